Context: an optimization exercise on an open-source flow, tuned for small area. The choices shown serve that exercise and are no tape-out recipe.
Where RTL was checked, it was by simulation tests only, not by an equivalence proof against the original.
The runs stand in the order in which they began. Some may have run side by side, so a run need not build on the results above it, and the first need not be the original design.
Not every run is shown, and edits may drop behaviour that the tests do not exercise.
No functional check of the RTL was part of runs 19, 21 and 23.
The clock port is modelled as an ideal driver; clocking choices that lean on that would not hold on a real chip.
Power and IR drop assume default switching activity.

`flow/design.v`:
```
module Clock_Divider (
        input clk, reset,
        output clk_1ms
        );
        reg [7:0] count;
        always @(posedge clk)
        begin
                if (!reset)
                        count <= 0;
                else
                        count <= count + 1;
        end
        assign clk_1ms = (count == 8'd255);
endmodule
module VGASigGen(
        input clk,reset,
        output hsync,vsync, video,
        output [9:0] pxl_x,pxl_y 
        );
        reg pxl_temp;
        wire pxl_nxt;
        wire pxl_counter;
        reg [9:0] h_c_temp, h_c_nxt, v_c_temp, v_c_nxt;
        reg vsync_temp, hsync_temp;
        wire vsync_nxt, hsync_nxt;
        always @(posedge clk)
                if(!reset)
                begin
                  pxl_temp <= 0;
                  v_c_temp <= 0;
                  h_c_temp <= 0;
                  vsync_temp   <= 0;
                  hsync_temp   <= 0;
                end
                else
                begin
                  pxl_temp <= pxl_nxt;
                  v_c_temp <= v_c_nxt;
                  h_c_temp <= h_c_nxt;
                  vsync_temp   <= vsync_nxt;
                  hsync_temp   <= hsync_nxt;
                end
        assign pxl_nxt = pxl_temp + 1;
        assign pxl_counter = (pxl_temp == 0);
        always @*
                begin
if (pxl_counter) begin
        if (h_c_temp == (640 + 60 + 56 + 40 - 1)) begin
        h_c_nxt = 0;
        end else begin
        h_c_nxt = h_c_temp + 1;
        end
end else begin
        h_c_nxt = h_c_temp;
end
if (pxl_counter && h_c_temp == (640 + 60 + 56 + 40 - 1)) begin
        if (v_c_temp == (480 + 33 + 0 + 2 - 1)) begin
        v_c_nxt = 0;
        end else begin
        v_c_nxt = v_c_temp + 1;
        end
end else begin
        v_c_nxt = v_c_temp;
end
                end
   assign hsync_nxt = h_c_temp >= (640 + 56) && h_c_temp <= (640 + 56 + 40 - 1);
   assign vsync_nxt = v_c_temp >= (480 + 0) && v_c_temp <= (480 + 0 + 2 - 1);
   assign video = (h_c_temp < 640) && (v_c_temp < 480);
   assign hsync  = hsync_temp;
   assign vsync  = vsync_temp;
   assign pxl_x        = h_c_temp;
   assign pxl_y        = v_c_temp;
endmodule
module StateGm(
        	input clk, clk_1ms, reset,
        	input [3:0] p1_scr, p2_scr,
        	output reg [1:0] stateGm
        	);
        	always @ (posedge clk)
        	begin
                    	if (!reset)
                                	stateGm <= 0;  
                    	else
                    	begin
                                	if ( p1_scr == 4'b0101)
                                            	stateGm <= 2'b10; 
                                	else if ( p2_scr == 4'b0101)
                                            	stateGm <= 2'b11; 
                                	else
                                            	stateGm <= 2'b01; 
                    	end
        	end
endmodule
module Ball(
        	input clk,clk_1ms,reset,
        	input [9:0] x, y,
        	output ball_on,
        	output [11:0] rgb_ball,
        	input [9:0] x_pdl1, x_pdl2, y_pdl1, y_pdl2,
        	output reg [3:0]  p1_scr, p2_scr,
        	input [1:0] stateGm
        	);
        	integer dx, dy;
        	reg [9:0] x_ball, y_ball;
        	always @ (posedge clk)
        	begin
                    	if(!reset)
                    	begin
                                	x_ball <= 640/2;
                                	y_ball <= 480/2;
                                	p1_scr <= 0;
                                	p2_scr <= 0;
                                dx = 1;
                                dy = 1;
                    	end
                    	else if (clk_1ms && stateGm == 2'b01)
                    	begin
                                	if ((y_ball == (16/2)+1) || (y_ball == (480-(16/2)-1)))
                                            	dy = dy*-1;
                                	if ((x_ball > (x_pdl2-16/2) && y_ball > (y_pdl2 - 80/2) && y_ball < (y_pdl2 + 80/2))
                                	|| (x_ball < (x_pdl1+16/2) && y_ball > (y_pdl1 - 80/2) && y_ball < (y_pdl1 + 80/2)))
                                            	dx = dx*-1;
                                	if (x_ball == (640 -16/2))
                                	begin
                                            	x_ball <= 640/2;
                                            	y_ball <= 480/2;
                                            	dy = dy*-1;
                                            	dx = dx*-1;
                                            	p1_scr <= p1_scr+1;
                                	end
                                	else if (x_ball == 0)
                                	begin
                                            	x_ball <= 640/2;
                                            	y_ball <= 480/2;
                                            	dy = dy*-1;
                                            	dx = dx*-1;
                                            	p2_scr <= p2_scr+1;
                                	end
                                	else
                                	begin
                                            	x_ball <= x_ball + dx;
                                            	y_ball <= y_ball + dy; 
                                	end
                    	end
                    	else
                    	begin
                                	x_ball <= x_ball;
                                	y_ball <= y_ball;
                    	end     
        	end
        	assign ball_on = (x >= x_ball-(16/2) && x <= x_ball+(16/2) && y >= y_ball-(16/2) && y <= y_ball+(16/2))?1:0;
        	assign rgb_ball = 12'b000011111111;
endmodule
module Pdl_Object(
        	input clk,clk_1ms,reset,
        	input btn, btn1, btn2, btn3,
        	input [9:0] x, y,
        	output pdl1_on,pdl2_on,
        	output [11:0] rgb_pdl1, rgb_pdl2,
        	output reg [9:0] x_pdl1,
        	output reg [9:0] y_pdl1,
        	output reg [9:0] x_pdl2,
        	output reg [9:0] y_pdl2
        	);
        	always @ (posedge clk)
        	begin
                    	if(!reset)  
                    	begin  
                                	x_pdl1 <= 20 + (16/2);
                                	y_pdl1 <= 480/2;
                                	x_pdl2 <= 640-(20 + (16/2));
                                	y_pdl2 <= 480/2;
                    	end
                    	else if (!clk_1ms)
                                y_pdl1 <= y_pdl1;
                        else if (!btn && y_pdl1-(80/2) > 0)
                                	y_pdl1 <= y_pdl1-1;
                    	else if (!btn1 && y_pdl1+(80/2) < 480)
                                	y_pdl1 <= y_pdl1+1;
                    	else if (!btn2 && y_pdl2-(80/2) > 0)
                                	y_pdl2 <= y_pdl2-1;
                    	else if (!btn3 && y_pdl2+(80/2) < 480 )
                                	y_pdl2 <= y_pdl2+1;
                    	else
                    	begin
        		    	y_pdl1 <= y_pdl1;
        		    	y_pdl2 <= y_pdl2;
                    	end
        	end
        	assign pdl1_on = (x >= x_pdl1-(16/2) && x <= x_pdl1+(16/2) && y >= y_pdl1-(80/2) && y < y_pdl1+(80/2))?1:0;
        	assign pdl2_on = (x >= x_pdl2-(16/2) && x <= x_pdl2+(16/2) && y >= y_pdl2-(80/2) && y < y_pdl2+(80/2))?1:0;
        	assign rgb_pdl1 = 12'b111100000000;
        	assign rgb_pdl2 = 12'b000000001111;
endmodule
module DispVGA(
        	input clk, reset,
        	input [9:0] x, y, 
        	input video,
        	output [11:0]redgrnblu,
        	input clk_1ms,
        	input pdl1_on, pdl2_on, ball_on,
        	input [11:0]redgrnblu_pdl1, redgrnblu_pdl2, redgrnblu_ball,
        	input [1:0] stateGm
        	);
        	reg [11:0] redgrnblu_reg;
        	always @(posedge clk)
        	begin
        	if (!reset)
                    	redgrnblu_reg <= 0;
        	else
                    	begin
                    		if (stateGm == 2'b10)
                    		begin
                                            	redgrnblu_reg <= redgrnblu_pdl1;
                                	end
                                	else if (stateGm == 2'b01)
                                	begin
                                            	if (pdl2_on)
                                                        	redgrnblu_reg <= redgrnblu_pdl2;
                                            	else if (pdl1_on)
                                                        	redgrnblu_reg <= redgrnblu_pdl1;
                                            	else if (ball_on)
                                                        	redgrnblu_reg <= redgrnblu_ball;
                                            	else
                                                        	redgrnblu_reg <= 12'b111111111111;
                                	end
                                	else if (stateGm == 2'b11)
                                            	redgrnblu_reg <= redgrnblu_pdl2;
                                	else redgrnblu_reg <= 0;
                    	end
        	end
        	assign redgrnblu = (video) ? redgrnblu_reg : 8'b0;
endmodule
module Seven_Segment_Display (
        input clk, clk_1ms, reset,
        input [3:0] p1_score, p2_score,
        output reg [6:0] seg1, seg2
        );
        reg [6:0] digit1, digit2;
        always @*
        begin
                case (p1_score)
                        4'd0: digit1 = 7'b1000000;
                        4'd1: digit1 = 7'b1111001;
                        4'd2: digit1 = 7'b0100100;
                        4'd3: digit1 = 7'b0110000;
                        4'd4: digit1 = 7'b0011001;
                        4'd5: digit1 = 7'b0010010;
                        4'd6: digit1 = 7'b0000010;
                        4'd7: digit1 = 7'b1111000;
                        4'd8: digit1 = 7'b0000000;
                        4'd9: digit1 = 7'b0010000;
                        default: digit1 = 7'b1111111;
                endcase
                case (p2_score)
                        4'd0: digit2 = 7'b1000000;
                        4'd1: digit2 = 7'b1111001;
                        4'd2: digit2 = 7'b0100100;
                        4'd3: digit2 = 7'b0110000;
                        4'd4: digit2 = 7'b0011001;
                        4'd5: digit2 = 7'b0010010;
                        4'd6: digit2 = 7'b0000010;
                        4'd7: digit2 = 7'b1111000;
                        4'd8: digit2 = 7'b0000000;
                        4'd9: digit2 = 7'b0010000;
                        default: digit2 = 7'b1111111;
                endcase
        end
        always @(posedge clk)
        begin
                if (!reset)
                begin
                        seg1 <= 7'b1111111;
                        seg2 <= 7'b1111111;
                end
                else
                begin
                        seg1 <= digit1;
                        seg2 <= digit2;
                end
        end
endmodule
module Top_Module (
        input clk, reset, btn, btn1, btn2, btn3,
        output [11:0] redgrnblu,
        output hsync, vsync,
        output [6:0] seg1, seg2
        );
        wire [9:0] tempx,tempy;
        wire video;
        wire clk_1ms;
        wire [11:0] redgrnblu_pdl1, redgrnblu_pdl2, redgrnblu_ball;
        wire ball_on, pdl1_on, pdl2_on;
        wire [9:0] tempx_pdl1, tempx_pdl2, tempy_pdl1, tempy_pdl2;
        wire [3:0] p1_score, p2_score;
        wire [1:0] stateGm;
        VGASigGen v1 (.clk(clk), .reset(reset), .hsync(hsync), .vsync(vsync), .pxl_x(tempx), .pxl_y(tempy), .video(video));
        DispVGA r1 (.clk(clk), .reset(reset), .x(tempx), .y(tempy), .video(video), .redgrnblu(redgrnblu), .clk_1ms(clk_1ms),
                    .pdl1_on(pdl1_on), .pdl2_on(pdl2_on), .ball_on(ball_on),
                    .redgrnblu_pdl1(redgrnblu_pdl1), .redgrnblu_pdl2(redgrnblu_pdl2), .redgrnblu_ball(redgrnblu_ball),
                    .stateGm(stateGm));
        Clock_Divider c1 (.clk(clk), .reset(reset), .clk_1ms(clk_1ms));
        Ball b1 (.clk(clk), .clk_1ms(clk_1ms), .reset(reset), .x(tempx), .y(tempy), .ball_on(ball_on), .rgb_ball(redgrnblu_ball),
                 .x_pdl1(tempx_pdl1), .x_pdl2(tempx_pdl2), .y_pdl1(tempy_pdl1), .y_pdl2(tempy_pdl2),
                 .p1_scr(p1_score), .p2_scr(p2_score), .stateGm(stateGm));
        Pdl_Object p1 (.clk(clk), .clk_1ms(clk_1ms), .reset(reset), .x(tempx), .y(tempy),
                       .btn(btn), .btn1(btn1), .btn2(btn2), .btn3(btn3),
                       .pdl1_on(pdl1_on), .rgb_pdl1(redgrnblu_pdl1), .pdl2_on(pdl2_on), .rgb_pdl2(redgrnblu_pdl2),
                       .x_pdl1(tempx_pdl1), .x_pdl2(tempx_pdl2), .y_pdl1(tempy_pdl1), .y_pdl2(tempy_pdl2));
        StateGm s1 (.clk(clk), .clk_1ms(clk_1ms), .reset(reset), .p1_scr(p1_score), .p2_scr(p2_score), .stateGm(stateGm));
        Seven_Segment_Display d1 (.clk(clk), .clk_1ms(clk_1ms), .reset(reset), .p1_score(p1_score), .p2_score(p2_score), .seg1(seg1), .seg2(seg2));
endmodule
```
`flow/run.sh`:
```
#!/bin/bash
# synth_recipe.tcl (not shown) runs the flow's synth.tcl, then flattens the netlist and writes it again
# the make line also repeats each setting of config.mk as NAME=value (left out here)
make -C /OpenROAD-flow-scripts/flow DESIGN_CONFIG=/design/flow/config.mk WORK_HOME=/design/flow/orfs CLKGATE_MAP_FILE= SYNTH_SCRIPT=/design/flow/synth_recipe.tcl finish
```
`flow/config.mk`:
```
export PLATFORM = sky130hd
export DESIGN_NAME = Top_Module
export DESIGN_NICKNAME = Top_Module
export VERILOG_FILES = /design/flow/design.v
export SDC_FILE = /design/flow/constraint.sdc
export NUM_CORES = 4
export LEC_CHECK = 0
export CAP_MARGIN = 20
export CORE_MARGIN = 2
export CORE_UTILIZATION = 40
export SLEW_MARGIN = 20
```
`flow/constraint.sdc`:
```
create_clock -name core_clock -period 8.0 [get_ports {clk}]
set_input_delay 1.6000 -clock core_clock [delete_from_list [all_inputs] [get_ports {clk}]]
set_output_delay 1.6000 -clock core_clock [all_outputs]
set_load 0.01 [all_outputs]
```
==> Flow_metrics.wiki, run 1 <==
{| class="wikitable"
! Metric !! Value
|-
| Yosys Warn Count || 7
|-
| Fraction of post-synthesis cell area in the top cell type by area || 23.7%
|-
| Final Skew || approximately 0.0092 ns
|-
| Synthesized-area fraction occupied by ao, oa, aoi and oai cells || 18.9%
|-
| Part of the Yosys area used for sequential elements || roughly a quarter
|-
| Wire length of the first global-routing pass || roughly 40000 um
|-
| Async S/R FF share, synth || 0%
|-
| Slew Limit Fails || 0
|-
| Mapped Area || 0.00979 mm2
|-
| Adder-cell area share of the yosys netlist || around a fifth
|-
| Final worst-path cycle share || between 60% and 70%
|-
| RSZ-0062 raised after global routing || no
|-
| Total of cells resized after clock tree synthesis || 0
|-
| Initial core utilization || between 40% and 50%
|-
| DRT antenna net count || 0
|-
| Insertion delay of the later-clocked pin in the worst-skew pair || 0.42 ns
|-
| Sw Pwr || between 300 and 400 uW
|-
| FILL cells || 2366
|-
| Clock tree root buffer cell || clkbuf_16
|-
| Top flip-flop cell by instance count after synthesis || dfxtp_1
|-
| DRC || 0
|-
| Number of flops mapped to enable cells by yosys || 0
|-
| Standby leakage power || between 4 and 5 nW
|-
| Final standard cell utilization of the core || between 40% and 50%
|-
| Worst Hold Class || reg -> reg
|-
| Yosys cell types || 75
|-
| Family with the most delay on the worst path || compound AO/OA/AOI/OAI gates
|-
| Overall routing resource usage || a little under a fifth
|-
| Post-synthesis mux area share || 1.69%
|-
| Standard cell area after detailed placement || between 0.01 and 0.015 mm2
|-
| Wirelength per Cell || approximately 16 um
|-
| Die X || 160 um
|-
| TritonCTS clock tree || built
|-
| Sum of negative setup slack || 0 ns
|-
| Port bufs || 33
|-
| Max clock buf depth || 2
|-
| Setup slack of the critical path after layout || between 2 and 3 ns
|-
| Seq cells post-synth || 116
|-
| Net count of the mapped netlist || 1346
|-
| Crit path capture type || register
|-
| Final worst path period need || between 5 and 6 ns
|-
| Worst-path maximum fanout || 14
|-
| Kind of start point of the critical path || register
|-
| Number of sinks handled by clock tree synthesis || 116
|-
| Number of buffers inserted during clock tree synthesis || 17
|-
| Standard cell core area || roughly 0.024 mm2
|-
| Placed wire-length estimate || ~18000 um
|-
| Peak ir drop on the vdd network || approximately 0.11 mV
|-
| Finished layout cell area || 0.0108 mm2
|-
| Post-Synth Simple-Gate Area || between 20% and 30%
|-
| Initial antenna violation count || 0
|-
| Dominant combinational cell family by area after synthesis || simple AND/OR/NAND/NOR gates
|-
| Power Dens Cells || between 100 and 150 mW/mm2
|-
| Cell Chain, Critical Path || inv_1, ha_1, nand2b_1, nand2_1, xor2_1, ha_1, o21ai_0, a221oi_1, nand4_1, a221oi_2, a22oi_1, buf_4, xnor2_1, ha_1, a21o_1, a21oi_1, o21ai_0, o41a_1, and4_1, nor3_1, xnor2_1, a31o_2
|-
| Layout net count || between 1000 and 1500
|-
| Max-cap viol count || 0
|-
| Number of inserted diodes || 0
|-
| Most frequent cell on the critical path || ha_1
|-
| Cell count after synthesis || roughly 1200
|-
| Site Rows || 57
|-
| Number of global-route vias before repair || just under 8000
|-
| Iteration count of the initial detailed-routing pass || 5
|-
| Relative slew slack || between 40% and 50%
|-
| Top area cells in the synthesized netlist || dfxtp_1 24%, ha_1 18%, xnor2_1 5.4%
|-
| Post-synthesis cell type with the largest combined area || dfxtp_1
|-
| DRT Wirelength || approximately 24000 um
|-
| Worst path required time || 8.31 ns
|-
| Post-CTS Repair Setup Buffers || 0
|-
| Category of the most critical setup path || reg -> reg
|-
| Post-Place Worst Slack || roughly 2.7 ns
|-
| Clk slew on worst S/H paths || around 0.060 ns
|-
| Die Area || around 0.026 mm2
|-
| Final Hold Vio Count || 0
|-
| Routability congestion estimate || about 0.87
|-
| Pin slew with the least headroom to its limit || roughly 0.85 ns
|-
| Cell-internal power || ~1.1 mW
|-
| # H-tree levels || 4
|-
| Top-Level Pins || 34
|-
| Minimum hold slack || around 0.46 ns
|-
| Maximum number of pins on one net before global-route repair || 62
|-
| Crit path DAT || ~5.7 ns
|-
| Cell with the biggest individual delay on the critical path || dfxtp_1
|-
| Fraction of synthesized cell area in xor and xnor cells || 10.9%
|-
| Violation count after the first detailed-route iteration || about 530
|-
| Highest clock rate || ~190 MHz
|-
| Setup violators final || 0
|-
| Fraction of power consumed by combinational cells || 6.1%
|-
| CTS hold repair buffers || 0
|-
| Die Height || roughly 160 um
|-
| Residual overflow from global routing || 0
|-
| Critical path's largest stage delay || about 0.65 ns
|-
| Switching part of the total power || 25.6%
|-
| Combined buffer and inverter count along the critical path || 2
|-
| Area Growth Syn to Fin || 10.2%
|-
| Clock network fraction of design power || around half
|-
| Share of power burned in registers || a little over two fifths
|-
| Outcome || timing/DRC/antenna clean
|-
| Per-cell via count in the routed design || 5.44
|-
| Average size of a mapped cell || 8.21 um2
|-
| Routed vias || a little over 8000
|-
| Share of cells above drive strength 1 || 4.67%
|}
[cell usage after synthesis, types with 12 or more instances]
cell	number
o211ai_1	12
nor4_1	14
nor2_1	112
nand2b_1	23
nand3_1	40
clkbuf_1	36
nor2b_1	18
xor2_1	57
mux2i_1	15
o21a_1	14
nand2_1	81
a21o_1	13
inv_1	56
nand4_1	12
dfxtp_1	116
xnor2_1	60
o21ai_0	66
and3_1	16
ha_1	143
nor3_1	27
a21oi_1	68
[per-layer routing]
| metal | up-vias | GRT usage, % | share of wire, % |
|---|---|---|---|
| met5 | - | 0 | 0 |
| met1 | 3847 | 26.6 | 50 |
| li1 | 4256 | - | - |
| met2 | 166 | 30.0 | 44 |
| met3 | 26 | 3.13 | 4.2 |
| met4 | 0 | 5.98 | 2.0 |
[final timing paths]
kind | from | end | slack (ns) | cells after the start
hold reg to reg | c1.count[0] | c1.count[0] | 0.46 | 1
setup / recovery | p1.y_pdl2[3] | b1.x_ball[9] | 2.63 | 22
setup reg to reg | p1.y_pdl2[3] | b1.x_ball[9] | 2.63 | 22
hold / removal | c1.count[0] | c1.count[0] | 0.46 | 1
[cells in the final DEF (no fill, tap or decap), types with 5 or more instances in the layout]
master,synthesis,layout
clkbuf_16,0,17
a31oi_1,6,6
o21a_1,14,14
nor2_1,112,112
a2111oi_0,5,5
o22ai_1,10,10
a22oi_1,11,11
nor3_1,27,27
nor2b_1,18,18
o21bai_1,6,6
and4_1,7,7
nand2b_1,23,23
nor4_1,14,14
a21oi_1,68,68
or3_1,11,11
nand2_1,81,81
nand3_1,40,40
o21ai_0,66,66
a211oi_1,10,10
xor2_1,57,57
nand3b_1,6,6
xnor2_1,60,60
o211ai_1,12,12
ha_1,143,143
inv_1,56,55
and3_1,16,16
mux2i_1,15,15
clkdlybuf4s50_1,0,32
dfxtp_1,116,116
nand4_1,12,12
and2_1,11,11
a21o_1,13,13
clkinvlp_4,0,5
buf_4,11,5
o31ai_1,6,6
[power by group through the flow]
stage	Combinational (mW)	Sequential, mW	Clock, mW
3_5_place_dp	0.0862	0.609	0
6_report	0.0861	0.596	0.734
2_1_floorplan	0.0615	0.605	0
3_3_place_gp	0.0849	0.609	0
4_1_cts	0.0865	0.596	0.750
5_1_grt	0.0960	0.598	0.781
[stage by stage]
| stage | power [mW] | instances |
|---|---|---|
| after floorplan | 0.667 | 1193 |
| after global placement | 0.694 | 1492 |
| after detailed placement | 0.695 | 1492 |
| after CTS | 1.43 | 1524 |
| after global routing | 1.47 | 1524 |
| final | 1.42 | 1524 |
[cell type report]
type                            instances  area, um2  share of cell area (%)
Multi-Input combinational cell        958       6930                    64.2
Clock buffer                           17        425                    3.94
Clock inverter                         15        135                    1.25
Sequential cell                       116       2320                    21.5
Tap cell                              324        405                    3.76
Inverter                               56        210                    1.95
Timing Repair Buffer                   38        363                    3.36
[cells by family (layout without fill, tap and decap cells)]
family | count (synthesis) | count (layout)
buf+inv | 119 | 126
compound gates | 279 | 279
mux | 16 | 16
fa+ha+maj | 148 | 148
simple gates | 396 | 396
xor+xnor | 119 | 119
flops | 116 | 116
==> inputs of run 2 (changes only) <==
==> flow/design.v (replaced) <==
module Top_Module (
        input clk, reset, btn, btn1, btn2, btn3,
        output [11:0] redgrnblu,
        output hsync, vsync,
        output [6:0] seg1, seg2
        );
        function [9:0] updn10(input [9:0] x, input up, input dn);
                integer i;
                reg c;
                begin
                        c = up | dn;
                        for (i = 0; i < 10; i = i + 1) begin
                                updn10[i] = x[i] ^ c;
                                c = c & (x[i] ^ dn);
                        end
                end
        endfunction
        function [9:0] subn10(input [9:0] x, input [9:0] yn);
                integer i;
                reg c;
                begin
                        c = 1'b1;
                        for (i = 0; i < 10; i = i + 1) begin
                                subn10[i] = x[i] ^ yn[i] ^ c;
                                c = (x[i] & yn[i]) | ((x[i] ^ yn[i]) & c);
                        end
                end
        endfunction
        function gt10(input [9:0] x, input [9:0] y);
                integer i;
                reg g;
                begin
                        g = 1'b0;
                        for (i = 0; i < 10; i = i + 1)
                                g = (x[i] & ~y[i]) | (~(x[i] ^ y[i]) & g);
                        gt10 = g;
                end
        endfunction
        reg  [9:0] a, v;
        reg        b;
        reg  [4:0] c5;
        reg  [9:0] xbn;            
        reg  [8:0] yb;             
        reg        dx, dy;         
        reg  [8:0] t1n, t2n;       
        reg  [2:0] s1, s2;
        reg        pend1, pend2;
        reg        hit;
        reg  [2:0] col;            
        wire [9:0] xb = ~xbn;
        wire [8:0] t1 = ~t1n, t2 = ~t2n;
        wire       a_end    = (a == 10'd795);
        wire       line_end = b & a_end;
        wire [9:0] a_nx     = line_end ? 10'd0 : updn10(a, b, 1'b0);
        wire       v_end    = (v == 10'd514);
        wire [9:0] v_nx     = (line_end & v_end) ? 10'd0 : updn10(v, line_end, 1'b0);
        wire       c5_inc   = b & a[1] & a[0];
        wire       tick     = c5_inc & (&c5);
        wire [9:0] c5_nx    = updn10({5'd0, c5}, c5_inc, 1'b0);
        assign hsync = (a[9:3] == 7'b1010111) | (a[9:5] == 5'b10110);
        assign vsync = (v[9:1] == 9'b011110000);
        wire video = ~(a_nx[9] & (a_nx[8] | a_nx[7])) & ~v_nx[9] & ~(&v_nx[8:5]);
        wire blank   = (s1 == 3'd7);
        wire win1    = (s1 == 3'd5);
        wire win2    = (s2 == 3'd5);
        wire playing = ~blank & ~win1 & ~win2;
        wire px1 = (a_nx[9:5] == 5'd0) & a_nx[4] & (a_nx[3] | a_nx[2])
                 | (a_nx[9:2] == 8'd8) | (a_nx == 10'd36);
        wire px2 = (a_nx[9:2] == 8'd151) | (a_nx[9:3] == 7'd76) | (a_nx[9:2] == 8'd154) | (a_nx == 10'd620);
        wire pxa = px1 | px2;
        wire xr = gt10(xb, 10'd604);
        wire xl = gt10(10'd36, xb);
        wire [8:0] pa  = pxa ? v_nx[8:0] : yb;
        wire       sl1 = pxa ? px1 : xl;
        wire [8:0] pbn = sl1 ? t1n : t2n;
        wire [9:0] p   = subn10({1'b0, pa}, {1'b1, pbn});
        wire pin = ~p[8] & ~p[7] & ~(p[6] & (p[5] | p[4]));
        wire hit_nx = pxa ? hit : ((xl | xr) & pin & (p[8:0] != 9'd0));
        wire edge_y = (yb == 9'd9) || (yb == 9'd471);
        wire dy1 = dy ^ edge_y;
        wire dx1 = dx ^ hit;
        wire sc1 = (xb == 10'd632);
        wire sc2 = (xb == 10'd0);
        wire step = tick & playing;
        wire mv   = step & ~sc1 & ~sc2;
        wire srv  = step & (sc1 | sc2);
        wire [9:0] xbn_mv = updn10(xbn, mv & ~dx1, mv & dx1);
        wire [9:0] yb_mv  = updn10({1'b0, yb}, mv & dy1, mv & ~dy1);
        wire t1_up = ~btn  & (t1 != 9'd0);
        wire t1_dn = ~btn1 & (t1 != 9'd400);
        wire t2_up = ~btn2 & (t2 != 9'd0);
        wire t2_dn = ~btn3 & (t2 != 9'd400);
        wire m1u = tick & t1_up;
        wire m1d = tick & ~t1_up & t1_dn;
        wire m2u = tick & ~t1_up & ~t1_dn & t2_up;
        wire m2d = tick & ~t1_up & ~t1_dn & ~t2_up & t2_dn;
        wire [9:0] t1n_nx = updn10({1'b0, t1n}, m1u, m1d);
        wire [9:0] t2n_nx = updn10({1'b0, t2n}, m2u, m2d);
        wire [9:0] zx = subn10(a_nx, xbn);
        wire [9:0] zy = subn10({1'b0, v_nx[8:0]}, {1'b1, ~yb});
        wire ball_x = ((&zx[9:3]) | (zx[9:3] == 7'd0) | (zx == 10'd8)) & (xb[9:3] != 7'd0);
        wire ball_y = (&zy[8:3]) | (zy[8:3] == 6'd0) | (zy[8:0] == 9'd8);
        wire ball_on = ball_x & ball_y;
        wire pdl1_on = px1 & pin;
        wire pdl2_on = px2 & pin;
        reg [2:0] col_nx;
        always @* begin
                if (blank) col_nx = 3'b000;
                else if (win1) col_nx = 3'b100;
                else if (win2) col_nx = 3'b001;
                else if (pdl2_on) col_nx = 3'b001;
                else if (pdl1_on) col_nx = 3'b100;
                else if (ball_on) col_nx = 3'b011;
                else col_nx = 3'b111;
        end
        always @(posedge clk) begin
                hit <= hit_nx;
                if (!reset) begin
                        a <= 0; b <= 0; v <= 0; c5 <= 0;
                        xbn <= ~10'd320; yb <= 9'd240; dx <= 1'b1; dy <= 1'b1;
                        t1n <= ~9'd200; t2n <= ~9'd200;
                        s1 <= 3'd7; s2 <= 3'd7; pend1 <= 1'b0; pend2 <= 1'b0;
                        col <= 3'b000;
                end else begin
                        b <= ~b;
                        a <= a_nx;
                        v <= v_nx;
                        c5 <= c5_nx[4:0];
                        s1 <= blank ? 3'd0 : (pend1 ? (s1 == 3'd0 ? 3'd1 : s1 == 3'd1 ? 3'd2 : s1 == 3'd2 ? 3'd3 : s1 == 3'd3 ? 3'd4 : 3'd5) : s1);
                        s2 <= blank ? 3'd0 : (pend2 ? (s2 == 3'd0 ? 3'd1 : s2 == 3'd1 ? 3'd2 : s2 == 3'd2 ? 3'd3 : s2 == 3'd3 ? 3'd4 : 3'd5) : s2);
                        pend1 <= step & sc1;
                        pend2 <= step & sc2;
                        xbn <= srv ? ~10'd320 : xbn_mv;
                        yb  <= srv ? 9'd240 : yb_mv[8:0];
                        if (step) begin
                                dx <= dx1 ^ srv;
                                dy <= dy1 ^ srv;
                        end
                        t1n <= t1n_nx[8:0];
                        t2n <= t2n_nx[8:0];
                        col <= col_nx;
                end
        end
        wire r  = video & col[2];
        wire g  = video & col[1];
        wire bl = video & col[0];
        assign redgrnblu = {r, r, r, r, g, g, g, g, bl, bl, bl, bl};
        function [6:0] seg7(input [2:0] s);
                case (s)
                        3'd0: seg7 = 7'b1000000;
                        3'd1: seg7 = 7'b1111001;
                        3'd2: seg7 = 7'b0100100;
                        3'd3: seg7 = 7'b0110000;
                        3'd4: seg7 = 7'b0011001;
                        3'd5: seg7 = 7'b0010010;
                        default: seg7 = 7'b1111111;
                endcase
        endfunction
        assign seg1 = seg7(s1);
        assign seg2 = seg7(s2);
endmodule
==> Flow_metrics.wiki, run 2 <==
{| class="wikitable"
! Metric !! Value
|-
| Outcome || timing/DRC/antenna clean
|-
| Iteration count of the initial detailed-routing pass || 5 (unchanged)
|-
| Wire length of the first global-routing pass || 21200 um (-47%)
|-
| Seq cells post-synth || 77 (-34%)
|-
| Most common cell after layout, fill and taps aside || dfxtp_1
|-
| Share of cells above drive strength 1 || 6.99% (+2.3 points)
|-
| Post-CTS Repair Setup Buffers || 0 (unchanged)
|-
| Final worst-path cycle share || 90.0% (+23 points)
|-
| Critical path's largest stage delay || 0.54 ns (-0.11 ns)
|-
| Final worst path period need || 7.20 ns (+1.83 ns)
|-
| Cell-internal power || 750 uW (-29%)
|-
| Yosys cell types || 79 (+5.3%)
|-
| Cell count after synthesis || 646 (-46%)
|-
| Worst r2r dst || col[2]
|-
| Kind of start point of the critical path || register
|-
| Fraction of post-synthesis cell area in the top cell type by area || 27.7% (+4.0 points)
|-
| Placed wire-length estimate || 9530 um (-46%)
|-
| Clock network fraction of design power || 46.1% (-5.7 points)
|-
| DRC || 0 (unchanged)
|-
| Highest-count cells in the layout ignoring fill and taps || 76 x dfxtp_1, 67 x nand2_1, 38 x nor2_1
|-
| Die X || 121 um (-24%)
|-
| Clk slew on worst S/H paths || 0.06 ns (about the same)
|-
| Peak ir drop on the vdd network || 0.107 mV (-2.7%)
|-
| Violation count after the first detailed-route iteration || 318 (-40%)
|-
| Slack of the worst reg-to-reg path || 0.80 ns (-1.83 ns)
|-
| Wirelength per Cell || 15.0 um (-5.1%)
|-
| Yosys Warn Count || 1 (-6)
|-
| Standby leakage power || 2.55 nW (-43%)
|-
| Relative slew slack || 51.0% (+8.3 points)
|-
| Met2 WL post-DR || 5650 um (-47%)
|-
| Residual overflow from global routing || 0 (unchanged)
|-
| Crit path DAT || 7.47 ns (+1.79 ns)
|-
| Origin of the critical flop-to-flop path || a[0]
|-
| Cell with the biggest individual delay on the critical path || or4b_1
|-
| Max-cap viol count || 0 (unchanged)
|-
| Clock tree root buffer cell || clkbuf_16
|-
| Worst Reg-to-Reg Cells || 32 (+45%)
|-
| Wl on met1 || 6080 um (-49%)
|-
| Worst path required time || 8.27 ns (-0.04 ns)
|-
| Routability congestion estimate || 0.895 (+2.6%)
|-
| Total length of routed met3 wires || 560 um (-45%)
|-
| Sw Pwr || 232 uW (-36%)
|-
| Total of cells resized after clock tree synthesis || 0 (unchanged)
|-
| Part of the Yosys area used for sequential elements || 28.3% (+4.5 points)
|-
| Area Growth Syn to Fin || 12.2%
|-
| Category of the most critical setup path || reg -> reg
|-
| Setup slack of the critical path after layout || 0.802 ns (-1.83 ns)
|-
| Standard cell core area || 0.0133 mm2 (-45%)
|-
| Share of power burned in registers || 41.3% (-0.8 points)
|-
| Family with the most delay on the worst path || adder cells
|-
| Regs by FF count || a: 10 flops, v: 10 flops, xbn: 10 flops
|-
| Post-Place Worst Slack || 0.886 ns (-1.81 ns)
|-
| Worst-path maximum fanout || 13 (-1)
|-
| Switching part of the total power || 23.6% (-2.0 points)
|-
| Port bufs || 33 (unchanged)
|-
| Routed vias || 4563 (-45%)
|-
| Average size of a mapped cell || 8.50 um2 (+3.5%)
|-
| Slew Limit Fails || 0 (unchanged)
|-
| Setup violators final || 0 (unchanged)
|-
| TritonCTS clock tree || built
|-
| Overall routing resource usage || 18.1% (-0.93 points)
|-
| Die Area || 0.0147 mm2 (-43%)
|-
| RSZ-0062 raised after global routing || no
|-
| Top-Level Pins || 34 (unchanged)
|-
| Die Height || 121 um (-24%)
|-
| Most instantiated library cell after synthesis || dfxtp_1
|-
| Number of inserted diodes || 0 (unchanged)
|-
| Most common library cells after synthesis || 76 x dfxtp_1, 67 x nand2_1, 38 x nor2_1
|-
| Fraction of power consumed by combinational cells || 12.6% (+6.5 points)
|-
| Highest clock rate || 139 MHz (-25%)
|-
| Crit path capture type || register
|-
| Maximum number of pins on one net before global-route repair || 58 (-6.5%)
|-
| Final Hold Vio Count || 0 (unchanged)
|-
| Post-synthesis cell type with the largest combined area || dfxtp_1
|-
| Instance count along the most critical hold path || 1 (unchanged)
|-
| Top area cells in the synthesized netlist || dfxtp_1 28%, fa_1 8.0%, ha_1 6.2%
|-
| Per-cell via count in the routed design || 5.47 (+0.52%)
|-
| Top flip-flop cell by instance count after synthesis || dfxtp_1
|-
| Site Rows || 42 (-26%)
|-
| Worst hold start || b
|-
| Final Skew || 0.00661 ns (-0.00257 ns)
|-
| DRT antenna net count || 0 (unchanged)
|-
| Number of sinks handled by clock tree synthesis || 77 (-34%)
|-
| Pin slew with the least headroom to its limit || 0.734 ns (-0.113 ns)
|-
| Sum of negative setup slack || 0 ns (unchanged)
|-
| Net count of the mapped netlist || 701 (-48%)
|-
| Most frequent cell on the critical path || ha_1
|-
| Number of flops mapped to enable cells by yosys || 1 (+1)
|-
| CTS hold repair buffers || 0 (unchanged)
|-
| Number of buffers inserted during clock tree synthesis || 9 (-8)
|-
| Power Dens Cells || 159 mW/mm2 (+21%)
|-
| FILL cells || 1312 (-45%)
|-
| Insertion delay of the later-clocked pin in the worst-skew pair || 0.35 ns (-0.07 ns)
|-
| Number of global-route vias before repair || 4479 (-42%)
|-
| Combined buffer and inverter count along the critical path || 5 (+3)
|-
| Mapped Area || 0.00549 mm2 (-44%)
|-
| Max clock buf depth || 2 (unchanged)
|-
| # H-tree levels || 3 (-1)
|-
| Async S/R FF share, synth || 0% (unchanged)
|-
| Initial core utilization || 41.1% (+0.63 points)
|-
| Layout net count || 709 (-47%)
|-
| Hold Path End || b
|-
| DRT Wirelength || 12500 um (-48%)
|-
| Initial antenna violation count || 0 (unchanged)
|-
| Worst Hold Class || reg -> reg
|-
| Top routing layer in use || met4
|}
[run 2: cell type report]
class | count | area (um2) | area share [%]
well taps | 176 | 220 | 3.57
repair buffers | 35 | 345 | 5.61
multi-input cells | 501 | 3610 | 58.5
clock buffers | 12 | 256 | 4.16
inverters | 30 | 113 | 1.83
clock inverters | 3 | 68.8 | 1.12
flip-flops and latches | 77 | 1550 | 25.2
[run 2: per-layer routing]
layer | up-vias | track usage [%]
li1 | 2265 | -
met1 | 2171 | 24.2
met2 | 114 | 28.7
met3 | 13 | 4.23
met4 | 0 | 6.32
met5 | - | 0
[run 2: worst register-to-register path, delay by kind of cell, from the launching register on]
family / cells / cell delay, ns
adder cells (fa/ha/maj): 17 / 3.82
AND/OR/NAND/NOR: 4 / 1.17
buffers and inverters: 5 / 0.30
flip-flops: 1 / 0.32
AO/OA/AOI/OAI: 4 / 1.13
XOR/XNOR: 2 / 0.41
[run 2: worst max-delay path by stage]
| stage | from | endpoint | slack [ns] | depth (start not counted) |
|---|---|---|---|---|
| floorplan | a[0] | col[2] | 1.41 | 30 |
| global placement | a[0] | col[2] | 1.13 | 32 |
| detailed placement | b | col[2] | 0.89 | 32 |
| CTS | b | col[2] | 0.89 | 32 |
| global route | a[0] | col[2] | 0.38 | 32 |
| finish | a[0] | col[2] | 0.80 | 32 |
[run 2: stage by stage]
stage	hold WS, ns	instance area [um2]	cells	power [mW]	utilization [%]
2_1_floorplan	0.418	5490	646	0.490	-
3_3_place_gp	0.430	5840	819	0.536	43.7
3_5_place_dp	0.465	5840	819	0.538	43.7
4_1_cts	0.474	6160	834	0.992	46.2
5_1_grt	0.495	6160	834	1.02	46.2
6_report	0.460	6160	834	0.982	46.2
[run 2: cells by family after synthesis]
| family | Yosys count | synth area share [%] |
|---|---|---|
| adder cells (fa/ha/maj) | 49 | 14.2 |
| XOR/XNOR | 52 | 8.43 |
| flip-flops | 77 | 28.3 |
| buffers and inverters | 68 | 6.06 |
| multiplexers | 19 | 3.65 |
| AND/OR/NAND/NOR | 278 | 27.0 |
| AO/OA/AOI/OAI | 103 | 12.4 |
[run 2: power by group through the flow]
stage | Combinational (mW) | Sequential (mW) | Clock [mW]
floorplan | 0.0847 | 0.405 | 0
global placement | 0.123 | 0.413 | 0
CTS | 0.125 | 0.405 | 0.461
finish | 0.124 | 0.405 | 0.453
detailed placement | 0.125 | 0.414 | 0
global route | 0.136 | 0.407 | 0.481
==> inputs of run 3 (changes only) <==
==> flow/flow/run.sh (new file) <==
#!/bin/bash
# Own layout flow: the standard synthesis, then the combinational logic of
# its netlist is re-mapped for area by Yosys/ABC (flip-flops kept as they are,
# same names and cells), checked equivalent to the standard netlist, and laid
# out with the standard ORFS steps using small port buffers and a clock tree
# without dummy loads.
set -uo pipefail
HERE=$PWD
R=$HERE/orfs/results/sky130hd/Top_Module/base
LIB=$FLOW_HOME/platforms/sky130hd/lib/sky130_fd_sc_hd__tt_025C_1v80.lib
FLOWDIR=$HERE/flow
CTS_BUF=${CTS_BUF:-sky130_fd_sc_hd__clkbuf_8}
if [[ -f $FLOWDIR/params.sh ]]; then source $FLOWDIR/params.sh; fi

bash standard.sh $R/1_2_yosys.v > $HERE/synth_standard.log 2>&1 || exit 1
cp $R/1_2_yosys.v $HERE/netlist_standard.v

LIB=$LIB ABCSCR="${ABCSCR:-+strash;&get,-n;&deepsyn,-T,30;&put;dch,-f;amap;}" IN_V=$HERE/netlist_standard.v OUT_V=$HERE/netlist_reopt.v \
  yosys -c $FLOWDIR/reopt.tcl > $HERE/reopt.log 2>&1
if LIB=$LIB A_V=$HERE/netlist_standard.v B_V=$HERE/netlist_reopt.v yosys -c $FLOWDIR/eqv.tcl > $HERE/equiv.log 2>&1; then
  cp $HERE/netlist_reopt.v $R/1_2_yosys.v
  echo "using re-mapped netlist" > $HERE/netlist_choice.log
else
  echo "re-mapped netlist not proven equivalent; using the standard netlist" > $HERE/netlist_choice.log
fi

bash standard.sh finish \
  BUFFER_PORTS_ARGS="-buffer_cell sky130_fd_sc_hd__buf_1" \
  CTS_ARGS="-sink_clustering_enable -repair_clock_nets -dont_use_dummy_load -buf_list $CTS_BUF" \
  > $HERE/layout_standard.log 2>&1
==> flow/flow/eqv.tcl (new file) <==
set lib $::env(LIB)
yosys read_liberty -ignore_miss_func $lib
yosys read_verilog $::env(A_V)
yosys rename Top_Module gold
yosys read_verilog $::env(B_V)
yosys rename Top_Module gate
yosys hierarchy -check
yosys proc
yosys flatten
yosys memory
yosys opt_clean
yosys equiv_make gold gate eq
yosys hierarchy -top eq
yosys equiv_simple -seq 2
yosys equiv_induct
yosys equiv_status -assert
==> flow/flow/reopt.tcl (new file) <==
# Re-map the combinational logic of the standard synthesis netlist for area.
# Flip-flop instances are kept as they are (same names, cells and nets).
set lib $::env(LIB)
set scr $::env(ABCSCR)
yosys read_liberty -ignore_miss_func $lib
yosys read_verilog $::env(IN_V)
yosys hierarchy -top Top_Module
# keep sequential cells as black boxes
foreach c {dfxtp_1 dfxtp_2 dfxtp_4 dfrtp_1 dfrtp_2 dfrtp_4 dfstp_1 dfstp_2 dfstp_4 conb_1} {
  yosys blackbox sky130_fd_sc_hd__$c
}
yosys flatten
yosys rename -hide w:*.*
yosys opt_clean -purge
yosys opt -full
yosys abc -liberty $lib -dont_use sky130_fd_sc_hd__lpflow_* -dont_use sky130_fd_sc_hd__probe* -dont_use *_16 -dont_use *_12 -script $scr
yosys opt_clean -purge
yosys hilomap -singleton -hicell sky130_fd_sc_hd__conb_1 HI -locell sky130_fd_sc_hd__conb_1 LO
yosys insbuf -buf sky130_fd_sc_hd__buf_1 A X
yosys rename -enumerate -pattern {_r%_} w:\$*
yosys rename -enumerate -pattern {_c%_} c:\$*
yosys stat -liberty $lib
yosys write_verilog -noattr -nohex -nodec $::env(OUT_V)
==> flow/standard.sh (new file) <==
#!/bin/bash
# synth_recipe.tcl (not shown) runs the flow's synth.tcl, then flattens the netlist and writes it again
# the make line also repeats each setting of config.mk as NAME=value (left out here)
make -C /OpenROAD-flow-scripts/flow DESIGN_CONFIG=/design/flow/config.mk WORK_HOME=/design/flow/orfs CLKGATE_MAP_FILE= SYNTH_SCRIPT=/design/flow/synth_recipe.tcl "${@:-finish}"
removed: flow/run.sh
==> Flow_metrics.wiki, run 3 <==
{| class="wikitable"
! Metric !! Value
|-
| Stopping stage || netlist read-in after synthesis
|-
| First logged error message || [ERROR STA-0171] /design/flow/orfs/results/sky130hd/Top_Module/base/1_2_yosys.v line 623, syntax error
|-
| Yosys Warn Count || 1 (unchanged)
|-
| Outcome || aborted with a tool error
|}
==> inputs of run 4 (changes only) <==
--- a/flow/flow/reopt.tcl
+++ b/flow/flow/reopt.tcl
@@ -8,4 +8,4 @@
 # keep sequential cells as black boxes
-foreach c {dfxtp_1 dfxtp_2 dfxtp_4 dfrtp_1 dfrtp_2 dfrtp_4 dfstp_1 dfstp_2 dfstp_4 conb_1} {
-  yosys blackbox sky130_fd_sc_hd__$c
+foreach pat {*df* *dl* *conb* *sdf*} {
+  yosys blackbox sky130_fd_sc_hd__$pat
 }
==> Flow_metrics.wiki, run 4 <==
{| class="wikitable"
! Metric !! Value
|-
| Max-cap viol count || 0
|-
| Clock tree root buffer cell || clkbuf_8
|-
| Cell count along the critical path || 28
|-
| DRC || 0
|-
| Initial core utilization || slightly above 40%
|-
| Die Area || between 0.01 and 0.015 mm2
|-
| Net count of the mapped netlist || roughly 670
|-
| Post-CTS Repair Setup Buffers || 0
|-
| Mapped Area || 0.00448 mm2
|-
| Number of buffers inserted during clock tree synthesis || 9
|-
| Setup slack of the critical path after layout || about 2.2 ns
|-
| Overall routing resource usage || about a fifth
|-
| Average size of a mapped cell || 6.78 um2
|-
| Outcome || timing/DRC/antenna clean
|-
| Pin slew with the least headroom to its limit || roughly 0.91 ns
|-
| Worst Reg-to-Reg Cells || 28
|-
| Critical path's largest stage delay || about 0.63 ns
|-
| CTS hold repair buffers || 0
|-
| Final worst-path cycle share || about 73%
|-
| CP Capture Point || col[2]
|-
| Setup violators final || 0
|-
| Peak ir drop on the vdd network || approximately 0.096 mV
|-
| Category of the most critical setup path || reg -> reg
|-
| Standby leakage power || ~1.6 nW
|-
| Cell count after synthesis || around 660
|-
| Number of global-route vias before repair || roughly 4200
|-
| Worst r2r dst || col[2]
|-
| Cell with the biggest individual delay on the critical path || a21oi_1
|-
| Port bufs || 33
|-
| Final worst path period need || around 5.8 ns
|-
| Share of cells above drive strength 1 || about 1.6%
|-
| Residual overflow from global routing || 0
|-
| Kind of start point of the critical path || register
|-
| Regs by FF count || a: 10 flops, v: 10 flops, xbn: 10 flops
|-
| Family with the most delay on the worst path || compound AO/OA/AOI/OAI gates
|-
| Die X || between 100 and 150 um
|-
| Number of sinks handled by clock tree synthesis || 77
|-
| Post-Place Worst Slack || 2.29 ns
|-
| Sum of negative setup slack || 0 ns
|-
| Clk slew on worst S/H paths || approximately 0.070 ns
|-
| Crit path launch || b
|-
| Final Hold Vio Count || 0
|-
| Highest clock rate || approximately 170 MHz
|-
| Slew Limit Fails || 0
|-
| Violation count after the first detailed-route iteration || roughly 250
|-
| Worst path required time || about 8.3 ns
|-
| Die Height || approximately 110 um
|-
| Number of inserted diodes || 0
|-
| Final Skew || about 0.017 ns
|-
| Yosys Warn Count || 1 (unchanged)
|-
| # H-tree levels || 3
|-
| Crit path capture type || register
|-
| Worst-path maximum fanout || 10
|-
| Top-Level Pins || 34
|-
| Area Growth Syn to Fin || 8.82%
|-
| Wire length of the first global-routing pass || ~19000 um
|-
| Origin of the critical flop-to-flop path || b
|-
| RSZ-0062 raised after global routing || no
|-
| Worst Hold Class || reg -> reg
|-
| Crit path DAT || between 6 and 7 ns
|-
| DRT Wirelength || 11600 um
|-
| DRT antenna net count || 0
|-
| Standard cell core area || 0.0109 mm2
|-
| Combined buffer and inverter count along the critical path || 4
|-
| Routability congestion estimate || 0.894
|-
| Placed wire-length estimate || 9020 um
|-
| Worst hold start || b
|-
| Wirelength per Cell || between 10 and 15 um
|-
| Total of cells resized after clock tree synthesis || 0
|-
| Maximum number of pins on one net before global-route repair || between 40 and 50
|-
| Iteration count of the initial detailed-routing pass || 5
|-
| Insertion delay of the later-clocked pin in the worst-skew pair || roughly 0.36 ns
|-
| Per-cell via count in the routed design || about 5.7
|-
| Site Rows || 38
|-
| TritonCTS clock tree || built
|-
| Most common cell after layout, fill and taps aside || clkinv_1
|-
| Highest-count cells in the layout ignoring fill and taps || 107 x clkinv_1, 106 x nor2_1, 76 x dfxtp_1
|-
| Max clock buf depth || 2
|-
| Routed vias || about 4700
|-
| Relative slew slack || between 30% and 40%
|-
| Layout net count || between 700 and 800
|-
| Initial antenna violation count || 0
|-
| Total power draw || 696 uW
|-
| Slack of the worst reg-to-reg path || ~2.2 ns
|-
| Power Dens Cells || ~140 mW/mm2
|}
-- run 4: metrics by stage --
stage	hold slack, ns	instance area, um2	utilization [%]	cells
after detailed placement	0.419	4750	43.6	824
final	0.437	4880	44.8	833
after global routing	0.455	4880	44.8	833
after floorplan	0.395	4480	-	661
after CTS	0.435	4870	44.8	833
after global placement	0.411	4750	43.6	824
-- run 4: where the power goes --
| part | internal, mW | switching [mW] | total, mW |
|---|---|---|---|
| clock | 0.101 | 0.130 | 0.230 |
| sequential | 0.391 | 0.00637 | 0.397 |
| combinational | 0.0213 | 0.0475 | 0.0688 |
| total | 0.513 | 0.183 | 0.696 |
-- run 4: layout make-up --
class                           count  area, um2
Tap cell                          140        175
Fill cell                        1126       6010
Clock buffer                        9        124
Inverter                          107        402
Timing Repair Buffer               34        131
Multi-Input combinational cell    466       2500
Sequential cell                    77       1550
-- run 4: worst min path at each step --
stage	to	slack, ns	cells past startpoint
after floorplan	b	0.40	1
after global placement	b	0.41	1
after detailed placement	b	0.42	1
after CTS	b	0.44	1
after global routing	b	0.45	1
final	b	0.44	1
-- run 4: metal layers --
metal	wire length (um)	global-route usage [%]	vias up
li1	-	-	2446
met1	5470	26.7	2122
met2	5280	32.9	145
met3	559	2.73	23
met4	314	10.7	0
met5	0	0	-
==> inputs of run 5 (changes only) <==
--- a/flow/flow/run.sh
+++ b/flow/flow/run.sh
@@ -11,4 +11,6 @@
 FLOWDIR=$HERE/flow
-CTS_BUF=${CTS_BUF:-sky130_fd_sc_hd__clkbuf_8}
+CTS_BUF=sky130_fd_sc_hd__clkbuf_8
+MY_CTS_ARGS=""
 if [[ -f $FLOWDIR/params.sh ]]; then source $FLOWDIR/params.sh; fi
+MY_CTS_ARGS=${MY_CTS_ARGS:-"-sink_clustering_enable -repair_clock_nets -dont_use_dummy_load -buf_list $CTS_BUF"}
 
@@ -28,3 +30,3 @@
   BUFFER_PORTS_ARGS="-buffer_cell sky130_fd_sc_hd__buf_1" \
-  CTS_ARGS="-sink_clustering_enable -repair_clock_nets -dont_use_dummy_load -buf_list $CTS_BUF" \
+  CTS_ARGS="$MY_CTS_ARGS" \
   > $HERE/layout_standard.log 2>&1
==> flow/flow/params.sh (new file) <==
MY_CTS_ARGS="-sink_clustering_enable -sink_clustering_size 40 -sink_clustering_max_diameter 300 -repair_clock_nets -dont_use_dummy_load -buf_list sky130_fd_sc_hd__clkbuf_8"
==> Flow_metrics.wiki, run 5 <==
{| class="wikitable"
! Metric !! Value
|-
| Insertion delay of the later-clocked pin in the worst-skew pair || 0.36 ns (about the same)
|-
| Overall routing resource usage || 20.5% (unchanged)
|-
| Worst path required time || 8.29 ns (about the same)
|-
| Critical path's largest stage delay || 0.63 ns (about the same)
|-
| Slew Limit Fails || 0 (unchanged)
|-
| Setup slack of the critical path after layout || 2.18 ns (unchanged)
|-
| Cell with the biggest individual delay on the critical path || a21oi_1
|-
| Minimum hold slack || 0.437 ns (unchanged)
|-
| Combined buffer and inverter count along the critical path || 4 (unchanged)
|-
| Category of the most critical setup path || reg -> reg
|-
| Maximum number of pins on one net before global-route repair || 44 (unchanged)
|-
| Clk slew on worst S/H paths || 0.07 ns (about the same)
|-
| Clock tree root buffer cell || clkbuf_8
|-
| Cell-internal power || 513 uW (unchanged)
|-
| Mapped Area || 0.00448 mm2 (unchanged)
|-
| Initial antenna violation count || 0 (unchanged)
|-
| Highest-count cells in the layout ignoring fill and taps || 107 x clkinv_1, 106 x nor2_1, 76 x dfxtp_1
|-
| Pin slew with the least headroom to its limit || 0.906 ns (unchanged)
|-
| Number of sinks handled by clock tree synthesis || 77 (unchanged)
|-
| Number of global-route vias before repair || 4171 (unchanged)
|-
| Top-Level Pins || 34 (unchanged)
|-
| DRC || 0 (unchanged)
|-
| Initial core utilization || 41.2% (unchanged)
|-
| Final Hold Vio Count || 0 (unchanged)
|-
| Fraction of power consumed by combinational cells || 9.9% (about the same)
|-
| Cell count after synthesis || 661 (unchanged)
|-
| Wire length of the first global-routing pass || 19400 um (unchanged)
|-
| Total of cells resized after clock tree synthesis || 0 (unchanged)
|-
| Peak ir drop on the vdd network || 0.0960 mV (unchanged)
|-
| RSZ-0062 raised after global routing || no
|-
| Routability congestion estimate || 0.894 (unchanged)
|-
| Placed wire-length estimate || 9020 um (unchanged)
|-
| Number of inserted diodes || 0 (unchanged)
|-
| Switching part of the total power || 26.3% (unchanged)
|-
| Post-Place Worst Slack || 2.29 ns (unchanged)
|-
| Share of cells above drive strength 1 || 1.59% (unchanged)
|-
| Kind of start point of the critical path || register
|-
| DRT antenna net count || 0 (unchanged)
|-
| # H-tree levels || 3 (unchanged)
|-
| Relative slew slack || 39.4% (unchanged)
|-
| Worst-path maximum fanout || 10 (unchanged)
|-
| Number of buffers inserted during clock tree synthesis || 9 (unchanged)
|-
| Highest clock rate || 172 MHz (unchanged)
|-
| TritonCTS clock tree || built
|-
| Regs by FF count || a: 10 flops, v: 10 flops, xbn: 10 flops
|-
| Layout net count || 701 (unchanged)
|-
| Routed vias || 4736 (unchanged)
|-
| Family with the most delay on the worst path || compound AO/OA/AOI/OAI gates
|-
| Setup violators final || 0 (unchanged)
|-
| Final Skew || 0.0167 ns (unchanged)
|-
| Violation count after the first detailed-route iteration || 248 (unchanged)
|-
| Most common cell after layout, fill and taps aside || clkinv_1
|-
| Net count of the mapped netlist || 667 (unchanged)
|-
| Iteration count of the initial detailed-routing pass || 5 (unchanged)
|-
| Share of power burned in registers || 57.1% (about the same)
|-
| Worst Hold Class || reg -> reg
|-
| Residual overflow from global routing || 0 (unchanged)
|-
| Wirelength per Cell || 14.0 um (unchanged)
|-
| Max-cap viol count || 0 (unchanged)
|-
| CTS hold repair buffers || 0 (unchanged)
|-
| Post-CTS Repair Setup Buffers || 0 (unchanged)
|-
| Standby leakage power || 1.62 nW (unchanged)
|-
| Sw Pwr || 183 uW (unchanged)
|-
| Final worst path period need || 5.82 ns (unchanged)
|-
| Crit path DAT || 6.11 ns (about the same)
|-
| Die Area || 0.0121 mm2 (unchanged)
|-
| Average size of a mapped cell || 6.78 um2 (unchanged)
|-
| Final worst-path cycle share || 72.7% (unchanged)
|-
| Max clock buf depth || 2 (unchanged)
|-
| DRT Wirelength || 11600 um (unchanged)
|-
| Die X || 110 um (unchanged)
|-
| Area Growth Syn to Fin || 8.82% (unchanged)
|-
| Yosys Warn Count || 1 (unchanged)
|-
| Port bufs || 33 (unchanged)
|-
| Sum of negative setup slack || 0 ns (unchanged)
|-
| Site Rows || 38 (unchanged)
|-
| Crit path capture type || register
|-
| Clock network fraction of design power || 33.1% (about the same)
|-
| Die Height || 110 um (unchanged)
|-
| Power Dens Cells || 143 mW/mm2 (unchanged)
|-
| Outcome || timing/DRC/antenna clean
|-
| Per-cell via count in the routed design || 5.69 (unchanged)
|-
| Standard cell core area || 0.0109 mm2 (unchanged)
|}
==> run 5: path summary, 6_finish.rpt <==
check	from	to	slack, ns	depth (start not counted)
setup / recovery	b	col[2]	2.18	28
hold / removal	b	b	0.44	1
setup reg to reg	b	col[2]	2.18	28
hold reg to reg	b	b	0.44	1
==> run 5: layout make-up <==
| type | instances | area (um2) |
|---|---|---|
| clock buffer | 9 | 124 |
| timing repair buffer | 34 | 131 |
| sequential | 77 | 1550 |
| tap | 140 | 175 |
| fill | 1126 | 6010 |
| inverter | 107 | 402 |
| multi-input combinational | 466 | 2500 |
==> run 5: power by group through the flow <==
stage          combinational, mW  clock [mW]  sequential [mW]
2_1_floorplan             0.0486           0            0.404
3_3_place_gp              0.0689           0            0.406
3_5_place_dp              0.0686           0            0.406
4_1_cts                   0.0689       0.236            0.397
5_1_grt                   0.0763       0.252            0.399
6_report                  0.0688       0.230            0.397
==> run 5: metrics by stage <==
stage	total power, mW	std cells	utilization, %	instance area (um2)
floorplan	0.453	661	-	4480
finish	0.696	833	44.8	4880
detailed placement	0.474	824	43.6	4750
global route	0.726	833	44.8	4880
CTS	0.702	833	44.8	4870
global placement	0.475	824	43.6	4750
==> run 5: layer usage <==
| metal | part of all wire (%) | GRT usage, % | routed length (um) |
|---|---|---|---|
| met1 | 47 | 26.7 | 5470 |
| met2 | 45 | 32.9 | 5280 |
| met3 | 4.8 | 2.73 | 559 |
| met4 | 2.7 | 10.7 | 314 |
| met5 | 0 | 0 | 0 |
==> run 5: worst reg2reg max path, delay by kind of cell, from the launching register on <==
family,cells,cell delay [ns]
compound gates,14,3.40
buf+inv,4,0.70
flops,1,0.36
simple gates,10,1.28
==> inputs of run 6 (changes only) <==
==> flow/flow/params.sh (replaced) <==
MY_CTS_ARGS="-sink_clustering_enable -sink_clustering_size 100 -sink_clustering_max_diameter 500 -sink_clustering_levels 1 -dont_use_dummy_load -buf_list sky130_fd_sc_hd__clkbuf_16"
==> Flow_metrics.wiki, run 6 <==
{| class="wikitable"
! Metric !! Value
|-
| Maximum number of pins on one net before global-route repair || 44 (unchanged)
|-
| Post-CTS Repair Setup Buffers || 0 (unchanged)
|-
| Finished layout cell area || 0.00498 mm2 (+2.1%)
|-
| DRT antenna net count || 0 (unchanged)
|-
| Register area || 0.00155 mm2 (unchanged)
|-
| Violation count after the first detailed-route iteration || 254 (+2.4%)
|-
| Worst-path maximum fanout || 10 (unchanged)
|-
| Share of cells above drive strength 1 || 1.59% (unchanged)
|-
| Standby leakage power || 1.67 nW (+2.8%)
|-
| Site Rows || 38 (unchanged)
|-
| Per-cell via count in the routed design || 5.65 (-0.68%)
|-
| Routability congestion estimate || 0.894 (unchanged)
|-
| Setup slack of the critical path after layout || 2.21 ns (+0.0311 ns)
|-
| CTS hold repair buffers || 0 (unchanged)
|-
| Number of global-route vias before repair || 4168 (-0.072%)
|-
| TritonCTS clock tree || built
|-
| Number of buffers inserted during clock tree synthesis || 9 (unchanged)
|-
| Power Dens Cells || 161 mW/mm2 (+13%)
|-
| Crit path DAT || 6.06 ns (-0.05 ns)
|-
| Instance count along the most critical hold path || 1 (unchanged)
|-
| Total power draw || 804 uW (+15%)
|-
| Final worst path period need || 5.79 ns (-0.0311 ns)
|-
| Highest clock rate || 173 MHz (+0.54%)
|-
| Standard cell area after detailed placement || 0.00475 mm2 (unchanged)
|-
| Layout net count || 701 (unchanged)
|-
| Setup violators final || 0 (unchanged)
|-
| DRT Wirelength || 11600 um (-0.39%)
|-
| Slew Limit Fails || 0 (unchanged)
|-
| Clock tree root buffer cell || clkbuf_16
|-
| Port bufs || 33 (unchanged)
|-
| Wirelength per Cell || 13.9 um (-0.39%)
|-
| Mapped Area || 0.00448 mm2 (unchanged)
|-
| Clk slew on worst S/H paths || 0.06 ns (about the same)
|-
| Die Area || 0.0121 mm2 (unchanged)
|-
| Pin slew with the least headroom to its limit || 0.868 ns (-0.0384 ns)
|-
| Critical path's largest stage delay || 0.63 ns (about the same)
|-
| Yosys Warn Count || 1 (unchanged)
|-
| Number of inserted diodes || 0 (unchanged)
|-
| Average size of a mapped cell || 6.78 um2 (unchanged)
|-
| Initial core utilization || 41.2% (unchanged)
|-
| Final worst-path cycle share || 72.3% (-0.39 points)
|-
| Cell with the biggest individual delay on the critical path || a21oi_1
|-
| RSZ-0062 raised after global routing || no
|-
| Area Growth Syn to Fin || 11.1%
|-
| Die X || 110 um (unchanged)
|-
| Max clock buf depth || 2 (unchanged)
|-
| Wire length of the first global-routing pass || 19400 um (-0.18%)
|-
| Number of sinks handled by clock tree synthesis || 77 (unchanged)
|-
| Iteration count of the initial detailed-routing pass || 5 (unchanged)
|-
| Final Hold Vio Count || 0 (unchanged)
|-
| Kind of start point of the critical path || register
|-
| Top-Level Pins || 34 (unchanged)
|-
| Post-Place Worst Slack || 2.29 ns (unchanged)
|-
| Standard cell core area || 0.0109 mm2 (unchanged)
|-
| Die Height || 110 um (unchanged)
|-
| # H-tree levels || 3 (unchanged)
|-
| DRC || 0 (unchanged)
|-
| Crit path capture type || register
|-
| Final standard cell utilization of the core || 45.7% (+0.93 points)
|-
| Cell count after synthesis || 661 (unchanged)
|-
| Overall routing resource usage || 20.5% (about the same)
|-
| Max-cap viol count || 0 (unchanged)
|-
| Net count of the mapped netlist || 667 (unchanged)
|-
| Category of the most critical setup path || reg -> reg
|-
| Outcome || timing/DRC/antenna clean
|-
| Initial antenna violation count || 0 (unchanged)
|-
| Worst Hold Class || reg -> reg
|-
| Placed wire-length estimate || 9020 um (unchanged)
|-
| Total of cells resized after clock tree synthesis || 0 (unchanged)
|-
| Worst path required time || 8.27 ns (-0.02 ns)
|-
| Most common cell after layout, fill and taps aside || clkinv_1
|-
| Insertion delay of the later-clocked pin in the worst-skew pair || 0.33 ns (-0.03 ns)
|-
| Highest-count cells in the layout ignoring fill and taps || 107 x clkinv_1, 106 x nor2_1, 76 x dfxtp_1
|-
| Routed vias || 4704 (-0.68%)
|-
| Multi-input combinational cell area || 0.00250 mm2 (unchanged)
|-
| FILL cells || 1115 (-0.98%)
|-
| Peak ir drop on the vdd network || 0.106 mV (+11%)
|-
| Final Skew || 0.0107 ns (-0.00594 ns)
|-
| Residual overflow from global routing || 0 (unchanged)
|-
| Relative slew slack || 41.9% (+2.6 points)
|-
| Worst Reg-to-Reg Cells || 28 (unchanged)
|-
| Regs by FF count || a: 10 flops, v: 10 flops, xbn: 10 flops
|-
| Sum of negative setup slack || 0 ns (unchanged)
|}
## run 6: stage by stage
stage          hold WS (ns)  std cells
2_1_floorplan         0.395        661
6_report              0.433        833
5_1_grt               0.449        833
3_3_place_gp          0.411        824
4_1_cts               0.430        833
3_5_place_dp          0.419        824
## run 6: layout make-up
| cell class | instances | area share [%] |
|---|---|---|
| multi-input combinational | 466 | 50.1 |
| sequential | 77 | 31.1 |
| inverter | 107 | 8.06 |
| clock buffer | 9 | 4.52 |
| tap | 140 | 3.52 |
| timing repair buffer | 34 | 2.64 |
## run 6: power by group
| group | total [mW] | internal [mW] | switching (mW) |
|---|---|---|---|
| clock network | 0.337 | 0.197 | 0.140 |
| logic | 0.0687 | 0.0213 | 0.0474 |
| registers | 0.398 | 0.392 | 0.00637 |
| total | 0.804 | 0.610 | 0.194 |
## run 6: metal layers
layer / global-route usage [%] / vias to the layer above / share of wire, %
li1: - / 2447 / -
met1: 26.7 / 2095 / 47
met2: 32.9 / 139 / 46
met3: 2.73 / 23 / 4.6
met4: 10.7 / 0 / 2.5
met5: 0 / - / 0
## run 6: path summary, 6_finish.rpt
path	to	slack, ns	from
max	col[2]	2.21	b
max reg2reg	col[2]	2.21	b
min	b	0.43	b
min reg2reg	b	0.43	b
## run 6: critical path: cells and delay by family, from the launching register on
| family | cells | cell delay [ns] |
|---|---|---|
| AOI/OAI and AO/OA | 14 | 3.37 |
| buffers and inverters | 4 | 0.69 |
| DFF | 1 | 0.35 |
| and+or+nand+nor | 10 | 1.28 |
==> inputs of run 7 (changes only) <==
==> flow/flow/params.sh (replaced) <==
MY_CTS_ARGS="-repair_clock_nets -dont_use_dummy_load -buf_list sky130_fd_sc_hd__clkbuf_16 -root_buf sky130_fd_sc_hd__clkbuf_16"
==> Flow_metrics.wiki, run 7 <==
{| class="wikitable"
! Metric !! Value
|-
| Worst-path maximum fanout || 10 (unchanged)
|-
| Cell with the biggest individual delay on the critical path || a21oi_1
|-
| Final worst path period need || 5.79 ns (unchanged)
|-
| DRT antenna net count || 0 (unchanged)
|-
| Slack of the worst reg-to-reg path || 2.21 ns (about the same)
|-
| Max clock buf depth || 2 (unchanged)
|-
| Kind of start point of the critical path || register
|-
| Placed wire-length estimate || 9020 um (unchanged)
|-
| Category of the most critical setup path || reg -> reg
|-
| Max-cap viol count || 0 (unchanged)
|-
| DRT Wirelength || 11600 um (unchanged)
|-
| Register area || 0.00155 mm2 (unchanged)
|-
| Overall routing resource usage || 20.5% (unchanged)
|-
| Setup violators final || 0 (unchanged)
|-
| Cell count after synthesis || 661 (unchanged)
|-
| Mapped Area || 0.00448 mm2 (unchanged)
|-
| Number of sinks handled by clock tree synthesis || 77 (unchanged)
|-
| Die Area || 0.0121 mm2 (unchanged)
|-
| Port bufs || 33 (unchanged)
|-
| Most common cell after layout, fill and taps aside || clkinv_1
|-
| Layout net count || 701 (unchanged)
|-
| Final standard cell utilization of the core || 45.7% (unchanged)
|-
| Wirelength per Cell || 13.9 um (unchanged)
|-
| DRC || 0 (unchanged)
|-
| Power Dens Cells || 161 mW/mm2 (unchanged)
|-
| Fraction of power consumed by combinational cells || 8.5% (about the same)
|-
| Clock tree root buffer cell || clkbuf_16
|-
| Top-Level Pins || 34 (unchanged)
|-
| Area Growth Syn to Fin || 11.1% (unchanged)
|-
| Regs by FF count || a: 10 flops, v: 10 flops, xbn: 10 flops
|-
| Clock network fraction of design power || 41.9% (about the same)
|-
| Die X || 110 um (unchanged)
|-
| Pin slew with the least headroom to its limit || 0.868 ns (unchanged)
|-
| Total power draw || 804 uW (unchanged)
|-
| TritonCTS clock tree || built
|-
| Yosys Warn Count || 1 (unchanged)
|-
| FILL cells || 1115 (unchanged)
|-
| Worst Reg-to-Reg Cells || 28 (unchanged)
|-
| Total of cells resized after clock tree synthesis || 0 (unchanged)
|-
| Highest-count cells in the layout ignoring fill and taps || 107 x clkinv_1, 106 x nor2_1, 76 x dfxtp_1
|-
| Worst Hold Class || reg -> reg
|-
| Critical path's largest stage delay || 0.63 ns (about the same)
|-
| Post-Place Worst Slack || 2.29 ns (unchanged)
|-
| Outcome || timing/DRC/antenna clean
|-
| Crit path capture type || register
|-
| Number of global-route vias before repair || 4168 (unchanged)
|-
| Share of power burned in registers || 49.5% (about the same)
|-
| Final Skew || 0.0107 ns (unchanged)
|-
| Violation count after the first detailed-route iteration || 254 (unchanged)
|-
| Final worst-path cycle share || 72.3% (unchanged)
|-
| Clk slew on worst S/H paths || 0.06 ns (about the same)
|-
| Number of buffers inserted during clock tree synthesis || 9 (unchanged)
|-
| Number of inserted diodes || 0 (unchanged)
|-
| Routed vias || 4704 (unchanged)
|-
| Slew Limit Fails || 0 (unchanged)
|-
| Share of cells above drive strength 1 || 1.59% (unchanged)
|-
| Initial core utilization || 41.2% (unchanged)
|-
| Worst r2r dst || col[2]
|-
| Wire length of the first global-routing pass || 19400 um (unchanged)
|-
| Origin of the critical flop-to-flop path || b
|-
| Instance count along the most critical hold path || 1 (unchanged)
|-
| Iteration count of the initial detailed-routing pass || 5 (unchanged)
|-
| Relative slew slack || 41.9% (unchanged)
|-
| Post-CTS Repair Setup Buffers || 0 (unchanged)
|-
| Per-cell via count in the routed design || 5.65 (unchanged)
|-
| Insertion delay of the later-clocked pin in the worst-skew pair || 0.33 ns (about the same)
|-
| Maximum number of pins on one net before global-route repair || 44 (unchanged)
|-
| Worst hold start || b
|-
| Site Rows || 38 (unchanged)
|-
| Average size of a mapped cell || 6.78 um2 (unchanged)
|-
| Hold Path End || b
|-
| Setup slack of the critical path after layout || 2.21 ns (unchanged)
|-
| RSZ-0062 raised after global routing || no
|-
| Final Hold Vio Count || 0 (unchanged)
|-
| Net count of the mapped netlist || 667 (unchanged)
|-
| Worst path required time || 8.27 ns (about the same)
|-
| Standby leakage power || 1.67 nW (unchanged)
|-
| Sum of negative setup slack || 0 ns (unchanged)
|-
| Sw Pwr || 194 uW (unchanged)
|-
| Initial antenna violation count || 0 (unchanged)
|-
| Multi-input combinational cell area || 0.00250 mm2 (unchanged)
|-
| Standard cell core area || 0.0109 mm2 (unchanged)
|-
| Switching part of the total power || 24.1% (unchanged)
|-
| Routability congestion estimate || 0.894 (unchanged)
|-
| Peak ir drop on the vdd network || 0.106 mV (unchanged)
|-
| Highest clock rate || 173 MHz (unchanged)
|-
| Crit path DAT || 6.06 ns (about the same)
|-
| Cell-internal power || 610 uW (unchanged)
|-
| CTS hold repair buffers || 0 (unchanged)
|-
| Residual overflow from global routing || 0 (unchanged)
|-
| # H-tree levels || 3 (unchanged)
|-
| Die Height || 110 um (unchanged)
|}
-- run 7: through the flow --
| stage | cells | cell area [um2] | hold WS, ns |
|---|---|---|---|
| 5_1_grt | 833 | 4980 | 0.449 |
| 4_1_cts | 833 | 4970 | 0.430 |
| 6_report | 833 | 4980 | 0.433 |
| 3_5_place_dp | 824 | 4750 | 0.419 |
| 2_1_floorplan | 661 | 4480 | 0.395 |
| 3_3_place_gp | 824 | 4750 | 0.411 |
-- run 7: worst max-delay path by stage --
| stage | from | to | slack, ns | depth (start not counted) |
|---|---|---|---|---|
| after floorplan | b | col[2] | 3.35 | 28 |
| after global placement | b | col[2] | 2.75 | 28 |
| after detailed placement | b | col[2] | 2.29 | 28 |
| after CTS | b | col[2] | 2.27 | 28 |
| after global routing | b | col[2] | 1.37 | 28 |
| final | b | col[2] | 2.21 | 28 |
-- run 7: cell type report --
type | count | share of cell area, %
flip-flops and latches | 77 | 31.1
clock buffers | 9 | 4.52
inverters | 107 | 8.06
multi-input cells | 466 | 50.1
well taps | 140 | 3.52
repair buffers | 34 | 2.64
-- run 7: worst max-delay path, delay by kind of cell, from the launching register on --
kind / cells / cell delay [ns]
DFF: 1 / 0.35
buffers and inverters: 4 / 0.69
and+or+nand+nor: 10 / 1.28
AOI/OAI and AO/OA: 14 / 3.37
-- run 7: metal layers --
layer / share of wire, % / vias up / global-route usage (%)
li1: - / 2447 / -
met3: 4.6 / 23 / 2.73
met1: 47 / 2095 / 26.7
met2: 46 / 139 / 32.9
met4: 2.5 / 0 / 10.7
met5: 0 / - / 0
-- run 7: power groups by stage --
stage	combinational, mW	clock [mW]	sequential [mW]
6_report	0.0687	0.337	0.398
5_1_grt	0.0763	0.361	0.399
4_1_cts	0.0689	0.346	0.398
3_5_place_dp	0.0686	0	0.406
3_3_place_gp	0.0689	0	0.406
2_1_floorplan	0.0486	0	0.404
==> inputs of run 8 (changes only) <==
--- a/flow/design.v
+++ b/flow/design.v
@@ -51,6 +51,6 @@
         wire [8:0] t1 = ~t1n, t2 = ~t2n;
-        wire       a_end    = (a == 10'd795);
+        wire       a_end    = a[9] & a[8] & a[4] & a[3] & a[1] & a[0];    
         wire       line_end = b & a_end;
         wire [9:0] a_nx     = line_end ? 10'd0 : updn10(a, b, 1'b0);
-        wire       v_end    = (v == 10'd514);
+        wire       v_end    = v[9] & v[1];                                
         wire [9:0] v_nx     = (line_end & v_end) ? 10'd0 : updn10(v, line_end, 1'b0);
@@ -60,4 +60,4 @@
         assign hsync = (a[9:3] == 7'b1010111) | (a[9:5] == 5'b10110);
-        assign vsync = (v[9:1] == 9'b011110000);
-        wire video = ~(a_nx[9] & (a_nx[8] | a_nx[7])) & ~v_nx[9] & ~(&v_nx[8:5]);
+        assign vsync = (&v[8:5]) & ~(|v[4:1]);
+        wire video = ~(a_nx[9] & (a_nx[8] | a_nx[7])) & ~(v_nx[9] | (&v_nx[8:5]));
         wire blank   = (s1 == 3'd7);
@@ -78,6 +78,6 @@
         wire hit_nx = pxa ? hit : ((xl | xr) & pin & (p[8:0] != 9'd0));
-        wire edge_y = (yb == 9'd9) || (yb == 9'd471);
+        wire edge_y = (yb[8:4] == 5'd0) & yb[3] & ~yb[2] & ~yb[1] | (yb[8] & yb[7] & yb[6] & yb[4] & yb[2] & yb[1] & yb[0]);
         wire dy1 = dy ^ edge_y;
         wire dx1 = dx ^ hit;
-        wire sc1 = (xb == 10'd632);
+        wire sc1 = xb[9] & xb[6] & xb[5] & xb[4] & xb[3];    
         wire sc2 = (xb == 10'd0);
@@ -89,5 +89,5 @@
         wire t1_up = ~btn  & (t1 != 9'd0);
-        wire t1_dn = ~btn1 & (t1 != 9'd400);
+        wire t1_dn = ~btn1 & ~(t1[8] & t1[7] & t1[4]);      
         wire t2_up = ~btn2 & (t2 != 9'd0);
-        wire t2_dn = ~btn3 & (t2 != 9'd400);
+        wire t2_dn = ~btn3 & ~(t2[8] & t2[7] & t2[4]);
         wire m1u = tick & t1_up;
@@ -128,4 +128,4 @@
                         c5 <= c5_nx[4:0];
-                        s1 <= blank ? 3'd0 : (pend1 ? (s1 == 3'd0 ? 3'd1 : s1 == 3'd1 ? 3'd2 : s1 == 3'd2 ? 3'd3 : s1 == 3'd3 ? 3'd4 : 3'd5) : s1);
-                        s2 <= blank ? 3'd0 : (pend2 ? (s2 == 3'd0 ? 3'd1 : s2 == 3'd1 ? 3'd2 : s2 == 3'd2 ? 3'd3 : s2 == 3'd3 ? 3'd4 : 3'd5) : s2);
+                        s1 <= blank ? 3'd0 : s1 + {2'd0, pend1};
+                        s2 <= blank ? 3'd0 : s2 + {2'd0, pend2};
                         pend1 <= step & sc1;
--- a/flow/flow/run.sh
+++ b/flow/flow/run.sh
@@ -13,2 +13,5 @@
 MY_CTS_ARGS=""
+COLLAPSE_CLOCK_TREE=1
+export MY_CLK_PORT=clk
+export MY_CLK_ROOT=sky130_fd_sc_hd__clkbuf_16
 if [[ -f $FLOWDIR/params.sh ]]; then source $FLOWDIR/params.sh; fi
@@ -28,3 +31,5 @@
 
-bash standard.sh finish \
+POST_CTS=""
+if [[ $COLLAPSE_CLOCK_TREE == 1 ]]; then POST_CTS="POST_CTS_TCL=$FLOWDIR/post_cts.tcl"; fi
+bash standard.sh finish $POST_CTS \
   BUFFER_PORTS_ARGS="-buffer_cell sky130_fd_sc_hd__buf_1" \
==> flow/flow/post_cts.tcl (new file) <==
# Collapse the clock tree that CTS built into a single root buffer that drives
# every clock sink directly (the design has under a hundred flip-flops).
set blk [ord::get_db_block]
set clk_net [$blk findNet $::env(MY_CLK_PORT)]
set roots {}
foreach it [$clk_net getITerms] {
  if {[$it isInputSignal]} { lappend roots [$it getInst] }
}
if {[llength $roots] == 1} {
  set root [lindex $roots 0]
  set root_out ""
  foreach it [$root getITerms] { if {[$it isOutputSignal]} { set root_out [$it getNet] } }
  set leaves {}
  foreach it [$root_out getITerms] {
    if {[$it isInputSignal]} {
      set inst [$it getInst]
      set m [[$inst getMaster] getName]
      if {[string match "*clkbuf*" $m]} { lappend leaves $inst }
    }
  }
  foreach leaf $leaves {
    set lout ""
    foreach it [$leaf getITerms] { if {[$it isOutputSignal]} { set lout [$it getNet] } }
    set sinks {}
    foreach it [$lout getITerms] { if {[$it isInputSignal]} { lappend sinks $it } }
    foreach it [$leaf getITerms] { if {[$it getNet] ne "NULL"} { $it disconnect } }
    foreach it $sinks { $it disconnect; $it connect $root_out }
    odb::dbInst_destroy $leaf
    odb::dbNet_destroy $lout
  }
  replace_cell $root $::env(MY_CLK_ROOT)
  puts "post_cts: collapsed [llength $leaves] leaf buffers into [$root getName] ($::env(MY_CLK_ROOT))"
  detailed_placement
  estimate_parasitics -placement
  report_clock_skew
} else {
  puts "post_cts: clock port drives [llength $roots] cells; tree left as built"
}
removed: flow/flow/params.sh
==> Flow_metrics.wiki, run 8 <==
{| class="wikitable"
! Metric !! Value
|-
| Mapped Area || 0.00454 mm2 (+1.2%)
|-
| Outcome || aborted with a tool error
|-
| Standard cell area after detailed placement || 0.00481 mm2 (+1.3%)
|-
| Average size of a mapped cell || 6.63 um2 (-2.2%)
|-
| Net count of the mapped netlist || 690 (+3.4%)
|-
| First logged error message || [ERROR STA-0124] instance type 'odb__dbInst' is not an instance.
|-
| Site Rows || 38 (unchanged)
|-
| Routability congestion estimate || 0.912 (+1.9%)
|-
| Port bufs || 33 (unchanged)
|-
| Stopping stage || clock tree synthesis
|-
| Yosys Warn Count || 1 (unchanged)
|-
| Die Height || 111 um (+0.56%)
|-
| Top-Level Pins || 34 (unchanged)
|-
| Initial core utilization || 41.5% (+0.30 points)
|-
| Die X || 111 um (+0.56%)
|-
| Cell count after synthesis || 684 (+3.5%)
|-
| Placed wire-length estimate || 9360 um (+3.7%)
|}
run 8: worst max-delay path by stage:
stage               cells after the start       endpoint
floorplan                              14  redgrnblu[10]
global placement                       25         col[2]
detailed placement                     26         col[2]
run 8: metrics by stage:
| stage | total power [mW] | worst slack, ns | cells | util (%) |
|---|---|---|---|---|
| after global placement | 0.497 | 3.18 | 848 | 44.0 |
| after detailed placement | 0.498 | 2.98 | 848 | 44.0 |
| after floorplan | 0.472 | 3.25 | 684 | - |
run 8: power by group through the flow:
stage               Combinational (mW)  Sequential (mW)  Clock [mW]
floorplan                       0.0636            0.408           0
global placement                0.0877            0.410           0
detailed placement              0.0882            0.410           0
==> inputs of run 9 (changes only) <==
--- a/flow/flow/run.sh
+++ b/flow/flow/run.sh
@@ -5,3 +5,3 @@
 # out with the standard ORFS steps using small port buffers and a clock tree
-# without dummy loads.
+# without dummy loads whose buffers are then shrunk while the clock slew allows.
 set -uo pipefail
@@ -13,5 +13,4 @@
 MY_CTS_ARGS=""
-COLLAPSE_CLOCK_TREE=1
-export MY_CLK_PORT=clk
-export MY_CLK_ROOT=sky130_fd_sc_hd__clkbuf_16
+SHRINK_CLOCK_TREE=1
+export MY_CLK_SLEW=0.112
 if [[ -f $FLOWDIR/params.sh ]]; then source $FLOWDIR/params.sh; fi
@@ -32,3 +31,3 @@
 POST_CTS=""
-if [[ $COLLAPSE_CLOCK_TREE == 1 ]]; then POST_CTS="POST_CTS_TCL=$FLOWDIR/post_cts.tcl"; fi
+if [[ $SHRINK_CLOCK_TREE == 1 ]]; then POST_CTS="POST_CTS_TCL=$FLOWDIR/post_cts.tcl"; fi
 bash standard.sh finish $POST_CTS \
==> flow/flow/post_cts.tcl (replaced) <==
# Shrink the clock buffers that CTS placed: each buffer takes the smallest
# clkbuf size that keeps every flip-flop clock pin's estimated slew under
# MY_CLK_SLEW (ns), leaves first, then the root.
proc clk_max_slew {} {
  estimate_parasitics -placement
  set mx 0
  foreach p [get_pins -hierarchical */CLK] {
    set s [get_property $p slew_max]
    if {$s > $mx} { set mx $s }
  }
  return $mx
}
set limit $::env(MY_CLK_SLEW)
set sizes {sky130_fd_sc_hd__clkbuf_1 sky130_fd_sc_hd__clkbuf_2 sky130_fd_sc_hd__clkbuf_4 sky130_fd_sc_hd__clkbuf_8 sky130_fd_sc_hd__clkbuf_16}
set bufs {}
set root {}
foreach inst [[ord::get_db_block] getInsts] {
  set m [[$inst getMaster] getName]
  if {[string match "sky130_fd_sc_hd__clkbuf_*" $m]} {
    set n [$inst getName]
    if {[string match "clkbuf_0_*" $n]} { lappend root $n } else { lappend bufs $n }
  }
}
puts "post_cts: start max clock slew [clk_max_slew]"
foreach n [concat $bufs $root] {
  set orig [[[[ord::get_db_block] findInst $n] getMaster] getName]
  foreach sz $sizes {
    if {$sz eq $orig} { break }
    replace_cell $n $sz
    if {[clk_max_slew] <= $limit} { break }
    replace_cell $n $orig
  }
  puts "post_cts: $n $orig -> [[[[ord::get_db_block] findInst $n] getMaster] getName]"
}
puts "post_cts: final max clock slew [clk_max_slew]"
detailed_placement
estimate_parasitics -placement
==> Flow_metrics.wiki, run 9 <==
{| class="wikitable"
! Metric !! Value
|-
| Number of global-route vias before repair || approximately 4400
|-
| Worst r2r dst || col[2]
|-
| Final Hold Vio Count || 0
|-
| Number of inserted diodes || 0
|-
| Worst Reg-to-Reg Cells || 25
|-
| Total power draw || ~700 uW
|-
| Routability congestion estimate || 0.912 (unchanged)
|-
| CP Capture Point || redgrnblu[8]
|-
| Worst Hold Class || reg -> reg
|-
| Setup violators final || 0
|-
| Final worst-path cycle share || approximately two thirds
|-
| Net count of the mapped netlist || 690 (unchanged)
|-
| Slack of the worst reg-to-reg path || about 3 ns
|-
| RSZ-0062 raised after global routing || no
|-
| TritonCTS clock tree || built
|-
| Peak ir drop on the vdd network || roughly 0.084 mV
|-
| Crit path DAT || roughly 3.8 ns
|-
| Kind of start point of the critical path || register
|-
| Clk slew on worst S/H paths || approximately 0.080 ns
|-
| Combined buffer and inverter count along the critical path || 6
|-
| Maximum number of pins on one net before global-route repair || 43
|-
| FILL cells || roughly 1100
|-
| Crit path capture type || primary output
|-
| Family with the most delay on the worst path || simple AND/OR/NAND/NOR gates
|-
| Standby leakage power || around 1.6 nW
|-
| Cell count after synthesis || 684 (unchanged)
|-
| DRT antenna net count || 0
|-
| DRC || 0
|-
| Highest-count cells in the layout ignoring fill and taps || 146 x nor2_1, 114 x clkinv_1, 76 x dfxtp_1
|-
| Max-cap viol count || 0
|-
| Placed cell count || 848 (unchanged)
|-
| Finished Layout Cells || approximately 860
|-
| Site Rows || 38 (unchanged)
|-
| Category of the most critical setup path || reg -> out
|-
| Crit path launch || a[1]
|-
| Share of cells above drive strength 1 || between 1.5 and 2%
|-
| Standard cell core area || 0.0109 mm2
|-
| Routed vias || just under 5000
|-
| Sum of negative setup slack || 0 ns
|-
| Minimum hold slack || approximately 0.46 ns
|-
| Power Dens Cells || ~140 mW/mm2
|-
| Top-Level Pins || 34 (unchanged)
|-
| Standard cell area after detailed placement || 0.00481 mm2 (unchanged)
|-
| Area Growth Syn to Fin || 7.92%
|-
| Highest clock rate || ~190 MHz
|-
| Finished layout cell area || ~0.0049 mm2
|-
| Most common cell after layout, fill and taps aside || nor2_1
|-
| Origin of the critical flop-to-flop path || a[1]
|-
| Insertion delay of the later-clocked pin in the worst-skew pair || 0.46 ns
|-
| Per-cell via count in the routed design || roughly 5.6
|-
| Slew Limit Fails || 0
|-
| Cell count along the critical path || 15
|-
| Overall routing resource usage || between 20% and 30%
|-
| Violation count after the first detailed-route iteration || ~380
|-
| Yosys Warn Count || 1 (unchanged)
|-
| Placed wire-length estimate || 9360 um (unchanged)
|-
| Die Height || 111 um (unchanged)
|-
| Multi-input combinational cell area || about 0.0025 mm2
|-
| Final standard cell utilization of the core || ~45%
|-
| Number of sinks handled by clock tree synthesis || between 70 and 80
|-
| Residual overflow from global routing || 0
|-
| Die X || 111 um (unchanged)
|-
| Wirelength per Cell || about 14 um
|-
| DRT Wirelength || between 10000 and 15000 um
|-
| Critical path's largest stage delay || between 0.3 and 0.4 ns
|-
| Iteration count of the initial detailed-routing pass || 5
|-
| Wire length of the first global-routing pass || about 21000 um
|-
| Cell Chain, Critical Path || clkinv_1, nor2_1, clkinv_1, nor4_1, buf_4, clkinv_1, nor2_1, clkinv_1, nor3_1, nand2_1, nor2_1, o22ai_1, o221ai_1, nor2b_1, buf_1
|-
| Post-Place Worst Slack || 2.98 ns (unchanged)
|-
| Pin slew with the least headroom to its limit || 0.872 ns
|-
| Mapped Area || 0.00454 mm2 (unchanged)
|-
| Most frequent cell on the critical path || clkinv_1
|-
| Outcome || timing/DRC/antenna clean
|-
| Average size of a mapped cell || 6.63 um2 (unchanged)
|-
| Worst-path maximum fanout || 7
|-
| Cell with the biggest individual delay on the critical path || dfxtp_1
|-
| Worst path required time || between 6 and 7 ns
|-
| Layout net count || 725
|-
| Port bufs || 33 (unchanged)
|-
| Final Skew || 0.0376 ns
|-
| Initial antenna violation count || 0
|-
| Setup slack of the critical path after layout || between 2 and 3 ns
|-
| Register area || roughly 0.0016 mm2
|-
| Final worst path period need || approximately 5.4 ns
|-
| Regs by FF count || a: 10 flops, v: 10 flops, xbn: 10 flops
|-
| Die Area || between 0.01 and 0.015 mm2
|-
| Initial core utilization || 41.5% (unchanged)
|-
| Relative slew slack || between 40% and 50%
|}
==> run 9: final cells by class <==
class | instances | share of cell area [%]
Multi-Input combinational cell | 482 | 51.4
Timing Repair Buffer | 35 | 2.84
Tap cell | 140 | 3.58
Inverter | 114 | 8.74
Sequential cell | 77 | 31.7
Clock buffer | 9 | 1.76
==> run 9: how the worst min path moves through the flow <==
stage	from	to	slack, ns	cells past startpoint
floorplan	b	b	0.41	1
global placement	b	b	0.43	1
detailed placement	b	b	0.44	1
global route	b	b	0.50	1
finish	b	b	0.46	1
==> run 9: layer usage <==
| metal | up-vias | global-route usage, % | wire (um) | part of all wire [%] |
|---|---|---|---|---|
| met3 | 27 | 3.13 | 559 | 4.7 |
| li1 | 2494 | - | - | - |
| met5 | - | 0 | 0 | 0 |
| met2 | 123 | 32.1 | 5330 | 44 |
| met4 | 0 | 8.58 | 310 | 2.6 |
| met1 | 2170 | 27.5 | 5800 | 48 |
==> run 9: where the power goes <==
| group | internal [mW] | switching (mW) |
|---|---|---|
| logic | 0.0284 | 0.0594 |
| clock network | 0.0680 | 0.130 |
| registers | 0.393 | 0.00765 |
| total | 0.490 | 0.197 |
==> inputs of run 10 (changes only) <==
--- a/flow/flow/run.sh
+++ b/flow/flow/run.sh
@@ -21,9 +21,32 @@
 
-LIB=$LIB ABCSCR="${ABCSCR:-+strash;&get,-n;&deepsyn,-T,30;&put;dch,-f;amap;}" IN_V=$HERE/netlist_standard.v OUT_V=$HERE/netlist_reopt.v \
-  yosys -c $FLOWDIR/reopt.tcl > $HERE/reopt.log 2>&1
-if LIB=$LIB A_V=$HERE/netlist_standard.v B_V=$HERE/netlist_reopt.v yosys -c $FLOWDIR/eqv.tcl > $HERE/equiv.log 2>&1; then
-  cp $HERE/netlist_reopt.v $R/1_2_yosys.v
-  echo "using re-mapped netlist" > $HERE/netlist_choice.log
+# several ABC runs in parallel (deepsyn seeds, plus plain amap); keep the
+# smallest netlist that is proven equivalent to the standard one
+SCRIPTS=(
+  "+strash;&get,-n;&deepsyn,-T,40,-S,1;&put;dch,-f;amap;"
+  "+strash;&get,-n;&deepsyn,-T,40,-S,2;&put;dch,-f;amap;"
+  "+strash;&get,-n;&deepsyn,-T,40,-S,3;&put;dch,-f;amap;"
+  "+strash;&get,-n;&deepsyn,-T,40;&put;dch,-f;amap;"
+  "+strash;dch,-f;amap;"
+)
+for i in "${!SCRIPTS[@]}"; do
+  LIB=$LIB ABCSCR="${SCRIPTS[$i]}" IN_V=$HERE/netlist_standard.v OUT_V=$HERE/netlist_reopt_$i.v \
+    yosys -c $FLOWDIR/reopt.tcl > $HERE/reopt_$i.log 2>&1 &
+done
+wait
+best=""; best_area=""
+for i in "${!SCRIPTS[@]}"; do
+  area=$(grep "Chip area" $HERE/reopt_$i.log | tail -1 | awk '{print $NF}')
+  [[ -z "$area" ]] && continue
+  if LIB=$LIB A_V=$HERE/netlist_standard.v B_V=$HERE/netlist_reopt_$i.v yosys -c $FLOWDIR/eqv.tcl > $HERE/equiv_$i.log 2>&1; then
+    echo "script $i area $area equivalent" >> $HERE/netlist_choice.log
+    if [[ -z "$best" ]] || awk "BEGIN{exit !($area < $best_area)}"; then best=$i; best_area=$area; fi
+  else
+    echo "script $i area $area NOT proven equivalent" >> $HERE/netlist_choice.log
+  fi
+done
+if [[ -n "$best" ]]; then
+  cp $HERE/netlist_reopt_$best.v $R/1_2_yosys.v
+  echo "using re-mapped netlist $best (area $best_area)" >> $HERE/netlist_choice.log
 else
-  echo "re-mapped netlist not proven equivalent; using the standard netlist" > $HERE/netlist_choice.log
+  echo "no re-mapped netlist proven equivalent; using the standard netlist" >> $HERE/netlist_choice.log
 fi
==> Flow_metrics.wiki, run 10 <==
{| class="wikitable"
! Metric !! Value
|-
| Share of cells above drive strength 1 || 1.86% (+0.33 points)
|-
| Wire length of the first global-routing pass || 19600 um (-4.7%)
|-
| Highest-count cells in the layout ignoring fill and taps || 113 x nor2_1, 106 x clkinv_1, 80 x o21ai_0
|-
| Pin slew with the least headroom to its limit || 0.804 ns (-0.0674 ns)
|-
| Final worst-path cycle share || 66.6% (-0.42 points)
|-
| Category of the most critical setup path || reg -> reg
|-
| Final Skew || 0.0280 ns (-0.00957 ns)
|-
| DRC || 0 (unchanged)
|-
| Initial core utilization || 41.0% (-0.46 points)
|-
| Standard cell core area || 0.0109 mm2 (-0.44%)
|-
| Net count of the mapped netlist || 670 (-2.9%)
|-
| Number of sinks handled by clock tree synthesis || 77 (unchanged)
|-
| Number of inserted diodes || 0 (unchanged)
|-
| Yosys Warn Count || 1 (unchanged)
|-
| Area Growth Syn to Fin || 8.46%
|-
| Regs by FF count || a: 10 flops, v: 10 flops, xbn: 10 flops
|-
| Final standard cell utilization of the core || 44.5% (-0.28 points)
|-
| Residual overflow from global routing || 0 (unchanged)
|-
| Slew Limit Fails || 0 (unchanged)
|-
| Final worst path period need || 5.33 ns (-0.0340 ns)
|-
| Worst Hold Class || reg -> reg
|-
| Port bufs || 33 (unchanged)
|-
| TritonCTS clock tree || built
|-
| Routability congestion estimate || 0.895 (-1.9%)
|-
| RSZ-0062 raised after global routing || no
|-
| Overall routing resource usage || 21.0% (+0.72 points)
|-
| Top-Level Pins || 34 (unchanged)
|-
| Finished layout cell area || 0.00484 mm2 (-1.0%)
|-
| Site Rows || 38 (unchanged)
|-
| Cell with the biggest individual delay on the critical path || a21oi_1
|-
| Outcome || timing/DRC/antenna clean
|-
| Crit path capture type || register
|-
| Die Height || 110 um (-0.75%)
|-
| Final Hold Vio Count || 0 (unchanged)
|-
| Setup violators final || 0 (unchanged)
|-
| Insertion delay of the later-clocked pin in the worst-skew pair || 0.56 ns (+0.10 ns)
|-
| Maximum number of pins on one net before global-route repair || 47 (+9.3%)
|-
| Per-cell via count in the routed design || 5.59 (-0.49%)
|-
| Placed cell count || 830 (-2.1%)
|-
| Max-cap viol count || 0 (unchanged)
|-
| Critical path's largest stage delay || 0.63 ns (+0.26 ns)
|-
| Worst path required time || 8.39 ns (+1.99 ns)
|-
| Relative slew slack || 46.2% (+4.4 points)
|-
| Sum of negative setup slack || 0 ns (unchanged)
|-
| Number of global-route vias before repair || 4187 (-4.5%)
|-
| Highest clock rate || 188 MHz (+0.64%)
|-
| Cell count after synthesis || 664 (-2.9%)
|-
| Finished Layout Cells || 839 (-2.1%)
|-
| Crit path DAT || 5.71 ns (+1.95 ns)
|-
| Placed wire-length estimate || 9110 um (-2.6%)
|-
| Die X || 110 um (-0.75%)
|-
| FILL cells || 1151 (+1.9%)
|-
| Peak ir drop on the vdd network || 0.102 mV (+22%)
|-
| Violation count after the first detailed-route iteration || 257 (-32%)
|-
| Power Dens Cells || 142 mW/mm2 (+1.1%)
|-
| Standby leakage power || 1.58 nW (+0.17%)
|-
| Standard cell area after detailed placement || 0.00475 mm2 (-1.1%)
|-
| Iteration count of the initial detailed-routing pass || 5 (unchanged)
|-
| Worst-path maximum fanout || 10 (+3)
|-
| Layout net count || 707 (-2.5%)
|-
| Wirelength per Cell || 14.1 um (+0.66%)
|-
| DRT antenna net count || 0 (unchanged)
|-
| Routed vias || 4690 (-2.6%)
|-
| Initial antenna violation count || 0 (unchanged)
|-
| Kind of start point of the critical path || register
|-
| Most common cell after layout, fill and taps aside || nor2_1
|-
| Cell Chain, Critical Path || nand2_1, clkinv_1, nand2_1, clkinv_1, nand2_1, nor2_1, clkinv_1, o21ai_0, nand2b_1, o22a_1, nor3_1, nand2_1, a21oi_1, clkinv_1, o22ai_1, o21a_1, a222oi_1, o22ai_1, a22oi_1, o21ai_0, o21ai_0, a221oi_1, o221ai_1, nor3_1
|-
| Average size of a mapped cell || 6.73 um2 (+1.4%)
|-
| DRT Wirelength || 11800 um (-1.5%)
|-
| Mapped Area || 0.00447 mm2 (-1.5%)
|-
| Minimum hold slack || 0.426 ns (-0.0299 ns)
|-
| Clk slew on worst S/H paths || 0.08 ns (about the same)
|-
| Die Area || 0.0120 mm2 (-1.5%)
|}
==> run 10: path summary, 6_finish.rpt <==
kind,cells after the start,to,slack [ns],startpoint
setup / recovery,24,hit,2.67,b
hold / removal,1,b,0.43,b
setup reg to reg,24,hit,2.67,b
hold reg to reg,1,b,0.43,b
==> run 10: cell type report <==
cell class	instances	area, um2	share of cell area (%)
tap	140	175	3.62
inverter	106	398	8.21
clock buffer	9	90.1	1.86
sequential	77	1550	32.0
timing repair buffer	37	154	3.18
multi-input combinational	470	2480	51.1
==> run 10: power breakdown <==
| part | internal, mW | switching [mW] |
|---|---|---|
| sequential | 0.393 | 0.00742 |
| clock | 0.0698 | 0.128 |
| combinational | 0.0278 | 0.0606 |
==> run 10: worst max-delay path: cells and delay by family (launching register included) <==
kind	cells	cell delay, ns
and+or+nand+nor	8	1.08
buffers and inverters	4	0.72
DFF	1	0.34
AOI/OAI and AO/OA	12	3.02
==> run 10: stage by stage <==
step | power, mW | setup slack, ns
2_1_floorplan | 0.470 | 3.57
3_3_place_gp | 0.497 | 3.01
3_5_place_dp | 0.498 | 2.83
5_1_grt | 0.721 | 1.99
6_report | 0.687 | 2.67
==> run 10: metal layers <==
metal  global-route usage, %  up-vias  part of all wire, %
li1                        -     2453                    -
met1                    27.6     2130                   48
met2                    34.7       92                   46
met3                    3.44       15                  4.3
met4                    7.78        0                  1.8
met5                       0        -                    0
==> inputs of run 11 (changes only) <==
--- a/flow/config.mk
+++ b/flow/config.mk
@@ -9,3 +9,3 @@
 export CORE_MARGIN = 2
-export CORE_UTILIZATION = 40
+export CORE_UTILIZATION = 65
 export SLEW_MARGIN = 20
==> Flow_metrics.wiki, run 11 <==
{| class="wikitable"
! Metric !! Value
|-
| Outcome || timing/DRC/antenna clean
|-
| Cell with the biggest individual delay on the critical path || nor3_1
|-
| Worst path required time || 6.40 ns (-1.99 ns)
|-
| RSZ-0062 raised after global routing || no
|-
| Worst Reg-to-Reg Cells || 19 (-21%)
|-
| Iteration count of the initial detailed-routing pass || 5 (unchanged)
|-
| Category of the most critical setup path || reg -> out
|-
| Finished layout cell area || 0.00475 mm2 (-2.0%)
|-
| Most common cell after layout, fill and taps aside || nor2_1
|-
| Cell count after synthesis || 664 (unchanged)
|-
| Standard cell core area || 0.00672 mm2 (-38%)
|-
| Critical path's largest stage delay || 0.82 ns (+0.19 ns)
|-
| Routability congestion estimate || 0.966 (+8.0%)
|-
| Standby leakage power || 1.56 nW (-0.82%)
|-
| Placed wire-length estimate || 8710 um (-4.4%)
|-
| Mapped Area || 0.00447 mm2 (unchanged)
|-
| TritonCTS clock tree || built
|-
| Wire length of the first global-routing pass || 18700 um (-4.5%)
|-
| Maximum number of pins on one net before global-route repair || 47 (unchanged)
|-
| Setup violators final || 0 (unchanged)
|-
| Peak ir drop on the vdd network || 0.150 mV (+47%)
|-
| Final worst path period need || 5.60 ns (+0.273 ns)
|-
| Wirelength per Cell || 14.8 um (+4.8%)
|-
| Yosys Warn Count || 1 (unchanged)
|-
| Total power draw || 677 uW (-1.4%)
|-
| Power Dens Cells || 143 mW/mm2 (+0.60%)
|-
| Number of inserted diodes || 0 (unchanged)
|-
| Cell Chain, Critical Path || nand2_1, clkinv_1, nand2_1, nor3_1, nand2_1, nor4_1, nand2_1, nor2_1, clkinv_1, nand2_1, o221ai_1, nor2b_1, buf_1
|-
| Highest-count cells in the layout ignoring fill and taps || 113 x nor2_1, 106 x clkinv_1, 80 x o21ai_0
|-
| Relative slew slack || 28.7% (-17 points)
|-
| Residual overflow from global routing || 0 (unchanged)
|-
| Overall routing resource usage || 31.1% (+10 points)
|-
| DRC || 0 (unchanged)
|-
| Routed vias || 4871 (+3.9%)
|-
| Number of global-route vias before repair || 4306 (+2.8%)
|-
| Final Skew || 0.0324 ns (+0.00446 ns)
|-
| Worst hold start || b
|-
| Family with the most delay on the worst path || simple AND/OR/NAND/NOR gates
|-
| Slew Limit Fails || 0 (unchanged)
|-
| Per-cell via count in the routed design || 6.27 (+12%)
|-
| Worst Hold Class || reg -> reg
|-
| Regs by FF count || a: 10 flops, v: 10 flops, xbn: 10 flops
|-
| Kind of start point of the critical path || register
|-
| Net count of the mapped netlist || 670 (unchanged)
|-
| DRT antenna net count || 0 (unchanged)
|-
| Crit path capture type || primary output
|-
| Port bufs || 33 (unchanged)
|-
| Die Height || 86.9 um (-21%)
|-
| Clk slew on worst S/H paths || 0.09 ns (about the same)
|-
| Highest clock rate || 178 MHz (-4.9%)
|-
| Instance count along the most critical hold path || 1 (unchanged)
|-
| Worst-path maximum fanout || 10 (unchanged)
|-
| Max-cap viol count || 0 (unchanged)
|-
| Initial antenna violation count || 0 (unchanged)
|-
| Worst r2r dst || col[2]
|-
| Crit path DAT || 4.00 ns (-1.71 ns)
|-
| Hold Path End || b
|-
| Minimum hold slack || 0.433 ns (+0.00668 ns)
|-
| Area Growth Syn to Fin || 6.30%
|-
| Average size of a mapped cell || 6.73 um2 (unchanged)
|-
| Pin slew with the least headroom to its limit || 1.06 ns (+0.257 ns)
|-
| Placed cell count || 768 (-7.5%)
|-
| Sum of negative setup slack || 0 ns (unchanged)
|-
| Standard cell area after detailed placement || 0.00466 mm2 (-1.9%)
|-
| Initial core utilization || 66.5% (+25 points)
|-
| Combined buffer and inverter count along the critical path || 3 (-1)
|-
| Number of sinks handled by clock tree synthesis || 77 (unchanged)
|-
| Layout net count || 705 (-0.28%)
|-
| Insertion delay of the later-clocked pin in the worst-skew pair || 0.53 ns (-0.03 ns)
|-
| Share of cells above drive strength 1 || 1.58% (-0.28 points)
|-
| Most frequent cell on the critical path || nand2_1
|-
| Origin of the critical flop-to-flop path || b
|-
| Slack of the worst reg-to-reg path || 2.43 ns (-0.24 ns)
|-
| Top-Level Pins || 34 (unchanged)
|-
| Final worst-path cycle share || 70.0% (+3.4 points)
|-
| Die Area || 0.00755 mm2 (-37%)
|-
| Final Hold Vio Count || 0 (unchanged)
|-
| Site Rows || 30 (-21%)
|-
| Violation count after the first detailed-route iteration || 622 (+140%)
|-
| DRT Wirelength || 11500 um (-3.0%)
|-
| Finished Layout Cells || 777 (-7.4%)
|-
| Die X || 86.9 um (-21%)
|}
-- run 11: changes by cell type in the layout (fill, tap and decap cells not counted) --
| cell | change |
|---|---|
| buf_4 | -2 |
| clkbuf_4 | +1 |
| clkbuf_8 | -1 |
-- run 11: final cells by class --
cell class              count  area [um2]
clock buffers               9        83.8
fillers                   606        1970
inverters                 106         398
multi-input cells         470        2480
flip-flops and latches     77        1550
well taps                  80         100
repair buffers             35         139
-- run 11: metal layers --
layer	routed length, um	global-route usage [%]	share of wire (%)
met1	5050	39.0	44
met2	5360	52.3	47
met3	780	6.54	6.8
met4	288	12.2	2.5
met5	0	0	0
-- run 11: how the worst max path moves through the flow --
stage	endpoint	slack, ns	startpoint	cells past startpoint
6_report	redgrnblu[0]	2.40	b	13
5_1_grt	col[2]	1.99	b	19
3_5_place_dp	hit	2.64	b	19
3_3_place_gp	col[2]	3.05	b	19
2_1_floorplan	redgrnblu[10]	3.57	b	13
-- run 11: power by group --
group | switching [mW] | leakage (nW) | internal (mW)
Clock | 0.124 | 0.0487 | 0.0647
Sequential | 0.00760 | 0.629 | 0.393
Combinational | 0.0601 | 0.887 | 0.0274
Total | 0.192 | 1.56 | 0.485
-- run 11: through the flow --
stage / utilization [%] / worst slack [ns]
final: 70.7 / 2.40
after global routing: 70.7 / 1.99
after detailed placement: 69.4 / 2.64
after global placement: 69.4 / 3.05
after floorplan: - / 3.57
==> inputs of run 12 (changes only) <==
--- a/flow/design.v
+++ b/flow/design.v
@@ -8,8 +8,10 @@
                 integer i;
-                reg c;
+                reg o, z;
                 begin
-                        c = up | dn;
+                        o = 1'b1;
+                        z = 1'b1;
                         for (i = 0; i < 10; i = i + 1) begin
-                                updn10[i] = x[i] ^ c;
-                                c = c & (x[i] ^ dn);
+                                updn10[i] = x[i] ^ ((up & o) | (dn & z));
+                                o = o & x[i];
+                                z = z & ~x[i];
                         end
--- a/flow/config.mk
+++ b/flow/config.mk
@@ -9,3 +9,3 @@
 export CORE_MARGIN = 2
-export CORE_UTILIZATION = 65
+export CORE_UTILIZATION = 75
 export SLEW_MARGIN = 20
==> Flow_metrics.wiki, run 12 <==
{| class="wikitable"
! Metric !! Value
|-
| DRC || 0 (unchanged)
|-
| Standard cell area after detailed placement || 0.00462 mm2 (-0.91%)
|-
| Wire length of the first global-routing pass || 18900 um (+0.59%)
|-
| Final Skew || 0.0374 ns (+0.00493 ns)
|-
| Met3 track demand over resource || 6.44% (-0.096 points)
|-
| Kind of start point of the critical path || register
|-
| TritonCTS clock tree || built
|-
| Initial antenna violation count || 0 (unchanged)
|-
| Power Dens Cells || 150 mW/mm2 (+4.9%)
|-
| Area Growth Syn to Fin || 6.23% (about the same)
|-
| Final worst path period need || 5.65 ns (+0.0464 ns)
|-
| Port bufs || 33 (unchanged)
|-
| Worst Hold Class || reg -> reg
|-
| Cell Chain, Critical Path || clkinv_1, nor2_1, clkinv_1, nor2_1, nand3_1, nor2_1, a211oi_1, nor4_1, nor2_1, nor2_1, clkinv_1, o22ai_1, nand2_1, o21a_1, nand2_1, nor3_1, o21ai_0, clkinv_1, a221o_1, o32a_1, o21ai_0, o41ai_1, o211a_1
|-
| Met1 track utilization from global routing || 46.0% (+6.9 points)
|-
| DRT Wirelength || 12000 um (+4.5%)
|-
| Routed vias || 4966 (+2.0%)
|-
| Category of the most critical setup path || reg -> reg
|-
| Cell-internal power || 503 uW (+3.7%)
|-
| Sum of negative setup slack || 0 ns (unchanged)
|-
| Overall routing resource usage || 37.1% (+6.0 points)
|-
| Top-Level Pins || 34 (unchanged)
|-
| Peak ir drop on the vdd network || 0.136 mV (-9.5%)
|-
| Die X || 80.9 um (-6.9%)
|-
| Cell count after synthesis || 654 (-1.5%)
|-
| Max-cap viol count || 0 (unchanged)
|-
| Die Area || 0.00655 mm2 (-13%)
|-
| Standby leakage power || 1.57 nW (+0.55%)
|-
| Total power draw || 705 uW (+4.2%)
|-
| Finished Layout Cells || 761 (-2.1%)
|-
| Initial core utilization || 76.3% (+9.8 points)
|-
| Multi-input combinational cell area || 0.00249 mm2 (+0.51%)
|-
| FILL cells || 418 (-31%)
|-
| Cell with the biggest individual delay on the critical path || nor4_1
|-
| Number of sinks handled by clock tree synthesis || 77 (unchanged)
|-
| Crit path capture type || register
|-
| Layout net count || 694 (-1.6%)
|-
| Violation count after the first detailed-route iteration || 492 (-21%)
|-
| Site Rows || 28 (-6.7%)
|-
| Routability congestion estimate || 0.954 (-1.2%)
|-
| Net count of the mapped netlist || 660 (-1.5%)
|-
| Instance count along the most critical hold path || 1 (unchanged)
|-
| Number of inserted diodes || 0 (unchanged)
|-
| Maximum number of pins on one net before global-route repair || 45 (-4.3%)
|-
| Per-cell via count in the routed design || 6.53 (+4.1%)
|-
| Worst Reg-to-Reg Cells || 23 (+4)
|-
| RSZ-0062 raised after global routing || no
|-
| Register area || 0.00155 mm2 (unchanged)
|-
| Regs by FF count || a: 10 flops, v: 10 flops, xbn: 10 flops
|-
| Share of power burned in registers || 57.2% (-2.0 points)
|-
| Insertion delay of the later-clocked pin in the worst-skew pair || 0.37 ns (-0.16 ns)
|-
| Fraction of power consumed by combinational cells || 14.9% (+2.0 points)
|-
| Mapped Area || 0.00444 mm2 (-0.64%)
|-
| Final worst-path cycle share || 70.6% (+0.58 points)
|-
| Setup slack of the critical path after layout || 2.35 ns (-0.0464 ns)
|-
| Highest-count cells in the layout ignoring fill and taps || 121 x nor2_1, 95 x clkinv_1, 76 x dfxtp_1
|-
| Number of global-route vias before repair || 4276 (-0.70%)
|-
| Worst-path maximum fanout || 11 (+1)
|-
| Setup violators final || 0 (unchanged)
|-
| Sw Pwr || 202 uW (+5.2%)
|-
| Slew Limit Fails || 0 (unchanged)
|-
| GRT met2 Usage || 62.6% (+10 points)
|-
| Outcome || timing/DRC/antenna clean
|-
| Most common cell after layout, fill and taps aside || nor2_1
|-
| Crit path DAT || 5.89 ns (+1.89 ns)
|-
| Final Hold Vio Count || 0 (unchanged)
|-
| Yosys Warn Count || 1 (unchanged)
|-
| Finished layout cell area || 0.00471 mm2 (-0.71%)
|-
| Most frequent cell on the critical path || nor2_1
|-
| Residual overflow from global routing || 0 (unchanged)
|-
| Iteration count of the initial detailed-routing pass || 5 (unchanged)
|-
| Placed cell count || 752 (-2.1%)
|-
| Standard cell core area || 0.00582 mm2 (-13%)
|-
| Average size of a mapped cell || 6.79 um2 (+0.87%)
|-
| Relative slew slack || 40.2% (+12 points)
|-
| DRT antenna net count || 0 (unchanged)
|-
| Die Height || 80.9 um (-6.9%)
|-
| Highest clock rate || 177 MHz (-0.82%)
|-
| Post-Place Worst Slack || 2.63 ns (-0.0113 ns)
|-
| Clk slew on worst S/H paths || 0.11 ns (+0.02 ns)
|-
| GRT Max-Usage Layer || met2
|-
| Switching part of the total power || 28.7% (+0.30 points)
|-
| Placed wire-length estimate || 9060 um (+4.0%)
|-
| Share of cells above drive strength 1 || 1.46% (-0.12 points)
|-
| Clock network fraction of design power || 27.9% (about the same)
|-
| Wirelength per Cell || 15.8 um (+6.7%)
|-
| Pin slew with the least headroom to its limit || 0.890 ns (-0.172 ns)
|-
| Critical path's largest stage delay || 0.51 ns (-0.31 ns)
|-
| Worst path required time || 8.24 ns (+1.84 ns)
|}
run 12: power by group through the flow:
stage / clock network [mW] / logic [mW] / registers, mW
after global placement: 0 / 0.101 / 0.411
after global routing: 0.207 / 0.119 / 0.405
final: 0.197 / 0.105 / 0.403
after floorplan: 0 / 0.0763 / 0.410
after detailed placement: 0 / 0.105 / 0.412
run 12: worst max-delay path: cells and delay by family, from the launching register on:
family	cells	cell delay, ns
AOI/OAI and AO/OA	9	2.02
buffers and inverters	4	0.82
DFF	1	0.37
and+or+nand+nor	10	2.32
run 12: layer usage:
layer	vias to the layer above	wire length, um
li1	2419	-
met1	2206	4910
met2	296	5610
met3	45	1090
met4	0	390
met5	-	0
run 12: final timing paths:
kind / slack (ns) / endpoint / startpoint
max: 2.35 / col[2] / a[1]
min: 0.45 / b / b
max reg2reg: 2.35 / col[2] / a[1]
min reg2reg: 0.45 / b / b
run 12: cell type report:
type | count | area share [%]
multi-input cells | 471 | 52.8
flip-flops and latches | 77 | 32.9
inverters | 95 | 7.56
repair buffers | 34 | 2.79
well taps | 75 | 1.99
clock buffers | 9 | 1.96
run 12: per-stage QoR:
step / hold slack [ns] / utilization [%]
6_report: 0.447 / 81.1
5_1_grt: 0.456 / 81.1
3_5_place_dp: 0.414 / 79.5
3_3_place_gp: 0.413 / 79.5
2_1_floorplan: 0.398 / -
==> inputs of run 13 (changes only) <==
--- a/flow/flow/run.sh
+++ b/flow/flow/run.sh
@@ -15,2 +15,3 @@
 export MY_CLK_SLEW=0.112
+export MY_CLK_LEAVES=8
 if [[ -f $FLOWDIR/params.sh ]]; then source $FLOWDIR/params.sh; fi
==> flow/flow/post_cts.tcl (replaced) <==
# Trim the clock tree that CTS built. First the leaf buffers are merged
# pairwise (closest first) until at most MY_CLK_LEAVES remain, each merged leaf
# moved to the middle of its sinks; then each clock buffer takes the smallest
# clkbuf size that keeps every flip-flop clock pin's estimated slew under
# MY_CLK_SLEW (ns), leaves first, then the root.
proc clk_max_slew {} {
  estimate_parasitics -placement
  set mx 0
  foreach p [get_pins -hierarchical */CLK] {
    set s [get_property $p slew_max]
    if {$s > $mx} { set mx $s }
  }
  return $mx
}
proc out_net {inst} {
  foreach it [$inst getITerms] { if {[$it isOutputSignal]} { return [$it getNet] } }
  return "NULL"
}
proc sink_iterms {net} {
  set r {}
  foreach it [$net getITerms] { if {[$it isInputSignal]} { lappend r $it } }
  return $r
}
proc centroid {iterms} {
  set sx 0; set sy 0; set n 0
  foreach it $iterms {
    set b [[$it getInst] getBBox]
    set sx [expr {$sx + ([$b xMin] + [$b xMax]) / 2}]
    set sy [expr {$sy + ([$b yMin] + [$b yMax]) / 2}]
    incr n
  }
  if {$n == 0} { return {0 0} }
  return [list [expr {$sx / $n}] [expr {$sy / $n}]]
}
set blk [ord::get_db_block]
set limit $::env(MY_CLK_SLEW)
set max_leaves $::env(MY_CLK_LEAVES)
set sizes {sky130_fd_sc_hd__clkbuf_1 sky130_fd_sc_hd__clkbuf_2 sky130_fd_sc_hd__clkbuf_4 sky130_fd_sc_hd__clkbuf_8 sky130_fd_sc_hd__clkbuf_16}
set root {}
set leaves {}
foreach inst [$blk getInsts] {
  set m [[$inst getMaster] getName]
  if {[string match "sky130_fd_sc_hd__clkbuf_*" $m]} {
    if {[string match "clkbuf_0_*" [$inst getName]]} { lappend root $inst } else { lappend leaves $inst }
  }
}
puts "post_cts: start max clock slew [clk_max_slew], [llength $leaves] leaves"
# merge leaves whose input is the root's output
while {[llength $leaves] > $max_leaves} {
  set best {}
  set bd 1e18
  for {set i 0} {$i < [llength $leaves]} {incr i} {
    set ci [centroid [sink_iterms [out_net [lindex $leaves $i]]]]
    for {set j [expr {$i + 1}]} {$j < [llength $leaves]} {incr j} {
      set cj [centroid [sink_iterms [out_net [lindex $leaves $j]]]]
      set d [expr {abs([lindex $ci 0] - [lindex $cj 0]) + abs([lindex $ci 1] - [lindex $cj 1])}]
      if {$d < $bd} { set bd $d; set best [list $i $j] }
    }
  }
  set a [lindex $leaves [lindex $best 0]]
  set b [lindex $leaves [lindex $best 1]]
  set na [out_net $a]
  set nb [out_net $b]
  foreach it [sink_iterms $nb] { $it disconnect; $it connect $na }
  foreach it [$b getITerms] { if {[$it getNet] ne "NULL"} { $it disconnect } }
  odb::dbInst_destroy $b
  odb::dbNet_destroy $nb
  set c [centroid [sink_iterms $na]]
  $a setLocation [lindex $c 0] [lindex $c 1]
  replace_cell [$a getName] sky130_fd_sc_hd__clkbuf_8
  set leaves [lreplace $leaves [lindex $best 1] [lindex $best 1]]
}
if {[llength $leaves] > 0} { detailed_placement }
puts "post_cts: [llength $leaves] leaves, max clock slew [clk_max_slew]"
foreach inst [concat $leaves $root] {
  set n [$inst getName]
  set orig [[$inst getMaster] getName]
  foreach sz $sizes {
    if {$sz eq $orig} { break }
    replace_cell $n $sz
    if {[clk_max_slew] <= $limit} { break }
    replace_cell $n $orig
  }
  puts "post_cts: $n $orig -> [[[$blk findInst $n] getMaster] getName]"
}
puts "post_cts: final max clock slew [clk_max_slew]"
detailed_placement
estimate_parasitics -placement
--- a/flow/config.mk
+++ b/flow/config.mk
@@ -10,2 +10,3 @@
 export CORE_UTILIZATION = 75
+export GPL_TIMING_DRIVEN = 0
 export SLEW_MARGIN = 20
==> Flow_metrics.wiki, run 13 <==
{| class="wikitable"
! Metric !! Value
|-
| Mapped Area || 0.00444 mm2 (unchanged)
|-
| Final worst-path cycle share || 79.2% (+8.6 points)
|-
| Pin slew with the least headroom to its limit || 1.10 ns (+0.209 ns)
|-
| Setup slack of the critical path after layout || 1.66 ns (-0.687 ns)
|-
| Highest clock rate || 158 MHz (-11%)
|-
| Number of sinks handled by clock tree synthesis || 77 (unchanged)
|-
| Placed wire-length estimate || 8780 um (-3.1%)
|-
| Port bufs || 33 (unchanged)
|-
| Post-Place Worst Slack || 2.01 ns (-0.625 ns)
|-
| Per-cell via count in the routed design || 6.60 (+1.2%)
|-
| RSZ-0062 raised after global routing || no
|-
| Sum of negative setup slack || 0 ns (unchanged)
|-
| Relative slew slack || 26.1% (-14 points)
|-
| Net count of the mapped netlist || 660 (unchanged)
|-
| Final worst path period need || 6.34 ns (+0.687 ns)
|-
| Iteration count of the initial detailed-routing pass || 8 (+3)
|-
| Highest-count cells in the layout ignoring fill and taps || 121 x nor2_1, 94 x clkinv_1, 76 x dfxtp_1
|-
| DRC || 0 (unchanged)
|-
| Number of global-route vias before repair || 4455 (+4.2%)
|-
| Regs by FF count || a: 10 flops, v: 10 flops, xbn: 10 flops
|-
| Outcome || timing/DRC/antenna clean
|-
| Kind of start point of the critical path || register
|-
| Area Growth Syn to Fin || 6.68%
|-
| Crit path capture type || register
|-
| Setup violators final || 0 (unchanged)
|-
| Layout net count || 704 (+1.4%)
|-
| Cell with the biggest individual delay on the critical path || nor4_1
|-
| Yosys Warn Count || 1 (unchanged)
|-
| Number of inserted diodes || 0 (unchanged)
|-
| Most common cell after layout, fill and taps aside || nor2_1
|-
| Family with the most delay on the worst path || simple AND/OR/NAND/NOR gates
|-
| Overall routing resource usage || 37.3% (+0.18 points)
|-
| Die X || 80.9 um (unchanged)
|-
| Critical path's largest stage delay || 0.86 ns (+0.35 ns)
|-
| Cell Chain, Critical Path || clkinv_1, nor2_1, clkinv_1, nor2_1, nand3_1, nor2_1, a211oi_1, nor4_1, nor2_1, nor2_1, clkinv_1, o22ai_1, nand2_1, o21a_1, nand2_1, nor3_1, o21ai_0, clkinv_1, a221o_1, o32a_1, o21ai_0, o41ai_1, o211a_1
|-
| Initial core utilization || 76.3% (unchanged)
|-
| Standard cell core area || 0.00582 mm2 (unchanged)
|-
| Standby leakage power || 1.58 nW (+0.31%)
|-
| Combined buffer and inverter count along the critical path || 4 (unchanged)
|-
| Multi-input combinational cell area || 0.00249 mm2 (unchanged)
|-
| FILL cells || 418 (unchanged)
|-
| Category of the most critical setup path || reg -> reg
|-
| Die Area || 0.00655 mm2 (unchanged)
|-
| DRT antenna net count || 0 (unchanged)
|-
| Crit path DAT || 6.73 ns (+0.84 ns)
|-
| Most frequent cell on the critical path || nor2_1
|-
| Final Skew || 0.0334 ns (-0.00396 ns)
|-
| Max-cap viol count || 0 (unchanged)
|-
| Slew Limit Fails || 0 (unchanged)
|-
| Top-Level Pins || 34 (unchanged)
|-
| Violation count after the first detailed-route iteration || 556 (+13%)
|-
| Wire length of the first global-routing pass || 19200 um (+1.6%)
|-
| Routed vias || 5092 (+2.5%)
|-
| TritonCTS clock tree || built
|-
| Initial antenna violation count || 0 (unchanged)
|-
| Worst Hold Class || reg -> reg
|-
| Cell count after synthesis || 654 (unchanged)
|-
| Wirelength per Cell || 15.4 um (-2.2%)
|-
| Register area || 0.00155 mm2 (unchanged)
|-
| Residual overflow from global routing || 0 (unchanged)
|-
| Average size of a mapped cell || 6.79 um2 (unchanged)
|-
| Maximum number of pins on one net before global-route repair || 46 (+2.2%)
|-
| Site Rows || 28 (unchanged)
|-
| Die Height || 80.9 um (unchanged)
|-
| Clk slew on worst S/H paths || 0.11 ns (about the same)
|-
| Peak ir drop on the vdd network || 0.133 mV (-2.2%)
|-
| Routability congestion estimate || 0.970 (+1.7%)
|-
| Worst path required time || 8.39 ns (+0.15 ns)
|-
| Worst-path maximum fanout || 11 (unchanged)
|-
| Minimum hold slack || 0.443 ns (-0.00403 ns)
|-
| DRT Wirelength || 11900 um (-0.88%)
|-
| Share of cells above drive strength 1 || 1.44% (-0.021 points)
|-
| Power Dens Cells || 147 mW/mm2 (-1.8%)
|-
| Final Hold Vio Count || 0 (unchanged)
|-
| Insertion delay of the later-clocked pin in the worst-skew pair || 0.50 ns (+0.13 ns)
|}
-- run 13: stage by stage --
stage / cell area [um2] / total power, mW / util [%] / cells
floorplan: 4440 / 0.486 / - / 654
global placement: 4660 / 0.520 / 80.1 / 762
detailed placement: 4660 / 0.523 / 80.1 / 762
global route: 4730 / 0.727 / 81.4 / 771
finish: 4730 / 0.696 / 81.4 / 771
-- run 13: report_power, final --
group | switching [mW] | internal [mW] | leakage [nW]
combinational | 0.0734 | 0.0384 | 0.903
sequential | 0.00804 | 0.395 | 0.629
clock | 0.121 | 0.0596 | 0.0461
total | 0.203 | 0.493 | 1.58
-- run 13: cell type report --
class / count / share of cell area, %
plain buffers: 11 / 0.872
multi-input cells: 471 / 52.6
inverters: 95 / 7.56
flip-flops and latches: 77 / 32.8
well taps: 75 / 1.98
repair buffers: 33 / 2.62
clock buffers: 9 / 1.64
-- run 13: metal layers --
metal | track usage [%] | wire [um] | vias up
li1 | - | - | 2440
met1 | 43.4 | 4590 | 2245
met2 | 63.5 | 5510 | 326
met3 | 9.22 | 1260 | 81
met4 | 19.3 | 538 | 0
met5 | 0 | 0 | -
-- run 13: worst paths after layout --
kind	from	to	slack, ns	cells after the start
hold / removal	b	b	0.44	1
setup reg to reg	a[1]	col[2]	1.66	23
hold reg to reg	b	b	0.44	1
setup / recovery	a[1]	col[2]	1.66	23
==> inputs of run 14 (changes only) <==
--- a/flow/config.mk
+++ b/flow/config.mk
@@ -9,3 +9,3 @@
 export CORE_MARGIN = 2
-export CORE_UTILIZATION = 75
+export CORE_UTILIZATION = 85
 export GPL_TIMING_DRIVEN = 0
==> Flow_metrics.wiki, run 14 <==
{| class="wikitable"
! Metric !! Value
|-
| Outcome || aborted with a tool error
|-
| Stopping stage || global placement without I/O
|-
| First logged error message || [ERROR GPL-0301] Utilization 104.114 % exceeds 100%.
|-
| Die X || 76.3 um (-5.8%)
|-
| Mapped Area || 0.00444 mm2 (unchanged)
|-
| Yosys Warn Count || 1 (unchanged)
|-
| Average size of a mapped cell || 6.79 um2 (unchanged)
|-
| Initial core utilization || 87.5% (+11 points)
|-
| Net count of the mapped netlist || 660 (unchanged)
|-
| Die Height || 76.3 um (-5.8%)
|-
| Cell count after synthesis || 654 (unchanged)
|-
| Site Rows || 26 (-7.1%)
|}
==> inputs of run 15 (changes only) <==
--- a/flow/flow/run.sh
+++ b/flow/flow/run.sh
@@ -29,4 +29,8 @@
   "+strash;&get,-n;&deepsyn,-T,40;&put;dch,-f;amap;"
+  "+strash;&get,-n;&deepsyn,-T,40,-S,4;&put;dch,-f;amap;"
+  "+strash;&get,-n;&deepsyn,-T,40,-S,5;&put;dch,-f;amap;"
+  "+strash;&get,-n;&deepsyn,-T,40,-S,6;&put;dch,-f;amap;"
   "+strash;dch,-f;amap;"
 )
+JOBS=${NUM_CORES:-4}
 for i in "${!SCRIPTS[@]}"; do
@@ -34,2 +38,3 @@
     yosys -c $FLOWDIR/reopt.tcl > $HERE/reopt_$i.log 2>&1 &
+  if (( (i + 1) % JOBS == 0 )); then wait; fi
 done
--- a/flow/config.mk
+++ b/flow/config.mk
@@ -9,4 +9,3 @@
 export CORE_MARGIN = 2
-export CORE_UTILIZATION = 85
-export GPL_TIMING_DRIVEN = 0
+export CORE_UTILIZATION = 80
 export SLEW_MARGIN = 20
==> Flow_metrics.wiki, run 15 <==
{| class="wikitable"
! Metric !! Value
|-
| Outcome || timing/DRC/antenna clean
|-
| DRT Wirelength || between 10000 and 15000 um
|-
| Die Area || 0.00614 mm2
|-
| Maximum number of pins on one net before global-route repair || 45
|-
| Power Dens Cells || ~140 mW/mm2
|-
| Peak ir drop on the vdd network || 0.121 mV
|-
| Most common cell after layout, fill and taps aside || nor2_1
|-
| Routability congestion estimate || between 1 and 1.5
|-
| Top-Level Pins || 34
|-
| Standard cell core area || ~0.0054 mm2
|-
| DRC || 0
|-
| Initial core utilization || 81.8% (-5.7 points)
|-
| Net count of the mapped netlist || 651 (-1.4%)
|-
| Post-Place Worst Slack || just under 2 ns
|-
| Share of cells above drive strength 1 || under 10%
|-
| DRT antenna net count || 0
|-
| Overall routing resource usage || 39.5%
|-
| Pin slew with the least headroom to its limit || 0.961 ns
|-
| Worst-path maximum fanout || 10
|-
| Violation count after the first detailed-route iteration || around 690
|-
| Iteration count of the initial detailed-routing pass || 5
|-
| Final Skew || ~0.038 ns
|-
| Clk slew on worst S/H paths || ~0.11 ns
|-
| Worst path required time || ~8.3 ns
|-
| Setup violators final || 0
|-
| Number of sinks handled by clock tree synthesis || 77
|-
| Wirelength per Cell || 15.5 um
|-
| Crit path capture type || register
|-
| Slew Limit Fails || 0
|-
| Worst Reg-to-Reg Cells || 29
|-
| Placed cell count || around 740
|-
| Layout net count || slightly below 700
|-
| Regs by FF count || a: 10 flops, v: 10 flops, xbn: 10 flops
|-
| Sum of negative setup slack || 0 ns
|-
| Final worst path period need || roughly 6.3 ns
|-
| Crit path DAT || between 6 and 7 ns
|-
| Number of inserted diodes || 0
|-
| Routed vias || around 5000
|-
| Cell with the biggest individual delay on the critical path || o21ai_0
|-
| Residual overflow from global routing || 0
|-
| Average size of a mapped cell || 6.85 um2 (+1.0%)
|-
| Most frequent cell on the critical path || nor2_1
|-
| Category of the most critical setup path || reg -> reg
|-
| Initial antenna violation count || 0
|-
| Yosys Warn Count || 1 (unchanged)
|-
| Mapped Area || 0.00442 mm2 (-0.39%)
|-
| Port bufs || 33
|-
| Die Height || 78.3 um (+2.7%)
|-
| Minimum hold slack || 0.435 ns
|-
| Final Hold Vio Count || 0
|-
| Final worst-path cycle share || between 70% and 80%
|-
| Setup slack of the critical path after layout || approximately 1.7 ns
|-
| Critical path's largest stage delay || a little under 0.8 ns
|-
| RSZ-0062 raised after global routing || no
|-
| Relative slew slack || between 30% and 40%
|-
| Instance count along the most critical hold path || 1
|-
| TritonCTS clock tree || built
|-
| Insertion delay of the later-clocked pin in the worst-skew pair || around 0.43 ns
|-
| Area Growth Syn to Fin || 6.06%
|-
| Wire length of the first global-routing pass || roughly 19000 um
|-
| Placed wire-length estimate || about 8500 um
|-
| Kind of start point of the critical path || register
|-
| Worst Hold Class || reg -> reg
|-
| Per-cell via count in the routed design || approximately 6.7
|-
| Number of global-route vias before repair || about 4300
|-
| Max-cap viol count || 0
|-
| Standby leakage power || 1.59 nW
|-
| Highest clock rate || ~160 MHz
|-
| Cell count after synthesis || 645 (-1.4%)
|-
| Site Rows || 27 (+3.8%)
|-
| Highest-count cells in the layout ignoring fill and taps || 119 x nor2_1, 82 x clkinv_1, 76 x dfxtp_1
|-
| Finished Layout Cells || 750
|-
| Die X || 78.3 um (+2.7%)
|}
-- run 15: power by group --
part | internal (mW) | total, mW | switching [mW] | leakage (nW)
registers | 0.393 | 0.401 | 0.00780 | 0.629
clock network | 0.0629 | 0.183 | 0.120 | 0.0466
logic | 0.0262 | 0.0846 | 0.0584 | 0.910
total | 0.482 | 0.668 | 0.186 | 1.59
-- run 15: layout make-up --
cell class                      instances  area, um2
Multi-Input combinational cell        475       2520
Sequential cell                        77       1550
Timing Repair Buffer                   35        139
Clock buffer                            9       80.1
Fill cell                             318        717
Inverter                               82        308
Tap cell                               72       90.1
-- run 15: per-layer routing --
| layer | part of all wire, % | GRT usage [%] |
|---|---|---|
| met4 | 3.7 | 15.4 |
| met3 | 9.6 | 4.71 |
| met5 | 0 | 0 |
| met1 | 40 | 51.8 |
| met2 | 46 | 66.8 |
-- run 15: worst paths after layout --
| check | from | end | slack (ns) |
|---|---|---|---|
| max | b | col[2] | 1.66 |
| min | b | b | 0.43 |
| max reg2reg | b | col[2] | 1.66 |
| min reg2reg | b | b | 0.43 |
-- run 15: worst max-delay path, delay by kind of cell, from the launching register on --
kind,cells,cell delay [ns]
flops,1,0.36
compound gates,11,3.03
simple gates,12,1.54
buf+inv,6,1.32
-- run 15: through the flow --
step	power (mW)	area [um2]	utilization [%]
after global placement	0.489	4610	85.3
after floorplan	0.466	4420	-
after global routing	0.689	4690	86.7
after detailed placement	0.493	4610	85.3
final	0.668	4690	86.7
==> inputs of run 16 (changes only) <==
--- a/flow/config.mk
+++ b/flow/config.mk
@@ -9,3 +9,3 @@
 export CORE_MARGIN = 2
-export CORE_UTILIZATION = 80
+export CORE_UTILIZATION = 75
 export SLEW_MARGIN = 20
==> Flow_metrics.wiki, run 16 <==
{| class="wikitable"
! Metric !! Value
|-
| Most frequent cell on the critical path || nor2_1
|-
| Die X || 80.8 um (+3.1%)
|-
| Die Area || 0.00652 mm2 (+6.3%)
|-
| Top-Level Pins || 34 (unchanged)
|-
| Share of cells above drive strength 1 || 1.62% (unchanged)
|-
| Slew Limit Fails || 0 (unchanged)
|-
| Relative slew slack || 31.2% (-4.0 points)
|-
| Worst path required time || 8.41 ns (+0.10 ns)
|-
| DRC || 0 (unchanged)
|-
| GRT Max-Usage Layer || met2
|-
| Layout net count || 686 (unchanged)
|-
| Die Height || 80.8 um (+3.1%)
|-
| TritonCTS clock tree || built
|-
| Finished Layout Cells || 750 (unchanged)
|-
| Regs by FF count || a: 10 flops, v: 10 flops, xbn: 10 flops
|-
| Sum of negative setup slack || 0 ns (unchanged)
|-
| Yosys Warn Count || 1 (unchanged)
|-
| Mapped Area || 0.00442 mm2 (unchanged)
|-
| Pin slew with the least headroom to its limit || 1.03 ns (+0.0704 ns)
|-
| Final worst-path cycle share || 78.3% (-0.89 points)
|-
| Crit path DAT || 6.68 ns (+0.03 ns)
|-
| Worst Reg-to-Reg Cells || 28 (-3.4%)
|-
| Power Dens Cells || 142 mW/mm2 (-0.68%)
|-
| Crit path launch || a[0]
|-
| Wire length of the first global-routing pass || 19300 um (-0.36%)
|-
| GRT met2 Usage || 63.7% (-3.1 points)
|-
| Number of inserted diodes || 0 (unchanged)
|-
| Final Hold Vio Count || 0 (unchanged)
|-
| Final worst path period need || 6.26 ns (-0.0712 ns)
|-
| Initial antenna violation count || 0 (unchanged)
|-
| Origin of the critical flop-to-flop path || a[0]
|-
| Site Rows || 27 (unchanged)
|-
| Most common cell after layout, fill and taps aside || nor2_1
|-
| RSZ-0062 raised after global routing || no
|-
| Crit path capture type || register
|-
| Number of sinks handled by clock tree synthesis || 77 (unchanged)
|-
| Final standard cell utilization of the core || 83.6% (-3.2 points)
|-
| Number of global-route vias before repair || 4469 (+5.0%)
|-
| Insertion delay of the later-clocked pin in the worst-skew pair || 0.49 ns (+0.06 ns)
|-
| Multi-input combinational cell area || 0.00252 mm2 (unchanged)
|-
| Clk slew on worst S/H paths || 0.10 ns (about the same)
|-
| Max-cap viol count || 0 (unchanged)
|-
| Per-cell via count in the routed design || 6.65 (-0.16%)
|-
| Port bufs || 33 (unchanged)
|-
| Cell with the biggest individual delay on the critical path || o21ai_0
|-
| Worst-path maximum fanout || 10 (unchanged)
|-
| Net count of the mapped netlist || 651 (unchanged)
|-
| Overall routing resource usage || 37.5% (-2.0 points)
|-
| Setup violators final || 0 (unchanged)
|-
| Worst Hold Class || reg -> reg
|-
| Wirelength per Cell || 15.8 um (+1.5%)
|-
| Category of the most critical setup path || reg -> reg
|-
| Standby leakage power || 1.58 nW (about the same)
|-
| Routed vias || 4986 (-0.16%)
|-
| Critical path's largest stage delay || 0.83 ns (+0.04 ns)
|-
| Area Growth Syn to Fin || 6.00% (about the same)
|-
| Highest-count cells in the layout ignoring fill and taps || 119 x nor2_1, 82 x clkinv_1, 76 x dfxtp_1
|-
| Slack of the worst reg-to-reg path || 1.74 ns (+0.07 ns)
|-
| Standard cell core area || 0.00561 mm2 (+3.8%)
|-
| Register area || 0.00155 mm2 (unchanged)
|-
| Met3 track demand over resource || 6.89% (+2.2 points)
|-
| Violation count after the first detailed-route iteration || 649 (-6.1%)
|-
| Placed cell count || 741 (unchanged)
|-
| Placed wire-length estimate || 8870 um (+4.5%)
|-
| Highest clock rate || 160 MHz (+1.1%)
|-
| Initial core utilization || 78.8% (-3.0 points)
|-
| FILL cells || 360 (+13%)
|-
| Residual overflow from global routing || 0 (unchanged)
|-
| Routability congestion estimate || 0.920 (-15%)
|-
| Worst r2r dst || col[0]
|-
| Iteration count of the initial detailed-routing pass || 7 (+2)
|-
| Average size of a mapped cell || 6.85 um2 (unchanged)
|-
| DRT Wirelength || 11800 um (+1.5%)
|-
| Outcome || timing/DRC/antenna clean
|-
| Final Skew || 0.0397 ns (+0.00165 ns)
|-
| DRT antenna net count || 0 (unchanged)
|-
| Peak ir drop on the vdd network || 0.125 mV (+2.7%)
|-
| Met1 track utilization from global routing || 46.1% (-5.7 points)
|-
| Kind of start point of the critical path || register
|-
| Maximum number of pins on one net before global-route repair || 46 (+2.2%)
|-
| Cell count after synthesis || 645 (unchanged)
|-
| CP Capture Point || col[0]
|}
run 16: how the worst min path moves through the flow:
stage               endpoint  startpoint  cells past startpoint  slack, ns
floorplan                  b           b                      1       0.40
global placement           b           b                      1       0.42
detailed placement         b           b                      1       0.43
global route               b           b                      1       0.46
finish                     b           b                      1       0.44
run 16: where the power goes:
| group | internal, mW | leakage, nW | switching (mW) | total [mW] |
|---|---|---|---|---|
| Clock | 0.0595 | 0.0461 | 0.117 | 0.177 |
| Combinational | 0.0262 | 0.910 | 0.0598 | 0.0860 |
| Sequential | 0.393 | 0.629 | 0.00750 | 0.400 |
run 16: cell type report:
type,instances,area share [%]
multi-input combinational,475,53.8
timing repair buffer,35,2.96
inverter,82,6.57
sequential,77,33.1
clock buffer,9,1.66
tap,72,1.92
run 16: stage by stage:
stage / setup slack [ns] / hold slack [ns] / cell area (um2) / total power, mW
global placement: 2.43 / 0.416 / 4610 / 0.489
detailed placement: 1.98 / 0.431 / 4610 / 0.494
floorplan: 2.63 / 0.399 / 4420 / 0.466
finish: 1.74 / 0.444 / 4690 / 0.663
global route: 1.09 / 0.461 / 4690 / 0.687
run 16: critical path, delay by kind of cell (launching register included):
kind            cells  cell delay, ns
flops               1            0.36
simple gates       12            1.62
compound gates     10            2.87
buf+inv             6            1.33
run 16: per-layer routing:
metal | wire length [um] | part of all wire, % | vias up
met5 | 0 | 0 | -
li1 | - | - | 2390
met3 | 1150 | 9.7 | 58
met4 | 361 | 3.1 | 0
met2 | 5480 | 46 | 309
met1 | 4840 | 41 | 2229
==> inputs of run 17 (changes only) <==
--- a/flow/design.v
+++ b/flow/design.v
@@ -16,2 +16,15 @@
                                 z = z & ~x[i];
+                        end
+                end
+        endfunction
+        function [9:0] subn10p8(input [9:0] x, input [9:0] yn);
+                integer i;
+                reg c;
+                reg [9:0] k;
+                begin
+                        c = 1'b1;
+                        k = 10'd8;
+                        for (i = 0; i < 10; i = i + 1) begin
+                                subn10p8[i] = x[i] ^ yn[i] ^ k[i] ^ c;
+                                c = (x[i] & yn[i]) | ((x[i] ^ yn[i]) & c) | (k[i] & ((x[i] ^ yn[i]) ^ c));
                         end
@@ -72,3 +85,3 @@
         wire pxa = px1 | px2;
-        wire xr = gt10(xb, 10'd604);
+        wire xr = xb[9] & xb[6] & (xb[5] | (xb[4] & xb[3] & xb[2] & (xb[1] | xb[0])));    
         wire xl = gt10(10'd36, xb);
@@ -100,6 +113,6 @@
         wire [9:0] t2n_nx = updn10({1'b0, t2n}, m2u, m2d);
-        wire [9:0] zx = subn10(a_nx, xbn);
-        wire [9:0] zy = subn10({1'b0, v_nx[8:0]}, {1'b1, ~yb});
-        wire ball_x = ((&zx[9:3]) | (zx[9:3] == 7'd0) | (zx == 10'd8)) & (xb[9:3] != 7'd0);
-        wire ball_y = (&zy[8:3]) | (zy[8:3] == 6'd0) | (zy[8:0] == 9'd8);
+        wire [9:0] zx = a_nx + xbn + 10'd9;        
+        wire [9:0] zy = {1'b0, v_nx[8:0]} + {1'b1, ~yb} + 10'd9;    
+        wire ball_x = (zx[9:5] == 5'd0) & (~zx[4] | (zx[3:0] == 4'd0)) & (xb[9:3] != 7'd0);
+        wire ball_y = (zy[8:5] == 4'd0) & (~zy[4] | (zy[3:0] == 4'd0));
         wire ball_on = ball_x & ball_y;
--- a/flow/flow/run.sh
+++ b/flow/flow/run.sh
@@ -25,2 +25,3 @@
 SCRIPTS=(
+  "+strash;&get,-n;&deepsyn,-T,40;&put;dch,-f;amap;"
   "+strash;&get,-n;&deepsyn,-T,40,-S,1;&put;dch,-f;amap;"
@@ -28,3 +29,2 @@
   "+strash;&get,-n;&deepsyn,-T,40,-S,3;&put;dch,-f;amap;"
-  "+strash;&get,-n;&deepsyn,-T,40;&put;dch,-f;amap;"
   "+strash;&get,-n;&deepsyn,-T,40,-S,4;&put;dch,-f;amap;"
@@ -32,2 +32,7 @@
   "+strash;&get,-n;&deepsyn,-T,40,-S,6;&put;dch,-f;amap;"
+  "+strash;&get,-n;&deepsyn,-T,40,-S,7;&put;dch,-f;amap;"
+  "+strash;&get,-n;&deepsyn,-T,40,-S,8;&put;dch,-f;amap;"
+  "+strash;&get,-n;&deepsyn,-T,40,-S,9;&put;dch,-f;amap;"
+  "+strash;&get,-n;&deepsyn,-T,40,-S,10;&put;dch,-f;amap;"
+  "+strash;&get,-n;&deepsyn,-T,40,-S,11;&put;dch,-f;amap;"
   "+strash;dch,-f;amap;"
==> Flow_metrics.wiki, run 17 <==
{| class="wikitable"
! Metric !! Value
|-
| Outcome || timing/DRC/antenna clean
|-
| Number of global-route vias before repair || 4298 (-3.8%)
|-
| Standard cell core area || 0.00557 mm2 (-0.60%)
|-
| Sum of negative setup slack || 0 ns (unchanged)
|-
| Highest clock rate || 182 MHz (+14%)
|-
| Per-cell via count in the routed design || 6.48 (-2.5%)
|-
| DRC || 0 (unchanged)
|-
| Clk slew on worst S/H paths || 0.08 ns (-0.02 ns)
|-
| Wirelength per Cell || 15.4 um (-2.5%)
|-
| Critical path's largest stage delay || 0.43 ns (-0.40 ns)
|-
| Power Dens Cells || 144 mW/mm2 (+2.1%)
|-
| Site Rows || 27 (unchanged)
|-
| Crit path launch || a[1]
|-
| Layout net count || 693 (+1.0%)
|-
| Routed vias || 4908 (-1.6%)
|-
| RSZ-0062 raised after global routing || no
|-
| Share of cells above drive strength 1 || 1.61% (-0.017 points)
|-
| Worst hold start || b
|-
| Number of sinks handled by clock tree synthesis || 77 (unchanged)
|-
| Number of inserted diodes || 0 (unchanged)
|-
| Highest-count cells in the layout ignoring fill and taps || 132 x nor2_1, 96 x clkinv_1, 76 x dfxtp_1
|-
| Standby leakage power || 1.57 nW (-0.95%)
|-
| Port bufs || 33 (unchanged)
|-
| Final Skew || 0.0347 ns (-0.00492 ns)
|-
| TritonCTS clock tree || built
|-
| Die X || 80.5 um (-0.36%)
|-
| Placed cell count || 748 (+0.94%)
|-
| Most frequent cell on the critical path || clkinv_1
|-
| Net count of the mapped netlist || 658 (+1.1%)
|-
| Final Hold Vio Count || 0 (unchanged)
|-
| DRT antenna net count || 0 (unchanged)
|-
| Pin slew with the least headroom to its limit || 0.714 ns (-0.317 ns)
|-
| Die Height || 80.5 um (-0.36%)
|-
| GRT met2 Usage || 63.7% (unchanged)
|-
| Worst Reg-to-Reg Cells || 21 (-25%)
|-
| Category of the most critical setup path || reg -> out
|-
| Worst r2r dst || col[2]
|-
| Routability congestion estimate || 0.931 (+1.2%)
|-
| Setup violators final || 0 (unchanged)
|-
| Residual overflow from global routing || 0 (unchanged)
|-
| Maximum number of pins on one net before global-route repair || 47 (+2.2%)
|-
| Most common cell after layout, fill and taps aside || nor2_1
|-
| Final worst path period need || 5.50 ns (-0.760 ns)
|-
| Relative slew slack || 52.2% (+21 points)
|-
| Met3 track demand over resource || 8.65% (+1.8 points)
|-
| Overall routing resource usage || 37.2% (-0.31 points)
|-
| Average size of a mapped cell || 6.73 um2 (-1.8%)
|-
| Mapped Area || 0.00439 mm2 (-0.76%)
|-
| Cell with the biggest individual delay on the critical path || a211oi_1
|-
| Peak ir drop on the vdd network || 0.144 mV (+15%)
|-
| Crit path DAT || 3.90 ns (-2.78 ns)
|-
| Die Area || 0.00648 mm2 (-0.72%)
|-
| Slew Limit Fails || 0 (unchanged)
|-
| Max-cap viol count || 0 (unchanged)
|-
| Worst-path maximum fanout || 11 (+1)
|-
| Slack of the worst reg-to-reg path || 2.86 ns (+1.12 ns)
|-
| Cell count after synthesis || 652 (+1.1%)
|-
| DRT Wirelength || 11600 um (-1.6%)
|-
| Top-Level Pins || 34 (unchanged)
|-
| Worst path required time || 6.40 ns (-2.01 ns)
|-
| Initial core utilization || 78.7% (-0.13 points)
|-
| Regs by FF count || a: 10 flops, v: 10 flops, xbn: 10 flops
|-
| Cell Chain, Critical Path || clkinv_1, nor2_1, clkinv_1, nor4_1, buf_4, nand2_1, clkinv_1, nand2_1, clkinv_1, nand2_1, clkinv_1, nand2_1, clkinv_1, nand2_1, a211oi_1, clkinv_1, o221ai_1, nor2b_1, buf_1
|-
| Wire length of the first global-routing pass || 18900 um (-2.4%)
|-
| Finished layout cell area || 0.00465 mm2 (-0.80%)
|-
| Finished Layout Cells || 757 (+0.93%)
|-
| Insertion delay of the later-clocked pin in the worst-skew pair || 0.43 ns (-0.06 ns)
|-
| Met1 track utilization from global routing || 44.5% (-1.6 points)
|-
| Iteration count of the initial detailed-routing pass || 5 (-2)
|-
| Violation count after the first detailed-route iteration || 449 (-31%)
|-
| GRT Max-Usage Layer || met2
|-
| Origin of the critical flop-to-flop path || a[1]
|-
| Standard cell area after detailed placement || 0.00457 mm2 (-0.73%)
|-
| Placed wire-length estimate || 8730 um (-1.6%)
|-
| Final worst-path cycle share || 68.8% (-9.5 points)
|-
| CP Capture Point || redgrnblu[4]
|-
| Kind of start point of the critical path || register
|-
| Initial antenna violation count || 0 (unchanged)
|-
| Area Growth Syn to Fin || 5.96% (about the same)
|-
| Yosys Warn Count || 1 (unchanged)
|-
| Crit path capture type || primary output
|-
| Worst Hold Class || reg -> reg
|}
[run 17: worst min-delay path by stage]
stage / slack (ns) / end / cells past startpoint
finish: 0.45 / b / 1
floorplan: 0.41 / b / 1
global route: 0.48 / b / 1
global placement: 0.42 / b / 1
detailed placement: 0.43 / b / 1
[run 17: where the power goes]
part | internal, mW | total (mW) | leakage (nW) | switching (mW)
combinational | 0.0291 | 0.0942 | 0.897 | 0.0651
clock | 0.0576 | 0.176 | 0.0440 | 0.119
sequential | 0.393 | 0.401 | 0.629 | 0.00822
[run 17: worst max-delay path: cells and delay by family (launching register included)]
family | cells | cell delay, ns
buffers and inverters | 9 | 1.19
AO/OA/AOI/OAI | 2 | 0.83
AND/OR/NAND/NOR | 8 | 1.16
flip-flops | 1 | 0.32
[run 17: metal layers]
metal / wire [um] / share of wire, % / vias up
li1: - / - / 2398
met1: 4760 / 41 / 2204
met2: 5510 / 47 / 260
met3: 992 / 8.5 / 46
met4: 375 / 3.2 / 0
met5: 0 / 0 / -
[run 17: stage by stage]
| stage | power (mW) | setup slack (ns) | util, % | hold slack, ns |
|---|---|---|---|---|
| after detailed placement | 0.501 | 2.97 | 82.1 | 0.434 |
| after global placement | 0.496 | 3.32 | 82.1 | 0.424 |
| final | 0.671 | 2.50 | 83.4 | 0.453 |
| after global routing | 0.696 | 2.19 | 83.4 | 0.481 |
| after floorplan | 0.473 | 2.94 | - | 0.408 |
[run 17: cell type report]
| class | count | area [um2] |
|---|---|---|
| fill | 367 | 926 |
| sequential | 77 | 1550 |
| inverter | 96 | 360 |
| multi-input combinational | 468 | 2430 |
| timing repair buffer | 35 | 139 |
| clock buffer | 9 | 73.8 |
| tap | 72 | 90.1 |
==> inputs of run 18 (changes only) <==
--- a/flow/flow/run.sh
+++ b/flow/flow/run.sh
@@ -14,3 +14,3 @@
 SHRINK_CLOCK_TREE=1
-export MY_CLK_SLEW=0.112
+export MY_CLK_SLEW=0.105
 export MY_CLK_LEAVES=8
@@ -22,17 +22,14 @@
 
-# several ABC runs in parallel (deepsyn seeds, plus plain amap); keep the
-# smallest netlist that is proven equivalent to the standard one
+# several ABC runs in parallel (deepsyn seeds, each stopping after 500 steps
+# without improvement, plus plain amap); keep the smallest netlist that is
+# proven equivalent to the standard one
 SCRIPTS=(
-  "+strash;&get,-n;&deepsyn,-T,40;&put;dch,-f;amap;"
-  "+strash;&get,-n;&deepsyn,-T,40,-S,1;&put;dch,-f;amap;"
-  "+strash;&get,-n;&deepsyn,-T,40,-S,2;&put;dch,-f;amap;"
-  "+strash;&get,-n;&deepsyn,-T,40,-S,3;&put;dch,-f;amap;"
-  "+strash;&get,-n;&deepsyn,-T,40,-S,4;&put;dch,-f;amap;"
-  "+strash;&get,-n;&deepsyn,-T,40,-S,5;&put;dch,-f;amap;"
-  "+strash;&get,-n;&deepsyn,-T,40,-S,6;&put;dch,-f;amap;"
-  "+strash;&get,-n;&deepsyn,-T,40,-S,7;&put;dch,-f;amap;"
-  "+strash;&get,-n;&deepsyn,-T,40,-S,8;&put;dch,-f;amap;"
-  "+strash;&get,-n;&deepsyn,-T,40,-S,9;&put;dch,-f;amap;"
-  "+strash;&get,-n;&deepsyn,-T,40,-S,10;&put;dch,-f;amap;"
-  "+strash;&get,-n;&deepsyn,-T,40,-S,11;&put;dch,-f;amap;"
+  "+strash;&get,-n;&deepsyn,-J,500,-S,0;&put;dch,-f;amap;"
+  "+strash;&get,-n;&deepsyn,-J,500,-S,1;&put;dch,-f;amap;"
+  "+strash;&get,-n;&deepsyn,-J,500,-S,2;&put;dch,-f;amap;"
+  "+strash;&get,-n;&deepsyn,-J,500,-S,3;&put;dch,-f;amap;"
+  "+strash;&get,-n;&deepsyn,-J,500,-S,4;&put;dch,-f;amap;"
+  "+strash;&get,-n;&deepsyn,-J,500,-S,5;&put;dch,-f;amap;"
+  "+strash;&get,-n;&deepsyn,-J,500,-S,6;&put;dch,-f;amap;"
+  "+strash;&get,-n;&deepsyn,-J,500,-S,7;&put;dch,-f;amap;"
   "+strash;dch,-f;amap;"
==> Flow_metrics.wiki, run 18 <==
{| class="wikitable"
! Metric !! Value
|-
| Outcome || timing/DRC/antenna clean
|-
| Overall routing resource usage || 37.2% (unchanged)
|-
| Site Rows || 27 (unchanged)
|-
| Final worst-path cycle share || 68.8% (about the same)
|-
| Clk slew on worst S/H paths || 0.08 ns (about the same)
|-
| Average size of a mapped cell || 6.73 um2 (unchanged)
|-
| Kind of start point of the critical path || register
|-
| Setup slack of the critical path after layout || 2.50 ns (+0.000570 ns)
|-
| Crit path launch || a[1]
|-
| DRC || 0 (unchanged)
|-
| Register area || 0.00155 mm2 (unchanged)
|-
| Iteration count of the initial detailed-routing pass || 5 (unchanged)
|-
| Most common cell after layout, fill and taps aside || nor2_1
|-
| Standard cell core area || 0.00557 mm2 (unchanged)
|-
| Post-Place Worst Slack || 2.97 ns (unchanged)
|-
| Category of the most critical setup path || reg -> out
|-
| Worst hold start || b
|-
| Worst path required time || 6.40 ns (about the same)
|-
| Most frequent cell on the critical path || clkinv_1
|-
| Relative slew slack || 52.1% (-0.059 points)
|-
| Final worst path period need || 5.50 ns (-0.000570 ns)
|-
| Slew Limit Fails || 0 (unchanged)
|-
| Placed wire-length estimate || 8730 um (unchanged)
|-
| Setup violators final || 0 (unchanged)
|-
| Mapped Area || 0.00439 mm2 (unchanged)
|-
| Cell count after synthesis || 652 (unchanged)
|-
| Routability congestion estimate || 0.931 (unchanged)
|-
| Insertion delay of the later-clocked pin in the worst-skew pair || 0.43 ns (about the same)
|-
| Net count of the mapped netlist || 658 (unchanged)
|-
| Die Area || 0.00648 mm2 (unchanged)
|-
| Origin of the critical flop-to-flop path || a[1]
|-
| Regs by FF count || a: 10 flops, v: 10 flops, xbn: 10 flops
|-
| Wirelength per Cell || 15.4 um (+0.17%)
|-
| Residual overflow from global routing || 0 (unchanged)
|-
| Port bufs || 33 (unchanged)
|-
| Crit path DAT || 3.90 ns (about the same)
|-
| Number of sinks handled by clock tree synthesis || 77 (unchanged)
|-
| Violation count after the first detailed-route iteration || 458 (+2.0%)
|-
| Final Skew || 0.0326 ns (-0.00209 ns)
|-
| TritonCTS clock tree || built
|-
| Peak ir drop on the vdd network || 0.158 mV (+9.5%)
|-
| Per-cell via count in the routed design || 6.49 (about the same)
|-
| Final Hold Vio Count || 0 (unchanged)
|-
| Cell with the biggest individual delay on the critical path || a211oi_1
|-
| DRT Wirelength || 11700 um (+0.17%)
|-
| Sum of negative setup slack || 0 ns (unchanged)
|-
| Wire length of the first global-routing pass || 18900 um (unchanged)
|-
| Yosys Warn Count || 1 (unchanged)
|-
| Worst-path maximum fanout || 11 (unchanged)
|-
| Highest-count cells in the layout ignoring fill and taps || 132 x nor2_1, 96 x clkinv_1, 76 x dfxtp_1
|-
| Standby leakage power || 1.57 nW (+0.17%)
|-
| Initial core utilization || 78.7% (unchanged)
|-
| RSZ-0062 raised after global routing || no
|-
| Number of inserted diodes || 0 (unchanged)
|-
| Power Dens Cells || 145 mW/mm2 (+0.64%)
|-
| Worst Hold Class || reg -> reg
|-
| Die X || 80.5 um (unchanged)
|-
| Cell Chain, Critical Path || clkinv_1, nor2_1, clkinv_1, nor4_1, buf_4, nand2_1, clkinv_1, nand2_1, clkinv_1, nand2_1, clkinv_1, nand2_1, clkinv_1, nand2_1, a211oi_1, clkinv_1, o221ai_1, nor2b_1, buf_1
|-
| Critical path's largest stage delay || 0.43 ns (about the same)
|-
| Multi-input combinational cell area || 0.00243 mm2 (unchanged)
|-
| Pin slew with the least headroom to its limit || 0.715 ns (+0.000883 ns)
|-
| Number of global-route vias before repair || 4298 (unchanged)
|-
| Max-cap viol count || 0 (unchanged)
|-
| Crit path capture type || primary output
|-
| Top-Level Pins || 34 (unchanged)
|-
| Die Height || 80.5 um (unchanged)
|-
| Maximum number of pins on one net before global-route repair || 47 (unchanged)
|-
| Layout net count || 693 (unchanged)
|-
| Initial antenna violation count || 0 (unchanged)
|-
| Area Growth Syn to Fin || 6.10%
|-
| Routed vias || 4912 (+0.081%)
|-
| Share of cells above drive strength 1 || 1.61% (unchanged)
|-
| FILL cells || 365 (-0.54%)
|-
| DRT antenna net count || 0 (unchanged)
|-
| Highest clock rate || 182 MHz (about the same)
|}
-- run 18: layout make-up --
class	instances	area share [%]
Multi-Input combinational cell	468	52.3
Timing Repair Buffer	35	2.98
Clock buffer	9	1.72
Inverter	96	7.74
Sequential cell	77	33.3
Tap cell	72	1.94
-- run 18: final timing paths --
kind | slack [ns] | endpoint | depth (start not counted)
max | 2.50 | redgrnblu[4] | 19
min | 0.45 | b | 1
max reg2reg | 2.86 | col[2] | 21
min reg2reg | 0.45 | b | 1
-- run 18: worst max-delay path: cells and delay by family (launching register included) --
kind / cells / cell delay (ns)
buffers and inverters: 9 / 1.19
and+or+nand+nor: 8 / 1.16
AOI/OAI and AO/OA: 2 / 0.83
DFF: 1 / 0.32
-- run 18: report_power, final --
part	total, mW	switching [mW]	leakage [nW]	internal (mW)
combinational	0.0941	0.0650	0.897	0.0290
sequential	0.401	0.00829	0.629	0.393
clock	0.181	0.119	0.0466	0.0628
total	0.677	0.192	1.57	0.485
-- run 18: per-layer routing --
layer | part of all wire (%) | GRT usage (%)
met1 | 41 | 44.5
met2 | 47 | 63.7
met3 | 8.8 | 8.65
met4 | 3.3 | 15.6
met5 | 0 | 0
-- run 18: through the flow --
stage / total power, mW / instance area [um2] / instances / hold slack [ns] / util, %
5_1_grt: 0.702 / 4650 / 757 / 0.481 / 83.5
6_report: 0.677 / 4650 / 757 / 0.453 / 83.5
3_3_place_gp: 0.496 / 4570 / 748 / 0.424 / 82.1
2_1_floorplan: 0.473 / 4390 / 652 / 0.408 / -
3_5_place_dp: 0.501 / 4570 / 748 / 0.434 / 82.1
==> inputs of run 19 (changes only) <==
--- a/flow/design.v
+++ b/flow/design.v
@@ -16,15 +16,2 @@
                                 z = z & ~x[i];
-                        end
-                end
-        endfunction
-        function [9:0] subn10p8(input [9:0] x, input [9:0] yn);
-                integer i;
-                reg c;
-                reg [9:0] k;
-                begin
-                        c = 1'b1;
-                        k = 10'd8;
-                        for (i = 0; i < 10; i = i + 1) begin
-                                subn10p8[i] = x[i] ^ yn[i] ^ k[i] ^ c;
-                                c = (x[i] & yn[i]) | ((x[i] ^ yn[i]) & c) | (k[i] & ((x[i] ^ yn[i]) ^ c));
                         end
@@ -92,3 +79,3 @@
         wire pin = ~p[8] & ~p[7] & ~(p[6] & (p[5] | p[4]));
-        wire hit_nx = pxa ? hit : ((xl | xr) & pin & (p[8:0] != 9'd0));
+        wire hit_nx = (pxa & hit) | (~pxa & (xl | xr) & pin & (p[8:0] != 9'd0));
         wire edge_y = (yb[8:4] == 5'd0) & yb[3] & ~yb[2] & ~yb[1] | (yb[8] & yb[7] & yb[6] & yb[4] & yb[2] & yb[1] & yb[0]);
==> Flow_metrics.wiki, run 19 <==
{| class="wikitable"
! Metric !! Value
|-
| Category of the most critical setup path || reg -> reg
|-
| Initial core utilization || 78.5% (-0.20 points)
|-
| Placed wire-length estimate || 8630 um (-1.2%)
|-
| Violation count after the first detailed-route iteration || 456 (-0.44%)
|-
| Final Hold Vio Count || 0 (unchanged)
|-
| Maximum number of pins on one net before global-route repair || 30 (-36%)
|-
| Met2 WL post-DR || 5390 um (-1.6%)
|-
| Net count of the mapped netlist || 652 (-0.91%)
|-
| Regs by FF count || a: 10 flops, v: 10 flops, xbn: 10 flops
|-
| Number of global-route vias before repair || 4318 (+0.47%)
|-
| Top routing layer in use || met4
|-
| Worst Hold Class || reg -> reg
|-
| Wirelength per Cell || 15.2 um (-1.6%)
|-
| Kind of start point of the critical path || register
|-
| Die X || 80.4 um (-0.12%)
|-
| DRT Wirelength || 11400 um (-2.2%)
|-
| Overall routing resource usage || 37.2% (about the same)
|-
| Final worst path period need || 6.37 ns (+0.872 ns)
|-
| Slack of the worst reg-to-reg path || 1.63 ns (-1.23 ns)
|-
| Mapped Area || 0.00438 mm2 (-0.26%)
|-
| Placed cell count || 743 (-0.67%)
|-
| Area Growth Syn to Fin || 6.66%
|-
| Standby leakage power || 1.56 nW (-0.90%)
|-
| Worst-path maximum fanout || 10 (-1)
|-
| Share of cells above drive strength 1 || 1.76% (+0.16 points)
|-
| Cell with the biggest individual delay on the critical path || nor4_1
|-
| Initial antenna violation count || 0 (unchanged)
|-
| DRT antenna net count || 0 (unchanged)
|-
| Wl on met1 || 4800 um (+0.61%)
|-
| Per-cell via count in the routed design || 6.45 (-0.63%)
|-
| Slew Limit Fails || 0 (unchanged)
|-
| Family with the most delay on the worst path || simple AND/OR/NAND/NOR gates
|-
| Most frequent cell on the critical path || a21oi_1
|-
| Crit path capture type || register
|-
| Die Height || 80.4 um (-0.12%)
|-
| Cell count after synthesis || 646 (-0.92%)
|-
| Routed vias || 4849 (-1.3%)
|-
| Clk slew on worst S/H paths || 0.08 ns (about the same)
|-
| Number of inserted diodes || 0 (unchanged)
|-
| Top-Level Pins || 34 (unchanged)
|-
| FILL cells || 396 (+8.5%)
|-
| TritonCTS clock tree || built
|-
| Iteration count of the initial detailed-routing pass || 5 (unchanged)
|-
| Site Rows || 27 (unchanged)
|-
| Critical path's largest stage delay || 0.55 ns (+0.12 ns)
|-
| Wire length of the first global-routing pass || 18800 um (-0.58%)
|-
| Combined buffer and inverter count along the critical path || 4 (-5)
|-
| Finished Layout Cells || 752 (-0.66%)
|-
| Outcome || timing/DRC/antenna clean
|-
| Number of sinks handled by clock tree synthesis || 77 (unchanged)
|-
| Relative slew slack || 51.7% (-0.42 points)
|-
| Die Area || 0.00646 mm2 (-0.25%)
|-
| Final Skew || 0.0327 ns (+0.0000317 ns)
|-
| DRC || 0 (unchanged)
|-
| Highest clock rate || 157 MHz (-14%)
|-
| Port bufs || 33 (unchanged)
|-
| Total length of routed met3 wires || 966 um (-5.7%)
|-
| Power Dens Cells || 146 mW/mm2 (+0.65%)
|-
| Final standard cell utilization of the core || 83.7% (+0.22 points)
|-
| Standard cell core area || 0.00557 mm2 (unchanged)
|-
| Max-cap viol count || 0 (unchanged)
|-
| Yosys Warn Count || 1 (unchanged)
|-
| Highest-count cells in the layout ignoring fill and taps || 123 x nor2_1, 95 x clkinv_1, 77 x dfxtp_1
|-
| Pin slew with the least headroom to its limit || 0.722 ns (+0.00633 ns)
|-
| Average size of a mapped cell || 6.77 um2 (+0.67%)
|-
| Insertion delay of the later-clocked pin in the worst-skew pair || 0.53 ns (+0.10 ns)
|-
| Most common cell after layout, fill and taps aside || nor2_1
|-
| Crit path DAT || 6.78 ns (+2.88 ns)
|-
| Routability congestion estimate || 0.944 (+1.4%)
|-
| Final worst-path cycle share || 79.7% (+11 points)
|-
| Sum of negative setup slack || 0 ns (unchanged)
|-
| RSZ-0062 raised after global routing || no
|-
| Residual overflow from global routing || 0 (unchanged)
|-
| Setup violators final || 0 (unchanged)
|-
| Layout net count || 688 (-0.72%)
|-
| Peak ir drop on the vdd network || 0.118 mV (-25%)
|-
| Worst path required time || 8.40 ns (+2.00 ns)
|}
[run 19: changes by cell type in the layout (fill, tap and decap cells not counted), sizes merged, moves of 4 or more]
cell,delta
a21oi,+11
and3,+4
nand2,-10
nor2,-9
nor3,-4
o21ai,+7
[run 19: final cells by class]
type / count / area [um2] / share of cell area (%)
Tap cell: 72 / 90.1 / 1.93
Inverter: 95 / 357 / 7.64
Sequential cell: 77 / 1540 / 33.0
Timing Repair Buffer: 36 / 146 / 3.14
Multi-Input combinational cell: 463 / 2440 / 52.2
Clock buffer: 9 / 96.3 / 2.06
[run 19: per-stage QoR]
| stage | worst slack (ns) | area, um2 | hold WS (ns) | total power, mW |
|---|---|---|---|---|
| finish | 1.63 | 4670 | 0.438 | 0.683 |
| global route | 1.02 | 4670 | 0.441 | 0.706 |
| detailed placement | 1.93 | 4570 | 0.412 | 0.494 |
| global placement | 2.38 | 4570 | 0.408 | 0.491 |
| floorplan | 2.30 | 4380 | 0.395 | 0.467 |
[run 19: path summary, 6_finish.rpt]
kind	from	to	depth (start not counted)
max	a[3]	col[2]	26
min	b	b	1
max reg2reg	a[3]	col[2]	26
min reg2reg	b	b	1
[run 19: power breakdown]
| part | internal, mW | switching (mW) | leakage, nW |
|---|---|---|---|
| Clock | 0.0750 | 0.123 | 0.0539 |
| Sequential | 0.392 | 0.00761 | 0.624 |
| Combinational | 0.0273 | 0.0582 | 0.880 |
| Total | 0.495 | 0.188 | 1.56 |
[run 19: routing by layer]
layer  GRT usage, %  up-vias
li1               -     2387
met1           46.1     2173
met2           63.7      259
met3           8.09       30
met4           13.1        0
met5              0        -
[run 19: worst register-to-register path, cell delays in order, from the launching register on]
cell	delay, ns
dfxtp_1	0.35
clkinv_1	0.12
nor2_1	0.24
clkinv_1	0.14
nor4_1	0.36
nor3_1	0.15
a21oi_1	0.28
clkinv_1	0.16
or2_0	0.24
a21oi_1	0.14
a21oi_1	0.05
nor4_1	0.55
nor2_1	0.11
nor2_1	0.55
clkinv_1	0.44
o22ai_1	0.28
nor2_1	0.08
a21oi_1	0.16
nor2b_1	0.16
o21ai_0	0.13
a211oi_1	0.29
or2_0	0.24
o21ai_0	0.15
a221oi_1	0.37
o211a_1	0.24
a21oi_1	0.08
o21a_1	0.20
==> inputs of run 20 (changes only) <==
--- a/flow/design.v
+++ b/flow/design.v
@@ -77,5 +77,5 @@
         wire [8:0] pbn = sl1 ? t1n : t2n;
-        wire [9:0] p   = subn10({1'b0, pa}, {1'b1, pbn});
+        wire [9:0] p   = {1'b0, pa} + {1'b1, pbn} + 10'd1;
         wire pin = ~p[8] & ~p[7] & ~(p[6] & (p[5] | p[4]));
-        wire hit_nx = (pxa & hit) | (~pxa & (xl | xr) & pin & (p[8:0] != 9'd0));
+        wire hit_nx = pxa ? hit : ((xl | xr) & pin & (p[8:0] != 9'd0));
         wire edge_y = (yb[8:4] == 5'd0) & yb[3] & ~yb[2] & ~yb[1] | (yb[8] & yb[7] & yb[6] & yb[4] & yb[2] & yb[1] & yb[0]);
==> Flow_metrics.wiki, run 20 <==
{| class="wikitable"
! Metric !! Value
|-
| Relative slew slack || 36.0% (-16 points)
|-
| Final worst-path cycle share || 66.5% (-13 points)
|-
| Sw Pwr || 194 uW (+2.8%)
|-
| Port bufs || 33 (unchanged)
|-
| Share of cells above drive strength 1 || 1.62% (-0.14 points)
|-
| Die X || 80.3 um (-0.11%)
|-
| Standard cell core area || 0.00557 mm2 (unchanged)
|-
| Power Dens Cells || 147 mW/mm2 (+0.22%)
|-
| Residual overflow from global routing || 0 (unchanged)
|-
| Cell-internal power || 485 uW (-1.8%)
|-
| Final Skew || 0.0334 ns (+0.000682 ns)
|-
| Die Height || 80.3 um (-0.11%)
|-
| Per-cell via count in the routed design || 6.52 (+1.1%)
|-
| TritonCTS clock tree || built
|-
| Standby leakage power || 1.54 nW (-1.4%)
|-
| Outcome || timing/DRC/antenna clean
|-
| Initial core utilization || 78.3% (-0.18 points)
|-
| Clock network fraction of design power || 27.6% (-1.3 points)
|-
| Yosys Warn Count || 1 (unchanged)
|-
| Top-Level Pins || 34 (unchanged)
|-
| Most common cell after layout, fill and taps aside || nor2_1
|-
| Placed wire-length estimate || 8370 um (-3.0%)
|-
| Worst-path maximum fanout || 7 (-3)
|-
| Sum of negative setup slack || 0 ns (unchanged)
|-
| Crit path capture type || register
|-
| Mapped Area || 0.00437 mm2 (-0.23%)
|-
| Insertion delay of the later-clocked pin in the worst-skew pair || 0.43 ns (-0.10 ns)
|-
| Finished Layout Cells || 749 (-0.40%)
|-
| Final worst path period need || 5.32 ns (-1.05 ns)
|-
| Fraction of power consumed by combinational cells || 13.2% (+0.7 points)
|-
| FILL cells || 386 (-2.5%)
|-
| Peak ir drop on the vdd network || 0.125 mV (+6.4%)
|-
| Category of the most critical setup path || reg -> reg
|-
| Worst Hold Class || reg -> reg
|-
| Maximum number of pins on one net before global-route repair || 45 (+50%)
|-
| Violation count after the first detailed-route iteration || 523 (+15%)
|-
| Routed vias || 4881 (+0.66%)
|-
| Finished layout cell area || 0.00463 mm2 (-0.78%)
|-
| Site Rows || 27 (unchanged)
|-
| Standard cell area after detailed placement || 0.00455 mm2 (-0.55%)
|-
| Kind of start point of the critical path || register
|-
| Wirelength per Cell || 15.0 um (-1.0%)
|-
| Placed cell count || 740 (-0.40%)
|-
| Average size of a mapped cell || 6.77 um2 (about the same)
|-
| Worst path required time || 8.30 ns (-0.10 ns)
|-
| Max-cap viol count || 0 (unchanged)
|-
| Crit path DAT || 5.63 ns (-1.15 ns)
|-
| Final Hold Vio Count || 0 (unchanged)
|-
| Clk slew on worst S/H paths || 0.10 ns (+0.02 ns)
|-
| Die Area || 0.00645 mm2 (-0.22%)
|-
| Routability congestion estimate || 0.976 (+3.4%)
|-
| Cell count after synthesis || 645 (-0.15%)
|-
| Highest clock rate || 188 MHz (+20%)
|-
| Share of power burned in registers || 59.2% (+0.7 points)
|-
| Overall routing resource usage || 36.7% (-0.50 points)
|-
| Number of inserted diodes || 0 (unchanged)
|-
| Pin slew with the least headroom to its limit || 0.956 ns (+0.234 ns)
|-
| Switching part of the total power || 28.5% (+0.93 points)
|-
| Slew Limit Fails || 0 (unchanged)
|-
| Area Growth Syn to Fin || 6.08%
|-
| DRT Wirelength || 11200 um (-1.4%)
|-
| Initial antenna violation count || 0 (unchanged)
|-
| Net count of the mapped netlist || 651 (-0.15%)
|-
| DRC || 0 (unchanged)
|-
| Setup violators final || 0 (unchanged)
|-
| Wire length of the first global-routing pass || 18700 um (-0.15%)
|-
| Number of sinks handled by clock tree synthesis || 77 (unchanged)
|-
| Final standard cell utilization of the core || 83.1% (-0.65 points)
|-
| Layout net count || 685 (-0.44%)
|-
| Number of global-route vias before repair || 4345 (+0.63%)
|-
| Iteration count of the initial detailed-routing pass || 5 (unchanged)
|-
| DRT antenna net count || 0 (unchanged)
|-
| RSZ-0062 raised after global routing || no
|-
| Highest-count cells in the layout ignoring fill and taps || 113 x nor2_1, 99 x clkinv_1, 76 x dfxtp_1
|-
| Regs by FF count || a: 10 flops, v: 10 flops, xbn: 10 flops
|}
[run 20: final timing paths]
check,from,end,slack [ns],cells past startpoint
setup / recovery,a[4],col[2],2.68,25
setup reg to reg,a[4],col[2],2.68,25
hold reg to reg,b,b,0.47,1
hold / removal,b,b,0.47,1
[run 20: area by class of cell]
cell class | count | area [um2] | area share (%)
timing repair buffer | 34 | 131 | 2.84
sequential | 77 | 1550 | 33.5
clock buffer | 9 | 80.1 | 1.73
inverter | 99 | 372 | 8.02
tap | 72 | 90.1 | 1.95
multi-input combinational | 458 | 2410 | 52.0
[run 20: routing by layer]
metal  up-vias  routed length, um  GRT usage (%)
met2       274               5290           62.4
met3        46                896           5.62
met5         -                  0              0
li1       2374                  -              -
met1      2187               4710           44.9
met4         0                344           18.6
[run 20: per-stage QoR]
step	worst slack, ns	hold WS [ns]	total power, mW
2_1_floorplan	4.00	0.407	0.474
3_3_place_gp	3.37	0.420	0.497
6_report	2.68	0.472	0.679
3_5_place_dp	3.07	0.446	0.500
5_1_grt	2.22	0.497	0.704
[run 20: power by group through the flow]
stage	registers, mW	logic, mW	clock network, mW
floorplan	0.408	0.0653	0
global placement	0.410	0.0871	0
detailed placement	0.410	0.0897	0
global route	0.403	0.102	0.199
finish	0.402	0.0900	0.187
[run 20: worst max-delay path, cell delays in order (launching register included)]
cell and delay, ns:
dfxtp_1 0.42, clkinv_1 0.16, nor2_1 0.25, nand4_1 0.26, clkinv_1 0.21, nand2_1 0.12
nor2_1 0.23, nand2_1 0.12, clkinv_1 0.07, nand2_1 0.07, clkinv_1 0.07, nand2_1 0.08
nor2_1 0.21, nand2_1 0.13, nor2_1 0.16, clkinv_1 0.10, a211oi_1 0.44, clkinv_1 0.22
o22ai_1 0.29, o21ai_0 0.17, and3b_1 0.20, o41ai_1 0.29, o21ai_0 0.25, nor2_1 0.32
nor4_1 0.13, a211oi_1 0.22
==> inputs of run 21 (changes only) <==
--- a/flow/design.v
+++ b/flow/design.v
@@ -79,3 +79,3 @@
         wire pin = ~p[8] & ~p[7] & ~(p[6] & (p[5] | p[4]));
-        wire hit_nx = pxa ? hit : ((xl | xr) & pin & (p[8:0] != 9'd0));
+        wire hit_nx = (pxa & hit) | (~pxa & (xl | xr) & pin & (p[8:0] != 9'd0));
         wire edge_y = (yb[8:4] == 5'd0) & yb[3] & ~yb[2] & ~yb[1] | (yb[8] & yb[7] & yb[6] & yb[4] & yb[2] & yb[1] & yb[0]);
==> Flow_metrics.wiki, run 21 <==
{| class="wikitable"
! Metric !! Value
|-
| Layout net count || 696 (+1.6%)
|-
| Initial antenna violation count || 0 (unchanged)
|-
| Number of global-route vias before repair || 4207 (-3.2%)
|-
| RSZ-0062 raised after global routing || no
|-
| Clk slew on worst S/H paths || 0.09 ns (about the same)
|-
| Standard cell area after detailed placement || 0.00460 mm2 (+1.1%)
|-
| Share of cells above drive strength 1 || 1.60% (-0.026 points)
|-
| Relative slew slack || 27.3% (-8.8 points)
|-
| Fraction of power consumed by combinational cells || 14.2% (+1.0 points)
|-
| Number of sinks handled by clock tree synthesis || 77 (unchanged)
|-
| Peak ir drop on the vdd network || 0.138 mV (+9.9%)
|-
| Most common cell after layout, fill and taps aside || nor2_1
|-
| Violation count after the first detailed-route iteration || 467 (-11%)
|-
| DRT antenna net count || 0 (unchanged)
|-
| Power Dens Cells || 145 mW/mm2 (-0.88%)
|-
| Setup violators final || 0 (unchanged)
|-
| Cell count along the critical path || 24 (-4.0%)
|-
| Die X || 80.7 um (+0.55%)
|-
| Critical path's largest stage delay || 0.56 ns (+0.12 ns)
|-
| Maximum number of pins on one net before global-route repair || 41 (-8.9%)
|-
| Area Growth Syn to Fin || 6.12% (about the same)
|-
| Combined buffer and inverter count along the critical path || 8 (+2)
|-
| Highest clock rate || 166 MHz (-12%)
|-
| Outcome || timing/DRC/antenna clean
|-
| Final worst path period need || 6.02 ns (+0.699 ns)
|-
| Regs by FF count || a: 10 flops, v: 10 flops, xbn: 10 flops
|-
| Standard cell core area || 0.00561 mm2 (+0.61%)
|-
| Site Rows || 27 (unchanged)
|-
| Origin of the critical flop-to-flop path || a[1]
|-
| DRT Wirelength || 11400 um (+1.7%)
|-
| Kind of start point of the critical path || register
|-
| Number of inserted diodes || 0 (unchanged)
|-
| Crit path launch || a[1]
|-
| Family with the most delay on the worst path || compound AO/OA/AOI/OAI gates
|-
| Routability congestion estimate || 0.983 (+0.76%)
|-
| Slack of the worst reg-to-reg path || 1.98 ns (-0.70 ns)
|-
| Cell with the biggest individual delay on the critical path || nor4_2
|-
| Placed wire-length estimate || 8760 um (+4.6%)
|-
| TritonCTS clock tree || built
|-
| Cell-internal power || 488 uW (+0.45%)
|-
| Worst Reg-to-Reg Cells || 24 (-4.0%)
|-
| Mapped Area || 0.00442 mm2 (+1.1%)
|-
| Initial core utilization || 78.7% (+0.42 points)
|-
| CP Capture Point || col[1]
|-
| Highest-count cells in the layout ignoring fill and taps || 135 x nor2_1, 98 x clkinv_1, 77 x dfxtp_1
|-
| Net count of the mapped netlist || 662 (+1.7%)
|-
| Worst-path maximum fanout || 11 (+4)
|-
| Per-cell via count in the routed design || 6.45 (-1.0%)
|-
| Routed vias || 4903 (+0.45%)
|-
| Worst r2r dst || col[1]
|-
| Residual overflow from global routing || 0 (unchanged)
|-
| Die Area || 0.00652 mm2 (+1.1%)
|-
| Pin slew with the least headroom to its limit || 1.08 ns (+0.124 ns)
|-
| Switching part of the total power || 28.4% (-0.10 points)
|-
| Insertion delay of the later-clocked pin in the worst-skew pair || 0.53 ns (+0.10 ns)
|-
| Final worst-path cycle share || 75.3% (+8.7 points)
|-
| Crit path capture type || register
|-
| Port bufs || 33 (unchanged)
|-
| Crit path DAT || 6.47 ns (+0.84 ns)
|-
| Cell count after synthesis || 656 (+1.7%)
|-
| Average size of a mapped cell || 6.73 um2 (-0.55%)
|-
| Worst path required time || 8.45 ns (+0.15 ns)
|-
| Overall routing resource usage || 37.0% (+0.24 points)
|-
| Top-Level Pins || 34 (unchanged)
|-
| Sw Pwr || 194 uW (about the same)
|-
| Share of power burned in registers || 59.0% (-0.2 points)
|-
| Sum of negative setup slack || 0 ns (unchanged)
|-
| Final Hold Vio Count || 0 (unchanged)
|-
| Standby leakage power || 1.59 nW (+3.4%)
|-
| Most frequent cell on the critical path || clkinv_1
|-
| Final Skew || 0.0334 ns (+0.0000465 ns)
|-
| Yosys Warn Count || 1 (unchanged)
|-
| Iteration count of the initial detailed-routing pass || 5 (unchanged)
|-
| DRC || 0 (unchanged)
|-
| Wirelength per Cell || 15.0 um (+0.19%)
|-
| Category of the most critical setup path || reg -> reg
|-
| Finished layout cell area || 0.00469 mm2 (+1.2%)
|-
| Cell Chain, Critical Path || clkinv_1, nor2_1, clkinv_1, nor4_2, clkinv_1, o211ai_1, clkinv_1, nand2_1, a31oi_1, nor4_1, clkinv_1, o21ai_0, clkinv_1, o22ai_1, nor2_1, a211oi_1, clkinv_1, o221ai_1, nor3_1, o21ai_0, clkinv_1, a21oi_1, nand2_1, nor2_1
|-
| Wire length of the first global-routing pass || 19000 um (+1.3%)
|-
| Slew Limit Fails || 0 (unchanged)
|-
| Clock network fraction of design power || 26.8% (-0.8 points)
|-
| Die Height || 80.7 um (+0.55%)
|-
| Worst Hold Class || reg -> reg
|-
| Max-cap viol count || 0 (unchanged)
|}
-- run 21: power groups by stage --
stage          sequential [mW]  combinational, mW  clock, mW
3_5_place_dp             0.410             0.0962          0
2_1_floorplan            0.408             0.0686          0
5_1_grt                  0.403              0.110      0.195
6_report                 0.402             0.0969      0.182
3_3_place_gp             0.410             0.0932          0
-- run 21: cell type report --
type                    instances  area [um2]
multi-input cells             470        2470
well taps                      72        90.1
fillers                       388         922
flip-flops and latches         77        1540
clock buffers                   9        83.8
inverters                      98         368
repair buffers                 34         131
-- run 21: worst min path at each step --
stage,end,cells past startpoint,startpoint
3_3_place_gp,b,1,b
2_1_floorplan,b,1,b
5_1_grt,b,1,b
3_5_place_dp,b,1,b
6_report,b,1,b
-- run 21: per-stage QoR --
stage	power, mW	utilization, %	hold slack [ns]	setup slack [ns]	std cells
floorplan	0.476	-	0.404	3.03	656
global placement	0.503	82.0	0.420	2.35	751
detailed placement	0.507	82.0	0.441	1.90	751
global route	0.708	83.6	0.466	1.30	760
finish	0.681	83.6	0.455	1.98	760
-- run 21: per-layer routing --
layer	GRT usage, %	vias up	wire length [um]
met5	0	-	0
li1	-	2409	-
met2	61.7	291	5210
met4	16.1	0	485
met3	6.22	49	973
met1	47.3	2154	4750
==> inputs of run 22 (changes only) <==
--- a/flow/design.v
+++ b/flow/design.v
@@ -79,3 +79,3 @@
         wire pin = ~p[8] & ~p[7] & ~(p[6] & (p[5] | p[4]));
-        wire hit_nx = (pxa & hit) | (~pxa & (xl | xr) & pin & (p[8:0] != 9'd0));
+        wire hit_nx = pxa ? hit : ((xl | xr) & pin & (p[8:0] != 9'd0));
         wire edge_y = (yb[8:4] == 5'd0) & yb[3] & ~yb[2] & ~yb[1] | (yb[8] & yb[7] & yb[6] & yb[4] & yb[2] & yb[1] & yb[0]);
--- a/flow/flow/run.sh
+++ b/flow/flow/run.sh
@@ -23,3 +23,3 @@
 # several ABC runs in parallel (deepsyn seeds, each stopping after 500 steps
-# without improvement, plus plain amap); keep the smallest netlist that is
+# without improvement, then two mapping variants; plus plain amap); keep the smallest netlist that is
 # proven equivalent to the standard one
@@ -27,9 +27,17 @@
   "+strash;&get,-n;&deepsyn,-J,500,-S,0;&put;dch,-f;amap;"
+  "+strash;&get,-n;&deepsyn,-J,500,-S,0;&put;dch;amap;"
   "+strash;&get,-n;&deepsyn,-J,500,-S,1;&put;dch,-f;amap;"
+  "+strash;&get,-n;&deepsyn,-J,500,-S,1;&put;dch;amap;"
   "+strash;&get,-n;&deepsyn,-J,500,-S,2;&put;dch,-f;amap;"
+  "+strash;&get,-n;&deepsyn,-J,500,-S,2;&put;dch;amap;"
   "+strash;&get,-n;&deepsyn,-J,500,-S,3;&put;dch,-f;amap;"
+  "+strash;&get,-n;&deepsyn,-J,500,-S,3;&put;dch;amap;"
   "+strash;&get,-n;&deepsyn,-J,500,-S,4;&put;dch,-f;amap;"
+  "+strash;&get,-n;&deepsyn,-J,500,-S,4;&put;dch;amap;"
   "+strash;&get,-n;&deepsyn,-J,500,-S,5;&put;dch,-f;amap;"
+  "+strash;&get,-n;&deepsyn,-J,500,-S,5;&put;dch;amap;"
   "+strash;&get,-n;&deepsyn,-J,500,-S,6;&put;dch,-f;amap;"
+  "+strash;&get,-n;&deepsyn,-J,500,-S,6;&put;dch;amap;"
   "+strash;&get,-n;&deepsyn,-J,500,-S,7;&put;dch,-f;amap;"
+  "+strash;&get,-n;&deepsyn,-J,500,-S,7;&put;dch;amap;"
   "+strash;dch,-f;amap;"
==> Flow_metrics.wiki, run 22 <==
{| class="wikitable"
! Metric !! Value
|-
| Outcome || timing/DRC/antenna clean
|-
| Number of global-route vias before repair || 4441 (+5.6%)
|-
| Max-cap viol count || 0 (unchanged)
|-
| Crit path DAT || 3.47 ns (-3.00 ns)
|-
| Category of the most critical setup path || reg -> out
|-
| Final worst-path cycle share || 63.3% (-12 points)
|-
| Crit path capture type || primary output
|-
| Regs by FF count || a: 10 flops, v: 10 flops, xbn: 10 flops
|-
| Cell with the biggest individual delay on the critical path || dfxtp_1
|-
| Kind of start point of the critical path || register
|-
| Violation count after the first detailed-route iteration || 579 (+24%)
|-
| Layout net count || 686 (-1.4%)
|-
| Iteration count of the initial detailed-routing pass || 7 (+2)
|-
| Placed wire-length estimate || 8880 um (+1.4%)
|-
| Cell count after synthesis || 645 (-1.7%)
|-
| Critical path's largest stage delay || 0.41 ns (-0.15 ns)
|-
| Worst-path maximum fanout || 5 (-6)
|-
| Peak ir drop on the vdd network || 0.129 mV (-6.5%)
|-
| Share of cells above drive strength 1 || 1.62% (+0.024 points)
|-
| Register area || 0.00155 mm2 (+0.65%)
|-
| Final Hold Vio Count || 0 (unchanged)
|-
| Combined buffer and inverter count along the critical path || 3 (-5)
|-
| Overall routing resource usage || 38.8% (+1.8 points)
|-
| Final worst path period need || 5.07 ns (-0.955 ns)
|-
| Clk slew on worst S/H paths || 0.09 ns (about the same)
|-
| DRT Wirelength || 11700 um (+2.5%)
|-
| DRT antenna net count || 0 (unchanged)
|-
| RSZ-0062 raised after global routing || no
|-
| Highest clock rate || 197 MHz (+19%)
|-
| Family with the most delay on the worst path || simple AND/OR/NAND/NOR gates
|-
| Worst path required time || 6.40 ns (-2.05 ns)
|-
| Standard cell core area || 0.00554 mm2 (-1.2%)
|-
| Setup slack of the critical path after layout || 2.93 ns (+0.955 ns)
|-
| Cell count along the critical path || 13 (-46%)
|-
| Average size of a mapped cell || 6.75 um2 (+0.29%)
|-
| Net count of the mapped netlist || 651 (-1.7%)
|-
| Die X || 80.2 um (-0.66%)
|-
| Port bufs || 33 (unchanged)
|-
| FILL cells || 378 (-2.6%)
|-
| DRC || 0 (unchanged)
|-
| Sum of negative setup slack || 0 ns (unchanged)
|-
| Routed vias || 4941 (+0.78%)
|-
| Power Dens Cells || 147 mW/mm2 (+1.1%)
|-
| Most frequent cell on the critical path || nor2_1
|-
| Die Area || 0.00643 mm2 (-1.3%)
|-
| Initial antenna violation count || 0 (unchanged)
|-
| Number of inserted diodes || 0 (unchanged)
|-
| Standby leakage power || 1.58 nW (-0.36%)
|-
| Pin slew with the least headroom to its limit || 0.872 ns (-0.207 ns)
|-
| Mapped Area || 0.00435 mm2 (-1.4%)
|-
| Site Rows || 27 (unchanged)
|-
| Yosys Warn Count || 1 (unchanged)
|-
| Cell Chain, Critical Path || clkinv_1, nor2_1, clkinv_1, nor2_1, nand2_1, nor3_1, nor2_1, o22ai_1, nand2_1, a21oi_1, nor2_1, nor2b_1, buf_1
|-
| Highest-count cells in the layout ignoring fill and taps || 122 x nor2_1, 92 x clkinv_1, 76 x dfxtp_1
|-
| Routability congestion estimate || 0.957 (-2.7%)
|-
| Worst Hold Class || reg -> reg
|-
| Wire length of the first global-routing pass || 19700 um (+4.0%)
|-
| Maximum number of pins on one net before global-route repair || 45 (+9.8%)
|-
| Top-Level Pins || 34 (unchanged)
|-
| Number of sinks handled by clock tree synthesis || 77 (unchanged)
|-
| Wirelength per Cell || 15.6 um (+3.9%)
|-
| Worst Reg-to-Reg Cells || 24 (unchanged)
|-
| Slew Limit Fails || 0 (unchanged)
|-
| Setup violators final || 0 (unchanged)
|-
| Finished layout cell area || 0.00463 mm2 (-1.3%)
|-
| Initial core utilization || 78.6% (-0.15 points)
|-
| Relative slew slack || 41.6% (+14 points)
|-
| Insertion delay of the later-clocked pin in the worst-skew pair || 0.51 ns (-0.02 ns)
|-
| Instance count along the most critical hold path || 1 (unchanged)
|-
| Multi-input combinational cell area || 0.00242 mm2 (-2.2%)
|-
| Final Skew || 0.0295 ns (-0.00395 ns)
|-
| Die Height || 80.2 um (-0.66%)
|-
| Residual overflow from global routing || 0 (unchanged)
|-
| Most common cell after layout, fill and taps aside || nor2_1
|-
| TritonCTS clock tree || built
|-
| Per-cell via count in the routed design || 6.59 (+2.1%)
|-
| Area Growth Syn to Fin || 6.24%
|-
| Post-Place Worst Slack || 3.20 ns (+1.30 ns)
|-
| Standard cell area after detailed placement || 0.00454 mm2 (-1.2%)
|}
[run 22: through the flow]
stage	hold WS (ns)	instances	utilization, %	total power [mW]
after floorplan	0.407	645	-	0.472
after global placement	0.423	741	82.0	0.498
after detailed placement	0.434	741	82.0	0.500
after global routing	0.489	750	83.5	0.706
final	0.457	750	83.5	0.680
[run 22: path summary, 6_finish.rpt]
kind	startpoint	slack, ns	end
worst min-delay path	b	0.46	b
worst min register to register	b	0.46	b
worst max-delay path	a[4]	2.93	redgrnblu[6]
worst max register to register	b	2.99	col[2]
[run 22: layer usage]
metal / GRT usage (%) / up-vias / wire [um] / part of all wire [%]
li1: - / 2376 / - / -
met1: 48.3 / 2201 / 4800 / 41
met2: 64.4 / 315 / 5420 / 46
met3: 7.30 / 49 / 1100 / 9.4
met4: 18.5 / 0 / 394 / 3.4
met5: 0 / - / 0 / 0
[run 22: power breakdown]
group	leakage [nW]	internal (mW)	switching [mW]
clock	0.0487	0.0647	0.123
sequential	0.629	0.393	0.00789
combinational	0.905	0.0276	0.0634
total	1.58	0.486	0.194
[run 22: final cells by class]
class	instances	area share [%]
multi-input combinational	465	52.2
sequential	77	33.5
inverter	92	7.47
timing repair buffer	35	3.00
tap	72	1.95
clock buffer	9	1.81
==> inputs of run 23 (changes only) <==
--- a/flow/design.v
+++ b/flow/design.v
@@ -70,3 +70,3 @@
                  | (a_nx[9:2] == 8'd8) | (a_nx == 10'd36);
-        wire px2 = (a_nx[9:2] == 8'd151) | (a_nx[9:3] == 7'd76) | (a_nx[9:2] == 8'd154) | (a_nx == 10'd620);
+        wire px2 = a_nx[9] & ~a_nx[8] & ((a_nx[6:2] == 5'd23) | (a_nx[6:3] == 4'd12) | (a_nx[6:2] == 5'd26) | (a_nx[6:0] == 7'd108));
         wire pxa = px1 | px2;
@@ -119,2 +119,4 @@
                 hit <= hit_nx;
+                pend1 <= step & sc1;
+                pend2 <= step & sc2;
                 if (!reset) begin
@@ -123,3 +125,3 @@
                         t1n <= ~9'd200; t2n <= ~9'd200;
-                        s1 <= 3'd7; s2 <= 3'd7; pend1 <= 1'b0; pend2 <= 1'b0;
+                        s1 <= 3'd7; s2 <= 3'd7;
                         col <= 3'b000;
@@ -132,4 +134,2 @@
                         s2 <= blank ? 3'd0 : s2 + {2'd0, pend2};
-                        pend1 <= step & sc1;
-                        pend2 <= step & sc2;
                         xbn <= srv ? ~10'd320 : xbn_mv;
==> Flow_metrics.wiki, run 23 <==
{| class="wikitable"
! Metric !! Value
|-
| Die X || 80.1 um (about the same)
|-
| Cell count after synthesis || 639 (-0.93%)
|-
| Final standard cell utilization of the core || 83.9% (+0.38 points)
|-
| Net count of the mapped netlist || 645 (-0.92%)
|-
| Sum of negative setup slack || 0 ns (unchanged)
|-
| Fraction of power consumed by combinational cells || 14.3% (+0.9 points)
|-
| Highest-count cells in the layout ignoring fill and taps || 121 x nor2_1, 96 x clkinv_1, 76 x dfxtp_1
|-
| Slew Limit Fails || 0 (unchanged)
|-
| Share of power burned in registers || 57.9% (-1.1 points)
|-
| Site Rows || 27 (unchanged)
|-
| Wire length of the first global-routing pass || 18700 um (-5.2%)
|-
| Top-Level Pins || 34 (unchanged)
|-
| Mapped Area || 0.00435 mm2 (-0.14%)
|-
| Worst-path maximum fanout || 6 (+1)
|-
| Relative slew slack || 30.0% (-12 points)
|-
| Final worst path period need || 5.30 ns (+0.229 ns)
|-
| Worst Reg-to-Reg Cells || 19 (-21%)
|-
| Routability congestion estimate || 0.963 (+0.57%)
|-
| Port bufs || 33 (unchanged)
|-
| Die Height || 80.1 um (about the same)
|-
| Peak ir drop on the vdd network || 0.126 mV (-2.3%)
|-
| Routed vias || 4873 (-1.4%)
|-
| FILL cells || 370 (-2.1%)
|-
| Placed wire-length estimate || 8490 um (-4.4%)
|-
| DRT antenna net count || 0 (unchanged)
|-
| Category of the most critical setup path || reg -> out
|-
| TritonCTS clock tree || built
|-
| Most common cell after layout, fill and taps aside || nor2_1
|-
| Switching part of the total power || 29.0% (+0.49 points)
|-
| Power Dens Cells || 150 mW/mm2 (+1.7%)
|-
| Area Growth Syn to Fin || 6.88%
|-
| DRC || 0 (unchanged)
|-
| Standard cell core area || 0.00554 mm2 (unchanged)
|-
| Share of cells above drive strength 1 || 1.78% (+0.16 points)
|-
| Kind of start point of the critical path || register
|-
| Crit path DAT || 3.70 ns (+0.23 ns)
|-
| Clk slew on worst S/H paths || 0.08 ns (about the same)
|-
| Wirelength per Cell || 15.7 um (+0.40%)
|-
| Clock network fraction of design power || 27.8% (+0.2 points)
|-
| Initial antenna violation count || 0 (unchanged)
|-
| Crit path capture type || primary output
|-
| Setup violators final || 0 (unchanged)
|-
| Worst path required time || 6.40 ns (about the same)
|-
| Number of global-route vias before repair || 4196 (-5.5%)
|-
| DRT Wirelength || 11700 um (-0.26%)
|-
| Initial core utilization || 78.5% (-0.11 points)
|-
| Final Skew || 0.0296 ns (+0.000106 ns)
|-
| Outcome || timing/DRC/antenna clean
|-
| Regs by FF count || a: 10 flops, v: 10 flops, xbn: 10 flops
|-
| Instance count along the most critical hold path || 1 (unchanged)
|-
| Pin slew with the least headroom to its limit || 1.04 ns (+0.167 ns)
|-
| RSZ-0062 raised after global routing || no
|-
| Die Area || 0.00642 mm2 (-0.14%)
|-
| Violation count after the first detailed-route iteration || 597 (+3.1%)
|-
| Yosys Warn Count || 1 (unchanged)
|-
| Final worst-path cycle share || 66.2% (+2.9 points)
|-
| Per-cell via count in the routed design || 6.54 (-0.71%)
|-
| Max-cap viol count || 0 (unchanged)
|-
| Residual overflow from global routing || 0 (unchanged)
|-
| Final Hold Vio Count || 0 (unchanged)
|-
| Number of inserted diodes || 0 (unchanged)
|-
| Number of sinks handled by clock tree synthesis || 77 (unchanged)
|-
| Overall routing resource usage || 36.9% (-1.8 points)
|-
| Iteration count of the initial detailed-routing pass || 6 (-1)
|-
| Layout net count || 681 (-0.73%)
|-
| Insertion delay of the later-clocked pin in the worst-skew pair || 0.43 ns (-0.08 ns)
|-
| Average size of a mapped cell || 6.80 um2 (+0.79%)
|-
| Worst Hold Class || reg -> reg
|-
| Maximum number of pins on one net before global-route repair || 37 (-18%)
|-
| Cell-internal power || 493 uW (+1.5%)
|-
| Standby leakage power || 1.61 nW (+1.6%)
|-
| Highest clock rate || 189 MHz (-4.3%)
|-
| Sw Pwr || 202 uW (+4.0%)
|}
==> run 23: path summary, 6_finish.rpt <==
path	end	startpoint	slack (ns)
worst max register to register	col[2]	b	2.97
worst min register to register	b	b	0.46
worst min-delay path	b	b	0.46
worst max-delay path	redgrnblu[4]	b	2.70
==> run 23: final cells by class <==
type	count	area (um2)	area share (%)
Timing Repair Buffer	36	164	3.53
Inverter	96	360	7.75
Multi-Input combinational cell	455	2390	51.5
Sequential cell	77	1550	33.4
Tap cell	72	90.1	1.94
Clock buffer	9	86.3	1.86
==> run 23: per-layer routing <==
metal | up-vias | share of wire, % | GRT usage, % | routed length [um]
li1 | 2355 | - | - | -
met5 | - | 0 | 0 | 0
met2 | 297 | 47 | 61.0 | 5520
met4 | 0 | 2.8 | 16.8 | 331
met1 | 2178 | 41 | 46.5 | 4810
met3 | 43 | 8.7 | 7.30 | 1020
==> run 23: through the flow <==
stage / worst slack [ns] / power [mW] / instances / hold WS (ns) / cell area (um2)
6_report: 2.70 / 0.695 / 745 / 0.460 / 4650
2_1_floorplan: 3.61 / 0.477 / 639 / 0.408 / 4350
3_5_place_dp: 3.16 / 0.507 / 735 / 0.440 / 4540
3_3_place_gp: 3.41 / 0.502 / 735 / 0.424 / 4540
5_1_grt: 2.46 / 0.717 / 745 / 0.496 / 4650
==> run 23: worst max-delay path, cell delays in order, from the launching register on <==
cell and delay (ns):
dfxtp_1 0.38, nand2_1 0.08, clkinv_1 0.06, nand2_1 0.15, nor4_1 0.64, buf_4 0.27
nand2_1 0.07, nor2_1 0.25, nand2_1 0.12, clkinv_1 0.07, nand2_1 0.07, clkinv_1 0.08
a21oi_1 0.08, o21ai_0 0.22, a21oi_1 0.07, nor2_1 0.33, nor2b_1 0.18, buf_1 0.16
==> run 23: power by group through the flow <==
stage / Combinational [mW] / Clock (mW) / Sequential [mW]
2_1_floorplan: 0.0685 / 0 / 0.408
3_3_place_gp: 0.0926 / 0 / 0.410
3_5_place_dp: 0.0966 / 0 / 0.410
5_1_grt: 0.111 / 0.204 / 0.403
6_report: 0.0992 / 0.193 / 0.402

## afterwards: timing with drivers on the ports
Ports are ideal in the flow. The routed layouts listed here were re-timed in OpenROAD.
Step 1: set_driving_cell puts a clkbuf_16 on clk and a buf_2 on each other input, an assumption about the parent block.
Step 2 times the ports against the registers' clock, not the clock port: input delays grow and output delays shrink by t, the midpoint of the rising clock arrivals with the driver on.
a / b / c = ideal ports / drivers / drivers and shift; a / b = the first two.
run	t, ns	slack for setup (ns)	latest minus earliest clock arrival (ns)
run 1	0.467	2.634 / 2.634 / 2.634	0.010 / 0.010
run 2	0.383	0.802 / 0.802 / 0.802	0.006 / 0.007
run 4	0.382	2.183 / 2.183 / 2.183	0.017 / 0.017
run 5	0.382	2.183 / 2.183 / 2.183	0.017 / 0.017
run 6	0.365	2.214 / 2.214 / 2.214	0.011 / 0.011
run 7	0.365	2.214 / 2.214 / 2.214	0.011 / 0.011
run 9	0.477	2.637 / 2.604 / 2.932	0.038 / 0.038
run 10	0.579	2.671 / 2.671 / 2.671	0.031 / 0.031
run 11	0.537	2.398 / 2.371 / 2.431	0.033 / 0.032
run 12	0.381	2.351 / 2.351 / 2.351	0.038 / 0.038
run 13	0.509	1.665 / 1.665 / 1.665	0.034 / 0.034
run 15	0.438	1.665 / 1.665 / 1.665	0.038 / 0.038
run 16	0.506	1.736 / 1.736 / 1.736	0.040 / 0.040
run 17	0.446	2.496 / 2.466 / 2.862	0.034 / 0.034
run 18	0.447	2.497 / 2.467 / 2.858	0.033 / 0.033
run 19	0.545	1.625 / 1.625 / 1.625	0.035 / 0.035
run 20	0.442	2.678 / 2.678 / 2.678	0.033 / 0.033
run 21	0.538	1.979 / 1.979 / 1.979	0.034 / 0.034
run 22	0.530	2.934 / 2.903 / 2.993	0.029 / 0.029
run 23	0.446	2.704 / 2.675 / 2.975	0.031 / 0.031
After both steps setup and hold are still met in every run listed.
